Background: an optimization exercise with open tools, aiming at a short achievable clock period and few clock cycles. Do not read the settings as production practice. RTL that was checked went through simulation tests only; none was proved equivalent to the original. Runs are listed by start time; runs that overlapped did not see each other's results, and the first one shown may already differ from the original design. Some runs may be left out. An edit can pass the tests and still lose a function that they never use. The RTL of runs 4 to 9, 14, 22 and 25 to 27 was laid out without a check of its function. No driver is modelled on the clock port, so clocking that relies on it looks cheaper here than on a real chip. Power figures rest on the tool's default switching activity, not on a simulated workload.

==> flow/design.v <==
`timescale 1ns / 1ps
module CacheController(
    rst,
    clk,
    wr,
    rd,
    data_rd,
    data_wr,
    addr_req,
    addr_resp,
    rdy,
    busy,
    wr_mem,
    rd_mem,
    busy_mem,
    data_rd_mem,
    data_wr_mem,
    addr_mem,
    cache_miss_count,
    cache_hit_count
    );
    input  rst;
    input  clk;
    input  wr;
    input  rd;
    output [31:0] data_rd;
    reg    [31:0] data_rd;
    input  [31:0] data_wr;
    input  [31:0] addr_req;
    output [31:0] addr_resp;
    reg    [31:0] addr_resp;
    output rdy;
    reg    rdy;
    output busy;
    reg    busy;
    output  wr_mem;
    output  rd_mem;
    input   busy_mem;
    input  [31:0] data_rd_mem;
    output [31:0] data_wr_mem;
    output [31:0] addr_mem;
    output [31:0] cache_miss_count;
    output [31:0] cache_hit_count;
    reg [15:0]  cache_valid;
    reg [23:0]  cache_tag [15:0];
    wire [23:0] addr_tag   = addr_req[31:8];
    wire [3:0]  addr_index = addr_req[7:4];
    wire req = wr | rd;
    assign rd_mem      = rd;
    assign wr_mem      = wr;
    assign addr_mem    = addr_req;
    assign data_wr_mem = data_wr;
    wire hit = cache_valid[addr_index] && (cache_tag[addr_index] == addr_tag);
    reg [31:0] hit_base, hit_base1, miss_base, miss_base1;
    reg        last_hit, last_miss;
    assign cache_hit_count  = last_hit  ? hit_base1  : hit_base;
    assign cache_miss_count = last_miss ? miss_base1 : miss_base;
    integer i;
    always @(posedge clk or posedge rst) begin
        if (rst) begin
            cache_valid <= 16'h0000;
            rdy         <= 1'b0;
            busy        <= 1'b1;
            last_hit    <= 1'b0;
            last_miss   <= 1'b0;
            hit_base    <= 32'd0;
            hit_base1   <= 32'd1;
            miss_base   <= 32'd0;
            miss_base1  <= 32'd1;
        end else begin
            rdy  <= req;
            busy <= busy_mem;
            if (req) begin
                cache_valid[addr_index] <= 1'b1;
                last_hit  <= hit;
                last_miss <= !hit;
                if (last_hit) begin
                    hit_base  <= hit_base1;
                    hit_base1 <= hit_base1 + 32'd1;
                end
                if (last_miss) begin
                    miss_base  <= miss_base1;
                    miss_base1 <= miss_base1 + 32'd1;
                end
            end
        end
    end
    always @(posedge clk) begin
        if (req)
            cache_tag[addr_index] <= addr_tag;
    end
    always @(posedge clk or posedge rst) begin
        if (rst) begin
            addr_resp <= 32'h00000000;
            data_rd   <= 32'h00000000;
        end else begin
            addr_resp <= addr_req;
            data_rd   <= data_rd_mem;
        end
    end
endmodule
==> flow/run.sh <==
#!/bin/bash
# synth_recipe.tcl (not shown) runs the flow's synth.tcl, then flattens the netlist and writes it again
# the make line also repeats each setting of config.mk as NAME=value (left out here)
make -C /OpenROAD-flow-scripts/flow DESIGN_CONFIG=/design/flow/config.mk WORK_HOME=/design/flow/orfs CLKGATE_MAP_FILE= SYNTH_SCRIPT=/design/flow/synth_recipe.tcl finish
==> flow/config.mk <==
export PLATFORM = sky130hd
export DESIGN_NAME = CacheController
export DESIGN_NICKNAME = CacheController
export VERILOG_FILES = /design/flow/design.v
export SDC_FILE = /design/flow/constraint.sdc
export NUM_CORES = 4
export LEC_CHECK = 0
export CAP_MARGIN = 20
export CORE_MARGIN = 2
export CORE_UTILIZATION = 45
export PLACE_DENSITY = 0.6
export SLEW_MARGIN = 20
==> flow/constraint.sdc <==
create_clock -name core_clock -period 5.5 [get_ports {clk}]
set_input_delay 1.1000 -clock core_clock [delete_from_list [all_inputs] [get_ports {clk}]]
set_output_delay 1.1000 -clock core_clock [all_outputs]
set_load 0.01 [all_outputs]
==> results of run 1 <==
[stage by stage]
stage          total power (W)  worst slack [ps]  hold slack, ps  instances  util, %
2_1_floorplan          0.00560              1230             423       1513        -
3_3_place_gp           0.00595              1330             440       2377     50.8
3_5_place_dp           0.00597              1230             445       2377     50.8
4_1_cts                 0.0104              1370             462       2501     54.9
5_1_grt                 0.0106              1260             478       2502     54.9
6_report                0.0103              1370             461       2502     54.9
[kinds of logic after synthesis]
group / count (synthesis) / synth area share (%)
fa+ha+maj: 7 / 0.358
flops: 596 / 68.8
buf+inv: 151 / 4.24
mux: 240 / 14.3
compound gates: 109 / 3.48
simple gates: 324 / 5.82
xor+xnor: 86 / 3.08
[routing by layer]
layer	vias to the layer above	track usage, %	part of all wire (%)
met5	-	0	0
met4	0	6.12	2.2
met3	104	4.30	6.5
met2	445	31.9	47
met1	7055	28.9	44
li1	6093	-	-
[final cells by class]
type | count | area, um^2
timing repair buffer | 296 | 2880
clock inverter | 31 | 309
tap | 696 | 871
inverter | 24 | 93.8
clock buffer | 93 | 1880
multi-input combinational | 766 | 6670
sequential | 596 | 16800
fill | 4301 | 24300
[registers in the layout (all words and copies together) (netlist names)]
signal       cells
miss_base       32
addr_resp       32
cache_valid     16
hit_base        32
cache_tag      384
miss_base1      32
data_rd         32
last_miss        1
busy             1
hit_base1       32
last_hit         1
rdy              1
[power by group through the flow]
stage / combinational, W / sequential, W / clock [W]
6_report: 0.000831 / 0.00504 / 0.00440
5_1_grt: 0.000899 / 0.00506 / 0.00468
4_1_cts: 0.000840 / 0.00504 / 0.00451
3_5_place_dp: 0.000836 / 0.00513 / 0
3_3_place_gp: 0.000831 / 0.00512 / 0
2_1_floorplan: 0.000477 / 0.00512 / 0
[placed cells by master (no fill, tap or decap), drive strengths merged, types with 7 or more instances in the layout]
cell and n:
a31oi 8, clkbuf 93, edfxtp 384, dfrtp 209, mux2 105, clkdlybuf4s50 229
o22ai 12, nand4 17, nand2 180, o21ai 13, nor2 48, inv 29
nor3 12, mux2i 64, mux4 71, a22oi 15, xor2 25, a31o 11
nand3 25, xnor2 61, and3 15, and2 8, a221oi 8, ha 7
clkinv 19, buf 67
[worst paths after layout]
check / endpoint / depth (start not counted)
min in group asynchronous: miss_base[5] / 2
worst max register to register: miss_base1[31] / 10
max in group asynchronous: busy / 4
worst min-delay path: cache_valid[14] / 1
worst max-delay path: addr_mem[17] / 2
worst min register to register: cache_valid[14] / 1
==> reports/qor.yml, run 1 <==
yosysTopAreaCell: "edfxtp_1"
power.share.clock_pct: 42.8
period_share_pct: 75.0
switching_power_w: 0.00229
path_common_cell: "clkdlybuf4s50_1"
cts_root_buf: "clkbuf_16"
finalSetupTns_ps: 0
nets: 1859
fin_skew_ps: 23.0
maxCapViolations: 0
synthCells: 1513
layout_min_cycle_time_ps: 4130
cp-end-kind: "output pin"
async_reset_ff_share_pct: 35.6
clk_latency_ps: 610
grt_max_degree: 92
cts.reportedPaths.clkPinSlew_ps: 60
ant_nets: 0
p_int_w: 0.00798
synth-edff-count: 384
ys_ff_latch: 596
clock.fmax_mhz: 242
die_y_um: 237
diodes: 0
r2r-start: "last_miss"
critPathTopFamily: "buffers and inverters"
arrival_ps: 3030
path_max_fanout: 23
gp_congestion: 0.832
crit_start: "addr_req[17]"
synth_ff_type: "edfxtp_1"
slew_headroom_pct: 31.8
slew_violations: 0
synth_top_area_share_pct: 47.1
crit_path_top_delay_cell: "clkdlybuf4s50_1"
grt_pass1_wl_um: 86300
cp-start-kind: "primary input"
pwr-share-comb_pct: 8.1
seq_area_frac_synth_pct: 68.8
start_util_pct: 45.5
grt.total_usage_pct: 20.4
drc_errors: 0
final_cell_area_um2: 29500
port_buffers: 232
tritoncts: "done"
area_growth_pct: 20.6
num_rows: 85
path_cells: "clkdlybuf4s50_1 -> clkdlybuf4s50_1"
power_density_nw_per_um2: 348
synthTopCellsByArea: "edfxtp_1 47%, dfrtp_1 21%, mux2_2 4.8%"
hold_class: "reg -> reg"
drt-pass1-iter-count: 5
core_region_area_um2: 53800
cts_max_level: 3
status: "timing/DRC/antenna clean"
die_x_um: 237
clock_sinks: 596
ys_top_cells_by_count: "384 x edfxtp_1, 209 x dfrtp_1, 180 x nand2_1"
yosys_warnings: 1
ys_types: 69
required_ps: 4400
post_dp_cell_area_um2: 27300
post_cts_buffers: 0
grt_pass1_vias: 13700
io_pins: 297
viasPerCell: 5.47
cts_buffers: 67
synth_area_um2: 24500
pwr-share-seq_pct: 49.1
min_from: "cache_valid[14]"
reg2reg_slack_ps: 2530
drt_iter0_drc: 1077
timing.critical_path.buf_inv: 2
cts_hold_buffers: 0
vias: 13700
drive_gt1_share_pct: 20.2
synthesis.nets: 1621
antenna_found_initial: 1
criticalPathCategory: "in -> out"
p_leak_nw: 11.3
rsz0062_at_grt: "false"
yosysMostFrequentCell: "edfxtp_1"
cts_resized: 0
wl_per_cell_um: 22.7
clockBufferDepth: 3
setup_viol: 0
dp_hpwl_um: 35000
hold_viol: 0
vdd_drop_max_mv: 0.220
crit_path_max_incr_delay_ps: 1140
tightestPinTransition_ps: 1020
dieArea_um2: 56300
avgSynthCellArea_um2: 16.2
grt_overflow: 0
switching_share_pct: 22.3
drt_wl_total_um: 56900
Testbench counts, summed over its fixed seeds: cycles 16,008.
==> run 2: changes to the inputs <==
--- a/flow/config.mk
+++ b/flow/config.mk
@@ -5,8 +5,10 @@
 export SDC_FILE = /design/flow/constraint.sdc
 export NUM_CORES = 4
 export LEC_CHECK = 0
+export ABC_CLOCK_PERIOD_IN_PS = 2000
 export CAP_MARGIN = 20
 export CORE_MARGIN = 2
 export CORE_UTILIZATION = 45
 export PLACE_DENSITY = 0.6
+export SETUP_SLACK_MARGIN = 3.4
 export SLEW_MARGIN = 20
==> reports/qor.yml, run 2 <==
hold_class: "reg -> reg"
die_x_um: 237  # unchanged
hold_viol: 0  # unchanged
synth_top_area_share_pct: 47.1  # unchanged
clockBufferDepth: 3  # unchanged
wl_per_cell_um: 25.9  # +14%
ant_nets: 0  # unchanged
clk_latency_ps: 630  # +20 ps
cts_max_level: 2  # -1
yosysTopAreaCell: "edfxtp_1"
post_dp_cell_area_um2: 27700  # +1.2%
finalSetupTns_ps: 0  # unchanged
yosysMostFrequentCell: "edfxtp_1"
grt.total_usage_pct: 24.0  # +3.6 points
dieArea_um2: 56300  # unchanged
synth_ff_type: "edfxtp_1"
drc_errors: 0  # unchanged
drt_iter0_drc: 1260  # +17%
avgSynthCellArea_um2: 16.2  # unchanged
drt_wl_total_um: 69000  # +21%
status: "timing/DRC/antenna clean"
ys_top_cells_by_count: "384 x edfxtp_1, 209 x dfrtp_1, 180 x nand2_1"
cp-start-kind: "flip-flop"
gp_congestion: 0.789  # -5.2%
num_rows: 85  # unchanged
tightestPinTransition_ps: 948  # -71.8 ps
layout_common_cells: "384 x edfxtp_1, 207 x dfrtp_1, 159 x nand2_1"
p_leak_nw: 13.2  # +16%
r2r_end: "last_miss"
setup_viol: 0  # unchanged
min_path_cells: 1  # unchanged
layout_min_cycle_time_ps: 3010  # -1110 ps
criticalPathCategory: "reg -> out"
cts.reportedPaths.clkPinSlew_ps: 60  # about the same
min_from: "cache_valid[10]"
async_reset_ff_share_pct: 35.6  # unchanged
period_share_pct: 54.8  # -20 points
final_cell_area_um2: 32900  # +11%
diodes: 0  # unchanged
regMostFlops: "cache_tag"
synthCells: 1513  # unchanged
required_ps: 4400  # about the same
synth-edff-count: 384  # unchanged
fin_skew_ps: 29.7  # +6.68 ps
cts_root_buf: "clkbuf_16"
synthTopCellsByArea: "edfxtp_1 47%, dfrtp_1 21%, mux2_2 4.8%"
arrival_ps: 1910  # -1120 ps
grt_max_degree: 116  # +26%
reg2reg_slack_ps: 3140  # +610 ps
vdd_drop_max_mv: 0.244  # +11%
tritoncts: "done"
grt_pass1_wl_um: 99100  # +15%
cp-end-kind: "output pin"
largest_reg_flops: 384  # unchanged
drive_gt1_share_pct: 41.1  # +21 points
yosys_warnings: 1  # unchanged
port_buffers: 232  # unchanged
clock_sinks: 596  # unchanged
dp_hpwl_um: 35000  # about the same
worstHoldEndpoint: "cache_valid[10]"
grt_overflow: 0  # unchanged
ys_types: 69  # unchanged
synthesis.nets: 1621  # unchanged
drt-pass1-iter-count: 5  # unchanged
maxCapViolations: 0  # unchanged
path_max_fanout: 8  # -65%
nets: 2023  # +8.8%
antenna_found_initial: 0  # -1
viasPerCell: 5.58  # +2.0%
seq_area_frac_synth_pct: 68.8  # unchanged
vias: 14900  # +8.6%
start_util_pct: 45.5  # unchanged
die_y_um: 237  # unchanged
clock.fmax_mhz: 332  # +37%
io_pins: 297  # unchanged
area_growth_pct: 34.2
slew_headroom_pct: 36.8  # +5.0 points
grt_pass1_vias: 15000  # +9.0%
rr_worst_depth: 6  # -4
power_density_nw_per_um2: 309  # -11%
rsz0062_at_grt: "true"
synth_area_um2: 24500  # unchanged
ys_ff_latch: 596  # unchanged
r2r-start: "cache_tag[7][8]"
slew_violations: 0  # unchanged
core_region_area_um2: 53800  # unchanged
cts_buffers: 61  # -9.0%
mostFrequentLayoutCell: "edfxtp_1"
run 2: cell counts after synthesis:
Identical to the previous run, type by type.
run 2: worst max path at each step:
stage | from | endpoint | slack, ps
floorplan | rst | addr_resp[0] | 1650
global placement | addr_req[4] | last_miss | 1410
detailed placement | addr_req[4] | last_miss | 1300
CTS | last_hit | cache_hit_count[9] | 2470
global route | last_hit | cache_hit_count[8] | 2450
finish | last_hit | cache_hit_count[9] | 2490
run 2: cells by family (layout without fill, tap and decap cells):
| logic type | count (synthesis) | after routing | synth area share [%] |
|---|---|---|---|
| AND/OR/NAND/NOR | 324 | 330 | 5.82 |
| buffers and inverters | 151 | 598 | 4.24 |
| flip-flops | 596 | 596 | 68.8 |
| multiplexers | 240 | 240 | 14.3 |
| AO/OA/AOI/OAI | 109 | 110 | 3.48 |
| XOR/XNOR | 86 | 86 | 3.08 |
| adder cells (fa/ha/maj) | 7 | 7 | 0.358 |
run 2: what timing repair did:
action / CTS / global route
setup buffers: 102 / 40
resized for setup: 1119 / 109
pin swaps: 41 / 34
cloned: 35 / 10
hold buffers: 0 / 0
setup endpoints to repair: 751 / 417
run 2: layout make-up:
type	instances	area [um^2]
fillers	4012	20900
flip-flops and latches	596	16800
multi-input cells	773	7610
repair buffers	458	5460
clock buffers	77	1620
well taps	696	871
clock inverters	38	333
inverters	24	128
repair inverters	1	5.00
run 2: power breakdown:
part           internal, W  switching, W
Clock              0.00231       0.00175
Sequential         0.00496     0.0000853
Combinational     0.000533      0.000540
run 2: through the flow:
stage	instances	setup WS, ps	hold WS, ps	total power, W	utilization (%)
3_3_place_gp	2361	1410	437	0.00597	51.4
5_1_grt	2663	2450	486	0.0105	61.1
4_1_cts	2613	2470	463	0.0102	59.3
6_report	2663	2490	469	0.0102	61.1
3_5_place_dp	2361	1300	446	0.00599	51.4
2_1_floorplan	1513	1650	423	0.00566	-
run 2: layer usage:
layer	up-vias	global-route usage, %	routed length, um
li1	6466	-	-
met1	7617	32.8	28400
met2	644	38.8	33000
met3	142	5.04	5540
met4	0	7.43	2080
met5	-	0	0
run 2: worst max-delay path, stage by stage (launching register included):
cell     delay, ps
dfrtp_2        440
buf_6          130
buf_12         140
buf_6          120
mux2_4         310
buf_6          130
==> run 3: changes to the inputs <==
--- a/flow/config.mk
+++ b/flow/config.mk
@@ -5,10 +5,10 @@
 export SDC_FILE = /design/flow/constraint.sdc
 export NUM_CORES = 4
 export LEC_CHECK = 0
-export ABC_CLOCK_PERIOD_IN_PS = 2000
+export ABC_CLOCK_PERIOD_IN_PS = 2500
 export CAP_MARGIN = 20
 export CORE_MARGIN = 2
 export CORE_UTILIZATION = 45
 export PLACE_DENSITY = 0.6
-export SETUP_SLACK_MARGIN = 3.4
+export SETUP_SLACK_MARGIN = 3.0
 export SLEW_MARGIN = 20
==> reports/qor.yml, run 3 <==
layout_common_cells: "384 x edfxtp_1, 207 x dfrtp_1, 170 x nand2_1"
min_path_cells: 1  # unchanged
gp_congestion: 0.818  # +3.7%
nets: 1967  # -2.8%
vias: 14500  # -2.6%
yosys_warnings: 1  # unchanged
drt-pass1-iter-count: 7  # +2
cts.reportedPaths.clkPinSlew_ps: 60  # about the same
dieArea_um2: 56300  # unchanged
drt_iter0_drc: 1296  # +2.9%
ys_types: 69  # unchanged
setup_viol: 0  # unchanged
grt_overflow: 0  # unchanged
grt_use_met3_pct: 5.38  # +0.34 points
tritoncts: "done"
period_share_pct: 55.4  # +0.60 points
slew_violations: 0  # unchanged
synth-edff-count: 384  # unchanged
dp_hpwl_um: 34800  # -0.64%
seq_area_frac_synth_pct: 68.8  # unchanged
yosysMostFrequentCell: "edfxtp_1"
hold_class: "reg -> reg"
path_max_fanout: 8  # unchanged
finalSetupTns_ps: 0  # unchanged
viasPerCell: 5.55  # -0.54%
ys_top_cells_by_count: "384 x edfxtp_1, 209 x dfrtp_1, 180 x nand2_1"
place_ws_ps: 1150  # -153 ps
clk_latency_ps: 630  # about the same
port_buffers: 232  # unchanged
required_ps: 4400  # about the same
synth_ff_type: "edfxtp_1"
synthTopCellsByArea: "edfxtp_1 47%, dfrtp_1 21%, mux2_2 4.8%"
grt_pass1_wl_um: 97400  # -1.8%
drt_wl_total_um: 66000  # -4.4%
cts_max_level: 2  # unchanged
reg2reg_slack_ps: 3000  # -140 ps
drive_gt1_share_pct: 35.1  # -6.0 points
met2_usage_pct: 38.1  # -0.68 points
cp-end-kind: "output pin"
ant_nets: 0  # unchanged
cp-start-kind: "flip-flop"
maxCapViolations: 0  # unchanged
arrival_ps: 1940  # +30 ps
io_pins: 297  # unchanged
grt.total_usage_pct: 23.5  # -0.46 points
avgSynthCellArea_um2: 16.2  # unchanged
num_rows: 85  # unchanged
num-fill-cells: 4124  # +2.8%
clock_sinks: 596  # unchanged
layout_min_cycle_time_ps: 3040  # +33.0 ps
core_region_area_um2: 53800  # unchanged
slew_headroom_pct: 39.5  # +2.7 points
clock.fmax_mhz: 328  # -1.1%
largest_reg_flops: 384  # unchanged
rsz0062_at_grt: "true"
mostFrequentLayoutCell: "edfxtp_1"
synthesis.nets: 1621  # unchanged
area_growth_pct: 30.0
hold_viol: 0  # unchanged
clockBufferDepth: 3  # unchanged
power_density_nw_per_um2: 323  # +4.3%
start_util_pct: 45.5  # unchanged
yosysTopAreaCell: "edfxtp_1"
r2r-start: "last_miss"
post_dp_cell_area_um2: 27500  # -0.70%
setup_ws_ps: 2460  # -33.0 ps
cts_buffers: 61  # unchanged
synth_area_um2: 24500  # unchanged
cts_root_buf: "clkbuf_16"
final_cell_area_um2: 31800  # -3.2%
worstHoldEndpoint: "cache_valid[6]"
synth_top_area_share_pct: 47.1  # unchanged
p_leak_nw: 12.7  # -3.4%
synthCells: 1513  # unchanged
status: "timing/DRC/antenna clean"
min_from: "cache_valid[6]"
grt_util_met1_pct: 32.2  # -0.68 points
wl_per_cell_um: 25.3  # -2.4%
fin_util_pct: 59.2  # -1.9 points
die_x_um: 237  # unchanged
die_y_um: 237  # unchanged
cts_hold_buffers: 0  # unchanged
drc_errors: 0  # unchanged
criticalPathCategory: "reg -> out"
r2r_end: "miss_base1[28]"
busiest_layer: "met2"
tightestPinTransition_ps: 908  # -40.0 ps
antenna_found_initial: 0  # unchanged
fin_skew_ps: 16.6  # -13.1 ps
rr_worst_depth: 11  # +5
grt_max_degree: 68  # -41%
ys_ff_latch: 596  # unchanged
async_reset_ff_share_pct: 35.6  # unchanged
grt_pass1_vias: 14600  # -2.4%
vdd_drop_max_mv: 0.232  # -4.9%
regMostFlops: "cache_tag"
[run 3: cell counts after synthesis]
Identical to the previous run, type by type.
[run 3: area by class of cell]
cell class | count | area, um^2 | area share (%)
Multi-Input combinational cell | 775 | 7400 | 23.2
Antenna cell | 1 | 2.50 | 0.00786
Timing Repair Buffer | 401 | 4540 | 14.2
Tap cell | 696 | 871 | 2.74
Clock inverter | 33 | 385 | 1.21
Inverter | 24 | 120 | 0.377
Clock buffer | 82 | 1680 | 5.26
Sequential cell | 596 | 16800 | 52.9
[run 3: power breakdown]
group | internal [W] | switching, W | leakage [nW]
Sequential | 0.00496 | 0.0000838 | 6.15
Clock | 0.00251 | 0.00173 | 1.01
Combinational | 0.000469 | 0.000520 | 5.58
[run 3: repair_timing]
action,in CTS,in global routing
cloned,34,2
resized for setup,833,92
setup endpoints to repair,634,151
pin swaps,29,15
buffers inserted,76,14
endpoints found under the hold margin,0,0
[run 3: through the flow]
step,cells,total power [W],hold slack [ps]
final,2608,0.0103,466
after global routing,2607,0.0106,478
after CTS,2591,0.0104,469
after detailed placement,2366,0.00598,454
after global placement,2366,0.00596,444
after floorplan,1513,0.00563,423
[run 3: how the worst max path moves through the flow]
stage / endpoint / slack [ps] / start
detailed placement: last_miss / 1150 / addr_req[4]
finish: cache_miss_count[6] / 2460 / last_miss
global route: cache_miss_count[6] / 2410 / last_miss
floorplan: addr_resp[0] / 1650 / rst
global placement: last_miss / 1050 / addr_req[5]
CTS: cache_miss_count[0] / 2440 / last_miss
[run 3: layer usage]
metal	wire [um]	up-vias
met5	0	-
met4	1890	0
met3	4760	122
li1	-	6350
met1	27800	7419
met2	31500	592
[run 3: critical path, cell delays in order (launching register included)]
cell     delay (ps)
dfrtp_2         470
buf_6           160
buf_12          120
buf_16          140
mux2_4          300
buf_6           120
[run 3: cell families after synthesis]
group           count (synthesis)  synth area share [%]
flops                         596                  68.8
simple gates                  324                  5.82
mux                           240                  14.3
buf+inv                       151                  4.24
compound gates                109                  3.48
xor+xnor                       86                  3.08
fa+ha+maj                       7                 0.358
==> run 4: changes to the inputs <==
--- a/flow/design.v
+++ b/flow/design.v
@@ -50,37 +50,35 @@
     assign wr_mem      = wr;
     assign addr_mem    = addr_req;
     assign data_wr_mem = data_wr;
-    wire hit = cache_valid[addr_index] && (cache_tag[addr_index] == addr_tag);
-    reg [31:0] hit_base, hit_base1, miss_base, miss_base1;
-    reg        last_hit, last_miss;
-    assign cache_hit_count  = last_hit  ? hit_base1  : hit_base;
-    assign cache_miss_count = last_miss ? miss_base1 : miss_base;
+    reg [15:0] line_hit;
     integer i;
+    always @(*) begin
+        for (i = 0; i < 16; i = i + 1)
+            line_hit[i] = cache_valid[i] && (cache_tag[i] == addr_tag);
+    end
+    wire hit = line_hit[addr_index];
+    reg [31:0] cache_hit_count, cache_miss_count;
+    reg [31:0] hit_count1, miss_count1;
     always @(posedge clk or posedge rst) begin
         if (rst) begin
-            cache_valid <= 16'h0000;
-            rdy         <= 1'b0;
-            busy        <= 1'b1;
-            last_hit    <= 1'b0;
-            last_miss   <= 1'b0;
-            hit_base    <= 32'd0;
-            hit_base1   <= 32'd1;
-            miss_base   <= 32'd0;
-            miss_base1  <= 32'd1;
+            cache_valid      <= 16'h0000;
+            rdy              <= 1'b0;
+            busy             <= 1'b1;
+            cache_hit_count  <= 32'd0;
+            hit_count1       <= 32'd1;
+            cache_miss_count <= 32'd0;
+            miss_count1      <= 32'd1;
         end else begin
             rdy  <= req;
             busy <= busy_mem;
             if (req) begin
                 cache_valid[addr_index] <= 1'b1;
-                last_hit  <= hit;
-                last_miss <= !hit;
-                if (last_hit) begin
-                    hit_base  <= hit_base1;
-                    hit_base1 <= hit_base1 + 32'd1;
-                end
-                if (last_miss) begin
-                    miss_base  <= miss_base1;
-                    miss_base1 <= miss_base1 + 32'd1;
+                if (hit) begin
+                    cache_hit_count <= hit_count1;
+                    hit_count1      <= hit_count1 + 32'd1;
+                end else begin
+                    cache_miss_count <= miss_count1;
+                    miss_count1      <= miss_count1 + 32'd1;
                 end
             end
         end
--- a/flow/config.mk
+++ b/flow/config.mk
@@ -5,10 +5,10 @@
 export SDC_FILE = /design/flow/constraint.sdc
 export NUM_CORES = 4
 export LEC_CHECK = 0
-export ABC_CLOCK_PERIOD_IN_PS = 2500
+export ABC_CLOCK_PERIOD_IN_PS = 2000
 export CAP_MARGIN = 20
 export CORE_MARGIN = 2
 export CORE_UTILIZATION = 45
 export PLACE_DENSITY = 0.6
-export SETUP_SLACK_MARGIN = 3.0
+export SETUP_SLACK_MARGIN = 3.1
 export SLEW_MARGIN = 20
==> reports/qor.yml, run 4 <==
status: "timing/DRC/antenna clean"
gp_congestion: 0.817  # about the same
cp-end-kind: "flip-flop"
grt_pass1_wl_um: 98800  # +1.4%
diodes: 0  # -1
num_rows: 85  # unchanged
num-fill-cells: 4092  # -0.78%
setup_viol: 0  # unchanged
drt_wl_total_um: 67800  # +2.6%
seq_area_frac_synth_pct: 67.9  # -0.87 points
cts.reportedPaths.clkPinSlew_ps: 60  # about the same
hold_class: "reg -> reg"
power_density_nw_per_um2: 333  # +3.0%
grt_pass1_vias: 14500  # -0.68%
tightestPinTransition_ps: 899  # -8.12 ps
ys_top_cells_by_count: "384 x edfxtp_1, 321 x xnor2_1, 207 x dfrtp_1"
synth-edff-count: 384  # unchanged
drc_errors: 0  # unchanged
synth.mux.area_fraction_pct: 3.38  # -11 points
r2r_end: "cache_hit_count[19]"
yosys_warnings: 1  # unchanged
mostFrequentLayoutCell: "edfxtp_1"
cts_hold_buffers: 0  # unchanged
slew_violations: 0  # unchanged
r2r-start: "cache_tag[2][22]"
synth_top_area_share_pct: 46.6  # -0.45 points
power_w: 0.0109  # +6.3%
antenna_found_initial: 2  # +2
synth_top_family_by_area: "XOR/XNOR gates"
vdd_drop_max_mv: 0.221  # -4.6%
area_growth_pct: 32.9
crit_start: "addr_req[30]"
die_x_um: 238  # +0.48%
ys_ff_latch: 594  # -0.34%
async_reset_ff_share_pct: 35.4  # -0.22 points
synthesis.nets: 1715  # +5.8%
synth_area_um2: 24700  # +0.98%
grt.total_usage_pct: 24.1  # +0.56 points
clock_sinks: 594  # -0.34%
port_buffers: 232  # unchanged
layout_min_cycle_time_ps: 3130  # +82.0 ps
drt_iter0_drc: 1244  # -4.0%
period_share_pct: 56.8  # +1.5 points
ys_types: 47  # -32%
dieArea_um2: 56800  # +0.96%
viasPerCell: 5.37  # -3.3%
critPathCapture: "cache_hit_count[19]"
synthCells: 1607  # +6.2%
holdWs_ps: 452  # -14.2 ps
ant_nets: 0  # unchanged
synthXorXnorAreaFrac_pct: 15.9  # +13 points
io_pins: 297  # unchanged
synthAdderAreaFrac_pct: 0.354  # -0.0035 points
synthTopCellsByArea: "edfxtp_1 47%, dfrtp_1 21%, xnor2_1 11%"
dp_hpwl_um: 36900  # +6.2%
regMostFlops: "cache_tag"
core_region_area_um2: 54000  # +0.40%
p_leak_nw: 12.6  # -1.2%
path_max_fanout: 8  # unchanged
fin_skew_ps: 16.0  # -0.520 ps
yosysTopAreaCell: "edfxtp_1"
slew_headroom_pct: 39.7  # +0.21 points
multi_input_comb_area_um2: 8040  # +8.7%
clock.fmax_mhz: 320  # -2.6%
hold_viol: 0  # unchanged
grt_max_degree: 123  # +81%
reg2reg_slack_ps: 2690  # -310 ps
finalSetupTns_ps: 0  # unchanged
maxCapViolations: 0  # unchanged
cts_buffers: 67  # +9.8%
setup_ws_ps: 2370  # -82.0 ps
avgSynthCellArea_um2: 15.4  # -4.9%
vias: 14500  # +0.021%
arrival_ps: 3610  # +1670 ps
criticalPathCategory: "in -> reg"
cts_max_level: 3  # +1
seqCellArea_um2: 16800  # -0.31%
place_ws_ps: 735  # -412 ps
clk_latency_ps: 600  # -30 ps
synth_compound_area_share_pct: 0.966  # -2.5 points
yosys.area_share.simple_pct: 7.46  # +1.6 points
drive_gt1_share_pct: 27.8  # -7.3 points
rsz0062_at_grt: "true"
tritoncts: "done"
drt-pass1-iter-count: 5  # -2
cts_root_buf: "clkbuf_16"
synth_ff_type: "edfxtp_1"
rr_worst_depth: 10  # -1
wl_per_cell_um: 25.1  # -0.76%
cp-start-kind: "primary input"
layout_common_cells: "384 x edfxtp_1, 297 x xnor2_1, 207 x dfrtp_1"
die_y_um: 238  # +0.48%
largest_reg_flops: 384  # unchanged
start_util_pct: 45.8  # +0.26 points
grt_overflow: 0  # unchanged
required_ps: 5980  # +1580 ps
nets: 2056  # +4.5%
yosysMostFrequentCell: "edfxtp_1"
clockBufferDepth: 3  # unchanged
==> run 4: cells by family (layout without fill, tap and decap cells) <==
logic type,after synthesis,count (layout)
DFF,594,594
xor gates and xnor gates,448,448
and+or+nand+nor,316,321
buffers and inverters,147,536
muxes,65,65
AOI/OAI and AO/OA,30,30
adders and majority gates,7,7
==> run 4: area by class of cell <==
cell class | count | area share, %
clock buffer | 98 | 6.00
clock inverter | 24 | 0.423
inverter | 8 | 0.129
multi-input combinational | 871 | 24.5
sequential | 594 | 51.1
tap | 696 | 2.65
timing repair buffer | 405 | 15.2
timing repair inverter | 1 | 0.0152
==> run 4: worst min path at each step <==
stage                          startpoint               to  slack, ps  cells after the start
after floorplan           cache_valid[14]  cache_valid[14]        420                      1
after global placement    cache_valid[14]  cache_valid[14]        430                      1
after detailed placement  cache_valid[14]  cache_valid[14]        440                      1
after CTS                 cache_valid[14]  cache_valid[14]        450                      1
after global routing       cache_valid[7]   cache_valid[7]        480                      1
final                     cache_valid[14]  cache_valid[14]        450                      1
==> run 4: metrics by stage <==
| step | instance area [um^2] | instances | utilization (%) |
|---|---|---|---|
| 2_1_floorplan | 25800 | 1607 | - |
| 3_3_place_gp | 28000 | 2457 | 51.9 |
| 3_5_place_dp | 28000 | 2457 | 51.9 |
| 4_1_cts | 32400 | 2679 | 60.0 |
| 5_1_grt | 32900 | 2697 | 60.8 |
| 6_report | 32900 | 2697 | 60.8 |
==> run 4: worst max-delay path: stages <==
cell	delay, ps
buf_16	120
buf_12	130
xor2_2	140
nor4_2	340
and4_1	260
nand4_1	200
a41oi_2	260
nand4_4	230
buf_6	190
nand2b_4	160
buf_12	160
mux2_4	290
==> run 4: power breakdown <==
part	leakage (nW)	internal, W	switching, W
sequential	6.11	0.00502	0.000169
combinational	5.45	0.000741	0.000697
clock	1.03	0.00253	0.00177
total	12.6	0.00829	0.00264
==> run 4: layer usage <==
layer | track usage (%) | vias up | wire length, um
li1 | - | 6391 | -
met1 | 32.7 | 7474 | 28500
met2 | 39.5 | 499 | 33200
met3 | 4.50 | 122 | 4130
met4 | 7.41 | 0 | 1900
met5 | 0 | - | 0
==> run 4: repair_timing <==
item                                    CTS  global route
cloned                                   24             5
pin swaps                                22            29
gates resized for setup                 622            68
endpoints found under the setup margin  692           231
buffers inserted                         76            13
==> run 5: changes to the inputs <==
--- a/flow/config.mk
+++ b/flow/config.mk
@@ -5,10 +5,10 @@
 export SDC_FILE = /design/flow/constraint.sdc
 export NUM_CORES = 4
 export LEC_CHECK = 0
-export ABC_CLOCK_PERIOD_IN_PS = 2000
+export ABC_CLOCK_PERIOD_IN_PS = 1500
 export CAP_MARGIN = 20
 export CORE_MARGIN = 2
 export CORE_UTILIZATION = 45
 export PLACE_DENSITY = 0.6
-export SETUP_SLACK_MARGIN = 3.1
+export SETUP_SLACK_MARGIN = 3.4
 export SLEW_MARGIN = 20
==> reports/qor.yml, run 5 <==
layout_min_cycle_time_ps: 3070  # -58.7 ps
setup_viol: 0  # unchanged
ys_ff_latch: 594  # unchanged
dp_hpwl_um: 36700  # -0.73%
cts.reportedPaths.clkPinSlew_ps: 60  # about the same
grt_max_degree: 68  # -45%
multi_input_comb_area_um2: 8560  # +6.4%
hold_class: "reg -> reg"
nets: 2219  # +7.9%
vdd_drop_max_mv: 0.284  # +28%
drive_gt1_share_pct: 42.3  # +15 points
port_buffers: 232  # unchanged
setup_ws_ps: 2430  # +58.7 ps
antenna_found_initial: 1  # -1
ys_top_cells_by_count: "384 x edfxtp_1, 321 x xnor2_1, 207 x dfrtp_1"
drt_iter0_drc: 1309  # +5.2%
drt-pass1-iter-count: 5  # unchanged
clock_sinks: 594  # unchanged
maxCapViolations: 0  # unchanged
ys_types: 47  # unchanged
grt_pass1_vias: 15400  # +6.0%
status: "timing/DRC/antenna clean"
yosysTopAreaCell: "edfxtp_1"
arrival_ps: 3570  # -40 ps
area_growth_pct: 41.5
drc_errors: 0  # unchanged
die_y_um: 238  # unchanged
num_rows: 85  # unchanged
avgSynthCellArea_um2: 15.4  # unchanged
largest_reg_flops: 384  # unchanged
slew_headroom_pct: 34.7  # -5.1 points
cts_root_buf: "clkbuf_16"
clk_latency_ps: 620  # +20 ps
period_share_pct: 55.8  # -1.1 points
yosys_warnings: 1  # unchanged
criticalPathCategory: "in -> reg"
path_max_fanout: 8  # unchanged
grt_pass1_wl_um: 105000  # +6.6%
finalSetupTns_ps: 0  # unchanged
ant_nets: 0  # unchanged
gp_congestion: 0.784  # -4.0%
drt_wl_total_um: 73300  # +8.2%
place_ws_ps: 737  # +1.48 ps
tightestPinTransition_ps: 975  # +75.4 ps
mostFrequentLayoutCell: "edfxtp_1"
p_leak_nw: 13.9  # +11%
hold_viol: 0  # unchanged
async_reset_ff_share_pct: 35.4  # unchanged
yosysMostFrequentCell: "edfxtp_1"
wl_per_cell_um: 25.6  # +2.1%
power_density_nw_per_um2: 320  # -3.9%
grt.total_usage_pct: 25.4  # +1.3 points
clockBufferDepth: 3  # unchanged
io_pins: 297  # unchanged
required_ps: 6000  # +20 ps
cts_hold_buffers: 0  # unchanged
synthTopCellsByArea: "edfxtp_1 47%, dfrtp_1 21%, xnor2_1 11%"
cp-start-kind: "primary input"
cts_buffers: 61  # -9.0%
regMostFlops: "cache_tag"
synth_ff_type: "edfxtp_1"
seqCellArea_um2: 16800  # unchanged
cts_max_level: 2  # -1
vias: 15400  # +6.5%
seq_area_frac_synth_pct: 67.9  # unchanged
viasPerCell: 5.40  # +0.49%
synthCells: 1607  # unchanged
cp-end-kind: "flip-flop"
synth-edff-count: 384  # unchanged
synth_top_area_share_pct: 46.6  # unchanged
clock.fmax_mhz: 326  # +1.9%
num-fill-cells: 3927  # -4.0%
die_x_um: 238  # unchanged
grt_overflow: 0  # unchanged
synthesis.nets: 1715  # unchanged
dieArea_um2: 56800  # unchanged
layout_common_cells: "384 x edfxtp_1, 270 x xnor2_1, 210 x buf_4"
fin_skew_ps: 13.8  # -2.23 ps
tritoncts: "done"
core_region_area_um2: 54000  # unchanged
synth_area_um2: 24700  # unchanged
slew_violations: 0  # unchanged
rsz0062_at_grt: "true"
start_util_pct: 45.8  # unchanged
==> run 5: cell counts after synthesis <==
No cell type changed its count.
==> run 5: path summary, 6_finish.rpt <==
path	startpoint	endpoint	slack (ps)	cells after the start
worst max-delay path	addr_req[19]	cache_hit_count[14]	2430	12
worst min-delay path	cache_valid[14]	cache_valid[14]	470	1
worst max register to register	cache_tag[13][19]	cache_hit_count[14]	2740	10
worst min register to register	cache_valid[14]	cache_valid[14]	470	1
max in group asynchronous	rst	addr_resp[5]	3710	4
min in group asynchronous	rst	addr_resp[19]	1230	2
==> run 5: per-layer routing <==
layer	global-route usage, %	share of wire [%]
met5	0	0
met4	7.01	2.4
met2	42.7	50
met3	3.61	5.5
met1	34.7	42
==> run 5: what timing repair did <==
item	4_1_cts	5_1_grt
endpoints found under the hold margin	0	0
endpoints found under the setup margin	858	490
buffers inserted	183	54
gates resized for setup	1057	99
gates cloned	44	5
pin swaps	79	35
==> run 5: kinds of logic after synthesis <==
group / count (synthesis) / synth area share, %
DFF: 594 / 67.9
xor gates and xnor gates: 448 / 15.9
muxes: 65 / 3.38
buffers and inverters: 147 / 4.08
and+or+nand+nor: 316 / 7.46
adders and majority gates: 7 / 0.354
AOI/OAI and AO/OA: 30 / 0.966
==> run 5: power by group <==
group          total [W]  leakage, nW  switching, W  internal, W
logic            0.00175         6.81      0.000797     0.000954
registers        0.00519         6.11      0.000175      0.00502
clock network    0.00425         1.03       0.00175      0.00250
==> run 5: metrics by stage <==
step | cell area [um^2] | utilization, % | hold slack (ps) | instances | power (W)
2_1_floorplan | 26000 | - | 420 | 1607 | 0.00602
3_5_place_dp | 28200 | 52.2 | 448 | 2458 | 0.00645
3_3_place_gp | 28200 | 52.2 | 446 | 2458 | 0.00643
5_1_grt | 35000 | 64.8 | 476 | 2858 | 0.0115
6_report | 35000 | 64.8 | 468 | 2859 | 0.0112
4_1_cts | 34000 | 62.8 | 463 | 2799 | 0.0111
==> run 5: layout make-up <==
cell class / count / area share (%)
clock inverter: 26 / 0.747
antenna: 1 / 0.00715
tap: 696 / 2.49
timing repair buffer: 571 / 19.0
clock buffer: 88 / 5.15
timing repair inverter: 1 / 0.0143
sequential: 594 / 48.0
inverter: 8 / 0.136
multi-input combinational: 874 / 24.5
==> run 5: worst max-delay path: stages <==
cell	delay, ps
buf_16	130
bufbuf_16	280
xnor2_1	160
nand4_1	210
nor4_2	310
a221oi_2	140
o21ai_2	220
nand4_4	150
buf_12	180
buf_12	120
nand2b_4	220
mux2_4	330
==> run 6: changes to the inputs <==
--- a/flow/design.v
+++ b/flow/design.v
@@ -57,30 +57,32 @@
             line_hit[i] = cache_valid[i] && (cache_tag[i] == addr_tag);
     end
     wire hit = line_hit[addr_index];
-    reg [31:0] cache_hit_count, cache_miss_count;
-    reg [31:0] hit_count1, miss_count1;
+    reg [31:0] hit_base, hit_base1, miss_base, miss_base1;
+    reg        last_hit, last_miss;
+    assign cache_hit_count  = last_hit  ? hit_base1  : hit_base;
+    assign cache_miss_count = last_miss ? miss_base1 : miss_base;
     always @(posedge clk or posedge rst) begin
         if (rst) begin
-            cache_valid      <= 16'h0000;
-            rdy              <= 1'b0;
-            busy             <= 1'b1;
-            cache_hit_count  <= 32'd0;
-            hit_count1       <= 32'd1;
-            cache_miss_count <= 32'd0;
-            miss_count1      <= 32'd1;
+            cache_valid <= 16'h0000;
+            rdy         <= 1'b0;
+            busy        <= 1'b1;
+            last_hit    <= 1'b0;
+            last_miss   <= 1'b0;
+            hit_base    <= 32'd0;
+            hit_base1   <= 32'd1;
+            miss_base   <= 32'd0;
+            miss_base1  <= 32'd1;
         end else begin
-            rdy  <= req;
-            busy <= busy_mem;
-            if (req) begin
+            rdy        <= req;
+            busy       <= busy_mem;
+            last_hit   <= req && hit;
+            last_miss  <= req && !hit;
+            hit_base   <= cache_hit_count;
+            hit_base1  <= cache_hit_count + 32'd1;
+            miss_base  <= cache_miss_count;
+            miss_base1 <= cache_miss_count + 32'd1;
+            if (req)
                 cache_valid[addr_index] <= 1'b1;
-                if (hit) begin
-                    cache_hit_count <= hit_count1;
-                    hit_count1      <= hit_count1 + 32'd1;
-                end else begin
-                    cache_miss_count <= miss_count1;
-                    miss_count1      <= miss_count1 + 32'd1;
-                end
-            end
         end
     end
     always @(posedge clk) begin
--- a/flow/config.mk
+++ b/flow/config.mk
@@ -8,7 +8,7 @@
 export ABC_CLOCK_PERIOD_IN_PS = 1500
 export CAP_MARGIN = 20
 export CORE_MARGIN = 2
-export CORE_UTILIZATION = 45
-export PLACE_DENSITY = 0.6
-export SETUP_SLACK_MARGIN = 3.4
+export CORE_UTILIZATION = 55
+export PLACE_DENSITY = 0.7
+export SETUP_SLACK_MARGIN = 3.3
 export SLEW_MARGIN = 20
==> reports/qor.yml, run 6 <==
die_y_um: 215  # -10%
hold_viol: 0  # unchanged
path_max_fanout: 6  # -2
ant_nets: 0  # unchanged
fin_skew_ps: 16.6  # +2.84 ps
dieArea_um2: 46000  # -19%
area_growth_pct: 43.4
critPathTopFamily: "flip-flops"
yosysTopAreaCell: "edfxtp_1"
setup_viol: 0  # unchanged
grt_pass1_wl_um: 102000  # -2.8%
synth_top_area_share_pct: 47.3  # +0.67 points
core_region_area_um2: 44000  # -19%
cp-start-kind: "flip-flop"
drt_wl_total_um: 79100  # +7.8%
ys_ff_latch: 596  # +0.34%
nets: 2294  # +3.4%
grt_pass1_vias: 15900  # +3.1%
largest_reg_flops: 384  # unchanged
timing.critical_path.buf_inv: 3  # -1
crit_path_max_incr_delay_ps: 560  # +230 ps
grt.total_usage_pct: 30.3  # +4.9 points
crit_path_top_delay_cell: "dfrtp_4"
port_buffers: 232  # unchanged
grt_max_degree: 113  # +66%
num-fill-cells: 2250  # -43%
layout_common_cells: "384 x edfxtp_1, 271 x xor2_1, 264 x buf_4"
mostFrequentLayoutCell: "edfxtp_1"
start_util_pct: 55.4  # +9.6 points
clockBufferDepth: 3  # unchanged
synthTopCellsByArea: "edfxtp_1 47%, dfrtp_1 21%, xor2_1 10%"
finalSetupTns_ps: 0  # unchanged
dp_hpwl_um: 34600  # -5.6%
cts_max_level: 2  # unchanged
maxCapViolations: 0  # unchanged
status: "timing/DRC/antenna clean"
period_share_pct: 56.3  # +0.54 points
yosysMostFrequentCell: "edfxtp_1"
wl_per_cell_um: 28.0  # +9.0%
p_leak_nw: 14.3  # +2.3%
reg2reg_slack_ps: 2500  # -240 ps
path_cells: "buf_8 -> buf_12 -> nor2b_2 -> a21o_1 -> buf_6"
clock_sinks: 596  # +0.34%
synth_ff_type: "edfxtp_1"
ys_top_cells_by_count: "384 x edfxtp_1, 279 x xor2_1, 209 x dfrtp_1"
die_x_um: 215  # -10%
cts_root_buf: "clkbuf_16"
slew_violations: 0  # unchanged
gp_congestion: 0.849  # +8.3%
cts_buffers: 60  # -1.6%
regMostFlops: "cache_tag"
drt-pass1-iter-count: 5  # unchanged
grt_overflow: 0  # unchanged
vdd_drop_max_mv: 0.304  # +7.2%
num_rows: 77  # -9.4%
seq_area_frac_synth_pct: 69.1  # +1.2 points
tritoncts: "done"
tightestPinTransition_ps: 855  # -120 ps
drt_iter0_drc: 1553  # +19%
cp-end-kind: "output pin"
clock.fmax_mhz: 323  # -0.96%
clk_latency_ps: 620  # about the same
cts.reportedPaths.clkPinSlew_ps: 60  # about the same
synthesis.nets: 1710  # -0.29%
drc_errors: 0  # unchanged
io_pins: 297  # unchanged
hold_class: "reg -> reg"
synthCells: 1602  # -0.31%
vias: 16300  # +5.6%
criticalPathCategory: "reg -> out"
yosys_warnings: 1  # unchanged
synth_area_um2: 24400  # -1.4%
avgSynthCellArea_um2: 15.2  # -1.1%
async_reset_ff_share_pct: 35.6  # +0.22 points
viasPerCell: 5.76  # +6.7%
rsz0062_at_grt: "true"
slew_headroom_pct: 42.7  # +8.0 points
ys_types: 59  # +26%
drive_gt1_share_pct: 43.4  # +1.1 points
layout_min_cycle_time_ps: 3100  # +29.7 ps
arrival_ps: 2000  # -1570 ps
required_ps: 4400  # -1600 ps
synth-edff-count: 384  # unchanged
antenna_found_initial: 1  # unchanged
power_w: 0.0109  # -2.9%
power_density_nw_per_um2: 311  # -2.8%
==> run 6: cell type report <==
class                   instances  area [um^2]  area share, %
flip-flops and latches        596        16800           48.2
well taps                     592          741           2.12
multi-input cells             854         8400           24.0
diodes                          1         2.50        0.00716
repair inverters                1         5.00         0.0143
repair buffers                639         6950           19.9
inverters                      34          154          0.440
clock buffers                  93         1740           4.97
clock inverters                18          116          0.333
==> run 6: report_power, final <==
part	internal, W	leakage, nW	switching [W]
clock network	0.00221	0.911	0.00173
registers	0.00501	6.16	0.000147
logic	0.000922	7.18	0.000855
total	0.00814	14.3	0.00273
==> run 6: metrics by stage <==
stage          instances  util [%]  hold WS, ps  setup WS [ps]  instance area (um^2)
2_1_floorplan       1602         -          407           1650                 25600
3_3_place_gp        2343      62.3          421           1570                 27400
3_5_place_dp        2343      62.3          434           1530                 27400
4_1_cts             2707      74.9          467           2460                 33000
5_1_grt             2827      79.4          489           2390                 34900
6_report            2828      79.4          474           2400                 35000
==> run 6: worst reg2reg max path, cell delays in order, from the launching register on <==
cell,delay (ps)
dfrtp_4,550
buf_8,170
buf_8,140
mux2i_4,190
buf_6,120
buf_6,110
a2111oi_4,390
nand2_1,190
or3_4,450
nor2_4,260
nand3_2,160
xnor2_2,160
==> run 6: per-layer routing <==
metal / vias up / track usage, % / share of wire, % / wire length, um
li1: 6832 / - / - / -
met5: - / 0 / 0 / 0
met1: 8443 / 39.6 / 39 / 30500
met4: 0 / 11.7 / 4.9 / 3870
met2: 796 / 51.0 / 50 / 39400
met3: 218 / 5.35 / 6.7 / 5280
==> run 6: cell families (layout without fill, tap and decap cells) <==
family                     Yosys count  after routing  synth area share, %
AOI/OAI and AO/OA                   53             53                 1.79
buffers and inverters              162            785                 3.75
adders and majority gates            7              7                0.359
xor gates and xnor gates           443            443                 15.9
DFF                                596            596                 69.1
muxes                               60             60                 2.65
other                                0              1                    0
and+or+nand+nor                    281            291                 6.46
==> run 6: timing repair <==
action / 4_1_cts / 5_1_grt
buffers inserted: 228 / 111
cloned: 25 / 9
gates resized for setup: 1132 / 207
hold buffers: 0 / 0
hold endpoints to repair: 0 / 0
pin swaps: 72 / 88
endpoints found under the setup margin: 657 / 565
==> run 6: final timing paths <==
path,start,end,depth (start not counted)
setup / recovery,last_hit,cache_hit_count[15],5
hold / removal,cache_valid[6],cache_valid[6],1
setup reg to reg,last_miss,miss_base1[29],11
hold reg to reg,cache_valid[6],cache_valid[6],1
max in group asynchronous,rst,data_rd[9],3
min in group asynchronous,rst,cache_valid[6],2
==> run 7: changes to the inputs <==
==> flow/config.mk (replaced) <==
export PLATFORM = sky130hd
export DESIGN_NAME = CacheController
export DESIGN_NICKNAME = CacheController
export VERILOG_FILES = /design/flow/design.v
export SDC_FILE = /design/flow/constraint.sdc
export NUM_CORES = 4
export LEC_CHECK = 0
export ABC_CLOCK_PERIOD_IN_PS = 2000
export CAP_MARGIN = 20
export CORE_MARGIN = 2
export CORE_UTILIZATION = 45
export PLACE_DENSITY = 0.6
export SETUP_SLACK_MARGIN = 3.1
export SLEW_MARGIN = 20
==> reports/qor.yml, run 7 <==
status: "timing/DRC/antenna clean"
die_y_um: 237  # +10%
mostFrequentLayoutCell: "edfxtp_1"
grt_max_degree: 132  # +17%
async_reset_ff_share_pct: 35.6  # unchanged
cts_hold_buffers: 0  # unchanged
ys_top_cells_by_count: "384 x edfxtp_1, 279 x xor2_1, 209 x dfrtp_1"
ys_ff_latch: 596  # unchanged
port_buffers: 232  # unchanged
grt.total_usage_pct: 25.2  # -5.1 points
fin_skew_ps: 17.1  # +0.467 ps
antenna_found_initial: 0  # -1
finalSetupTns_ps: 0  # unchanged
crit_path_top_delay_cell: "dfrtp_4"
cts_max_level: 3  # +1
clock_sinks: 596  # unchanged
nets: 2235  # -2.6%
seqCellArea_um2: 16800  # about the same
criticalPathCategory: "reg -> out"
drt-pass1-iter-count: 5  # unchanged
num_rows: 85  # +10%
yosysTopAreaCell: "edfxtp_1"
required_ps: 4400  # about the same
area_growth_pct: 42.4
clockBufferDepth: 3  # unchanged
cts_buffers: 67  # +12%
drc_errors: 0  # unchanged
synthTopCellsByArea: "edfxtp_1 47%, dfrtp_1 21%, xor2_1 10%"
grt_overflow: 0  # unchanged
period_share_pct: 55.2  # -1.1 points
grt_pass1_vias: 14900  # -6.3%
io_pins: 297  # unchanged
fin_util_pct: 64.6  # -15 points
cts.reportedPaths.clkPinSlew_ps: 60  # about the same
grt_pass1_wl_um: 102000  # -0.51%
finalNonFillerCells: 2875  # +1.7%
vias: 14900  # -8.3%
dp_hpwl_um: 35800  # +3.5%
gp_congestion: 0.817  # -3.8%
hold_viol: 0  # unchanged
slew_violations: 0  # unchanged
min_path_cells: 1  # unchanged
crit_path_max_incr_delay_ps: 560  # about the same
num-fill-cells: 3746  # +66%
drive_gt1_share_pct: 37.5  # -6.0 points
tightestPinTransition_ps: 851  # -4.32 ps
diodes: 0  # -1
regMostFlops: "cache_tag"
setup_viol: 0  # unchanged
yosys_warnings: 1  # unchanged
die_x_um: 237  # +10%
tritoncts: "done"
layout_common_cells: "384 x edfxtp_1, 276 x xor2_1, 229 x buf_4"
synthCells: 1602  # unchanged
path_cells: "buf_12 -> buf_4 -> mux2i_4 -> inv_2 -> buf_2"
rsz0062_at_grt: "true"
largest_reg_flops: 384  # unchanged
wl_per_cell_um: 24.9  # -11%
synth_area_um2: 24400  # unchanged
ant_nets: 0  # unchanged
avgSynthCellArea_um2: 15.2  # unchanged
arrival_ps: 1940  # -60 ps
multi_input_comb_area_um2: 8130  # -3.2%
synth_ff_type: "edfxtp_1"
start_util_pct: 45.4  # -10 points
slew_headroom_pct: 43.3  # +0.60 points
p_leak_nw: 14.0  # -2.2%
ys_types: 59  # unchanged
layout_min_cycle_time_ps: 3040  # -60.2 ps
synth-edff-count: 384  # unchanged
maxCapViolations: 0  # unchanged
cp-start-kind: "flip-flop"
vdd_drop_max_mv: 0.215  # -29%
synth_top_area_share_pct: 47.3  # unchanged
hold_class: "reg -> reg"
post_dp_cell_area_um2: 27500  # +0.22%
drt_iter0_drc: 1266  # -18%
drt_wl_total_um: 71600  # -9.4%
cts_root_buf: "clkbuf_16"
holdWs_ps: 461  # -12.7 ps
seq_area_frac_synth_pct: 69.1  # unchanged
clk_latency_ps: 590  # -30 ps
dieArea_um2: 56100  # +22%
core_region_area_um2: 53700  # +22%
clock.fmax_mhz: 329  # +2.0%
power_density_nw_per_um2: 320  # +3.0%
synthesis.nets: 1710  # unchanged
final_cell_area_um2: 34700  # -0.67%
yosysMostFrequentCell: "edfxtp_1"
path_max_fanout: 8  # +2
dpl.cell_count: 2451  # +4.6%
rr_worst_depth: 20  # +9
cp-end-kind: "output pin"
viasPerCell: 5.20  # -9.8%
-- run 7: cell types whose count changed in the layout (fill, tap and decap cells not counted), moves of 13 or more --
cell and change:
dlygate4sd2_1 +60, buf_2 -54, clkinv_1 +13, buf_4 -35, buf_6 -34
-- run 7: per-stage QoR --
stage	power (W)	setup WS [ps]
after floorplan	0.00583	1650
after CTS	0.0110	2420
after detailed placement	0.00623	1380
after global placement	0.00621	1410
final	0.0111	2460
after global routing	0.0115	2410
-- run 7: cell type report --
class / instances / share of cell area, %
clock inverters: 30 / 0.595
well taps: 696 / 2.51
inverters: 34 / 0.443
flip-flops and latches: 596 / 48.5
repair buffers: 580 / 19.0
multi-input cells: 848 / 23.4
clock buffers: 91 / 5.51
-- run 7: report_power, final --
| part | switching, W | total (W) | leakage, nW | internal, W |
|---|---|---|---|---|
| registers | 0.000125 | 0.00513 | 6.16 | 0.00501 |
| clock network | 0.00177 | 0.00434 | 1.04 | 0.00257 |
| logic | 0.000784 | 0.00164 | 6.75 | 0.000855 |
| total | 0.00268 | 0.0111 | 14.0 | 0.00843 |
-- run 7: repair_timing --
item	4_1_cts	5_1_grt
endpoints found under the hold margin	0	0
setup buffers	211	69
pin swaps	43	60
gates cloned	22	1
setup endpoints to repair	610	160
gates resized for setup	939	149
-- run 7: path summary, 6_finish.rpt --
kind / from / to / slack (ps)
setup / recovery: last_hit / cache_hit_count[14] / 2460
hold reg to reg: cache_valid[6] / cache_valid[6] / 460
setup reg to reg: last_miss / miss_base1[14] / 2550
min in group asynchronous: rst / data_rd[17] / 930
max in group asynchronous: rst / addr_resp[27] / 3380
hold / removal: cache_valid[6] / cache_valid[6] / 460
-- run 7: logic make-up (layout without fill, tap and decap cells) --
| kind of cell | count (synthesis) | in the layout | share of synthesized area [%] |
|---|---|---|---|
| AND/OR/NAND/NOR | 281 | 285 | 6.46 |
| multiplexers | 60 | 60 | 2.65 |
| adder cells (fa/ha/maj) | 7 | 7 | 0.359 |
| XOR/XNOR | 443 | 443 | 15.9 |
| buffers and inverters | 162 | 735 | 3.75 |
| AO/OA/AOI/OAI | 53 | 53 | 1.79 |
| flip-flops | 596 | 596 | 69.1 |
-- run 7: routing by layer --
| layer | GRT usage, % | routed length, um | vias to the layer above |
|---|---|---|---|
| li1 | - | - | 6702 |
| met1 | 33.7 | 30400 | 7648 |
| met2 | 40.8 | 34700 | 461 |
| met3 | 4.85 | 3900 | 127 |
| met4 | 10.0 | 2640 | 0 |
| met5 | 0 | 0 | - |
-- run 7: critical path: cells and delay by family, from the launching register on --
family	cells	cell delay, ps
multiplexers	1	240
flip-flops	1	560
buffers and inverters	4	530
==> run 8: changes to the inputs <==
--- a/flow/design.v
+++ b/flow/design.v
@@ -54,35 +54,27 @@
     integer i;
     always @(*) begin
         for (i = 0; i < 16; i = i + 1)
-            line_hit[i] = cache_valid[i] && (cache_tag[i] == addr_tag);
+            line_hit[i] = (addr_index == i) && cache_valid[i] && (cache_tag[i] == addr_tag);
     end
-    wire hit = line_hit[addr_index];
-    reg [31:0] hit_base, hit_base1, miss_base, miss_base1;
-    reg        last_hit, last_miss;
-    assign cache_hit_count  = last_hit  ? hit_base1  : hit_base;
-    assign cache_miss_count = last_miss ? miss_base1 : miss_base;
+    wire hit = |line_hit;
+    reg [31:0] cache_hit_count, cache_miss_count;
     always @(posedge clk or posedge rst) begin
         if (rst) begin
-            cache_valid <= 16'h0000;
-            rdy         <= 1'b0;
-            busy        <= 1'b1;
-            last_hit    <= 1'b0;
-            last_miss   <= 1'b0;
-            hit_base    <= 32'd0;
-            hit_base1   <= 32'd1;
-            miss_base   <= 32'd0;
-            miss_base1  <= 32'd1;
+            cache_valid      <= 16'h0000;
+            rdy              <= 1'b0;
+            busy             <= 1'b1;
+            cache_hit_count  <= 32'd0;
+            cache_miss_count <= 32'd0;
         end else begin
-            rdy        <= req;
-            busy       <= busy_mem;
-            last_hit   <= req && hit;
-            last_miss  <= req && !hit;
-            hit_base   <= cache_hit_count;
-            hit_base1  <= cache_hit_count + 32'd1;
-            miss_base  <= cache_miss_count;
-            miss_base1 <= cache_miss_count + 32'd1;
-            if (req)
+            rdy  <= req;
+            busy <= busy_mem;
+            if (req) begin
                 cache_valid[addr_index] <= 1'b1;
+                if (hit)
+                    cache_hit_count <= cache_hit_count + 32'd1;
+                else
+                    cache_miss_count <= cache_miss_count + 32'd1;
+            end
         end
     end
     always @(posedge clk) begin
==> reports/qor.yml, run 8 <==
status: "timing/DRC/antenna clean"
p_leak_nw: 12.0  # -14%
dieArea_um2: 51700  # -7.8%
power.share.clock_pct: 39.9  # +0.8 points
ant_nets: 0  # unchanged
die_x_um: 227  # -4.0%
drt_iter0_drc: 1265  # -0.079%
grt_pass1_vias: 13900  # -6.2%
p_int_w: 0.00720  # -15%
avgSynthCellArea_um2: 15.0  # -1.5%
area_growth_pct: 39.8
crit_start: "addr_req[5]"
io_pins: 297  # unchanged
vias: 14100  # -5.5%
tritoncts: "done"
drive_gt1_share_pct: 32.5  # -5.0 points
synth_compound_area_share_pct: 0.814  # -0.97 points
required_ps: 6010  # +1610 ps
cts_max_level: 2  # -1
cts_buffers: 56  # -16%
slew_headroom_pct: 26.8  # -17 points
rsz0062_at_grt: "true"
synth.mux.area_fraction_pct: 0.100  # -2.6 points
synth_top_area_share_pct: 51.4  # +4.1 points
fin_skew_ps: 24.4  # +7.33 ps
setup_viol: 0  # unchanged
hold_class: "reg -> reg"
pwr-share-comb_pct: 12.4  # -2.4 points
criticalPathCategory: "in -> reg"
grt_pass1_wl_um: 97500  # -4.2%
largest_reg_flops: 384  # unchanged
arrival_ps: 3450  # +1510 ps
cts_hold_buffers: 0  # unchanged
grt.total_usage_pct: 26.7  # +1.5 points
hold_viol: 0  # unchanged
clock.fmax_mhz: 341  # +3.4%
grt_overflow: 0  # unchanged
r2r_end: "cache_miss_count[28]"
gp_congestion: 0.794  # -2.8%
layout_min_cycle_time_ps: 2940  # -101 ps
core_region_area_um2: 49100  # -8.7%
clock_sinks: 530  # -11%
switching_power_w: 0.00230  # -14%
ys_types: 40  # -32%
maxCapViolations: 0  # unchanged
layout_common_cells: "405 x xor2_1, 384 x edfxtp_1, 157 x buf_4"
cp-start-kind: "primary input"
antenna_found_initial: 4  # +4
reg2reg_slack_ps: 2840  # +290 ps
yosys.area_share.simple_pct: 8.69  # +2.2 points
synth-edff-count: 384  # unchanged
dp_hpwl_um: 33500  # -6.3%
vdd_drop_max_mv: 0.249  # +16%
critPathCapture: "cache_hit_count[6]"
synthTopCellsByArea: "edfxtp_1 51%, dfrtp_1 16%, xor2_1 16%"
die_y_um: 227  # -4.0%
drt_wl_total_um: 68700  # -4.1%
wl_per_cell_um: 26.1  # +4.8%
path_max_fanout: 7  # -1
yosysMostFrequentCell: "xor2_1"
cts_root_buf: "clkbuf_16"
start_util_pct: 45.8  # +0.36 points
pwr-share-seq_pct: 47.7  # +1.5 points
mostFrequentLayoutCell: "xor2_1"
cp-end-kind: "flip-flop"
seq_area_frac_synth_pct: 67.7  # -1.4 points
clk_latency_ps: 640  # +50 ps
holdWs_ps: 456  # -5.03 ps
period_share_pct: 53.4  # -1.8 points
grt_max_degree: 147  # +11%
viasPerCell: 5.36  # +3.2%
yosysTopAreaCell: "edfxtp_1"
switching_share_pct: 24.2  # +0.095 points
regMostFlops: "cache_tag"
ys_top_cells_by_count: "409 x xor2_1, 384 x edfxtp_1, 145 x dfrtp_1"
r2r-start: "cache_miss_count[6]"
power_w: 0.00950  # -14%
drc_errors: 0  # unchanged
synthCells: 1497  # -6.6%
tightestPinTransition_ps: 1100  # +245 ps
cts.reportedPaths.clkPinSlew_ps: 60  # about the same
async_reset_ff_share_pct: 27.5  # -8.0 points
finalSetupTns_ps: 0  # unchanged
drt-pass1-iter-count: 5  # unchanged
synth_top_family_by_area: "XOR/XNOR gates"
port_buffers: 232  # unchanged
nets: 2024  # -9.4%
slew_violations: 0  # unchanged
clockBufferDepth: 3  # unchanged
num_rows: 81  # -4.7%
synth_area_um2: 22400  # -7.9%
yosys_warnings: 1  # unchanged
synth_ff_type: "edfxtp_1"
rr_worst_depth: 8  # -60%
synthXorXnorAreaFrac_pct: 17.6  # +1.7 points
synthAdderAreaFrac_pct: 0.390  # +0.031 points
power_density_nw_per_um2: 303  # -5.4%
synthesis.nets: 1605  # -6.1%
ys_ff_latch: 530  # -11%
-- run 8: changes by cell type in the layout (fill, tap and decap cells not counted), sizes merged, moves of 36 or more --
cell | before | now
xnor2 | 164 | 40
nor4 | 63 | 99
buf | 467 | 329
clkdlybuf4s15 | 5 | 60
xor2 | 279 | 409
dfrtp | 209 | 145
-- run 8: how the worst min path moves through the flow --
stage                          startpoint              end  slack (ps)  cells after the start
after global placement     cache_valid[5]   cache_valid[5]         440                      1
after CTS                 cache_valid[13]  cache_valid[13]         460                      1
after detailed placement   cache_valid[7]   cache_valid[7]         450                      1
after global routing      cache_valid[13]  cache_valid[13]         470                      1
after floorplan           cache_valid[13]  cache_valid[13]         430                      1
final                      cache_valid[7]   cache_valid[7]         460                      1
-- run 8: area by class of cell --
class                      count  area, um^2
clock buffer                  81        1610
multi-input combinational    824        7330
clock inverter                25         230
tap                          664         831
fill                        3583       17700
inverter                       9        58.8
sequential                   530       15200
timing repair buffer         495        6110
antenna                        2        5.00
-- run 8: cell families (layout without fill, tap and decap cells) --
kind of cell    after synthesis  in the layout
compound gates               24             24
fa+ha+maj                     7              7
simple gates                342            342
buf+inv                     143            610
other cells                   0              2
mux                           2              2
flops                       530            530
xor+xnor                    449            449
-- run 8: what timing repair did --
item,CTS,global route
setup buffers,156,22
endpoints found under the setup margin,628,149
gates cloned,36,1
pin swaps,64,32
resized for setup,790,72
-- run 8: metrics by stage --
stage	util (%)	setup slack [ps]	std cells	instance area, um^2
after global routing	64.0	2520	2629	31400
after global placement	51.7	463	2307	25400
after detailed placement	51.7	445	2307	25400
after floorplan	-	2270	1497	23200
after CTS	63.0	2620	2605	30900
final	64.0	2560	2630	31400
-- run 8: routing by layer --
layer,vias to the layer above,part of all wire (%),global-route usage [%]
met5,-,0,0
met4,0,2.6,8.43
met3,106,7.3,5.03
met2,509,48,42.5
met1,7324,42,37.3
li1,6170,-,-
-- run 8: worst max-delay path, stage by stage --
cell and delay (ps):
buf_12 130, inv_12 50, ha_4 160, nand4b_1 160
nor4_2 350, nand4_1 210, o22ai_4 230, nor4_4 50
buf_4 160, and2_4 190, or4b_4 500, xnor2_2 140
-- run 8: power by group through the flow --
stage          logic (W)  registers (W)  clock network, W
2_1_floorplan   0.000459        0.00464                 0
5_1_grt          0.00124        0.00454           0.00401
3_5_place_dp    0.000795        0.00463                 0
6_report         0.00118        0.00453           0.00380
3_3_place_gp    0.000787        0.00463                 0
4_1_cts          0.00114        0.00453           0.00384
==> run 9: changes to the inputs <==
--- a/flow/config.mk
+++ b/flow/config.mk
@@ -5,10 +5,10 @@
 export SDC_FILE = /design/flow/constraint.sdc
 export NUM_CORES = 4
 export LEC_CHECK = 0
-export ABC_CLOCK_PERIOD_IN_PS = 2000
+export ABC_CLOCK_PERIOD_IN_PS = 1000
 export CAP_MARGIN = 20
 export CORE_MARGIN = 2
 export CORE_UTILIZATION = 45
 export PLACE_DENSITY = 0.6
-export SETUP_SLACK_MARGIN = 3.1
+export SETUP_SLACK_MARGIN = 3.3
 export SLEW_MARGIN = 20
==> reports/qor.yml, run 9 <==
status: "timing/DRC/antenna clean"
antenna_found_initial: 0  # -4
ant_nets: 0  # unchanged
r2r-start: "cache_hit_count[4]"
power_density_nw_per_um2: 305  # +0.71%
num_rows: 81  # unchanged
finalSetupTns_ps: 0  # unchanged
hold_viol: 0  # unchanged
die_y_um: 227  # unchanged
layout_common_cells: "405 x xor2_1, 384 x edfxtp_1, 160 x buf_4"
cp-end-kind: "flip-flop"
clk_latency_ps: 640  # about the same
crit_path_max_incr_delay_ps: 510  # about the same
cts_root_buf: "clkbuf_16"
vias: 14100  # +0.12%
seq_area_frac_synth_pct: 67.7  # unchanged
critPathTopFamily: "simple AND/OR/NAND/NOR gates"
dieArea_um2: 51700  # unchanged
avgSynthCellArea_um2: 15.0  # unchanged
worstHoldEndpoint: "cache_valid[5]"
synth_top_area_share_pct: 51.4  # unchanged
timing.critical_path.buf_inv: 4  # +1
ys_ff_latch: 530  # unchanged
hold_class: "reg -> reg"
num-fill-cells: 3638  # +1.5%
criticalPathCategory: "in -> reg"
gp_congestion: 0.770  # -3.1%
setup_viol: 0  # unchanged
grt_overflow: 0  # unchanged
wl_per_cell_um: 25.3  # -3.1%
drt_iter0_drc: 1005  # -21%
synthesis.nets: 1605  # unchanged
maxCapViolations: 0  # unchanged
core_region_area_um2: 49100  # unchanged
drt_wl_total_um: 66800  # -2.7%
yosysTopAreaCell: "edfxtp_1"
clock.fmax_mhz: 334  # -1.9%
cts.reportedPaths.clkPinSlew_ps: 60  # about the same
yosysMostFrequentCell: "xor2_1"
tritoncts: "done"
clock_sinks: 530  # unchanged
slew_violations: 0  # unchanged
layout_min_cycle_time_ps: 2990  # +58.3 ps
cp-start-kind: "primary input"
viasPerCell: 5.35  # -0.30%
fin_util_pct: 63.8  # -0.15 points
drc_errors: 0  # unchanged
tightestPinTransition_ps: 1200  # +101 ps
reg2reg_slack_ps: 2750  # -90 ps
ys_top_cells_by_count: "409 x xor2_1, 384 x edfxtp_1, 145 x dfrtp_1"
path_common_cell: "buf_16"
grt.total_usage_pct: 26.0  # -0.68 points
rr_worst_depth: 7  # -1
slew_headroom_pct: 19.9  # -6.9 points
nets: 2036  # +0.59%
diodes: 0  # -2
largest_reg_flops: 384  # unchanged
drt-pass1-iter-count: 5  # unchanged
fin_skew_ps: 28.1  # +3.69 ps
synth-edff-count: 384  # unchanged
period_share_pct: 54.4  # +1.1 points
synthTopCellsByArea: "edfxtp_1 51%, dfrtp_1 16%, xor2_1 16%"
regMostFlops: "cache_tag"
io_pins: 297  # unchanged
drive_gt1_share_pct: 37.2  # +4.6 points
p_leak_nw: 12.0  # +0.37%
grt_max_degree: 130  # -12%
grt_pass1_wl_um: 95800  # -1.7%
start_util_pct: 45.8  # unchanged
ys_types: 40  # unchanged
cts_buffers: 57  # +1.8%
path_max_fanout: 11  # +4
arrival_ps: 3500  # +50 ps
path_cells: "buf_16 -> xor2_1 -> nor4_1 -> nand4_1 -> o22ai_4 -> nor4_4 -> buf_4 -> nand2_8 -> buf_6 -> buf_16 -> nand2_4 -> mux2_4"
min_from: "cache_valid[5]"
area_growth_pct: 39.5
die_x_um: 227  # unchanged
cts_max_level: 2  # unchanged
synth_area_um2: 22400  # unchanged
grt_pass1_vias: 13900  # -0.22%
async_reset_ff_share_pct: 27.5  # unchanged
crit_path_top_delay_cell: "nor4_1"
dp_hpwl_um: 33900  # +1.0%
required_ps: 6010  # about the same
rsz0062_at_grt: "true"
port_buffers: 232  # unchanged
min_path_cells: 1  # unchanged
clockBufferDepth: 3  # unchanged
mostFrequentLayoutCell: "xor2_1"
synthCells: 1497  # unchanged
cts_hold_buffers: 0  # unchanged
yosys_warnings: 1  # unchanged
r2r_end: "cache_hit_count[27]"
vdd_drop_max_mv: 0.258  # +3.8%
synth_ff_type: "edfxtp_1"
## run 9: timing repair
| action | CTS | global route |
|---|---|---|
| cloned | 29 | 2 |
| setup buffers | 154 | 34 |
| pin swaps | 52 | 80 |
| gates resized for setup | 1090 | 95 |
| setup endpoints to repair | 660 | 331 |
## run 9: cells by family after synthesis
family | share of synthesized area, %
AOI/OAI and AO/OA | 0.814
xor gates and xnor gates | 17.6
adders and majority gates | 0.390
buffers and inverters | 4.76
DFF | 67.7
muxes | 0.100
and+or+nand+nor | 8.69
## run 9: worst max-delay path by stage
stage | startpoint | to | slack (ps) | cells after the start
finish | addr_req[17] | cache_hit_count[1] | 2510 | 12
global route | addr_req[17] | cache_hit_count[1] | 2470 | 12
CTS | addr_req[24] | cache_hit_count[20] | 2500 | 12
detailed placement | addr_req[5] | cache_hit_count[6] | 510 | 10
global placement | addr_req[5] | cache_miss_count[28] | 590 | 11
floorplan | addr_req[5] | cache_hit_count[6] | 2270 | 12
## run 9: report_power, final
part / internal, W / total (W) / switching, W
Clock: 0.00222 / 0.00381 / 0.00160
Sequential: 0.00446 / 0.00454 / 0.0000797
Combinational: 0.000582 / 0.00119 / 0.000611
## run 9: cell type report
cell class,instances,area [um^2],area share [%]
clock inverters,30,290,0.927
inverters,9,58.8,0.188
repair buffers,506,5940,19.0
well taps,664,831,2.65
flip-flops and latches,530,15200,48.6
multi-input cells,824,7420,23.7
clock buffers,78,1560,4.97
## run 9: through the flow
step | worst slack [ps] | hold slack (ps) | instance area [um^2] | power (W) | instances
6_report | 2510 | 457 | 31300 | 0.00955 | 2641
5_1_grt | 2470 | 482 | 31300 | 0.00985 | 2641
4_1_cts | 2500 | 457 | 30400 | 0.00954 | 2605
3_5_place_dp | 508 | 444 | 25500 | 0.00544 | 2314
3_3_place_gp | 595 | 440 | 25500 | 0.00542 | 2314
2_1_floorplan | 2270 | 427 | 23500 | 0.00512 | 1497
## run 9: layer usage
metal | wire, um | global-route usage, %
met3 | 4020 | 4.63
met1 | 28100 | 36.2
met4 | 1720 | 7.59
met5 | 0 | 0
met2 | 33000 | 42.2
==> run 10: changes to the inputs <==
--- a/flow/design.v
+++ b/flow/design.v
@@ -57,24 +57,52 @@
             line_hit[i] = (addr_index == i) && cache_valid[i] && (cache_tag[i] == addr_tag);
     end
     wire hit = |line_hit;
-    reg [31:0] cache_hit_count, cache_miss_count;
+    reg [31:0] hit_base, hit_base1, miss_base, miss_base1;
+    reg [7:0]  hit_sel, miss_sel;
+    wire [31:0] hit_now, miss_now;    
+    genvar g;
+    generate
+        for (g = 0; g < 8; g = g + 1) begin : grp
+            assign hit_now[4*g+3:4*g]  = hit_sel[g]  ? hit_base1[4*g+3:4*g]  : hit_base[4*g+3:4*g];
+            assign miss_now[4*g+3:4*g] = miss_sel[g] ? miss_base1[4*g+3:4*g] : miss_base[4*g+3:4*g];
+        end
+    endgenerate
+    assign cache_hit_count  = hit_now;
+    assign cache_miss_count = miss_now;
+    wire [7:0] hit_carry, miss_carry;
+    generate
+        for (g = 0; g < 8; g = g + 1) begin : cry
+            if (g == 0) begin : c0
+                assign hit_carry[g]  = 1'b1;
+                assign miss_carry[g] = 1'b1;
+            end else begin : cn
+                assign hit_carry[g]  = &hit_now[4*g-1:0];
+                assign miss_carry[g] = &miss_now[4*g-1:0];
+            end
+        end
+    endgenerate
     always @(posedge clk or posedge rst) begin
         if (rst) begin
-            cache_valid      <= 16'h0000;
-            rdy              <= 1'b0;
-            busy             <= 1'b1;
-            cache_hit_count  <= 32'd0;
-            cache_miss_count <= 32'd0;
+            cache_valid <= 16'h0000;
+            rdy         <= 1'b0;
+            busy        <= 1'b1;
+            hit_sel     <= 8'h00;
+            miss_sel    <= 8'h00;
+            hit_base    <= 32'd0;
+            hit_base1   <= 32'd1;
+            miss_base   <= 32'd0;
+            miss_base1  <= 32'd1;
         end else begin
-            rdy  <= req;
-            busy <= busy_mem;
-            if (req) begin
+            rdy        <= req;
+            busy       <= busy_mem;
+            hit_sel    <= (req &&  hit) ? hit_carry  : 8'h00;
+            miss_sel   <= (req && !hit) ? miss_carry : 8'h00;
+            hit_base   <= hit_now;
+            hit_base1  <= hit_now + 32'd1;
+            miss_base  <= miss_now;
+            miss_base1 <= miss_now + 32'd1;
+            if (req)
                 cache_valid[addr_index] <= 1'b1;
-                if (hit)
-                    cache_hit_count <= cache_hit_count + 32'd1;
-                else
-                    cache_miss_count <= cache_miss_count + 32'd1;
-            end
         end
     end
     always @(posedge clk) begin
--- a/flow/config.mk
+++ b/flow/config.mk
@@ -5,10 +5,10 @@
 export SDC_FILE = /design/flow/constraint.sdc
 export NUM_CORES = 4
 export LEC_CHECK = 0
-export ABC_CLOCK_PERIOD_IN_PS = 1000
+export ABC_CLOCK_PERIOD_IN_PS = 2000
 export CAP_MARGIN = 20
 export CORE_MARGIN = 2
 export CORE_UTILIZATION = 45
 export PLACE_DENSITY = 0.6
-export SETUP_SLACK_MARGIN = 3.3
+export SETUP_SLACK_MARGIN = 3.1
 export SLEW_MARGIN = 20
==> reports/qor.yml, run 10 <==
start_util_pct: 45.6  # -0.14 points
synth-edff-count: 384  # unchanged
yosysTopAreaCell: "edfxtp_1"
area_growth_pct: 40.6
grt_pass1_vias: 15600  # +12%
finalNonFillerCells: 2997  # +13%
path_max_fanout: 3  # -8
clock.fmax_mhz: 363  # +8.6%
seq_area_frac_synth_pct: 68.3  # +0.61 points
dpl.cell_count: 2547  # +10%
dp_hpwl_um: 37100  # +9.6%
ant_nets: 0  # unchanged
yosys_warnings: 1  # unchanged
drt_wl_total_um: 72300  # +8.2%
drc_errors: 0  # unchanged
die_y_um: 241  # +5.8%
core_region_area_um2: 55200  # +13%
ys_ff_latch: 610  # +15%
vdd_drop_max_mv: 0.231  # -10%
synth_top_area_share_pct: 45.8  # -5.6 points
worstHoldEndpoint: "cache_valid[11]"
grt_pass1_wl_um: 103000  # +7.9%
reg2reg_slack_ps: 2780  # +30 ps
drive_gt1_share_pct: 37.6  # +0.41 points
slew_headroom_pct: 27.1  # +7.2 points
post_dp_cell_area_um2: 28000  # +10%
status: "timing/DRC/antenna clean"
synthesis.nets: 1748  # +8.9%
cp-start-kind: "flip-flop"
cts_hold_buffers: 0  # unchanged
criticalPathCategory: "reg -> out"
async_reset_ff_share_pct: 37.0  # +9.5 points
clockBufferDepth: 3  # unchanged
holdWs_ps: 465  # +7.38 ps
fin_skew_ps: 22.3  # -5.81 ps
gp_congestion: 0.814  # +5.7%
layout_common_cells: "384 x edfxtp_1, 339 x xnor2_1, 247 x buf_4"
port_buffers: 232  # unchanged
p_leak_nw: 13.8  # +15%
slew_violations: 0  # unchanged
synth_ff_type: "edfxtp_1"
grt.total_usage_pct: 24.8  # -1.2 points
cts.reportedPaths.clkPinSlew_ps: 60  # about the same
cts_max_level: 3  # +1
required_ps: 4400  # -1610 ps
synthTopCellsByArea: "edfxtp_1 46%, dfrtp_1 22%, xnor2_1 12%"
die_x_um: 241  # +5.8%
maxCapViolations: 0  # unchanged
cts_buffers: 67  # +18%
io_pins: 297  # unchanged
ys_types: 56  # +40%
num_rows: 86  # +6.2%
setup_ws_ps: 2740  # +238 ps
rsz0062_at_grt: "true"
mostFrequentLayoutCell: "edfxtp_1"
tightestPinTransition_ps: 1090  # -103 ps
place_ws_ps: 1240  # +728 ps
clock_sinks: 610  # +15%
synth_area_um2: 25200  # +12%
finalSetupTns_ps: 0  # unchanged
drt_iter0_drc: 1112  # +11%
ys_top_cells_by_count: "384 x edfxtp_1, 342 x xnor2_1, 223 x dfrtp_1"
cp-end-kind: "output pin"
yosysMostFrequentCell: "edfxtp_1"
vias: 15400  # +9.4%
nets: 2306  # +13%
setup_viol: 0  # unchanged
viasPerCell: 5.15  # -3.6%
rr_worst_depth: 19  # +12
antenna_found_initial: 3  # +3
min_path_cells: 1  # unchanged
dieArea_um2: 57900  # +12%
r2r_end: "miss_base1[17]"
hold_class: "reg -> reg"
drt-pass1-iter-count: 7  # +2
grt_max_degree: 170  # +31%
power_density_nw_per_um2: 307  # +0.81%
period_share_pct: 50.1  # -4.3 points
tritoncts: "done"
cts_root_buf: "clkbuf_16"
final_cell_area_um2: 35400  # +13%
hold_viol: 0  # unchanged
layout_min_cycle_time_ps: 2760  # -238 ps
largest_reg_flops: 384  # unchanged
regMostFlops: "cache_tag"
wl_per_cell_um: 24.1  # -4.6%
avgSynthCellArea_um2: 15.4  # +2.4%
grt_overflow: 0  # unchanged
clk_latency_ps: 610  # -30 ps
r2r-start: "miss_sel[4]"
arrival_ps: 1660  # -1840 ps
min_from: "cache_valid[11]"
synthCells: 1640  # +9.6%
-- run 10: cell types whose count changed in the layout (fill, tap and decap cells not counted), sizes merged, moves of 12 or more --
cell / previous run / this run
mux2: 2 / 33
dlygate4sd2: 1 / 64
nand3: 49 / 32
xnor2: 40 / 342
inv: 9 / 35
mux2i: 0 / 29
dfrtp: 145 / 223
nand2: 34 / 48
clkbuf: 80 / 92
nor4: 99 / 42
buf: 453 / 505
xor2: 409 / 99
nand4: 37 / 83
-- run 10: cells by family (layout without fill, tap and decap cells) --
logic type | Yosys count | count (layout) | share of synthesized area (%)
DFF | 610 | 610 | 68.3
xor gates and xnor gates | 441 | 441 | 15.3
and+or+nand+nor | 314 | 315 | 7.06
buffers and inverters | 163 | 770 | 4.94
muxes | 62 | 62 | 2.63
AOI/OAI and AO/OA | 43 | 43 | 1.42
adders and majority gates | 7 | 7 | 0.348
other | 0 | 1 | 0
-- run 10: per-stage QoR --
| stage | total power, W | util (%) |
|---|---|---|
| final | 0.0109 | 64.1 |
| after detailed placement | 0.00604 | 50.8 |
| after floorplan | 0.00573 | - |
| after global placement | 0.00602 | 50.7 |
| after global routing | 0.0112 | 64.1 |
| after CTS | 0.0109 | 62.2 |
-- run 10: routing by layer --
| layer | wire length [um] | track usage, % | part of all wire [%] | up-vias |
|---|---|---|---|---|
| li1 | - | - | - | 6883 |
| met1 | 30500 | 33.1 | 42 | 7979 |
| met2 | 35300 | 40.3 | 49 | 457 |
| met3 | 4240 | 4.83 | 5.9 | 124 |
| met4 | 2290 | 9.82 | 3.2 | 4 |
| met5 | 28 | 0 | 0.039 | - |
-- run 10: worst max path at each step --
stage | startpoint | to | depth (start not counted)
5_1_grt | miss_sel[4] | cache_miss_count[16] | 5
6_report | miss_sel[4] | cache_miss_count[16] | 5
2_1_floorplan | rst | addr_resp[0] | 1
4_1_cts | miss_sel[1] | cache_miss_count[5] | 3
3_5_place_dp | addr_req[7] | hit_sel[6] | 8
3_3_place_gp | addr_req[7] | hit_sel[2] | 8
-- run 10: layout make-up --
cell class	count	area, um^2
timing repair buffer	618	6860
clock inverter	27	357
tap	748	936
antenna	1	2.50
sequential	610	17200
clock buffer	92	1870
inverter	33	150
fill	3971	19800
multi-input combinational	868	8000
-- run 10: critical path, stage by stage (launching register included) --
cell	delay (ps)
dfrtp_2	440
buf_6	130
buf_6	110
mux2i_4	180
inv_2	80
buf_6	130
-- run 10: report_power, final --
part           leakage, nW  switching, W  internal [W]  total [W]
registers             6.36     0.0000850       0.00506    0.00514
logic                 6.35      0.000564      0.000592    0.00116
clock network         1.09       0.00185       0.00273    0.00458
total                 13.8       0.00250       0.00838     0.0109
-- run 10: repair_timing --
action / in CTS / in global routing
setup buffers: 260 / 55
pin swaps: 17 / 40
gates cloned: 15 / 0
setup endpoints to repair: 588 / 200
resized for setup: 991 / 133
Testbench counts for the RTL of run 10, summed over its fixed seeds: cycles 16,008.
==> run 11: changes to the inputs <==
--- a/flow/config.mk
+++ b/flow/config.mk
@@ -9,6 +9,8 @@
 export CAP_MARGIN = 20
 export CORE_MARGIN = 2
 export CORE_UTILIZATION = 45
+export CTS_CLUSTER_DIAMETER = 80
+export CTS_CLUSTER_SIZE = 40
 export PLACE_DENSITY = 0.6
-export SETUP_SLACK_MARGIN = 3.1
+export SETUP_SLACK_MARGIN = 3.2
 export SLEW_MARGIN = 20
==> reports/qor.yml, run 11 <==
synth_ff_type: "edfxtp_1"
hold_class: "reg -> reg"
synthXorXnorAreaFrac_pct: 15.3  # unchanged
arrival_ps: 1610  # -50 ps
seq_area_frac_synth_pct: 68.3  # unchanged
drt_wl_total_um: 71400  # -1.3%
num_rows: 86  # unchanged
synth_compound_area_share_pct: 1.42  # unchanged
fin_skew_ps: 29.3  # +7.02 ps
vias: 15300  # -0.83%
status: "timing/DRC/antenna clean"
drc_errors: 0  # unchanged
synth-edff-count: 384  # unchanged
synthAdderAreaFrac_pct: 0.348  # unchanged
clock_sinks: 610  # unchanged
regMostFlops: "cache_tag"
grt_max_degree: 86  # -49%
dieArea_um2: 57900  # unchanged
cts_max_level: 2  # -1
ys_types: 56  # unchanged
path_cells: "buf_6 -> mux2_4 -> buf_6"
synth_area_um2: 25200  # unchanged
p_leak_nw: 13.5  # -1.8%
finalSetupTns_ps: 0  # unchanged
tightestPinTransition_ps: 973  # -120 ps
synthTopCellsByArea: "edfxtp_1 46%, dfrtp_1 22%, xnor2_1 12%"
yosysMostFrequentCell: "edfxtp_1"
drt_iter0_drc: 1135  # +2.1%
setup_viol: 0  # unchanged
diodes: 0  # -1
clk_latency_ps: 590  # -20 ps
core_region_area_um2: 55200  # unchanged
ant_nets: 0  # unchanged
slew_violations: 0  # unchanged
yosysTopAreaCell: "edfxtp_1"
clockBufferDepth: 3  # unchanged
required_ps: 4400  # about the same
port_buffers: 232  # unchanged
die_y_um: 241  # unchanged
drt-pass1-iter-count: 5  # -2
path_max_fanout: 4  # +1
synth_top_area_share_pct: 45.8  # unchanged
post_dp_cell_area_um2: 28100  # +0.15%
layout_min_cycle_time_ps: 2710  # -45.6 ps
crit_path_max_incr_delay_ps: 470  # +30 ps
cp-end-kind: "output pin"
seqCellArea_um2: 17200  # unchanged
maxCapViolations: 0  # unchanged
grt.total_usage_pct: 24.5  # -0.33 points
multi_input_comb_area_um2: 8130  # +1.6%
grt_pass1_vias: 15400  # -1.6%
dp_hpwl_um: 37300  # +0.41%
grt_overflow: 0  # unchanged
io_pins: 297  # unchanged
cts_buffers: 37  # -45%
criticalPathCategory: "reg -> out"
synth.mux.area_fraction_pct: 2.63  # unchanged
wl_per_cell_um: 24.0  # -0.61%
ys_ff_latch: 610  # unchanged
ys_top_cells_by_count: "384 x edfxtp_1, 342 x xnor2_1, 223 x dfrtp_1"
antenna_found_initial: 0  # -3
mostFrequentLayoutCell: "edfxtp_1"
synth_top_family_by_area: "XOR/XNOR gates"
area_growth_pct: 37.8
crit_path_top_delay_cell: "dfrtp_2"
timing.critical_path.buf_inv: 2  # -2
path_common_cell: "buf_6"
num-fill-cells: 4056  # +2.1%
slew_headroom_pct: 35.0  # +7.9 points
layout_common_cells: "384 x edfxtp_1, 340 x xnor2_1, 281 x buf_4"
avgSynthCellArea_um2: 15.4  # unchanged
largest_reg_flops: 384  # unchanged
critPathTopFamily: "flip-flops"
yosys_warnings: 1  # unchanged
yosys.area_share.simple_pct: 7.06  # unchanged
cts_root_buf: "clkbuf_16"
grt_pass1_wl_um: 103000  # -0.67%
final_cell_area_um2: 34700  # -2.0%
cp-start-kind: "flip-flop"
cts.reportedPaths.clkPinSlew_ps: 100  # +40 ps
period_share_pct: 49.3  # -0.83 points
clock.fmax_mhz: 369  # +1.7%
vdd_drop_max_mv: 0.186  # -20%
start_util_pct: 45.6  # unchanged
viasPerCell: 5.15  # -0.16%
gp_congestion: 0.832  # +2.3%
nets: 2311  # +0.22%
power_density_nw_per_um2: 272  # -12%
async_reset_ff_share_pct: 37.0  # unchanged
drive_gt1_share_pct: 41.0  # +3.4 points
tritoncts: "done"
rsz0062_at_grt: "true"
die_x_um: 241  # unchanged
synthCells: 1640  # unchanged
hold_viol: 0  # unchanged
synthesis.nets: 1748  # unchanged
run 11: cell types whose count changed in the layout (fill, tap and decap cells not counted), moves of 4 or more:
cell           delta
nor4_1            -5
buf_12           -10
buf_2            +46
buf_4            +34
buf_16            +4
dlygate4sd2_1    -64
clkbuf_1         -15
bufinv_16         -5
clkbuf_16        -31
clkbuf_8          -5
clkbuf_2         +11
clkinv_2          -9
run 11: per-stage QoR:
step	total power [W]	worst slack, ps	hold WS [ps]	util, %	std cells
2_1_floorplan	0.00575	1450	407	-	1640
3_3_place_gp	0.00603	1310	422	50.8	2549
3_5_place_dp	0.00605	1240	432	50.8	2551
4_1_cts	0.00945	2760	466	61.3	2915
5_1_grt	0.00974	2750	491	62.8	2977
6_report	0.00942	2790	473	62.8	2977
run 11: worst reg2reg max path, cell delays in order (launching register included):
cell and delay, ps:
dfrtp_2 430, buf_6 140, mux2i_4 180, inv_2 80, buf_6 90, buf_6 80
buf_6 80, buf_6 80, buf_6 80, buf_6 90, buf_6 80, buf_6 80
buf_6 80, buf_6 80, buf_6 90, nand3_4 110, nor3_4 290, nand2_1 100
xnor2_1 130
run 11: repair_timing:
action | 4_1_cts | 5_1_grt
gates resized for setup | 1156 | 155
setup buffers | 281 | 60
hold buffers | 0 | 0
pin swaps | 37 | 39
endpoints found under the setup margin | 591 | 198
gates cloned | 18 | 2
endpoints found under the hold margin | 0 | 0
run 11: final cells by class:
| cell class | count | area share [%] |
|---|---|---|
| clock buffer | 40 | 2.73 |
| timing repair buffer | 652 | 20.1 |
| tap | 748 | 2.70 |
| inverter | 33 | 0.433 |
| clock inverter | 25 | 0.949 |
| multi-input combinational | 869 | 23.4 |
| sequential | 610 | 49.6 |
run 11: logic make-up after synthesis:
group,after synthesis
AO/OA/AOI/OAI,43
XOR/XNOR,441
adder cells (fa/ha/maj),7
buffers and inverters,163
flip-flops,610
multiplexers,62
AND/OR/NAND/NOR,314
run 11: path summary, 6_finish.rpt:
check	slack, ps	from	end	cells after the start
min reg2reg	470	cache_valid[3]	cache_valid[3]	1
max	2790	miss_sel[6]	cache_miss_count[26]	3
max in group asynchronous	3410	rst	miss_sel[0]	3
min	470	cache_valid[3]	cache_valid[3]	1
min in group asynchronous	1090	rst	hit_base1[14]	2
max reg2reg	3030	hit_sel[6]	hit_base1[30]	18
run 11: power by group:
part           switching (W)  total [W]  internal [W]
combinational       0.000565    0.00117      0.000604
clock                0.00168    0.00311       0.00143
sequential         0.0000881    0.00514       0.00505
total                0.00233    0.00942       0.00709
run 11: layer usage:
metal,vias up,part of all wire (%),global-route usage (%)
li1,6865,-,-
met3,92,4.3,2.80
met1,7992,42,33.5
met2,370,51,42.1
met4,0,2.3,5.87
met5,-,0,0
==> run 12: changes to the inputs <==
==> flow/flow/run.sh (new file) <==
#!/bin/bash
# Standard layout with an extra timing-repair pass after clock tree synthesis
# (flow/post_cts.tcl). Each tool's full output stays in orfs/logs/; the make
# output is also kept in standard.log.
set -euo pipefail
here=$(pwd)
export POST_CTS_TCL="$here/flow/post_cts.tcl"
bash standard.sh > "$here/standard.log" 2>&1
==> flow/flow/post_cts.tcl (new file) <==
# Extra setup repair after CTS: more passes and all move types, then legalise.
estimate_parasitics -placement
report_worst_slack -max
log_cmd repair_timing -setup -setup_margin 3.4 -repair_tns 100 -max_passes 400 -verbose
detailed_placement
check_placement -verbose
estimate_parasitics -placement
report_worst_slack -max
==> flow/standard.sh (new file) <==
#!/bin/bash
# synth_recipe.tcl (not shown) runs the flow's synth.tcl, then flattens the netlist and writes it again
# the make line also repeats each setting of config.mk as NAME=value (left out here)
make -C /OpenROAD-flow-scripts/flow DESIGN_CONFIG=/design/flow/config.mk WORK_HOME=/design/flow/orfs CLKGATE_MAP_FILE= SYNTH_SCRIPT=/design/flow/synth_recipe.tcl "${@:-finish}"
removed: flow/run.sh
==> reports/qor.yml, run 12 <==
status: "timing/DRC/antenna clean"
num_rows: 86  # unchanged
nets: 2372  # +2.6%
ys_types: 56  # unchanged
io_pins: 297  # unchanged
grt_pass1_wl_um: 108000  # +5.4%
clock.fmax_mhz: 369  # about the same
criticalPathCategory: "reg -> out"
antenna_found_initial: 0  # unchanged
post_dp_cell_area_um2: 28100  # unchanged
core_region_area_um2: 55200  # unchanged
grt.total_usage_pct: 26.0  # +1.5 points
die_x_um: 241  # unchanged
diodes: 0  # unchanged
wl_per_cell_um: 24.5  # +2.2%
slew_violations: 0  # unchanged
rsz0062_at_grt: "true"
grt_pass1_vias: 15900  # +3.3%
p_leak_nw: 14.0  # +3.5%
num-fill-cells: 3912  # -3.6%
synthesis.nets: 1748  # unchanged
tightestPinTransition_ps: 760  # -214 ps
gp_congestion: 0.832  # unchanged
period_share_pct: 49.3  # about the same
grt_max_degree: 86  # unchanged
grt_overflow: 0  # unchanged
maxCapViolations: 0  # unchanged
crit_path_max_incr_delay_ps: 450  # -20 ps
final_cell_area_um2: 35500  # +2.5%
pwr-share-comb_pct: 12.8  # +0.4 points
p_int_w: 0.00711  # +0.33%
synth_ff_type: "edfxtp_1"
clock_sinks: 610  # unchanged
drc_errors: 0  # unchanged
path_cells: "buf_6 -> mux2_4 -> buf_6"
cp-start-kind: "flip-flop"
synth_top_area_share_pct: 45.8  # unchanged
critPathTopFamily: "flip-flops"
clk_latency_ps: 600  # about the same
r2r_end: "hit_base1[13]"
yosysMostFrequentCell: "edfxtp_1"
layout_min_cycle_time_ps: 2710  # +1.97 ps
power_density_nw_per_um2: 267  # -1.8%
largest_reg_flops: 384  # unchanged
drt-pass1-iter-count: 5  # unchanged
switching_power_w: 0.00236  # +1.3%
rr_worst_depth: 17  # -1
viasPerCell: 5.15  # +0.17%
ys_top_cells_by_count: "384 x edfxtp_1, 342 x xnor2_1, 223 x dfrtp_1"
dp_hpwl_um: 37300  # unchanged
pwr-share-seq_pct: 54.2  # -0.3 points
switching_share_pct: 25.0  # +0.18 points
synth_area_um2: 25200  # unchanged
reg2reg_slack_ps: 2890  # -140 ps
synthCells: 1640  # unchanged
power_w: 0.00947  # +0.57%
crit_path_top_delay_cell: "dfrtp_2"
yosysTopAreaCell: "edfxtp_1"
area_growth_pct: 41.1
setup_viol: 0  # unchanged
holdWs_ps: 469  # -3.95 ps
arrival_ps: 1610  # about the same
fin_skew_ps: 30.9  # +1.55 ps
tritoncts: "done"
min_from: "cache_valid[3]"
ant_nets: 0  # unchanged
slew_headroom_pct: 48.9  # +14 points
dieArea_um2: 57900  # unchanged
avgSynthCellArea_um2: 15.4  # unchanged
port_buffers: 232  # unchanged
finalSetupTns_ps: 0  # unchanged
place_ws_ps: 1240  # unchanged
seq_area_frac_synth_pct: 68.3  # unchanged
required_ps: 4400  # about the same
drive_gt1_share_pct: 44.1  # +3.1 points
cp-end-kind: "output pin"
vias: 15700  # +2.2%
min_path_cells: 1  # unchanged
regMostFlops: "cache_tag"
worstHoldEndpoint: "cache_valid[3]"
drt_wl_total_um: 74500  # +4.3%
setup_ws_ps: 2790  # -1.97 ps
synth-edff-count: 384  # unchanged
vdd_drop_max_mv: 0.190  # +2.1%
power.share.clock_pct: 33.0  # about the same
die_y_um: 241  # unchanged
r2r-start: "hit_sel[3]"
yosys_warnings: 1  # unchanged
ys_ff_latch: 610  # unchanged
cts.reportedPaths.clkPinSlew_ps: 90  # about the same
drt_iter0_drc: 1221  # +7.6%
path_common_cell: "buf_6"
synthTopCellsByArea: "edfxtp_1 46%, dfrtp_1 22%, xnor2_1 12%"
async_reset_ff_share_pct: 37.0  # unchanged
start_util_pct: 45.6  # unchanged
hold_class: "reg -> reg"
layout_common_cells: "384 x edfxtp_1, 330 x xnor2_1, 315 x buf_4"
hold_viol: 0  # unchanged
path_max_fanout: 4  # unchanged
mostFrequentLayoutCell: "edfxtp_1"
timing.critical_path.buf_inv: 2  # unchanged
## run 12: worst max path at each step
stage / start / endpoint / slack, ps / cells past startpoint
detailed placement: addr_req[4] / hit_sel[5] / 1240 / 9
finish: hit_sel[3] / cache_hit_count[15] / 2790 / 3
floorplan: rst / addr_resp[0] / 1450 / 1
global placement: addr_req[4] / hit_sel[2] / 1310 / 9
global route: hit_sel[3] / cache_hit_count[15] / 2740 / 3
## run 12: logic make-up (layout without fill, tap and decap cells)
logic type	count (synthesis)	after routing	share of synthesized area (%)
flops	610	610	68.3
simple gates	314	323	7.06
compound gates	43	43	1.42
xor+xnor	441	441	15.3
mux	62	62	2.63
buf+inv	163	804	4.94
fa+ha+maj	7	7	0.348
## run 12: layout make-up
cell class	instances	area, um^2	share of cell area (%)
clock inverter	25	329	0.926
tap	748	936	2.63
timing repair inverter	1	7.51	0.0211
clock buffer	40	947	2.67
sequential	610	17200	48.4
multi-input combinational	876	8430	23.7
timing repair buffer	705	7530	21.2
inverter	33	150	0.422
## run 12: routing by layer
metal / up-vias / GRT usage (%) / routed length (um)
met2: 419 / 44.9 / 37800
met1: 8149 / 35.3 / 31500
met3: 96 / 2.95 / 3450
li1: 6995 / - / -
met4: 0 / 6.04 / 1820
met5: - / 0 / 0
## run 12: through the flow
stage,util [%],instances
final,64.4,3038
after global routing,64.4,3038
after detailed placement,50.8,2551
after global placement,50.8,2549
after floorplan,-,1640
## run 12: power groups by stage
stage	Sequential [W]	Clock [W]	Combinational, W
floorplan	0.00522	0	0.000533
global placement	0.00522	0	0.000810
detailed placement	0.00522	0	0.000822
global route	0.00516	0.00335	0.00128
finish	0.00514	0.00313	0.00121
==> run 13: changes to the inputs <==
==> flow/run.sh (new file) <==
#!/bin/bash
# synth_recipe.tcl (not shown) runs the flow's synth.tcl, then flattens the netlist and writes it again
# the make line also repeats each setting of config.mk as NAME=value (left out here)
make -C /OpenROAD-flow-scripts/flow DESIGN_CONFIG=/design/flow/config.mk WORK_HOME=/design/flow/orfs CLKGATE_MAP_FILE= SYNTH_SCRIPT=/design/flow/synth_recipe.tcl finish
--- a/flow/config.mk
+++ b/flow/config.mk
@@ -5,7 +5,7 @@
 export SDC_FILE = /design/flow/constraint.sdc
 export NUM_CORES = 4
 export LEC_CHECK = 0
-export ABC_CLOCK_PERIOD_IN_PS = 2000
+export ABC_CLOCK_PERIOD_IN_PS = 400
 export CAP_MARGIN = 20
 export CORE_MARGIN = 2
 export CORE_UTILIZATION = 45
removed: flow/flow/run.sh
removed: flow/flow/post_cts.tcl
removed: flow/standard.sh
==> reports/qor.yml, run 13 <==
drt_wl_total_um: 71400  # -4.1%
layout_common_cells: "384 x edfxtp_1, 340 x xnor2_1, 281 x buf_4"
drive_gt1_share_pct: 41.0  # -3.1 points
worstHoldEndpoint: "cache_valid[3]"
ys_ff_latch: 610  # unchanged
pwr-share-seq_pct: 54.5  # +0.3 points
gp_congestion: 0.832  # unchanged
cp-start-kind: "flip-flop"
cts_buffers: 37
vdd_drop_max_mv: 0.186  # -2.0%
seq_area_frac_synth_pct: 68.3  # unchanged
die_y_um: 241  # unchanged
arrival_ps: 1610  # about the same
switching_power_w: 0.00233  # -1.3%
cts.reportedPaths.clkPinSlew_ps: 100  # about the same
io_pins: 297  # unchanged
switching_share_pct: 24.8  # -0.18 points
num_rows: 86  # unchanged
hold_viol: 0  # unchanged
yosysMostFrequentCell: "edfxtp_1"
status: "timing/DRC/antenna clean"
ys_types: 56  # unchanged
core_region_area_um2: 55200  # unchanged
grt_overflow: 0  # unchanged
grt.total_usage_pct: 24.5  # -1.5 points
drt-pass1-iter-count: 5  # unchanged
synthesis.nets: 1748  # unchanged
drt_iter0_drc: 1135  # -7.0%
mostFrequentLayoutCell: "edfxtp_1"
viasPerCell: 5.15  # -0.17%
cts_hold_buffers: 0
yosys_warnings: 1  # unchanged
start_util_pct: 45.6  # unchanged
diodes: 0  # unchanged
clk_latency_ps: 590  # about the same
p_leak_nw: 13.5  # -3.4%
r2r-start: "hit_sel[6]"
synthCells: 1640  # unchanged
setup_viol: 0  # unchanged
tritoncts: "done"
reg2reg_slack_ps: 3030  # +140 ps
power_density_nw_per_um2: 272  # +1.9%
drc_errors: 0  # unchanged
slew_violations: 0  # unchanged
post_dp_cell_area_um2: 28100  # unchanged
grt_max_degree: 86  # unchanged
port_buffers: 232  # unchanged
clockBufferDepth: 3
finalNonFillerCells: 2977  # -2.0%
criticalPathCategory: "reg -> out"
async_reset_ff_share_pct: 37.0  # unchanged
dieArea_um2: 57900  # unchanged
clock.fmax_mhz: 369  # about the same
r2r_end: "hit_base1[30]"
dp_hpwl_um: 37300  # unchanged
ant_nets: 0  # unchanged
num-fill-cells: 4056  # +3.7%
synth-edff-count: 384  # unchanged
finalSetupTns_ps: 0  # unchanged
grt_pass1_wl_um: 103000  # -5.1%
largest_reg_flops: 384  # unchanged
hold_class: "reg -> reg"
area_growth_pct: 37.8
cp-end-kind: "output pin"
antenna_found_initial: 0  # unchanged
ys_top_cells_by_count: "384 x edfxtp_1, 342 x xnor2_1, 223 x dfrtp_1"
layout_min_cycle_time_ps: 2710  # -1.97 ps
final_cell_area_um2: 34700  # -2.4%
grt_pass1_vias: 15400  # -3.1%
nets: 2311  # -2.6%
power.share.clock_pct: 33.1  # about the same
vias: 15300  # -2.2%
multi_input_comb_area_um2: 8130  # -3.5%
regMostFlops: "cache_tag"
p_int_w: 0.00709  # -0.33%
tightestPinTransition_ps: 973  # +214 ps
required_ps: 4400  # about the same
clock_sinks: 610  # unchanged
slew_headroom_pct: 35.0  # -14 points
maxCapViolations: 0  # unchanged
dpl.cell_count: 2551  # unchanged
yosysTopAreaCell: "edfxtp_1"
pwr-share-comb_pct: 12.4  # -0.4 points
synthTopCellsByArea: "edfxtp_1 46%, dfrtp_1 22%, xnor2_1 12%"
min_from: "cache_valid[3]"
cts_max_level: 2
die_x_um: 241  # unchanged
rr_worst_depth: 18  # +1
synth_top_area_share_pct: 45.8  # unchanged
wl_per_cell_um: 24.0  # -2.2%
seqCellArea_um2: 17200  # unchanged
period_share_pct: 49.3  # about the same
rsz0062_at_grt: "true"
avgSynthCellArea_um2: 15.4  # unchanged
cts_root_buf: "clkbuf_16"
path_max_fanout: 4  # unchanged
synth_area_um2: 25200  # unchanged
fin_skew_ps: 29.3  # -1.55 ps
min_path_cells: 1  # unchanged
synth_ff_type: "edfxtp_1"
run 13: cell types whose count changed in the layout (fill, tap and decap cells not counted), moves of 6 or more:
cell,delta
buf_6,-25
xnor2_2,-10
buf_2,+9
buf_4,-34
xnor2_1,+10
nor2_1,+6
nand2_1,+6
nor2_4,-11
buf_12,-6
run 13: stage by stage:
stage | hold slack, ps | total power [W] | worst slack [ps] | util (%)
floorplan | 407 | 0.00575 | 1450 | -
global placement | 422 | 0.00603 | 1310 | 50.8
detailed placement | 432 | 0.00605 | 1240 | 50.8
CTS | 466 | 0.00945 | 2760 | 61.3
global route | 491 | 0.00974 | 2750 | 62.8
finish | 473 | 0.00942 | 2790 | 62.8
run 13: layout make-up:
cell class | instances | share of cell area (%)
multi-input cells | 869 | 23.4
clock buffers | 40 | 2.73
flip-flops and latches | 610 | 49.6
clock inverters | 25 | 0.949
inverters | 33 | 0.433
well taps | 748 | 2.70
repair buffers | 652 | 20.1
run 13: worst max-delay path by stage:
stage	startpoint	end	slack [ps]	cells past startpoint
after floorplan	rst	addr_resp[0]	1450	1
after global routing	hit_sel[3]	cache_hit_count[15]	2750	3
after detailed placement	addr_req[4]	hit_sel[5]	1240	9
after global placement	addr_req[4]	hit_sel[2]	1310	9
final	miss_sel[6]	cache_miss_count[26]	2790	3
after CTS	miss_sel[6]	cache_miss_count[26]	2760	3
run 13: metal layers:
metal  global-route usage [%]  vias up  part of all wire [%]  routed length, um
li1                         -     6865                     -                  -
met1                     33.5     7992                    42              30200
met2                     42.1      370                    51              36600
met3                     2.80       92                   4.3               3070
met4                     5.87        0                   2.3               1610
met5                        0        -                     0                  0
run 13: logic make-up after synthesis:
| logic type | Yosys count | synth area share (%) |
|---|---|---|
| AOI/OAI and AO/OA | 43 | 1.42 |
| xor gates and xnor gates | 441 | 15.3 |
| adders and majority gates | 7 | 0.348 |
| buffers and inverters | 163 | 4.94 |
| DFF | 610 | 68.3 |
| muxes | 62 | 2.63 |
| and+or+nand+nor | 314 | 7.06 |
run 13: worst max-delay path, cell delays in order (launching register included):
cell     delay [ps]
dfrtp_2         470
buf_6           130
mux2_4          300
buf_6           130
run 13: power groups by stage:
stage | sequential [W] | combinational [W] | clock (W)
3_5_place_dp | 0.00522 | 0.000822 | 0
2_1_floorplan | 0.00522 | 0.000533 | 0
5_1_grt | 0.00515 | 0.00124 | 0.00335
3_3_place_gp | 0.00522 | 0.000810 | 0
6_report | 0.00514 | 0.00117 | 0.00311
4_1_cts | 0.00513 | 0.00113 | 0.00318
run 13: timing repair:
item                                     CTS  global route
pin swaps                                 37            39
setup buffers                            281            60
gates cloned                              18             2
gates resized for setup                 1156           155
endpoints found under the setup margin   591           198
==> run 14: changes to the inputs <==
--- a/flow/design.v
+++ b/flow/design.v
@@ -60,6 +60,8 @@
     reg [31:0] hit_base, hit_base1, miss_base, miss_base1;
     reg [7:0]  hit_sel, miss_sel;
     wire [31:0] hit_now, miss_now;    
+    wire [31:0] hit_next  = hit_sel[0]  ? hit_base1  : hit_base;
+    wire [31:0] miss_next = miss_sel[0] ? miss_base1 : miss_base;
     genvar g;
     generate
         for (g = 0; g < 8; g = g + 1) begin : grp
@@ -76,8 +78,8 @@
                 assign hit_carry[g]  = 1'b1;
                 assign miss_carry[g] = 1'b1;
             end else begin : cn
-                assign hit_carry[g]  = &hit_now[4*g-1:0];
-                assign miss_carry[g] = &miss_now[4*g-1:0];
+                assign hit_carry[g]  = &hit_next[4*g-1:0];
+                assign miss_carry[g] = &miss_next[4*g-1:0];
             end
         end
     endgenerate
@@ -97,10 +99,10 @@
             busy       <= busy_mem;
             hit_sel    <= (req &&  hit) ? hit_carry  : 8'h00;
             miss_sel   <= (req && !hit) ? miss_carry : 8'h00;
-            hit_base   <= hit_now;
-            hit_base1  <= hit_now + 32'd1;
-            miss_base  <= miss_now;
-            miss_base1 <= miss_now + 32'd1;
+            hit_base   <= hit_next;
+            hit_base1  <= hit_next + 32'd1;
+            miss_base  <= miss_next;
+            miss_base1 <= miss_next + 32'd1;
             if (req)
                 cache_valid[addr_index] <= 1'b1;
         end
--- a/flow/config.mk
+++ b/flow/config.mk
@@ -5,7 +5,7 @@
 export SDC_FILE = /design/flow/constraint.sdc
 export NUM_CORES = 4
 export LEC_CHECK = 0
-export ABC_CLOCK_PERIOD_IN_PS = 400
+export ABC_CLOCK_PERIOD_IN_PS = 2000
 export CAP_MARGIN = 20
 export CORE_MARGIN = 2
 export CORE_UTILIZATION = 45
==> reports/qor.yml, run 14 <==
status: "timing/DRC/antenna clean"
core_region_area_um2: 56600  # +2.5%
setup_ws_ps: 2730  # -56.4 ps
die_x_um: 244  # +1.2%
clockBufferDepth: 3  # unchanged
p_leak_nw: 13.5  # -0.16%
power_density_nw_per_um2: 275  # +1.1%
wl_per_cell_um: 23.6  # -1.4%
ys_top_cells_by_count: "384 x edfxtp_1, 229 x xor2_1, 223 x dfrtp_1"
arrival_ps: 1670  # +60 ps
rsz0062_at_grt: "true"
crit_path_max_incr_delay_ps: 520  # +50 ps
synthCells: 1719  # +4.8%
path_max_fanout: 5  # +1
slew_violations: 0  # unchanged
criticalPathCategory: "reg -> out"
cts.reportedPaths.clkPinSlew_ps: 100  # about the same
drc_errors: 0  # unchanged
drt-pass1-iter-count: 5  # unchanged
grt_max_degree: 127  # +48%
finalSetupTns_ps: 0  # unchanged
io_pins: 297  # unchanged
cp-end-kind: "output pin"
viasPerCell: 5.22  # +1.5%
vias: 15300  # -0.45%
synth_ff_type: "edfxtp_1"
place_ws_ps: 699  # -544 ps
yosysMostFrequentCell: "edfxtp_1"
mostFrequentLayoutCell: "edfxtp_1"
tritoncts: "done"
grt_pass1_wl_um: 101000  # -1.4%
area_growth_pct: 32.4
fin_skew_ps: 23.1  # -6.26 ps
layout_min_cycle_time_ps: 2770  # +56.4 ps
clock_sinks: 610  # unchanged
critPathTopFamily: "flip-flops"
timing.critical_path.buf_inv: 2  # unchanged
synth-edff-count: 384  # unchanged
ys_ff_latch: 610  # unchanged
synth_top_area_share_pct: 44.7  # -1.1 points
avgSynthCellArea_um2: 15.0  # -2.2%
synthesis.nets: 1827  # +4.5%
maxCapViolations: 0  # unchanged
power_w: 0.00939  # -0.34%
ys_types: 57  # +1.8%
ant_nets: 0  # unchanged
synth_area_um2: 25800  # +2.5%
vdd_drop_max_mv: 0.209  # +12%
required_ps: 4400  # about the same
grt_overflow: 0  # unchanged
dieArea_um2: 59300  # +2.5%
hold_class: "reg -> reg"
die_y_um: 244  # +1.2%
yosys_warnings: 1  # unchanged
setup_viol: 0  # unchanged
port_buffers: 232  # unchanged
drt_wl_total_um: 69100  # -3.3%
synthTopCellsByArea: "edfxtp_1 45%, dfrtp_1 22%, xor2_1 7.8%"
drt_iter0_drc: 1217  # +7.2%
tightestPinTransition_ps: 919  # -54.3 ps
cp-start-kind: "flip-flop"
num-fill-cells: 4372  # +7.8%
regMostFlops: "cache_tag"
antenna_found_initial: 1  # +1
grt_pass1_vias: 15400  # +0.14%
dp_hpwl_um: 38100  # +2.1%
num_rows: 87  # +1.2%
layout_common_cells: "384 x edfxtp_1, 228 x xor2_1, 210 x dfrtp_1"
slew_headroom_pct: 38.4  # +3.4 points
path_common_cell: "buf_6"
yosysTopAreaCell: "edfxtp_1"
crit_path_top_delay_cell: "dfrtp_4"
start_util_pct: 45.6  # about the same
clock.fmax_mhz: 361  # -2.0%
grt.total_usage_pct: 23.0  # -1.5 points
async_reset_ff_share_pct: 37.0  # unchanged
period_share_pct: 50.3  # +1.0 points
gp_congestion: 0.789  # -5.2%
cts_max_level: 2  # unchanged
hold_viol: 0  # unchanged
cts_root_buf: "clkbuf_16"
largest_reg_flops: 384  # unchanged
drive_gt1_share_pct: 37.3  # -3.7 points
clk_latency_ps: 590  # about the same
nets: 2246  # -2.8%
cts_buffers: 35  # -5.4%
seq_area_frac_synth_pct: 66.6  # -1.7 points
path_cells: "buf_6 -> mux2_4 -> buf_6"
==> run 14: changes by cell type in the layout (fill, tap and decap cells not counted), moves of 24 or more <==
cell and delta:
inv_1 +25, buf_4 -114, nor4_1 +25, nand4_1 -25, mux2_2 +38, xnor2_1 -136
mux2i_1 +24, xor2_1 +132
==> run 14: what timing repair did <==
| action | 4_1_cts | 5_1_grt |
|---|---|---|
| setup buffers | 168 | 32 |
| cloned | 22 | 4 |
| hold buffers | 0 | 0 |
| gates resized for setup | 1071 | 147 |
| endpoints found under the setup margin | 619 | 297 |
| pin swaps | 24 | 38 |
==> run 14: path summary, 6_finish.rpt <==
path / start / endpoint / slack, ps / cells past startpoint
hold reg to reg: cache_valid[13] / cache_valid[13] / 470 / 1
setup / recovery: hit_sel[0] / cache_hit_count[1] / 2730 / 3
max in group asynchronous: rst / addr_resp[21] / 3420 / 3
hold / removal: cache_valid[13] / cache_valid[13] / 470 / 1
setup reg to reg: hit_sel[0] / hit_sel[1] / 2750 / 17
min in group asynchronous: rst / miss_base1[1] / 1040 / 2
==> run 14: cell families (layout without fill, tap and decap cells) <==
logic type,after synthesis,count (layout),synth area share (%)
adder cells (fa/ha/maj),7,7,0.339
AND/OR/NAND/NOR,321,323,7.04
buffers and inverters,173,615,4.46
AO/OA/AOI/OAI,49,49,1.61
other,0,1,0
XOR/XNOR,443,443,15.0
flip-flops,610,610,66.6
multiplexers,116,116,4.91
==> run 14: metrics by stage <==
stage | hold WS (ps) | instances | utilization [%] | instance area [um^2]
after global routing | 504 | 2920 | 60.4 | 34200
after detailed placement | 430 | 2631 | 51.2 | 29000
after CTS | 473 | 2883 | 59.0 | 33400
final | 468 | 2920 | 60.4 | 34200
after global placement | 415 | 2626 | 51.1 | 28900
after floorplan | 407 | 1719 | - | 26900
==> run 14: worst register-to-register path: cells and delay by family (launching register included) <==
kind / cells / cell delay (ps)
mux: 1 / 170
simple gates: 2 / 290
buf+inv: 14 / 1670
flops: 1 / 520
==> run 14: final cells by class <==
class / instances / area (um^2) / area share (%)
Timing Repair Buffer: 517 / 5920 / 17.3
Tap cell: 756 / 946 / 2.77
Sequential cell: 610 / 17200 / 50.3
Multi-Input combinational cell: 938 / 8730 / 25.5
Inverter: 35 / 164 / 0.479
Timing Repair inverter: 1 / 5.00 / 0.0146
Clock inverter: 27 / 334 / 0.977
Antenna cell: 1 / 2.50 / 0.00732
Clock buffer: 35 / 876 / 2.56
==> run 14: power by group <==
part / switching [W] / internal (W)
clock: 0.00173 / 0.00130
combinational: 0.000597 / 0.000609
sequential: 0.0000887 / 0.00506
total: 0.00242 / 0.00697
==> run 14: layer usage <==
layer | track usage (%) | vias to the layer above | share of wire, % | wire (um)
li1 | - | 6882 | - | -
met1 | 32.5 | 7887 | 43 | 29900
met2 | 38.9 | 409 | 50 | 34800
met3 | 2.83 | 72 | 4.8 | 3320
met4 | 3.98 | 0 | 1.5 | 1050
met5 | 0 | - | 0 | 0
==> run 15: changes to the inputs <==
--- a/flow/design.v
+++ b/flow/design.v
@@ -60,8 +60,6 @@
     reg [31:0] hit_base, hit_base1, miss_base, miss_base1;
     reg [7:0]  hit_sel, miss_sel;
     wire [31:0] hit_now, miss_now;    
-    wire [31:0] hit_next  = hit_sel[0]  ? hit_base1  : hit_base;
-    wire [31:0] miss_next = miss_sel[0] ? miss_base1 : miss_base;
     genvar g;
     generate
         for (g = 0; g < 8; g = g + 1) begin : grp
@@ -78,8 +76,8 @@
                 assign hit_carry[g]  = 1'b1;
                 assign miss_carry[g] = 1'b1;
             end else begin : cn
-                assign hit_carry[g]  = &hit_next[4*g-1:0];
-                assign miss_carry[g] = &miss_next[4*g-1:0];
+                assign hit_carry[g]  = &hit_now[4*g-1:0];
+                assign miss_carry[g] = &miss_now[4*g-1:0];
             end
         end
     endgenerate
@@ -99,10 +97,10 @@
             busy       <= busy_mem;
             hit_sel    <= (req &&  hit) ? hit_carry  : 8'h00;
             miss_sel   <= (req && !hit) ? miss_carry : 8'h00;
-            hit_base   <= hit_next;
-            hit_base1  <= hit_next + 32'd1;
-            miss_base  <= miss_next;
-            miss_base1 <= miss_next + 32'd1;
+            hit_base   <= hit_now;
+            hit_base1  <= hit_now + 32'd1;
+            miss_base  <= miss_now;
+            miss_base1 <= miss_now + 32'd1;
             if (req)
                 cache_valid[addr_index] <= 1'b1;
         end
==> flow/config.mk (replaced) <==
export PLATFORM = sky130hd
export DESIGN_NAME = CacheController
export DESIGN_NICKNAME = CacheController
export VERILOG_FILES = /design/flow/design.v
export SDC_FILE = /design/flow/constraint.sdc
export NUM_CORES = 4
export LEC_CHECK = 0
export CAP_MARGIN = 20
export CORE_MARGIN = 2
export CORE_UTILIZATION = 30
export CTS_CLUSTER_DIAMETER = 80
export CTS_CLUSTER_SIZE = 40
export PLACE_DENSITY = 0.45
export SETUP_SLACK_MARGIN = 3.2
export SLEW_MARGIN = 20
==> reports/qor.yml, run 15 <==
status: "timing/DRC/antenna clean"
rsz0062_at_grt: "true"
wl_per_cell_um: 24.0  # +1.3%
slew_headroom_pct: 42.0  # +3.6 points
period_share_pct: 50.4  # +0.067 points
criticalPathCategory: "reg -> out"
fin_skew_ps: 21.9  # -1.13 ps
synth_area_um2: 25200  # -2.5%
seq_area_frac_synth_pct: 68.3  # +1.7 points
crit_start: "miss_sel[5]"
cp-start-kind: "flip-flop"
dieArea_um2: 86300  # +45%
area_growth_pct: 38.8
drt_iter0_drc: 743  # -39%
dp_hpwl_um: 43900  # +15%
rr_worst_depth: 20  # +3
yosys_warnings: 1  # unchanged
finalSetupTns_ps: 0  # unchanged
synth_top_area_share_pct: 45.8  # +1.1 points
start_util_pct: 30.2  # -15 points
arrival_ps: 1670  # about the same
io_pins: 297  # unchanged
p_leak_nw: 13.4  # -0.55%
tritoncts: "done"
clock.fmax_mhz: 361  # -0.13%
viasPerCell: 4.55  # -13%
slew_violations: 0  # unchanged
synthCells: 1640  # -4.6%
grt_max_degree: 99  # -22%
tightestPinTransition_ps: 869  # -50.5 ps
grt_pass1_vias: 15300  # -0.40%
avgSynthCellArea_um2: 15.4  # +2.2%
synthesis.nets: 1748  # -4.3%
critPathCapture: "cache_miss_count[23]"
cts_buffers: 38  # +8.6%
yosysMostFrequentCell: "edfxtp_1"
diodes: 0  # -1
drt-pass1-iter-count: 5  # unchanged
layout_common_cells: "384 x edfxtp_1, 328 x xnor2_1, 270 x buf_4"
cts.reportedPaths.clkPinSlew_ps: 90  # about the same
antenna_found_initial: 0  # -1
min_from: "cache_valid[9]"
ys_top_cells_by_count: "384 x edfxtp_1, 342 x xnor2_1, 223 x dfrtp_1"
r2r_end: "miss_base1[22]"
die_x_um: 294  # +21%
nets: 2296  # +2.2%
drt_wl_total_um: 79000  # +14%
layout_min_cycle_time_ps: 2770  # +3.66 ps
ys_ff_latch: 610  # unchanged
cp-end-kind: "output pin"
port_buffers: 232  # unchanged
synth_ff_type: "edfxtp_1"
ys_types: 56  # -1.8%
r2r-start: "miss_sel[5]"
grt_pass1_wl_um: 112000  # +10%
yosysTopAreaCell: "edfxtp_1"
reg2reg_slack_ps: 2730  # -20 ps
core_region_area_um2: 83400  # +47%
grt_overflow: 0  # unchanged
clock_sinks: 610  # unchanged
ant_nets: 0  # unchanged
clockBufferDepth: 3  # unchanged
cts_hold_buffers: 0  # unchanged
required_ps: 4400  # about the same
vias: 15000  # -1.7%
drc_errors: 0  # unchanged
num_rows: 106  # +22%
hold_viol: 0  # unchanged
dpl.cell_count: 2900  # +10%
power_density_nw_per_um2: 277  # +0.91%
synth-edff-count: 384  # unchanged
async_reset_ff_share_pct: 37.0  # unchanged
regMostFlops: "cache_tag"
hold_class: "reg -> reg"
cts_max_level: 2  # unchanged
finalNonFillerCells: 3297  # +13%
path_max_fanout: 2  # -3
die_y_um: 294  # +21%
setup_viol: 0  # unchanged
vdd_drop_max_mv: 0.182  # -13%
gp_congestion: 0.758  # -3.8%
grt.total_usage_pct: 18.0  # -5.0 points
largest_reg_flops: 384  # unchanged
drive_gt1_share_pct: 41.3  # +4.1 points
cts_root_buf: "clkbuf_16"
clk_latency_ps: 590  # about the same
maxCapViolations: 0  # unchanged
synthTopCellsByArea: "edfxtp_1 46%, dfrtp_1 22%, xnor2_1 12%"
mostFrequentLayoutCell: "edfxtp_1"
## run 15: changes by cell type after synthesis, sizes merged, moves of 6 or more
| cell | before | now |
|---|---|---|
| a31o | 8 | 0 |
| buf | 134 | 123 |
| mux2 | 86 | 33 |
| nand2 | 41 | 48 |
| nand3 | 38 | 32 |
| nand4 | 56 | 82 |
| nor2 | 41 | 35 |
| nor4 | 65 | 42 |
| xnor2 | 214 | 342 |
| xor2 | 229 | 99 |
## run 15: per-stage QoR
step / setup slack, ps / area [um^2] / power, W / hold slack [ps] / utilization, %
2_1_floorplan: 1450 / 25900 / 0.00575 / 407 / -
3_3_place_gp: 944 / 28500 / 0.00608 / 425 / 34.2
3_5_place_dp: 1020 / 28600 / 0.00609 / 438 / 34.2
4_1_cts: 2730 / 33800 / 0.00978 / 469 / 40.5
5_1_grt: 2660 / 35000 / 0.0101 / 488 / 41.9
6_report: 2730 / 35000 / 0.00969 / 469 / 41.9
## run 15: where the power goes
| part | switching [W] | total (W) | leakage (nW) | internal, W |
|---|---|---|---|---|
| sequential | 0.0000847 | 0.00513 | 6.36 | 0.00505 |
| clock | 0.00176 | 0.00340 | 0.681 | 0.00164 |
| combinational | 0.000582 | 0.00115 | 6.41 | 0.000572 |
| total | 0.00242 | 0.00969 | 13.4 | 0.00726 |
## run 15: cell families after synthesis
| group | share of synthesized area (%) |
|---|---|
| xor+xnor | 15.3 |
| simple gates | 7.06 |
| flops | 68.3 |
| mux | 2.63 |
| fa+ha+maj | 0.348 |
| buf+inv | 4.94 |
| compound gates | 1.42 |
## run 15: per-layer routing
metal	global-route usage [%]	routed length, um	vias to the layer above
li1	-	-	6833
met1	24.6	36000	7839
met2	30.9	39500	248
met3	2.33	2290	70
met4	3.11	1220	0
met5	0	0	-
## run 15: critical path, stage by stage, from the launching register on
cell and delay (ps):
dfrtp_2 420, buf_6 120, buf_6 120, mux2_4 300
buf_6 120
## run 15: area by class of cell
class | count | area, um^2
timing repair buffer | 636 | 6690
tap | 1080 | 1350
clock buffer | 45 | 1040
clock inverter | 24 | 365
multi-input combinational | 869 | 8150
inverter | 33 | 150
fill | 7552 | 48500
sequential | 610 | 17200
## run 15: what timing repair did
item,in CTS,in global routing
endpoints found under the setup margin,649,185
pin swaps,21,34
resized for setup,1190,155
setup buffers,254,56
cloned,15,2
## run 15: worst min path at each step
stage                     end  slack (ps)  cells past startpoint
6_report       cache_valid[9]         470                      1
4_1_cts        cache_valid[2]         470                      1
3_3_place_gp    miss_base1[0]         430                      1
3_5_place_dp    miss_base1[0]         440                      1
2_1_floorplan   miss_base1[0]         410                      1
5_1_grt        cache_valid[9]         490                      1
Testbench counts for the RTL of run 15, summed over its fixed seeds: cycles 16,008.
==> run 16: changes to the inputs <==
==> flow/flow/run.sh (new file) <==
#!/bin/bash
# The standard layout, with each feed-through input placed next to the output
# it drives (addr_req[i]/addr_mem[i], data_wr[i]/data_wr_mem[i], rd/rd_mem,
# wr/wr_mem). Each tool's full output stays in orfs/logs/; the make output is
# also kept in standard.log.
set -euo pipefail
here=$(pwd)
args=""
for i in $(seq 0 31); do
  args+=" -group_pins {addr_req[$i] addr_mem[$i]}"
  args+=" -group_pins {data_wr[$i] data_wr_mem[$i]}"
done
args+=" -group_pins {rd rd_mem} -group_pins {wr wr_mem}"
export PLACE_PINS_ARGS="$args"
bash standard.sh > "$here/standard.log" 2>&1
==> flow/standard.sh (new file) <==
#!/bin/bash
# synth_recipe.tcl (not shown) runs the flow's synth.tcl, then flattens the netlist and writes it again
# the make line also repeats each setting of config.mk as NAME=value (left out here)
make -C /OpenROAD-flow-scripts/flow DESIGN_CONFIG=/design/flow/config.mk WORK_HOME=/design/flow/orfs CLKGATE_MAP_FILE= SYNTH_SCRIPT=/design/flow/synth_recipe.tcl "${@:-finish}"
--- a/flow/config.mk
+++ b/flow/config.mk
@@ -5,11 +5,12 @@
 export SDC_FILE = /design/flow/constraint.sdc
 export NUM_CORES = 4
 export LEC_CHECK = 0
+export ABC_CLOCK_PERIOD_IN_PS = 2000
 export CAP_MARGIN = 20
 export CORE_MARGIN = 2
-export CORE_UTILIZATION = 30
+export CORE_UTILIZATION = 45
 export CTS_CLUSTER_DIAMETER = 80
 export CTS_CLUSTER_SIZE = 40
-export PLACE_DENSITY = 0.45
+export PLACE_DENSITY = 0.6
 export SETUP_SLACK_MARGIN = 3.2
 export SLEW_MARGIN = 20
removed: flow/run.sh
==> reports/qor.yml, run 16 <==
cts_root_buf: "clkbuf_16"
hold_class: "reg -> reg"
largest_reg_flops: 384  # unchanged
seq_area_frac_synth_pct: 68.3  # unchanged
vias: 15000  # +0.35%
seqCellArea_um2: 17200  # about the same
slew_violations: 0  # unchanged
ant_nets: 0  # unchanged
setup_viol: 0  # unchanged
dr_wl_met3_um: 3320  # +45%
drt_iter0_drc: 1253  # +69%
grt_pass1_vias: 15200  # -1.0%
yosysMostFrequentCell: "edfxtp_1"
slew_headroom_pct: 31.9  # -10 points
required_ps: 4400  # about the same
synthesis.nets: 1748  # unchanged
cts.reportedPaths.clkPinSlew_ps: 90  # about the same
hold_viol: 0  # unchanged
die_y_um: 241  # -18%
regMostFlops: "cache_tag"
path_max_fanout: 4  # +2
period_share_pct: 50.8  # +0.39 points
post_dp_cell_area_um2: 28100  # -1.6%
ys_types: 56  # unchanged
drt_wl_total_um: 68700  # -13%
wl_met2_um: 34800  # -12%
cts_buffers: 36  # -5.3%
yosysTopAreaCell: "edfxtp_1"
synth_top_area_share_pct: 45.8  # unchanged
min_from: "cache_valid[1]"
drc_errors: 0  # unchanged
ys_ff_latch: 610  # unchanged
io_pins: 297  # unchanged
synth_area_um2: 25200  # unchanged
multi_input_comb_area_um2: 8020  # -1.6%
cp-start-kind: "flip-flop"
num-fill-cells: 4039  # -47%
synthTopCellsByArea: "edfxtp_1 46%, dfrtp_1 22%, xnor2_1 12%"
r2r-start: "hit_sel[3]"
wl_per_cell_um: 23.3  # -2.8%
tightestPinTransition_ps: 1020  # +153 ps
crit_path_top_delay_cell: "dfrtp_2"
layout_min_cycle_time_ps: 2790  # +21.6 ps
die_x_um: 241  # -18%
gp_congestion: 0.851  # +12%
antenna_found_initial: 0  # unchanged
path_cells: "mux2i_1 -> inv_1 -> buf_6"
async_reset_ff_share_pct: 37.0  # unchanged
grt_pass1_wl_um: 97500  # -13%
power_density_nw_per_um2: 275  # -0.67%
min_path_cells: 1  # unchanged
maxCapViolations: 0  # unchanged
final_cell_area_um2: 34100  # -2.5%
grt_overflow: 0  # unchanged
synthCells: 1640  # unchanged
cp-end-kind: "output pin"
yosys_warnings: 1  # unchanged
clock.fmax_mhz: 358  # -0.77%
rr_worst_depth: 18  # -10%
viasPerCell: 5.10  # +12%
crit_path_max_incr_delay_ps: 440  # +20 ps
wl_met1_um: 28800  # -20%
drive_gt1_share_pct: 40.4  # -0.93 points
status: "timing/DRC/antenna clean"
drt-pass1-iter-count: 5  # unchanged
highest_layer: "met4"
worstHoldEndpoint: "cache_valid[1]"
start_util_pct: 45.6  # +15 points
grt.total_usage_pct: 23.0  # +5.0 points
avgSynthCellArea_um2: 15.4  # unchanged
cts_max_level: 2  # unchanged
reg2reg_slack_ps: 2900  # +170 ps
clockBufferDepth: 3  # unchanged
finalSetupTns_ps: 0  # unchanged
rsz0062_at_grt: "true"
area_growth_pct: 35.3
synth_ff_type: "edfxtp_1"
synth-edff-count: 384  # unchanged
layout_common_cells: "384 x edfxtp_1, 337 x xnor2_1, 250 x buf_4"
core_region_area_um2: 55200  # -34%
nets: 2283  # -0.57%
cts_hold_buffers: 0  # unchanged
clock_sinks: 610  # unchanged
clk_latency_ps: 600  # about the same
criticalPathCategory: "reg -> out"
tritoncts: "done"
arrival_ps: 1690  # +20 ps
r2r_end: "hit_base1[13]"
ys_top_cells_by_count: "384 x edfxtp_1, 342 x xnor2_1, 223 x dfrtp_1"
dp_hpwl_um: 37500  # -14%
grt_max_degree: 175  # +77%
diodes: 0  # unchanged
mostFrequentLayoutCell: "edfxtp_1"
vdd_drop_max_mv: 0.181  # -0.18%
num_rows: 86  # -19%
p_leak_nw: 13.1  # -2.5%
fin_skew_ps: 31.0  # +9.04 ps
port_buffers: 232  # unchanged
dieArea_um2: 57900  # -33%
-- run 16: cell counts after synthesis --
Identical to the previous run, type by type.
-- run 16: repair_timing --
item,in CTS,in global routing
pin swaps,22,45
cloned,11,2
setup endpoints to repair,590,217
gates resized for setup,1091,196
setup buffers,239,76
-- run 16: worst max path at each step --
| stage | startpoint | endpoint | slack (ps) |
|---|---|---|---|
| final | miss_sel[5] | cache_miss_count[22] | 2710 |
| after global routing | miss_sel[5] | cache_miss_count[22] | 2630 |
| after global placement | addr_req[7] | hit_sel[2] | 1200 |
| after CTS | miss_sel[6] | cache_miss_count[26] | 2740 |
| after floorplan | rst | addr_resp[0] | 1450 |
| after detailed placement | addr_req[7] | hit_sel[2] | 1170 |
-- run 16: per-layer routing --
| metal | up-vias | GRT usage, % |
|---|---|---|
| li1 | 6792 | - |
| met1 | 7775 | 31.0 |
| met2 | 375 | 39.0 |
| met3 | 101 | 3.05 |
| met4 | 0 | 6.51 |
| met5 | - | 0 |
-- run 16: stage by stage --
step                instances  setup slack [ps]  utilization, %  total power, W  hold slack (ps)
floorplan                1640              1450               -         0.00575              407
global placement         2554              1200            50.8         0.00603              424
detailed placement       2557              1170            50.9         0.00604              436
CTS                      2871              2740            59.2         0.00940              476
global route             2949              2630            61.7         0.00970              487
finish                   2949              2710            61.7         0.00938              470
-- run 16: worst max-delay path, delay by kind of cell (launching register included) --
family                 cells  cell delay (ps)
multiplexers               1              370
buffers and inverters      2              310
flip-flops                 1              440
-- run 16: report_power, final --
group	total (W)	internal, W	switching, W
clock network	0.00317	0.00144	0.00173
logic	0.00108	0.000536	0.000539
registers	0.00513	0.00505	0.0000798
total	0.00938	0.00703	0.00235
-- run 16: logic make-up after synthesis --
| logic type | Yosys count | synth area share, % |
|---|---|---|
| flops | 610 | 68.3 |
| xor+xnor | 441 | 15.3 |
| simple gates | 314 | 7.06 |
| buf+inv | 163 | 4.94 |
| mux | 62 | 2.63 |
| compound gates | 43 | 1.42 |
| fa+ha+maj | 7 | 0.348 |
-- run 16: layout make-up --
class	count	area share, %
multi-input combinational	871	23.6
inverter	33	0.441
tap	748	2.75
sequential	610	50.5
timing repair buffer	623	19.0
clock inverter	27	1.08
clock buffer	37	2.72
==> run 17: changes to the inputs <==
--- a/flow/flow/run.sh
+++ b/flow/flow/run.sh
@@ -12,4 +12,5 @@
 done
 args+=" -group_pins {rd rd_mem} -group_pins {wr wr_mem}"
 export PLACE_PINS_ARGS="$args"
+export POST_CTS_TCL="$here/flow/post_cts.tcl"
 bash standard.sh > "$here/standard.log" 2>&1
==> flow/flow/post_cts.tcl (new file) <==
# Extra setup repair after CTS, raising the target in small steps, then
# legalise the placement again.
estimate_parasitics -placement
report_worst_slack -max
foreach m {2.80 2.85 2.90 2.95 3.00 3.05 3.10 3.15 3.20 3.30} {
  log_cmd repair_timing -setup -setup_margin $m -repair_tns 100 -verbose
  report_worst_slack -max
}
detailed_placement
check_placement -verbose
estimate_parasitics -placement
report_worst_slack -max
==> reports/qor.yml, run 17 <==
vdd_drop_max_mv: 0.182  # +0.24%
layout_min_cycle_time_ps: 2750  # -46.5 ps
p_int_w: 0.00706  # +0.43%
regMostFlops: "cache_tag"
fin_skew_ps: 23.9  # -7.12 ps
hold_viol: 0  # unchanged
layout_common_cells: "384 x edfxtp_1, 332 x xnor2_1, 295 x buf_4"
core_region_area_um2: 55200  # unchanged
fin_util_pct: 63.4  # +1.6 points
diodes: 0  # unchanged
wl_per_cell_um: 24.1  # +3.7%
switching_share_pct: 25.3  # +0.20 points
pwr-share-comb_pct: 11.9  # +0.4 points
ys_types: 56  # unchanged
synth-edff-count: 384  # unchanged
async_reset_ff_share_pct: 37.0  # unchanged
p_leak_nw: 13.7  # +4.4%
switching_power_w: 0.00239  # +1.5%
ant_nets: 0  # unchanged
ys_top_cells_by_count: "384 x edfxtp_1, 342 x xnor2_1, 223 x dfrtp_1"
ys_ff_latch: 610  # unchanged
slew_headroom_pct: 29.6  # -2.3 points
die_y_um: 241  # unchanged
synth_ff_type: "edfxtp_1"
drt_iter0_drc: 1309  # +4.5%
num_rows: 86  # unchanged
finalSetupTns_ps: 0  # unchanged
vias: 15600  # +3.5%
mostFrequentLayoutCell: "edfxtp_1"
synthesis.nets: 1748  # unchanged
yosysMostFrequentCell: "edfxtp_1"
avgSynthCellArea_um2: 15.4  # unchanged
io_pins: 297  # unchanged
clock.fmax_mhz: 364  # +1.7%
pwr-share-seq_pct: 54.3  # -0.4 points
drc_errors: 0  # unchanged
start_util_pct: 45.6  # unchanged
clk_latency_ps: 600  # about the same
tritoncts: "done"
synth_top_area_share_pct: 45.8  # unchanged
synthTopCellsByArea: "edfxtp_1 46%, dfrtp_1 22%, xnor2_1 12%"
status: "timing/DRC/antenna clean"
post_dp_cell_area_um2: 28100  # unchanged
synth_area_um2: 25200  # unchanged
power.share.clock_pct: 33.8  # about the same
dieArea_um2: 57900  # unchanged
setup_viol: 0  # unchanged
viasPerCell: 5.15  # +0.89%
dp_hpwl_um: 37500  # unchanged
maxCapViolations: 0  # unchanged
grt_overflow: 0  # unchanged
grt.total_usage_pct: 24.8  # +1.8 points
antenna_found_initial: 1  # +1
drt-pass1-iter-count: 5  # unchanged
cp-start-kind: "flip-flop"
path_max_fanout: 4  # unchanged
synthCells: 1640  # unchanged
largest_reg_flops: 384  # unchanged
criticalPathCategory: "reg -> out"
seq_area_frac_synth_pct: 68.3  # unchanged
required_ps: 4400  # about the same
die_x_um: 241  # unchanged
grt_pass1_vias: 16200  # +6.5%
tightestPinTransition_ps: 1060  # +34.7 ps
num-fill-cells: 3938  # -2.5%
area_growth_pct: 38.9
rsz0062_at_grt: "true"
yosys_warnings: 1  # unchanged
final_cell_area_um2: 35000  # +2.6%
hold_class: "reg -> reg"
nets: 2358  # +3.3%
power_w: 0.00944  # +0.70%
cp-end-kind: "output pin"
yosysTopAreaCell: "edfxtp_1"
cts.reportedPaths.clkPinSlew_ps: 100  # about the same
multi_input_comb_area_um2: 8220  # +2.4%
grt_pass1_wl_um: 105000  # +7.3%
arrival_ps: 1650  # -40 ps
holdWs_ps: 469  # -1.04 ps
clock_sinks: 610  # unchanged
port_buffers: 232  # unchanged
drive_gt1_share_pct: 43.0  # +2.6 points
period_share_pct: 49.9  # -0.85 points
power_density_nw_per_um2: 270  # -1.9%
drt_wl_total_um: 73000  # +6.3%
seqCellArea_um2: 17200  # unchanged
slew_violations: 0  # unchanged
grt_max_degree: 175  # unchanged
gp_congestion: 0.851  # unchanged
run 17: cell counts after synthesis:
Identical to the previous run, type by type.
run 17: stage by stage:
stage	setup WS (ps)	cells
2_1_floorplan	1450	1640
5_1_grt	2700	3024
6_report	2750	3024
3_3_place_gp	1200	2554
3_5_place_dp	1170	2557
run 17: logic make-up after synthesis:
group / count (synthesis) / synth area share [%]
XOR/XNOR: 441 / 15.3
AND/OR/NAND/NOR: 314 / 7.06
multiplexers: 62 / 2.63
AO/OA/AOI/OAI: 43 / 1.42
flip-flops: 610 / 68.3
adder cells (fa/ha/maj): 7 / 0.348
buffers and inverters: 163 / 4.94
run 17: routing by layer:
layer	vias to the layer above	wire length [um]	global-route usage [%]	share of wire [%]
li1	6955	-	-	-
met1	8008	29700	32.4	41
met2	468	37000	42.7	51
met3	130	4180	3.76	5.7
met4	2	2110	7.60	2.9
met5	-	13	0	0.018
run 17: path summary, 6_finish.rpt:
kind	slack [ps]	depth (start not counted)	from	endpoint
worst min-delay path	470	1	cache_valid[1]	cache_valid[1]
worst max register to register	2810	19	hit_sel[3]	hit_base1[13]
worst max-delay path	2750	5	hit_sel[5]	cache_hit_count[20]
min in group asynchronous	1060	3	rst	hit_base1[13]
worst min register to register	470	1	cache_valid[1]	cache_valid[1]
max in group asynchronous	3510	3	rst	miss_sel[0]
run 17: power by group through the flow:
stage,registers [W],clock network (W),logic [W]
floorplan,0.00522,0,0.000533
global placement,0.00522,0,0.000813
detailed placement,0.00522,0,0.000823
global route,0.00515,0.00341,0.00120
finish,0.00513,0.00319,0.00113
run 17: area by class of cell:
cell class	instances	area share [%]
timing repair buffer	695	20.5
clock inverter	27	1.05
tap	748	2.68
clock buffer	37	2.65
inverter	33	0.429
sequential	610	49.2
multi-input combinational	874	23.5
run 17: critical path, stage by stage (launching register included):
cell,delay (ps)
dfrtp_2,460
buf_6,130
buf_6,110
mux2i_4,180
inv_2,70
buf_6,120
==> run 18: changes to the inputs <==
--- a/flow/flow/run.sh
+++ b/flow/flow/run.sh
@@ -12,5 +12,4 @@
 done
 args+=" -group_pins {rd rd_mem} -group_pins {wr wr_mem}"
 export PLACE_PINS_ARGS="$args"
-export POST_CTS_TCL="$here/flow/post_cts.tcl"
 bash standard.sh > "$here/standard.log" 2>&1
==> flow/config.mk (replaced) <==
export PLATFORM = sky130hd
export DESIGN_NAME = CacheController
export DESIGN_NICKNAME = CacheController
export VERILOG_FILES = /design/flow/design.v
export SDC_FILE = /design/flow/constraint.sdc
export NUM_CORES = 4
export LEC_CHECK = 0
export CAP_MARGIN = 20
export CORE_MARGIN = 2
export CORE_UTILIZATION = 55
export PLACE_DENSITY = 0.7
export SETUP_SLACK_MARGIN = 3.2
export SLEW_MARGIN = 20
removed: flow/flow/post_cts.tcl
==> reports/qor.yml, run 18 <==
viasPerCell: 5.59  # +8.7%
drt_iter0_drc: 1397  # +6.7%
dieArea_um2: 47500  # -18%
finalNonFillerCells: 2874  # -5.0%
synthesis.nets: 1748  # unchanged
p_int_w: 0.00806  # +14%
clock_sinks: 610  # unchanged
grt_max_degree: 148  # -15%
power_density_nw_per_um2: 300  # +11%
path_cells: "buf_6 -> mux2i_4 -> inv_2 -> buf_6 -> buf_6 -> buf_6 -> buf_6 -> buf_6 -> buf_6 -> buf_6 -> nand4_1 -> or3_4 -> buf_12 -> nor3_4 -> nand2_1 -> xnor2_1"
setup_ws_ps: 2650  # -106 ps
crit_path_max_incr_delay_ps: 450  # about the same
antenna_found_initial: 1  # unchanged
criticalPathCategory: "reg -> reg"
fin_util_pct: 77.5  # +14 points
layout_min_cycle_time_ps: 2850  # +106 ps
clockBufferDepth: 3
crit_path_top_delay_cell: "dfrtp_2"
synth_top_area_share_pct: 45.8  # unchanged
cts.reportedPaths.clkPinSlew_ps: 60  # -40 ps
grt_overflow: 0  # unchanged
tightestPinTransition_ps: 776  # -281 ps
power.share.clock_pct: 39.3  # +5.5 points
clock.fmax_mhz: 351  # -3.7%
num_rows: 78  # -9.3%
synth_area_um2: 25200  # unchanged
fin_skew_ps: 17.7  # -6.13 ps
wl_per_cell_um: 25.5  # +5.6%
cts_buffers: 61
cts_root_buf: "clkbuf_16"
switching_power_w: 0.00246  # +3.2%
ys_types: 56  # unchanged
slew_violations: 0  # unchanged
vdd_drop_max_mv: 0.315  # +73%
largest_reg_flops: 384  # unchanged
cts_hold_buffers: 0
grt_pass1_wl_um: 102000  # -2.9%
port_buffers: 232  # unchanged
die_y_um: 218  # -9.4%
diodes: 0  # unchanged
yosysMostFrequentCell: "edfxtp_1"
arrival_ps: 3370  # +1720 ps
finalSetupTns_ps: 0  # unchanged
period_share_pct: 51.9  # +1.9 points
drive_gt1_share_pct: 41.7  # -1.3 points
tritoncts: "done"
p_leak_nw: 13.9  # +1.3%
seq_area_frac_synth_pct: 68.3  # unchanged
avgSynthCellArea_um2: 15.4  # unchanged
switching_share_pct: 23.4  # -1.9 points
cp-end-kind: "flip-flop"
mostFrequentLayoutCell: "edfxtp_1"
power_w: 0.0105  # +11%
rsz0062_at_grt: "true"
regMostFlops: "cache_tag"
slew_headroom_pct: 48.1  # +19 points
pwr-share-seq_pct: 48.9  # -5.4 points
dpl.cell_count: 2391  # -6.5%
drt-pass1-iter-count: 5  # unchanged
critPathTopFamily: "buffers and inverters"
nets: 2331  # -1.1%
pwr-share-comb_pct: 11.8  # about the same
area_growth_pct: 39.5
cp-start-kind: "flip-flop"
maxCapViolations: 0  # unchanged
timing.critical_path.buf_inv: 10  # +6
synthTopCellsByArea: "edfxtp_1 46%, dfrtp_1 22%, xnor2_1 12%"
grt.total_usage_pct: 29.1  # +4.3 points
required_ps: 6020  # +1620 ps
drt_wl_total_um: 73300  # +0.40%
place_ws_ps: 1270  # +102 ps
synth_ff_type: "edfxtp_1"
vias: 16100  # +3.3%
yosysTopAreaCell: "edfxtp_1"
grt_pass1_vias: 16300  # +0.67%
ant_nets: 0  # unchanged
setup_viol: 0  # unchanged
dp_hpwl_um: 36000  # -4.1%
core_region_area_um2: 45300  # -18%
synthCells: 1640  # unchanged
clk_latency_ps: 640  # +40 ps
die_x_um: 218  # -9.4%
status: "timing/DRC/antenna clean"
cts_max_level: 2
path_common_cell: "buf_6"
layout_common_cells: "384 x edfxtp_1, 337 x xnor2_1, 276 x buf_4"
hold_viol: 0  # unchanged
reg2reg_slack_ps: 2650  # -160 ps
hold_class: "reg -> reg"
start_util_pct: 55.6  # +10 points
gp_congestion: 0.856  # +0.61%
yosys_warnings: 1  # unchanged
path_max_fanout: 3  # -1
drc_errors: 0  # unchanged
io_pins: 297  # unchanged
synth-edff-count: 384  # unchanged
ys_ff_latch: 610  # unchanged
ys_top_cells_by_count: "384 x edfxtp_1, 342 x xnor2_1, 223 x dfrtp_1"
async_reset_ff_share_pct: 37.0  # unchanged
[run 18: cell count changes in the layout (fill, tap and decap cells not counted), moves of 7 or more]
| cell | change |
|---|---|
| clkbuf_8 | +7 |
| nor2_4 | -7 |
| buf_4 | -19 |
| clkinv_2 | +10 |
| buf_6 | -62 |
| buf_2 | +12 |
| clkbuf_1 | +7 |
| clkinv_1 | +19 |
| buf_12 | +16 |
| clkbuf_16 | +27 |
| inv_8 | -9 |
[run 18: per-layer routing]
metal  GRT usage (%)  routed length, um
met1            38.8              28700
met2            48.3              37000
met3            4.52               4680
met5               0                 13
met4            11.6               2850
[run 18: path summary, 6_finish.rpt]
kind | startpoint | end | cells past startpoint
max in group asynchronous | rst | miss_base1[0] | 3
min in group asynchronous | rst | data_rd[1] | 2
worst max-delay path | hit_sel[4] | hit_base1[30] | 16
worst min-delay path | cache_valid[10] | cache_valid[10] | 1
worst max register to register | hit_sel[4] | hit_base1[30] | 16
worst min register to register | cache_valid[10] | cache_valid[10] | 1
[run 18: timing repair]
action / 4_1_cts / 5_1_grt
setup endpoints to repair: 592 / 253
pin swaps: 43 / 49
gates cloned: 11 / 1
buffers inserted: 287 / 69
resized for setup: 1202 / 130
[run 18: power by group through the flow]
stage,clock (W),combinational (W),sequential (W)
5_1_grt,0.00435,0.00131,0.00516
2_1_floorplan,0,0.000533,0.00522
3_3_place_gp,0,0.000791,0.00522
3_5_place_dp,0,0.000812,0.00522
6_report,0.00414,0.00124,0.00515
4_1_cts,0.00414,0.00112,0.00514
[run 18: kinds of logic after synthesis]
kind of cell	after synthesis	share of synthesized area, %
buffers and inverters	163	4.94
flip-flops	610	68.3
AND/OR/NAND/NOR	314	7.06
XOR/XNOR	441	15.3
adder cells (fa/ha/maj)	7	0.348
AO/OA/AOI/OAI	43	1.42
multiplexers	62	2.63
[run 18: final cells by class]
| class | instances | area [um^2] |
|---|---|---|
| repair buffers | 648 | 6870 |
| multi-input cells | 869 | 8150 |
| clock buffers | 79 | 1750 |
| clock inverters | 35 | 235 |
| flip-flops and latches | 610 | 17200 |
| inverters | 33 | 150 |
| fillers | 2503 | 10200 |
| well taps | 600 | 751 |
[run 18: metrics by stage]
stage / hold slack, ps / cell area (um^2)
final: 459 / 35100
after global routing: 483 / 35100
after CTS: 462 / 33900
after detailed placement: 440 / 27800
after global placement: 417 / 27800
after floorplan: 407 / 25900
==> run 19: changes to the inputs <==
--- a/flow/config.mk
+++ b/flow/config.mk
@@ -7,7 +7,7 @@
 export LEC_CHECK = 0
 export CAP_MARGIN = 20
 export CORE_MARGIN = 2
-export CORE_UTILIZATION = 55
-export PLACE_DENSITY = 0.7
+export CORE_UTILIZATION = 45
+export PLACE_DENSITY = 0.6
 export SETUP_SLACK_MARGIN = 3.2
 export SLEW_MARGIN = 20
==> reports/qor.yml, run 19 <==
status: "timing/DRC/antenna clean"
vias: 15300  # -5.1%
clock_sinks: 610  # unchanged
grt_pass1_wl_um: 97700  # -3.8%
setup_viol: 0  # unchanged
post_dp_cell_area_um2: 28100  # +1.1%
dieArea_um2: 57900  # +22%
wl_per_cell_um: 22.9  # -10%
async_reset_ff_share_pct: 37.0  # unchanged
drt_wl_total_um: 68700  # -6.3%
hold_class: "reg -> reg"
ys_ff_latch: 610  # unchanged
ys_types: 56  # unchanged
criticalPathCategory: "reg -> out"
grt_max_degree: 175  # +18%
clk_latency_ps: 610  # -30 ps
seq_area_frac_synth_pct: 68.3  # unchanged
drt_iter0_drc: 1257  # -10%
grt.total_usage_pct: 23.0  # -6.1 points
dp_hpwl_um: 37500  # +4.3%
mostFrequentLayoutCell: "edfxtp_1"
required_ps: 4400  # -1620 ps
cp-end-kind: "output pin"
synthCells: 1640  # unchanged
antenna_found_initial: 0  # -1
cts_root_buf: "clkbuf_16"
core_region_area_um2: 55200  # +22%
start_util_pct: 45.6  # -10 points
period_share_pct: 50.0  # -1.8 points
area_growth_pct: 38.1
vdd_drop_max_mv: 0.194  # -38%
reg2reg_slack_ps: 2880  # +230 ps
die_x_um: 241  # +10%
path_max_fanout: 4  # +1
drc_errors: 0  # unchanged
drive_gt1_share_pct: 40.0  # -1.7 points
num_rows: 86  # +10%
p_leak_nw: 13.5  # -2.5%
synth_ff_type: "edfxtp_1"
slew_headroom_pct: 28.4  # -20 points
diodes: 0  # unchanged
nets: 2307  # -1.0%
arrival_ps: 1650  # -1720 ps
viasPerCell: 5.08  # -9.2%
largest_reg_flops: 384  # unchanged
fin_skew_ps: 28.1  # +10.3 ps
cts_max_level: 3  # +1
grt_pass1_vias: 15500  # -4.9%
fin_util_pct: 63.0  # -15 points
synth_area_um2: 25200  # unchanged
cp-start-kind: "flip-flop"
maxCapViolations: 0  # unchanged
clockBufferDepth: 3  # unchanged
drt-pass1-iter-count: 7  # +2
synth_top_area_share_pct: 45.8  # unchanged
yosysTopAreaCell: "edfxtp_1"
ys_top_cells_by_count: "384 x edfxtp_1, 342 x xnor2_1, 223 x dfrtp_1"
die_y_um: 241  # +10%
cts.reportedPaths.clkPinSlew_ps: 60  # about the same
layout_min_cycle_time_ps: 2750  # -101 ps
dpl.cell_count: 2557  # +6.9%
tightestPinTransition_ps: 1070  # +297 ps
tritoncts: "done"
min_path_cells: 1  # unchanged
clock.fmax_mhz: 363  # +3.7%
io_pins: 297  # unchanged
rr_worst_depth: 18  # +2
port_buffers: 232  # unchanged
hold_viol: 0  # unchanged
cts_buffers: 68  # +11%
power_w: 0.0106  # +0.67%
avgSynthCellArea_um2: 15.4  # unchanged
rsz0062_at_grt: "true"
grt_overflow: 0  # unchanged
layout_common_cells: "384 x edfxtp_1, 337 x xnor2_1, 265 x buf_4"
synthTopCellsByArea: "edfxtp_1 46%, dfrtp_1 22%, xnor2_1 12%"
num-fill-cells: 4022  # +61%
finalSetupTns_ps: 0  # unchanged
synthesis.nets: 1748  # unchanged
gp_congestion: 0.851  # -0.61%
regMostFlops: "cache_tag"
power_density_nw_per_um2: 305  # +1.6%
slew_violations: 0  # unchanged
yosysMostFrequentCell: "edfxtp_1"
finalNonFillerCells: 3002  # +4.5%
yosys_warnings: 1  # unchanged
ant_nets: 0  # unchanged
final_cell_area_um2: 34800  # -0.94%
synth-edff-count: 384  # unchanged
[run 19: area by class of cell]
cell class / count / area, um^2 / share of cell area (%)
Multi-Input combinational cell: 871 / 7960 / 22.9
Timing Repair Buffer: 615 / 6410 / 18.4
Clock inverter: 23 / 181 / 0.522
Clock buffer: 102 / 1940 / 5.59
Inverter: 33 / 150 / 0.432
Tap cell: 748 / 936 / 2.69
Sequential cell: 610 / 17200 / 49.5
[run 19: path summary, 6_finish.rpt]
check,from,end
max,hit_sel[3],cache_hit_count[13]
min,cache_valid[1],cache_valid[1]
max reg2reg,hit_sel[3],hit_base1[13]
min reg2reg,cache_valid[1],cache_valid[1]
max in group asynchronous,rst,miss_sel[3]
min in group asynchronous,rst,hit_base1[13]
[run 19: repair_timing]
action	4_1_cts	5_1_grt
cloned	11	8
buffers inserted	205	96
endpoints found under the hold margin	0	0
resized for setup	1110	134
pin swaps	22	48
setup endpoints to repair	590	239
hold buffers	0	0
[run 19: power breakdown]
group	total (W)	leakage [nW]	switching (W)	internal, W
clock network	0.00436	1.03	0.00181	0.00255
logic	0.00110	6.12	0.000548	0.000555
registers	0.00514	6.36	0.0000801	0.00506
total	0.0106	13.5	0.00244	0.00816
[run 19: critical path, stage by stage, from the launching register on]
cell and delay, ps:
dfrtp_2 460, buf_6 140, mux2i_4 230, inv_2 90, buf_6 130
[run 19: metal layers]
layer | up-vias | part of all wire (%) | GRT usage [%] | wire, um
met5 | - | 0 | 0 | 0
met3 | 109 | 5.1 | 3.50 | 3530
met1 | 7869 | 42 | 30.9 | 28900
met4 | 0 | 2.2 | 6.57 | 1520
met2 | 381 | 51 | 38.9 | 34800
li1 | 6897 | - | - | -
[run 19: cell families after synthesis]
family,synth area share [%]
xor gates and xnor gates,15.3
buffers and inverters,4.94
adders and majority gates,0.348
DFF,68.3
and+or+nand+nor,7.06
muxes,2.63
AOI/OAI and AO/OA,1.42
[run 19: per-stage QoR]
step	hold WS, ps	setup WS (ps)
global placement	424	1200
floorplan	407	1450
finish	464	2750
detailed placement	436	1170
global route	480	2700
CTS	468	2720
==> run 20: changes to the inputs <==
--- a/flow/flow/run.sh
+++ b/flow/flow/run.sh
@@ -11,5 +11,6 @@
   args+=" -group_pins {data_wr[$i] data_wr_mem[$i]}"
 done
 args+=" -group_pins {rd rd_mem} -group_pins {wr wr_mem}"
+args+=" -exclude top:* -exclude right:*"
 export PLACE_PINS_ARGS="$args"
 bash standard.sh > "$here/standard.log" 2>&1
--- a/flow/config.mk
+++ b/flow/config.mk
@@ -5,9 +5,12 @@
 export SDC_FILE = /design/flow/constraint.sdc
 export NUM_CORES = 4
 export LEC_CHECK = 0
+export ABC_CLOCK_PERIOD_IN_PS = 2000
 export CAP_MARGIN = 20
 export CORE_MARGIN = 2
 export CORE_UTILIZATION = 45
+export CTS_CLUSTER_DIAMETER = 80
+export CTS_CLUSTER_SIZE = 40
 export PLACE_DENSITY = 0.6
 export SETUP_SLACK_MARGIN = 3.2
 export SLEW_MARGIN = 20
==> reports/qor.yml, run 20 <==
final_cell_area_um2: 34800  # about the same
status: "timing/DRC/antenna clean"
rsz0062_at_grt: "true"
grt_pass1_wl_um: 112000  # +15%
min_from: "cache_valid[9]"
clockBufferDepth: 3  # unchanged
core_region_area_um2: 55200  # unchanged
slew_headroom_pct: 43.2  # +15 points
synth_top_area_share_pct: 45.8  # unchanged
viasPerCell: 5.29  # +4.1%
drt_iter0_drc: 1287  # +2.4%
worstHoldEndpoint: "cache_valid[9]"
synth-edff-count: 384  # unchanged
grt.total_usage_pct: 27.1  # +4.1 points
path_max_fanout: 4  # unchanged
drt_wl_total_um: 78900  # +15%
io_pins: 297  # unchanged
dp_hpwl_um: 42500  # +13%
antenna_found_initial: 5  # +5
drt-pass1-iter-count: 5  # -2
cp-end-kind: "output pin"
p_leak_nw: 13.6  # +0.38%
hold_viol: 0  # unchanged
synthesis.nets: 1748  # unchanged
mostFrequentLayoutCell: "edfxtp_1"
critPathTopFamily: "flip-flops"
cts.reportedPaths.clkPinSlew_ps: 110  # +50 ps
synthTopCellsByArea: "edfxtp_1 46%, dfrtp_1 22%, xnor2_1 12%"
yosys_warnings: 1  # unchanged
power_density_nw_per_um2: 269  # -12%
arrival_ps: 1710  # +60 ps
crit_path_top_delay_cell: "dfrtp_2"
clock_sinks: 610  # unchanged
vias: 15700  # +3.2%
path_common_cell: "buf_6"
maxCapViolations: 0  # unchanged
synth_ff_type: "edfxtp_1"
regMostFlops: "cache_tag"
cts_max_level: 1  # -2
dpl.cell_count: 2556  # -0.039%
required_ps: 4400  # about the same
ys_top_cells_by_count: "384 x edfxtp_1, 342 x xnor2_1, 223 x dfrtp_1"
largest_reg_flops: 384  # unchanged
r2r_end: "miss_base1[3]"
yosysTopAreaCell: "edfxtp_1"
ant_nets: 0  # unchanged
start_util_pct: 45.6  # unchanged
synth_area_um2: 25200  # unchanged
crit_path_max_incr_delay_ps: 490  # +30 ps
die_y_um: 241  # unchanged
post_dp_cell_area_um2: 28100  # about the same
port_buffers: 232  # unchanged
criticalPathCategory: "reg -> out"
hold_class: "reg -> reg"
rr_worst_depth: 19  # +1
grt_overflow: 0  # unchanged
path_cells: "buf_6 -> mux2_4 -> buf_6"
cts_root_buf: "clkbuf_16"
wl_per_cell_um: 26.5  # +16%
r2r-start: "miss_sel[0]"
finalSetupTns_ps: 0  # unchanged
clock.fmax_mhz: 356  # -2.0%
yosysMostFrequentCell: "edfxtp_1"
dieArea_um2: 57900  # unchanged
ys_ff_latch: 610  # unchanged
avgSynthCellArea_um2: 15.4  # unchanged
seq_area_frac_synth_pct: 68.3  # unchanged
drc_errors: 0  # unchanged
vdd_drop_max_mv: 0.261  # +34%
gp_congestion: 0.863  # +1.5%
cp-start-kind: "flip-flop"
finalNonFillerCells: 2976  # -0.87%
reg2reg_slack_ps: 2730  # -150 ps
cts_buffers: 31  # -54%
slew_violations: 0  # unchanged
clk_latency_ps: 640  # +30 ps
timing.critical_path.buf_inv: 2  # -1
area_growth_pct: 38.1  # about the same
min_path_cells: 1  # unchanged
setup_viol: 0  # unchanged
grt_pass1_vias: 15800  # +1.8%
power_w: 0.00936  # -12%
num_rows: 86  # unchanged
cts_hold_buffers: 0  # unchanged
layout_min_cycle_time_ps: 2810  # +56.0 ps
synthCells: 1640  # unchanged
period_share_pct: 51.0  # +1.0 points
fin_skew_ps: 38.7  # +10.6 ps
layout_common_cells: "384 x edfxtp_1, 337 x xnor2_1, 253 x buf_4"
grt_max_degree: 108  # -38%
async_reset_ff_share_pct: 37.0  # unchanged
ys_types: 56  # unchanged
drive_gt1_share_pct: 41.8  # +1.8 points
nets: 2310  # +0.13%
die_x_um: 241  # unchanged
tritoncts: "done"
tightestPinTransition_ps: 851  # -223 ps
run 20: cell count changes in the layout (fill, tap and decap cells not counted), moves of 6 or more:
cell	before	now
bufbuf_16	10	18
dfrtp_2	16	26
dfrtp_1	207	197
buf_4	265	253
buf_8	12	19
clkbuf_16	76	31
clkbuf_1	26	1
clkinv_1	11	2
nor3_4	8	15
buf_6	172	224
nor4_2	20	13
buf_16	23	29
buf_2	64	54
run 20: worst max path at each step:
stage	startpoint	cells past startpoint	end	slack, ps
2_1_floorplan	rst	1	addr_resp[0]	1450
3_3_place_gp	addr_req[6]	7	hit_sel[6]	1220
3_5_place_dp	addr_req[6]	7	hit_sel[1]	1070
4_1_cts	miss_sel[1]	3	cache_miss_count[5]	2680
5_1_grt	miss_sel[1]	3	cache_miss_count[6]	2670
6_report	miss_sel[1]	3	cache_miss_count[6]	2690
run 20: repair_timing:
| item | 4_1_cts | 5_1_grt |
|---|---|---|
| setup endpoints to repair | 596 | 224 |
| resized for setup | 1264 | 170 |
| buffers inserted | 277 | 62 |
| pin swaps | 39 | 44 |
| gates cloned | 22 | 0 |
run 20: per-stage QoR:
step	hold WS, ps	setup slack, ps	util [%]
2_1_floorplan	407	1450	-
3_3_place_gp	426	1220	50.8
3_5_place_dp	429	1070	50.9
4_1_cts	468	2680	60.8
5_1_grt	482	2670	63.0
6_report	470	2690	63.0
run 20: kinds of logic after synthesis:
logic type,after synthesis,share of synthesized area (%)
xor gates and xnor gates,441,15.3
adders and majority gates,7,0.348
AOI/OAI and AO/OA,43,1.42
DFF,610,68.3
buffers and inverters,163,4.94
and+or+nand+nor,314,7.06
muxes,62,2.63
run 20: where the power goes:
part	switching (W)	internal [W]	total, W
sequential	0.0000995	0.00505	0.00515
combinational	0.000630	0.000690	0.00132
clock	0.00172	0.00117	0.00289
run 20: cell type report:
type,instances,area (um^2)
inverter,33,153
tap,748,936
sequential,610,17200
clock buffer,32,779
clock inverter,25,350
multi-input combinational,870,8140
timing repair buffer,656,7200
antenna,2,5.00
fill,4001,20400
run 20: metal layers:
metal  vias to the layer above  share of wire (%)  track usage, %
met2                       491                 50            46.0
met4                         0                2.0            5.46
li1                       6874                  -               -
met5                         -                  0               0
met1                      8281                 42            37.6
met3                        94                5.7            3.72
==> run 21: changes to the inputs <==
==> flow/run.sh (new file) <==
#!/bin/bash
# synth_recipe.tcl (not shown) runs the flow's synth.tcl, then flattens the netlist and writes it again
# the make line also repeats each setting of config.mk as NAME=value (left out here)
make -C /OpenROAD-flow-scripts/flow DESIGN_CONFIG=/design/flow/config.mk WORK_HOME=/design/flow/orfs CLKGATE_MAP_FILE= SYNTH_SCRIPT=/design/flow/synth_recipe.tcl finish
--- a/flow/config.mk
+++ b/flow/config.mk
@@ -5,7 +5,7 @@
 export SDC_FILE = /design/flow/constraint.sdc
 export NUM_CORES = 4
 export LEC_CHECK = 0
-export ABC_CLOCK_PERIOD_IN_PS = 2000
+export ABC_AREA = 1
 export CAP_MARGIN = 20
 export CORE_MARGIN = 2
 export CORE_UTILIZATION = 45
removed: flow/flow/run.sh
removed: flow/standard.sh
==> reports/qor.yml, run 21 <==
place_ws_ps: 1490  # +424 ps
slew_violations: 0  # unchanged
drt_wl_total_um: 87800  # +11%
mostFrequentLayoutCell: "nand2_1"
required_ps: 4400  # about the same
period_share_pct: 49.7  # -1.3 points
synth-edff-count: 384  # unchanged
criticalPathCategory: "reg -> out"
r2r-start: "hit_sel[3]"
crit_path_max_incr_delay_ps: 430  # -60 ps
layout_common_cells: "664 x nand2_1, 384 x edfxtp_1, 245 x inv_1"
antenna_found_initial: 1  # -4
ant_nets: 0  # unchanged
cts_max_level: 2  # +1
regMostFlops: "cache_tag"
io_pins: 297  # unchanged
clk_latency_ps: 610  # -30 ps
grt.total_usage_pct: 27.5  # +0.35 points
die_x_um: 248  # +3.0%
rsz0062_at_grt: "true"
setup_viol: 0  # unchanged
avgSynthCellArea_um2: 10.3  # -33%
tightestPinTransition_ps: 960  # +109 ps
synthTopCellsByArea: "edfxtp_1 43%, dfrtp_1 21%, nand2_1 10%"
yosysTopAreaCell: "edfxtp_1"
cts_root_buf: "clkbuf_16"
hold_viol: 0  # unchanged
vdd_drop_max_mv: 0.238  # -8.8%
path_max_fanout: 4  # unchanged
nets: 3261  # +41%
clockBufferDepth: 3  # unchanged
gp_congestion: 0.884  # +2.4%
reg2reg_slack_ps: 2800  # +70 ps
hold_class: "reg -> reg"
num_rows: 89  # +3.5%
yosysMostFrequentCell: "nand2_1"
drt_iter0_drc: 1765  # +37%
area_growth_pct: 36.9
grt_pass1_wl_um: 124000  # +11%
crit_path_top_delay_cell: "dfrtp_2"
largest_reg_flops: 384  # unchanged
crit_start: "hit_sel[7]"
num-fill-cells: 4590  # +15%
clock_sinks: 610  # unchanged
viasPerCell: 5.17  # -2.3%
grt_max_degree: 118  # +9.3%
ys_ff_latch: 610  # unchanged
clock.fmax_mhz: 366  # +2.6%
setup_ws_ps: 2760  # +71.6 ps
grt_overflow: 0  # unchanged
vias: 20400  # +30%
port_buffers: 232  # unchanged
cp-start-kind: "flip-flop"
critPathTopFamily: "buffers and inverters"
synthesis.nets: 2711  # +55%
status: "timing/DRC/antenna clean"
min_path_cells: 2  # +1
start_util_pct: 45.4  # -0.21 points
diodes: 0  # -2
die_y_um: 248  # +3.0%
cts.reportedPaths.clkPinSlew_ps: 100  # about the same
ys_top_cells_by_count: "744 x nand2_1, 384 x edfxtp_1, 312 x inv_1"
synth_area_um2: 26700  # +6.2%
wl_per_cell_um: 22.2  # -16%
power_density_nw_per_um2: 262  # -2.5%
core_region_area_um2: 58900  # +6.7%
grt_pass1_vias: 19900  # +27%
ys_types: 36  # -36%
arrival_ps: 1640  # -70 ps
slew_headroom_pct: 35.9  # -7.3 points
worstHoldEndpoint: "cache_valid[1]"
drive_gt1_share_pct: 32.5  # -9.3 points
rr_worst_depth: 18  # -1
finalSetupTns_ps: 0  # unchanged
drc_errors: 0  # unchanged
cts_buffers: 37  # +19%
layout_min_cycle_time_ps: 2740  # -71.6 ps
power_w: 0.00960  # +2.6%
seq_area_frac_synth_pct: 64.3  # -4.0 points
synth_ff_type: "edfxtp_1"
fin_util_pct: 62.1  # -0.87 points
async_reset_ff_share_pct: 37.0  # unchanged
path_cells: "buf_6 -> buf_8 -> o21ai_4 -> inv_2 -> buf_6"
fin_skew_ps: 47.0  # +8.36 ps
r2r_end: "hit_base1[27]"
synth_top_area_share_pct: 43.1  # -2.7 points
cp-end-kind: "output pin"
synthCells: 2603  # +59%
cts_hold_buffers: 0  # unchanged
path_common_cell: "buf_6"
dieArea_um2: 61400  # +6.1%
timing.critical_path.buf_inv: 4  # +2
drt-pass1-iter-count: 7  # +2
tritoncts: "done"
p_leak_nw: 15.9  # +17%
yosys_warnings: 1  # unchanged
dp_hpwl_um: 47200  # +11%
min_from: "cache_valid[1]"
maxCapViolations: 0  # unchanged
==> run 21: cell count changes in the layout (fill, tap and decap cells not counted), moves of 36 or more <==
cell,previous run,this run
nand2_1,37,664
inv_1,1,245
xnor2_1,337,117
nor2_1,12,226
o21ai_0,2,74
nand4_1,81,23
nand2_2,6,58
o21ai_4,0,48
xor2_1,98,61
nor2_2,3,39
==> run 21: metal layers <==
layer	up-vias	routed length (um)	track usage (%)
met1	10100	34500	35.5
met5	-	0	0
met3	206	6010	3.61
met2	811	43500	47.0
li1	9302	-	-
met4	0	3730	10.9
==> run 21: power by group <==
part	internal [W]	switching [W]	leakage, nW
Clock	0.00147	0.00173	0.626
Sequential	0.00505	0.0000716	6.33
Combinational	0.000571	0.000712	8.91
Total	0.00708	0.00252	15.9
==> run 21: cell type report <==
class	instances	area [um^2]	area share, %
flip-flops and latches	610	17200	47.0
clock buffers	42	966	2.64
inverters	318	1320	3.61
clock inverters	23	343	0.937
repair buffers	630	6700	18.3
well taps	773	967	2.64
multi-input cells	1555	9090	24.8
repair inverters	1	8.76	0.0239
==> run 21: logic make-up (layout without fill, tap and decap cells) <==
group | after synthesis | in the layout | synth area share, %
AO/OA/AOI/OAI | 184 | 184 | 3.67
XOR/XNOR | 183 | 183 | 5.99
adder cells (fa/ha/maj) | 7 | 7 | 0.327
buffers and inverters | 438 | 1014 | 7.41
flip-flops | 610 | 610 | 64.3
multiplexers | 12 | 12 | 0.505
AND/OR/NAND/NOR | 1169 | 1169 | 17.8
==> run 21: worst max path at each step <==
stage                                 to  slack (ps)  cells past startpoint
global placement             miss_sel[7]        1540                     13
CTS                 cache_miss_count[30]        2750                      3
floorplan                   addr_resp[0]        1450                      1
detailed placement           miss_sel[2]        1490                     13
finish               cache_hit_count[28]        2760                      5
global route         cache_hit_count[28]        2710                      5
==> run 21: repair_timing <==
item	4_1_cts	5_1_grt
setup buffers	272	72
pin swaps	81	84
resized for setup	1355	255
cloned	12	3
setup endpoints to repair	596	159
==> run 21: metrics by stage <==
| stage | std cells | instance area [um^2] | hold WS (ps) |
|---|---|---|---|
| 2_1_floorplan | 2603 | 27400 | 427 |
| 5_1_grt | 3952 | 36600 | 500 |
| 3_5_place_dp | 3528 | 29800 | 455 |
| 4_1_cts | 3877 | 35200 | 466 |
| 6_report | 3952 | 36600 | 476 |
| 3_3_place_gp | 3526 | 29800 | 446 |
==> run 21: worst register-to-register path: stages, from the launching register on <==
cell and delay [ps]:
dfrtp_2 500, buf_6 170, nand2_4 60, o21ai_4 60
inv_2 70, buf_6 90, buf_6 80, buf_6 80
buf_6 80, buf_6 90, buf_6 80, buf_6 90
buf_6 90, buf_6 110, nand2_8 70, nor3_4 240
nand2_2 90, nor4_4 320, xor2_1 250
==> run 22: changes to the inputs <==
--- a/flow/design.v
+++ b/flow/design.v
@@ -56,9 +56,14 @@
         for (i = 0; i < 16; i = i + 1)
             line_hit[i] = (addr_index == i) && cache_valid[i] && (cache_tag[i] == addr_tag);
     end
-    wire hit = |line_hit;
+    wire hit_lo  = |line_hit[7:0];
+    wire hit_hi  = |line_hit[15:8];
+    wire miss_lo = !addr_index[3] && !hit_lo;
+    wire miss_hi =  addr_index[3] && !hit_hi;
     reg [31:0] hit_base, hit_base1, miss_base, miss_base1;
-    reg [7:0]  hit_sel, miss_sel;
+    reg [7:0]  hit_sel_lo, hit_sel_hi, miss_sel_lo, miss_sel_hi;
+    wire [7:0] hit_sel  = hit_sel_lo  | hit_sel_hi;
+    wire [7:0] miss_sel = miss_sel_lo | miss_sel_hi;
     wire [31:0] hit_now, miss_now;    
     genvar g;
     generate
@@ -86,8 +91,10 @@
             cache_valid <= 16'h0000;
             rdy         <= 1'b0;
             busy        <= 1'b1;
-            hit_sel     <= 8'h00;
-            miss_sel    <= 8'h00;
+            hit_sel_lo  <= 8'h00;
+            hit_sel_hi  <= 8'h00;
+            miss_sel_lo <= 8'h00;
+            miss_sel_hi <= 8'h00;
             hit_base    <= 32'd0;
             hit_base1   <= 32'd1;
             miss_base   <= 32'd0;
@@ -95,8 +102,10 @@
         end else begin
             rdy        <= req;
             busy       <= busy_mem;
-            hit_sel    <= (req &&  hit) ? hit_carry  : 8'h00;
-            miss_sel   <= (req && !hit) ? miss_carry : 8'h00;
+            hit_sel_lo  <= (req && hit_lo)  ? hit_carry  : 8'h00;
+            hit_sel_hi  <= (req && hit_hi)  ? hit_carry  : 8'h00;
+            miss_sel_lo <= (req && miss_lo) ? miss_carry : 8'h00;
+            miss_sel_hi <= (req && miss_hi) ? miss_carry : 8'h00;
             hit_base   <= hit_now;
             hit_base1  <= hit_now + 32'd1;
             miss_base  <= miss_now;
--- a/flow/config.mk
+++ b/flow/config.mk
@@ -5,7 +5,7 @@
 export SDC_FILE = /design/flow/constraint.sdc
 export NUM_CORES = 4
 export LEC_CHECK = 0
-export ABC_AREA = 1
+export ABC_CLOCK_PERIOD_IN_PS = 2000
 export CAP_MARGIN = 20
 export CORE_MARGIN = 2
 export CORE_UTILIZATION = 45
==> reports/qor.yml, run 22 <==
status: "timing/DRC/antenna clean"
cts_buffers: 34  # -8.1%
hold_class: "reg -> reg"
path_cells: "buf_6 -> nor2_4 -> mux2_4 -> buf_6"
async_reset_ff_share_pct: 38.7  # +1.6 points
antenna_found_initial: 0  # -1
mostFrequentLayoutCell: "edfxtp_1"
ys_ff_latch: 626  # +2.6%
wl_per_cell_um: 24.2  # +8.8%
synth_area_um2: 25700  # -3.9%
core_region_area_um2: 56400  # -4.3%
cts.reportedPaths.clkPinSlew_ps: 110  # about the same
grt_max_degree: 110  # -6.8%
layout_min_cycle_time_ps: 2920  # +186 ps
dpl.cell_count: 2630  # -25%
clock_sinks: 626  # +2.6%
critPathCapture: "cache_miss_count[6]"
drt-pass1-iter-count: 6  # -1
hold_viol: 0  # unchanged
cp-start-kind: "flip-flop"
die_x_um: 243  # -2.0%
r2r-start: "miss_sel_lo[0]"
grt_pass1_vias: 16200  # -19%
min_path_cells: 1  # -1
timing.critical_path.buf_inv: 2  # -2
cts_max_level: 2  # unchanged
dieArea_um2: 59000  # -3.9%
arrival_ps: 1820  # +180 ps
vias: 16100  # -21%
r2r_end: "miss_base[3]"
yosysTopAreaCell: "edfxtp_1"
grt_overflow: 0  # unchanged
seqCellArea_um2: 17600  # +2.3%
clock.fmax_mhz: 342  # -6.4%
power_density_nw_per_um2: 267  # +1.9%
path_max_fanout: 6  # +2
synthTopCellsByArea: "edfxtp_1 45%, dfrtp_1 23%, xnor2_1 11%"
avgSynthCellArea_um2: 14.9  # +45%
regMostFlops: "cache_tag"
maxCapViolations: 0  # unchanged
drt_iter0_drc: 1208  # -32%
vdd_drop_max_mv: 0.220  # -7.3%
grt.total_usage_pct: 24.3  # -3.2 points
area_growth_pct: 40.2
reg2reg_slack_ps: 2690  # -110 ps
num_rows: 87  # -2.2%
port_buffers: 232  # unchanged
nets: 2398  # -26%
grt_pass1_wl_um: 106000  # -14%
synthCells: 1719  # -34%
viasPerCell: 5.24  # +1.5%
num-fill-cells: 4097  # -11%
gp_congestion: 0.789  # -11%
seq_area_frac_synth_pct: 68.5  # +4.2 points
slew_headroom_pct: 36.6  # +0.78 points
cts_root_buf: "clkbuf_16"
tightestPinTransition_ps: 949  # -10.4 ps
crit_path_top_delay_cell: "dfrtp_2"
slew_violations: 0  # unchanged
synth_top_area_share_pct: 44.9  # +1.8 points
dp_hpwl_um: 39000  # -18%
die_y_um: 243  # -2.0%
clk_latency_ps: 590  # -20 ps
finalSetupTns_ps: 0  # unchanged
rsz0062_at_grt: "true"
layout_common_cells: "384 x edfxtp_1, 307 x xnor2_1, 267 x buf_4"
path_common_cell: "buf_6"
ant_nets: 0  # unchanged
p_leak_nw: 14.4  # -9.0%
crit_path_max_incr_delay_ps: 470  # +40 ps
rr_worst_depth: 19  # +1
crit_start: "miss_sel_hi[1]"
criticalPathCategory: "reg -> out"
cp-end-kind: "output pin"
tritoncts: "done"
cp.depth: 4  # -1
drt_wl_total_um: 74200  # -15%
drive_gt1_share_pct: 42.5  # +10 points
diodes: 0  # unchanged
yosysMostFrequentCell: "edfxtp_1"
synth_ff_type: "edfxtp_1"
period_share_pct: 53.1  # +3.4 points
required_ps: 4400  # about the same
ys_types: 63  # +75%
setup_viol: 0  # unchanged
multi_input_comb_area_um2: 9110  # +0.17%
clockBufferDepth: 3  # unchanged
largest_reg_flops: 384  # unchanged
io_pins: 297  # unchanged
yosys_warnings: 1  # unchanged
critPathTopFamily: "flip-flops"
drc_errors: 0  # unchanged
start_util_pct: 45.6  # +0.16 points
ys_top_cells_by_count: "384 x edfxtp_1, 326 x xnor2_1, 239 x dfrtp_1"
synth-edff-count: 384  # unchanged
synthesis.nets: 1827  # -33%
holdWs_ps: 486  # +10.0 ps
fin_skew_ps: 19.2  # -27.8 ps
finalNonFillerCells: 3071  # -22%
==> run 22: cell count changes after synthesis, sizes merged, moves of 53 or more <==
| cell | change |
|---|---|
| inv | -284 |
| xor2 | +53 |
| nand4 | +54 |
| xnor2 | +205 |
| o21ai | -157 |
| nor2 | -246 |
| nand2 | -685 |
==> run 22: cell type report <==
cell class,instances,share of cell area (%)
inverter,30,0.424
sequential,626,48.9
timing repair buffer,656,19.5
multi-input combinational,942,25.3
clock buffer,36,2.44
tap,756,2.63
clock inverter,25,0.875
==> run 22: through the flow <==
step	area (um^2)	total power [W]	utilization (%)	worst slack, ps
after floorplan	26600	0.00586	-	1230
after global placement	28900	0.00615	51.2	1370
after detailed placement	28900	0.00617	51.2	1350
after CTS	34600	0.00952	61.3	2600
after global routing	36000	0.00994	63.9	2530
final	36000	0.00963	63.9	2580
==> run 22: what timing repair did <==
item                       in CTS  in global routing
hold buffers                    0                  0
gates resized for setup      1237                199
pin swaps                      64                 72
gates cloned                   16                  3
setup buffers                 275                 86
setup endpoints to repair     630                227
==> run 22: logic make-up after synthesis <==
| family | after synthesis | synth area share [%] |
|---|---|---|
| and+or+nand+nor | 363 | 7.93 |
| DFF | 626 | 68.5 |
| buffers and inverters | 156 | 3.76 |
| AOI/OAI and AO/OA | 61 | 1.75 |
| adders and majority gates | 7 | 0.341 |
| muxes | 65 | 2.71 |
| xor gates and xnor gates | 441 | 15.0 |
==> run 22: worst min path at each step <==
stage,start,end,slack (ps)
global route,cache_valid[8],cache_valid[8],520
CTS,cache_valid[9],cache_valid[9],490
detailed placement,miss_base[0],miss_base1[0],430
finish,cache_valid[9],cache_valid[9],490
floorplan,hit_base[0],hit_base1[0],410
global placement,miss_base[0],miss_base1[0],430
==> run 22: worst register-to-register path: stages (launching register included) <==
cell	delay [ps]
dfrtp_2	460
nor2_4	180
mux2i_2	240
inv_1	90
buf_4	150
buf_6	110
buf_6	100
buf_6	100
buf_6	110
buf_6	110
buf_6	100
buf_6	100
buf_6	100
buf_6	100
buf_6	100
buf_6	100
buf_6	100
buf_4	120
buf_4	120
buf_4	120
==> run 22: metal layers <==
metal / wire length [um] / track usage [%]
met4: 2260 / 8.12
met1: 31700 / 33.0
met5: 0 / 0
met2: 37100 / 40.7
met3: 3100 / 3.13
==> run 22: where the power goes <==
group          total (W)  leakage [nW]  internal (W)  switching [W]
registers        0.00524          6.59       0.00516      0.0000738
logic            0.00137          7.27      0.000723       0.000646
clock network    0.00303         0.579       0.00132        0.00171
==> run 23: changes to the inputs <==
--- a/flow/design.v
+++ b/flow/design.v
@@ -56,14 +56,9 @@
         for (i = 0; i < 16; i = i + 1)
             line_hit[i] = (addr_index == i) && cache_valid[i] && (cache_tag[i] == addr_tag);
     end
-    wire hit_lo  = |line_hit[7:0];
-    wire hit_hi  = |line_hit[15:8];
-    wire miss_lo = !addr_index[3] && !hit_lo;
-    wire miss_hi =  addr_index[3] && !hit_hi;
+    wire hit = |line_hit;
     reg [31:0] hit_base, hit_base1, miss_base, miss_base1;
-    reg [7:0]  hit_sel_lo, hit_sel_hi, miss_sel_lo, miss_sel_hi;
-    wire [7:0] hit_sel  = hit_sel_lo  | hit_sel_hi;
-    wire [7:0] miss_sel = miss_sel_lo | miss_sel_hi;
+    reg [7:0]  hit_sel, miss_sel;
     wire [31:0] hit_now, miss_now;    
     genvar g;
     generate
@@ -91,10 +86,8 @@
             cache_valid <= 16'h0000;
             rdy         <= 1'b0;
             busy        <= 1'b1;
-            hit_sel_lo  <= 8'h00;
-            hit_sel_hi  <= 8'h00;
-            miss_sel_lo <= 8'h00;
-            miss_sel_hi <= 8'h00;
+            hit_sel     <= 8'h00;
+            miss_sel    <= 8'h00;
             hit_base    <= 32'd0;
             hit_base1   <= 32'd1;
             miss_base   <= 32'd0;
@@ -102,10 +95,8 @@
         end else begin
             rdy        <= req;
             busy       <= busy_mem;
-            hit_sel_lo  <= (req && hit_lo)  ? hit_carry  : 8'h00;
-            hit_sel_hi  <= (req && hit_hi)  ? hit_carry  : 8'h00;
-            miss_sel_lo <= (req && miss_lo) ? miss_carry : 8'h00;
-            miss_sel_hi <= (req && miss_hi) ? miss_carry : 8'h00;
+            hit_sel    <= (req &&  hit) ? hit_carry  : 8'h00;
+            miss_sel   <= (req && !hit) ? miss_carry : 8'h00;
             hit_base   <= hit_now;
             hit_base1  <= hit_now + 32'd1;
             miss_base  <= miss_now;
--- a/flow/config.mk
+++ b/flow/config.mk
@@ -5,12 +5,11 @@
 export SDC_FILE = /design/flow/constraint.sdc
 export NUM_CORES = 4
 export LEC_CHECK = 0
-export ABC_CLOCK_PERIOD_IN_PS = 2000
 export CAP_MARGIN = 20
 export CORE_MARGIN = 2
 export CORE_UTILIZATION = 45
 export CTS_CLUSTER_DIAMETER = 80
 export CTS_CLUSTER_SIZE = 40
 export PLACE_DENSITY = 0.6
-export SETUP_SLACK_MARGIN = 3.2
+export SETUP_SLACK_MARGIN = 3.6
 export SLEW_MARGIN = 20
==> reports/qor.yml, run 23 <==
status: "timing/DRC/antenna clean"
dieArea_um2: 57900  # -2.0%
yosysMostFrequentCell: "edfxtp_1"
seq_area_frac_synth_pct: 68.3  # -0.20 points
hold_class: "reg -> reg"
hold_viol: 0  # unchanged
path_cells: "buf_6 -> mux2_4 -> buf_6"
drt-pass1-iter-count: 5  # -1
power_density_nw_per_um2: 268  # +0.30%
synth_ff_type: "edfxtp_1"
io_pins: 297  # unchanged
dp_hpwl_um: 37900  # -2.7%
setup_ws_ps: 2740  # +162 ps
grt_util_met1_pct: 33.9  # +0.89 points
clk_latency_ps: 610  # +20 ps
synth_area_um2: 25200  # -2.0%
vdd_drop_max_mv: 0.279  # +26%
tritoncts: "done"
grt.total_usage_pct: 25.9  # +1.6 points
required_ps: 4400  # about the same
yosysTopAreaCell: "edfxtp_1"
synthTopCellsByArea: "edfxtp_1 46%, dfrtp_1 22%, xnor2_1 12%"
cts.reportedPaths.clkPinSlew_ps: 110  # about the same
finalSetupTns_ps: 0  # unchanged
ys_types: 56  # -11%
drt_wl_total_um: 76200  # +2.7%
num_rows: 86  # -1.1%
drt_iter0_drc: 1275  # +5.5%
ant_nets: 0  # unchanged
mostFrequentLayoutCell: "edfxtp_1"
setup_viol: 0  # unchanged
avgSynthCellArea_um2: 15.4  # +2.7%
arrival_ps: 1660  # -160 ps
slew_headroom_pct: 52.1  # +15 points
layout_common_cells: "384 x edfxtp_1, 324 x xnor2_1, 277 x buf_4"
path_common_cell: "buf_6"
async_reset_ff_share_pct: 37.0  # -1.6 points
layout_min_cycle_time_ps: 2760  # -162 ps
nets: 2371  # -1.1%
viasPerCell: 5.23  # -0.26%
vias: 15900  # -1.4%
synth-edff-count: 384  # unchanged
cp-start-kind: "flip-flop"
drc_errors: 0  # unchanged
holdWs_ps: 472  # -15.0 ps
ys_top_cells_by_count: "384 x edfxtp_1, 342 x xnor2_1, 223 x dfrtp_1"
clock.fmax_mhz: 362  # +5.9%
slew_violations: 0  # unchanged
grt_overflow: 0  # unchanged
timing.critical_path.buf_inv: 2  # unchanged
p_leak_nw: 14.2  # -1.6%
synthesis.nets: 1748  # -4.3%
crit_path_max_incr_delay_ps: 490  # +20 ps
met2_usage_pct: 43.1  # +2.3 points
diodes: 0  # unchanged
grt_use_met3_pct: 4.95  # +1.8 points
die_y_um: 241  # -0.99%
grt_pass1_vias: 15800  # -2.8%
grt_pass1_wl_um: 107000  # +0.25%
largest_reg_flops: 384  # unchanged
clock_sinks: 610  # -2.6%
ys_ff_latch: 610  # -2.6%
core_region_area_um2: 55200  # -2.1%
busiest_layer: "met2"
grt_max_degree: 123  # +12%
critPathTopFamily: "flip-flops"
maxCapViolations: 0  # unchanged
synth_top_area_share_pct: 45.8  # +0.91 points
crit_path_top_delay_cell: "dfrtp_2"
fin_util_pct: 65.2  # +1.4 points
place_ws_ps: 1210  # -134 ps
wl_per_cell_um: 25.1  # +3.8%
antenna_found_initial: 0  # unchanged
die_x_um: 241  # -0.99%
cp-end-kind: "output pin"
regMostFlops: "cache_tag"
start_util_pct: 45.6  # +0.050 points
area_growth_pct: 43.0
synthCells: 1640  # -4.6%
port_buffers: 232  # unchanged
fin_skew_ps: 37.1  # +17.8 ps
tightestPinTransition_ps: 712  # -238 ps
drive_gt1_share_pct: 44.6  # +2.2 points
cts_root_buf: "clkbuf_16"
criticalPathCategory: "reg -> out"
clockBufferDepth: 3  # unchanged
path_max_fanout: 4  # -2
rsz0062_at_grt: "true"
yosys_warnings: 1  # unchanged
cts_max_level: 2  # unchanged
cts_buffers: 36  # +5.9%
gp_congestion: 0.815  # +3.3%
period_share_pct: 50.2  # -2.9 points
==> run 23: power breakdown <==
part           switching [W]  total [W]  internal (W)
registers          0.0000866    0.00513       0.00505
logic               0.000629    0.00129      0.000659
clock network        0.00178    0.00323       0.00146
total                0.00249    0.00966       0.00717
==> run 23: cell type report <==
| class | instances | area, um^2 |
|---|---|---|
| clock inverter | 24 | 380 |
| timing repair buffer | 700 | 7730 |
| sequential | 610 | 17200 |
| fill | 3955 | 19200 |
| clock buffer | 40 | 968 |
| inverter | 33 | 153 |
| multi-input combinational | 882 | 8630 |
| tap | 748 | 936 |
==> run 23: worst paths after layout <==
path / from / endpoint / slack [ps] / depth (start not counted)
worst max-delay path: hit_sel[0] / cache_hit_count[1] / 2740 / 3
worst min-delay path: cache_valid[3] / cache_valid[3] / 470 / 1
worst max register to register: hit_sel[0] / hit_base1[3] / 2840 / 17
worst min register to register: cache_valid[3] / cache_valid[3] / 470 / 1
max in group asynchronous: rst / miss_sel[6] / 3770 / 3
min in group asynchronous: rst / hit_base[8] / 800 / 2
==> run 23: logic make-up after synthesis <==
logic type / count (synthesis) / synth area share (%)
AOI/OAI and AO/OA: 43 / 1.42
xor gates and xnor gates: 441 / 15.3
adders and majority gates: 7 / 0.348
buffers and inverters: 163 / 4.94
DFF: 610 / 68.3
muxes: 62 / 2.63
and+or+nand+nor: 314 / 7.06
==> run 23: metrics by stage <==
step                      power, W  std cells  instance area (um^2)
final                      0.00966       3037                 36000
after global routing       0.00999       3037                 36000
after CTS                  0.00961       2945                 34400
after detailed placement   0.00609       2542                 28300
after global placement     0.00607       2540                 28300
after floorplan            0.00578       1640                 26300
==> run 23: routing by layer <==
metal | part of all wire [%] | vias to the layer above
li1 | - | 6998
met1 | 40 | 8245
met2 | 50 | 526
met3 | 6.6 | 117
met4 | 3.9 | 0
met5 | 0 | -
==> run 23: what timing repair did <==
item                                     CTS  global route
cloned                                    29             2
hold buffers                               0             0
pin swaps                                 73            78
buffers inserted                         310            90
endpoints found under the setup margin   655           603
gates resized for setup                 1244           169
hold endpoints to repair                   0             0
Testbench counts for the RTL of run 23, summed over its fixed seeds: cycles 16,008.
==> run 24: changes to the inputs <==
--- a/flow/config.mk
+++ b/flow/config.mk
@@ -11,5 +11,5 @@
 export CTS_CLUSTER_DIAMETER = 80
 export CTS_CLUSTER_SIZE = 40
 export PLACE_DENSITY = 0.6
-export SETUP_SLACK_MARGIN = 3.6
+export SETUP_SLACK_MARGIN = 2.95
 export SLEW_MARGIN = 20
==> reports/qor.yml, run 24 <==
status: "timing/DRC/antenna clean"
tightestPinTransition_ps: 887  # +175 ps
num-fill-cells: 4176  # +5.6%
r2r_end: "miss_base1[21]"
clockBufferDepth: 3  # unchanged
mostFrequentLayoutCell: "edfxtp_1"
setup_viol: 0  # unchanged
synth_top_area_share_pct: 45.8  # unchanged
fin_skew_ps: 28.0  # -9.05 ps
drt_wl_total_um: 68800  # -9.8%
synth_compound_area_share_pct: 1.42  # unchanged
cts.reportedPaths.clkPinSlew_ps: 100  # about the same
required_ps: 4400  # about the same
dieArea_um2: 57900  # unchanged
clk_latency_ps: 580  # -30 ps
num_rows: 86  # unchanged
ant_nets: 0  # unchanged
synth.mux.area_fraction_pct: 2.63  # unchanged
period_share_pct: 49.8  # -0.34 points
setup_ws_ps: 2760  # +18.7 ps
layout_min_cycle_time_ps: 2740  # -18.7 ps
slew_violations: 0  # unchanged
cts_root_buf: "clkbuf_16"
drc_errors: 0  # unchanged
synthTopCellsByArea: "edfxtp_1 46%, dfrtp_1 22%, xnor2_1 12%"
seq_area_frac_synth_pct: 68.3  # unchanged
dp_hpwl_um: 37200  # -1.9%
diodes: 0  # unchanged
synth_area_um2: 25200  # unchanged
regMostFlops: "cache_tag"
criticalPathCategory: "reg -> out"
yosysMostFrequentCell: "edfxtp_1"
min_path_cells: 1  # unchanged
grt_overflow: 0  # unchanged
gp_congestion: 0.846  # +3.7%
switching_share_pct: 25.6  # -0.23 points
async_reset_ff_share_pct: 37.0  # unchanged
reg2reg_slack_ps: 2880  # +40 ps
avgSynthCellArea_um2: 15.4  # unchanged
rr_worst_depth: 19  # +2
port_buffers: 232  # unchanged
power_w: 0.00937  # -3.0%
clock_sinks: 610  # unchanged
multi_input_comb_area_um2: 7980  # -7.6%
worstHoldEndpoint: "cache_valid[2]"
grt_pass1_vias: 14900  # -5.6%
vdd_drop_max_mv: 0.203  # -27%
yosys.area_share.simple_pct: 7.06  # unchanged
synth_ff_type: "edfxtp_1"
cts_max_level: 2  # unchanged
die_y_um: 241  # unchanged
hold_class: "reg -> reg"
cts_buffers: 37  # +2.8%
synth_top_family_by_area: "XOR/XNOR gates"
wl_per_cell_um: 23.9  # -4.6%
min_from: "cache_valid[2]"
ys_types: 56  # unchanged
grt.total_usage_pct: 23.7  # -2.2 points
nets: 2206  # -7.0%
r2r-start: "miss_sel[5]"
synthXorXnorAreaFrac_pct: 15.3  # unchanged
start_util_pct: 45.6  # unchanged
viasPerCell: 5.23  # about the same
drive_gt1_share_pct: 33.7  # -11 points
io_pins: 297  # unchanged
slew_headroom_pct: 40.9  # -11 points
arrival_ps: 1640  # -20 ps
power.share.clock_pct: 34.0  # +0.5 points
rsz0062_at_grt: "true"
yosys_warnings: 1  # unchanged
grt_pass1_wl_um: 99300  # -7.0%
synthCells: 1640  # unchanged
cts_hold_buffers: 0  # unchanged
hold_viol: 0  # unchanged
power_density_nw_per_um2: 281  # +4.8%
place_ws_ps: 1350  # +138 ps
largest_reg_flops: 384  # unchanged
cp-start-kind: "flip-flop"
antenna_found_initial: 1  # +1
path_max_fanout: 4  # unchanged
finalSetupTns_ps: 0  # unchanged
yosysTopAreaCell: "edfxtp_1"
drt-pass1-iter-count: 7  # +2
synth-edff-count: 384  # unchanged
seqCellArea_um2: 17200  # unchanged
pwr-share-comb_pct: 11.3  # -2.0 points
ys_top_cells_by_count: "384 x edfxtp_1, 342 x xnor2_1, 223 x dfrtp_1"
p_leak_nw: 12.7  # -11%
switching_power_w: 0.00240  # -3.8%
clock.fmax_mhz: 365  # +0.68%
synthesis.nets: 1748  # unchanged
grt_max_degree: 93  # -24%
holdWs_ps: 469  # -2.34 ps
area_growth_pct: 32.4
vias: 15000  # -5.5%
tritoncts: "done"
die_x_um: 241  # unchanged
core_region_area_um2: 55200  # unchanged
layout_common_cells: "384 x edfxtp_1, 339 x xnor2_1, 207 x dfrtp_1"
drt_iter0_drc: 1197  # -6.1%
cp-end-kind: "output pin"
pwr-share-seq_pct: 54.8  # +1.6 points
ys_ff_latch: 610  # unchanged
p_int_w: 0.00697  # -2.7%
maxCapViolations: 0  # unchanged
synthAdderAreaFrac_pct: 0.348  # unchanged
==> run 24: layout make-up <==
cell class	count	share of cell area (%)
clock buffers	40	2.81
clock inverters	25	1.10
inverters	33	0.405
multi-input cells	878	23.9
flip-flops and latches	610	51.6
well taps	748	2.81
repair buffers	538	17.3
==> run 24: worst max-delay path by stage <==
stage,from,end,slack (ps),cells past startpoint
after floorplan,rst,addr_resp[0],1450,1
after global placement,addr_req[7],hit_sel[2],1400,7
after detailed placement,addr_req[7],hit_sel[7],1350,7
after CTS,hit_sel[6],cache_hit_count[27],2730,4
after global routing,hit_sel[2],cache_hit_count[9],2720,3
final,hit_sel[6],cache_hit_count[26],2760,3
==> run 24: power groups by stage <==
stage	clock [W]	combinational [W]	sequential [W]
floorplan	0	0.000509	0.00522
CTS	0.00325	0.00101	0.00513
global route	0.00341	0.00112	0.00515
detailed placement	0	0.000815	0.00522
finish	0.00318	0.00105	0.00513
global placement	0	0.000804	0.00522
==> run 24: layer usage <==
metal	vias to the layer above	GRT usage [%]	wire length (um)
li1	6666	-	-
met1	7820	32.5	29000
met2	446	39.9	34500
met3	84	3.75	3870
met4	0	5.80	1380
met5	-	0	0
==> run 24: timing repair <==
item                       in CTS  in global routing
setup endpoints to repair     577                183
buffers inserted              201                 38
gates cloned                   22                  0
resized for setup             909                120
pin swaps                      30                 28
==> run 24: worst max-delay path, cell delays in order, from the launching register on <==
cell and delay, ps:
dfrtp_2 480, buf_6 140, mux2_4 310, buf_6 120
==> run 24: stage by stage <==
step / utilization [%] / std cells / instance area (um^2)
3_5_place_dp: 50.5 / 2545 / 27900
5_1_grt: 60.4 / 2872 / 33300
6_report: 60.4 / 2872 / 33300
4_1_cts: 58.8 / 2833 / 32500
3_3_place_gp: 50.4 / 2543 / 27800
2_1_floorplan: - / 1640 / 25500
==> run 24: cell families (layout without fill, tap and decap cells) <==
family	count (synthesis)	in the layout
XOR/XNOR	441	441
multiplexers	62	62
buffers and inverters	163	636
AO/OA/AOI/OAI	43	43
flip-flops	610	610
AND/OR/NAND/NOR	314	325
adder cells (fa/ha/maj)	7	7
==> run 25: changes to the inputs <==
--- a/flow/design.v
+++ b/flow/design.v
@@ -60,6 +60,9 @@
     reg [31:0] hit_base, hit_base1, miss_base, miss_base1;
     reg [7:0]  hit_sel, miss_sel;
     wire [31:0] hit_now, miss_now;    
+    reg         last_hit;
+    wire [31:0] hit_next  = (rdy &&  last_hit) ? hit_base1  : hit_base;
+    wire [31:0] miss_next = (rdy && !last_hit) ? miss_base1 : miss_base;
     genvar g;
     generate
         for (g = 0; g < 8; g = g + 1) begin : grp
@@ -76,8 +79,8 @@
                 assign hit_carry[g]  = 1'b1;
                 assign miss_carry[g] = 1'b1;
             end else begin : cn
-                assign hit_carry[g]  = &hit_now[4*g-1:0];
-                assign miss_carry[g] = &miss_now[4*g-1:0];
+                assign hit_carry[g]  = &hit_next[4*g-1:0];
+                assign miss_carry[g] = &miss_next[4*g-1:0];
             end
         end
     endgenerate
@@ -86,6 +89,7 @@
             cache_valid <= 16'h0000;
             rdy         <= 1'b0;
             busy        <= 1'b1;
+            last_hit    <= 1'b0;
             hit_sel     <= 8'h00;
             miss_sel    <= 8'h00;
             hit_base    <= 32'd0;
@@ -95,12 +99,13 @@
         end else begin
             rdy        <= req;
             busy       <= busy_mem;
+            last_hit   <= hit;
             hit_sel    <= (req &&  hit) ? hit_carry  : 8'h00;
             miss_sel   <= (req && !hit) ? miss_carry : 8'h00;
-            hit_base   <= hit_now;
-            hit_base1  <= hit_now + 32'd1;
-            miss_base  <= miss_now;
-            miss_base1 <= miss_now + 32'd1;
+            hit_base   <= hit_next;
+            hit_base1  <= hit_next + 32'd1;
+            miss_base  <= miss_next;
+            miss_base1 <= miss_next + 32'd1;
             if (req)
                 cache_valid[addr_index] <= 1'b1;
         end
--- a/flow/config.mk
+++ b/flow/config.mk
@@ -5,11 +5,12 @@
 export SDC_FILE = /design/flow/constraint.sdc
 export NUM_CORES = 4
 export LEC_CHECK = 0
+export ABC_CLOCK_PERIOD_IN_PS = 2000
 export CAP_MARGIN = 20
 export CORE_MARGIN = 2
 export CORE_UTILIZATION = 45
 export CTS_CLUSTER_DIAMETER = 80
 export CTS_CLUSTER_SIZE = 40
 export PLACE_DENSITY = 0.6
-export SETUP_SLACK_MARGIN = 2.95
+export SETUP_SLACK_MARGIN = 3.2
 export SLEW_MARGIN = 20
==> reports/qor.yml, run 25 <==
cp-end-kind: "flip-flop"
layout_common_cells: "384 x edfxtp_1, 344 x xnor2_1, 210 x dfrtp_1"
slew_violations: 0  # unchanged
post_dp_cell_area_um2: 28900  # +3.9%
cts_root_buf: "clkbuf_16"
p_leak_nw: 13.8  # +8.7%
grt_pass1_wl_um: 106000  # +7.1%
drt-pass1-iter-count: 5  # -2
grt_overflow: 0  # unchanged
mostFrequentLayoutCell: "edfxtp_1"
antenna_found_initial: 0  # -1
cts.reportedPaths.clkPinSlew_ps: 100  # about the same
drc_errors: 0  # unchanged
synthCells: 1764  # +7.6%
synth_area_um2: 25800  # +2.5%
io_pins: 297  # unchanged
seq_area_frac_synth_pct: 66.7  # -1.6 points
cts_max_level: 2  # unchanged
ys_top_cells_by_count: "384 x edfxtp_1, 362 x xnor2_1, 224 x dfrtp_1"
arrival_ps: 3250  # +1610 ps
ys_types: 59  # +5.4%
grt_max_degree: 138  # +48%
hold_viol: 0  # unchanged
clockBufferDepth: 3  # unchanged
layout_min_cycle_time_ps: 2740  # +1.15 ps
synth_ff_type: "edfxtp_1"
hold_class: "reg -> reg"
synth_top_area_share_pct: 44.7  # -1.1 points
largest_reg_flops: 384  # unchanged
area_growth_pct: 35.7
setup_viol: 0  # unchanged
yosysTopAreaCell: "edfxtp_1"
die_x_um: 243  # +1.2%
drt_wl_total_um: 72400  # +5.3%
fin_skew_ps: 31.4  # +3.33 ps
drt_iter0_drc: 1357  # +13%
avgSynthCellArea_um2: 14.6  # -4.7%
diodes: 0  # unchanged
gp_congestion: 0.786  # -7.0%
regMostFlops: "cache_tag"
critPathCapture: "hit_sel[1]"
grt_pass1_vias: 15800  # +5.8%
vias: 15800  # +5.3%
num-fill-cells: 4143  # -0.79%
wl_per_cell_um: 24.2  # +1.1%
cts_buffers: 34  # -8.1%
criticalPathCategory: "in -> reg"
reg2reg_slack_ps: 2810  # -70 ps
power_density_nw_per_um2: 271  # -3.6%
final_cell_area_um2: 35000  # +5.1%
tightestPinTransition_ps: 875  # -12.1 ps
status: "timing/DRC/antenna clean"
nets: 2317  # +5.0%
start_util_pct: 45.7  # +0.071 points
r2r-start: "rdy"
drive_gt1_share_pct: 38.1  # +4.5 points
dp_hpwl_um: 37500  # +0.95%
cts_hold_buffers: 0  # unchanged
rr_worst_depth: 12  # -7
num_rows: 87  # +1.2%
path_max_fanout: 4  # unchanged
ys_ff_latch: 611  # +0.16%
ant_nets: 0  # unchanged
synthesis.nets: 1872  # +7.1%
tritoncts: "done"
synth-edff-count: 384  # unchanged
rsz0062_at_grt: "true"
viasPerCell: 5.29  # +1.1%
async_reset_ff_share_pct: 37.2  # +0.10 points
synthTopCellsByArea: "edfxtp_1 45%, dfrtp_1 22%, xnor2_1 12%"
clock.fmax_mhz: 365  # about the same
maxCapViolations: 0  # unchanged
clock_sinks: 611  # +0.16%
yosysMostFrequentCell: "edfxtp_1"
vdd_drop_max_mv: 0.261  # +28%
port_buffers: 232  # unchanged
required_ps: 6010  # +1610 ps
finalSetupTns_ps: 0  # unchanged
grt.total_usage_pct: 24.2  # +0.52 points
crit_start: "addr_req[27]"
r2r_end: "hit_base1[30]"
clk_latency_ps: 610  # +30 ps
die_y_um: 243  # +1.2%
dieArea_um2: 59300  # +2.5%
period_share_pct: 49.9  # about the same
yosys_warnings: 1  # unchanged
slew_headroom_pct: 41.6  # +0.67 points
cp-start-kind: "primary input"
core_region_area_um2: 56500  # +2.3%
==> run 25: cell count changes in the layout (fill, tap and decap cells not counted), sizes merged, moves of 7 or more <==
cell | before | now
dlygate4sd2 | 64 | 0
buf | 421 | 481
nand3 | 32 | 39
clkinv | 7 | 17
nand3b | 10 | 1
mux2 | 33 | 85
bufbuf | 11 | 20
xor2 | 99 | 83
a31o | 0 | 8
xnor2 | 342 | 362
nand2 | 48 | 84
nand2b | 3 | 12
==> run 25: worst max-delay path: stages <==
cell	delay [ps]
buf_16	120
buf_4	170
xnor2_1	160
nand4_1	210
nor4_4	450
a32oi_1	180
and3_1	220
nand4_1	110
buf_6	140
buf_12	110
buf_16	100
nor3b_4	160
==> run 25: layout make-up <==
| class | instances | area (um^2) | share of cell area [%] |
|---|---|---|---|
| clock inverter | 25 | 327 | 0.932 |
| timing repair buffer | 538 | 6230 | 17.8 |
| multi-input combinational | 986 | 9190 | 26.2 |
| tap | 756 | 946 | 2.70 |
| inverter | 37 | 176 | 0.504 |
| timing repair inverter | 1 | 5.00 | 0.0143 |
| clock buffer | 37 | 926 | 2.64 |
| sequential | 611 | 17200 | 49.2 |
==> run 25: cell families after synthesis <==
group | synth area share [%]
flip-flops | 66.7
XOR/XNOR | 15.1
AND/OR/NAND/NOR | 7.72
buffers and inverters | 3.82
multiplexers | 5.07
AO/OA/AOI/OAI | 1.26
adder cells (fa/ha/maj) | 0.339
==> run 25: how the worst min path moves through the flow <==
stage                          startpoint              end  slack [ps]  depth (start not counted)
after detailed placement   cache_valid[1]   cache_valid[1]         460                          1
after CTS                    miss_base[0]    miss_base1[0]         480                          1
after global placement    cache_valid[15]  cache_valid[15]         440                          1
after global routing         miss_base[0]    miss_base1[0]         500                          1
final                        miss_base[0]    miss_base1[0]         490                          1
after floorplan           cache_valid[15]  cache_valid[15]         430                          1
==> run 25: per-layer routing <==
metal	GRT usage, %	routed length, um
met1	33.9	31300
met3	3.64	3930
met5	0	0
met2	40.7	36000
met4	4.45	1260
==> run 25: what timing repair did <==
item | CTS | global route
resized for setup | 1191 | 126
hold endpoints to repair | 0 | 0
buffers inserted | 188 | 42
pin swaps | 47 | 39
setup endpoints to repair | 807 | 172
gates cloned | 28 | 1
==> run 25: stage by stage <==
step | hold WS, ps | util (%) | power [W] | std cells | worst slack, ps
final | 486 | 62.0 | 0.00950 | 2991 | 2760
after global routing | 498 | 62.0 | 0.00981 | 2991 | 2730
after CTS | 481 | 60.3 | 0.00954 | 2944 | 2760
after detailed placement | 456 | 51.2 | 0.00619 | 2666 | 1240
after global placement | 443 | 51.2 | 0.00617 | 2665 | 1270
after floorplan | 428 | - | 0.00585 | 1764 | 1440
==> run 25: power by group <==
group	internal (W)	switching (W)	leakage (nW)
sequential	0.00507	0.000101	6.37
clock	0.00134	0.00173	0.603
combinational	0.000645	0.000607	6.82
total	0.00705	0.00244	13.8
==> run 26: changes to the inputs <==
--- a/flow/design.v
+++ b/flow/design.v
@@ -90,8 +90,6 @@
             rdy         <= 1'b0;
             busy        <= 1'b1;
             last_hit    <= 1'b0;
-            hit_sel     <= 8'h00;
-            miss_sel    <= 8'h00;
             hit_base    <= 32'd0;
             hit_base1   <= 32'd1;
             miss_base   <= 32'd0;
@@ -100,8 +98,6 @@
             rdy        <= req;
             busy       <= busy_mem;
             last_hit   <= hit;
-            hit_sel    <= (req &&  hit) ? hit_carry  : 8'h00;
-            miss_sel   <= (req && !hit) ? miss_carry : 8'h00;
             hit_base   <= hit_next;
             hit_base1  <= hit_next + 32'd1;
             miss_base  <= miss_next;
@@ -109,6 +105,10 @@
             if (req)
                 cache_valid[addr_index] <= 1'b1;
         end
+    end
+    always @(posedge clk) begin
+        hit_sel  <= (req &&  hit) ? hit_carry  : 8'h00;
+        miss_sel <= (req && !hit) ? miss_carry : 8'h00;
     end
     always @(posedge clk) begin
         if (req)
==> reports/qor.yml, run 26 <==
path_cells: "buf_16 -> buf_12 -> bufbuf_16 -> xor2_2 -> nor4_2 -> nand4_1 -> nor4_4 -> nor4_4 -> nand3_4 -> buf_12 -> buf_16 -> and3_4"
io_pins: 297  # unchanged
start_util_pct: 45.5  # -0.14 points
synthCells: 1785  # +1.2%
dpl.cell_count: 2688  # +0.83%
synth_ff_type: "edfxtp_1"
cts_buffers: 37  # +8.8%
vdd_drop_max_mv: 0.266  # +1.9%
cts_max_level: 2  # unchanged
clockBufferDepth: 3  # unchanged
path_max_fanout: 6  # +2
seqCellArea_um2: 17200  # -0.24%
required_ps: 6020  # about the same
num-fill-cells: 4147  # +0.097%
grt_pass1_wl_um: 103000  # -2.9%
ys_top_cells_by_count: "384 x edfxtp_1, 298 x xnor2_1, 208 x dfrtp_1"
nets: 2334  # +0.73%
synth-edff-count: 384  # unchanged
drt-pass1-iter-count: 5  # unchanged
tightestPinTransition_ps: 922  # +47.2 ps
arrival_ps: 3320  # +70 ps
area_growth_pct: 35.8  # about the same
cts.reportedPaths.clkPinSlew_ps: 90  # about the same
drt_iter0_drc: 1309  # -3.5%
hold_viol: 0  # unchanged
synthTopCellsByArea: "edfxtp_1 45%, dfrtp_1 20%, xnor2_1 10%"
layout_min_cycle_time_ps: 2800  # +60.4 ps
synth_area_um2: 25700  # -0.30%
fin_skew_ps: 35.5  # +4.10 ps
regMostFlops: "cache_tag"
dp_hpwl_um: 38400  # +2.4%
min_path_cells: 1  # unchanged
ys_ff_latch: 611  # unchanged
slew_headroom_pct: 38.5  # -3.1 points
clock_sinks: 611  # unchanged
num_rows: 87  # unchanged
wl_per_cell_um: 23.6  # -2.4%
rsz0062_at_grt: "true"
grt_pass1_vias: 16000  # +1.6%
viasPerCell: 5.26  # -0.52%
antenna_found_initial: 0  # unchanged
grt.total_usage_pct: 23.3  # -0.91 points
rr_worst_depth: 10  # -2
setup_viol: 0  # unchanged
cp-start-kind: "primary input"
finalSetupTns_ps: 0  # unchanged
yosysMostFrequentCell: "edfxtp_1"
maxCapViolations: 0  # unchanged
grt_max_degree: 175  # +27%
port_buffers: 232  # unchanged
clk_latency_ps: 600  # about the same
synth_top_area_share_pct: 44.8  # +0.13 points
clock.fmax_mhz: 357  # -2.2%
die_y_um: 243  # -0.15%
p_leak_nw: 13.8  # about the same
criticalPathCategory: "in -> reg"
crit_path_max_incr_delay_ps: 410  # -40 ps
cts_hold_buffers: 0  # unchanged
layout_common_cells: "384 x edfxtp_1, 279 x xnor2_1, 207 x dfrtp_1"
vias: 15800  # +0.044%
post_dp_cell_area_um2: 28900  # -0.13%
cp-end-kind: "flip-flop"
die_x_um: 243  # -0.15%
status: "timing/DRC/antenna clean"
drc_errors: 0  # unchanged
grt_overflow: 0  # unchanged
ant_nets: 0  # unchanged
final_cell_area_um2: 34900  # -0.26%
power_density_nw_per_um2: 273  # +0.55%
avgSynthCellArea_um2: 14.4  # -1.5%
multi_input_comb_area_um2: 9140  # -0.54%
yosysTopAreaCell: "edfxtp_1"
tritoncts: "done"
finalNonFillerCells: 3008  # +0.57%
async_reset_ff_share_pct: 34.5  # -2.6 points
slew_violations: 0  # unchanged
cts_root_buf: "clkbuf_16"
synthesis.nets: 1893  # +1.1%
crit_path_top_delay_cell: "nor4_4"
seq_area_frac_synth_pct: 66.6  # -0.11 points
dieArea_um2: 59100  # -0.30%
yosys_warnings: 1  # unchanged
drive_gt1_share_pct: 36.9  # -1.3 points
hold_class: "reg -> reg"
mostFrequentLayoutCell: "edfxtp_1"
ys_types: 54  # -8.5%
core_region_area_um2: 56500  # unchanged
largest_reg_flops: 384  # unchanged
gp_congestion: 0.848  # +7.9%
period_share_pct: 51.0  # +1.1 points
drt_wl_total_um: 71100  # -1.9%
diodes: 0  # unchanged
[run 26: final cells by class]
| type | instances | share of cell area (%) |
|---|---|---|
| clock buffer | 40 | 2.74 |
| clock inverter | 25 | 0.949 |
| inverter | 37 | 0.483 |
| multi-input combinational | 1004 | 26.2 |
| sequential | 611 | 49.2 |
| tap | 756 | 2.71 |
| timing repair buffer | 535 | 17.7 |
[run 26: power by group]
| part | internal, W | switching, W | total, W |
|---|---|---|---|
| sequential | 0.00506 | 0.0000915 | 0.00515 |
| combinational | 0.000620 | 0.000586 | 0.00121 |
| clock | 0.00147 | 0.00170 | 0.00317 |
| total | 0.00715 | 0.00237 | 0.00952 |
[run 26: metrics by stage]
step | hold slack, ps | setup WS, ps | util, % | power [W]
after global placement | 450 | 1230 | 51.1 | 0.00614
after detailed placement | 462 | 1220 | 51.2 | 0.00616
after floorplan | 429 | 1660 | - | 0.00585
final | 472 | 2700 | 61.8 | 0.00952
after global routing | 515 | 2640 | 61.8 | 0.00984
after CTS | 478 | 2810 | 59.4 | 0.00953
[run 26: logic make-up (layout without fill, tap and decap cells)]
family / Yosys count / in the layout / share of synthesized area, %
simple gates: 398 / 403 / 8.29
fa+ha+maj: 7 / 7 / 0.340
buf+inv: 175 / 637 / 3.86
flops: 611 / 611 / 66.6
xor+xnor: 448 / 448 / 15.2
mux: 110 / 110 / 4.67
compound gates: 36 / 36 / 1.00
[run 26: final timing paths]
kind	to	slack, ps	from
worst max-delay path	hit_sel[4]	2700	addr_req[8]
worst min-delay path	miss_base1[0]	470	miss_base[0]
worst max register to register	miss_base1[30]	2910	rdy
worst min register to register	miss_base1[0]	470	miss_base[0]
max in group asynchronous	hit_base1[7]	3490	rst
min in group asynchronous	addr_resp[22]	720	rst
[run 26: repair_timing]
action,4_1_cts,5_1_grt
gates cloned,22,5
endpoints found under the setup margin,642,246
resized for setup,1105,202
setup buffers,164,62
pin swaps,46,64
[run 26: worst max-delay path, delay by kind of cell]
family	cells	cell delay, ps
buffers and inverters	5	730
AND/OR/NAND/NOR	6	1300
XOR/XNOR	1	170
[run 26: per-layer routing]
metal / up-vias / share of wire, % / routed length [um] / global-route usage (%)
met5: - / 0 / 0 / 0
met4: 0 / 1.7 / 1180 / 5.12
met3: 69 / 4.7 / 3350 / 3.06
met2: 449 / 50 / 35600 / 39.8
met1: 8184 / 44 / 31000 / 32.0
li1: 7116 / - / - / -
==> run 27: changes to the inputs <==
--- a/flow/design.v
+++ b/flow/design.v
@@ -50,19 +50,19 @@
     assign wr_mem      = wr;
     assign addr_mem    = addr_req;
     assign data_wr_mem = data_wr;
-    reg [15:0] line_hit;
-    integer i;
-    always @(*) begin
-        for (i = 0; i < 16; i = i + 1)
-            line_hit[i] = (addr_index == i) && cache_valid[i] && (cache_tag[i] == addr_tag);
-    end
+    wire [15:0] line_hit;
+    genvar l;
+    generate
+        for (l = 0; l < 16; l = l + 1) begin : line
+            LineMatch #(.INDEX(l)) match(
+                .addr_tag(addr_tag), .addr_index(addr_index),
+                .tag(cache_tag[l]), .valid(cache_valid[l]), .hit(line_hit[l]));
+        end
+    endgenerate
     wire hit = |line_hit;
     reg [31:0] hit_base, hit_base1, miss_base, miss_base1;
     reg [7:0]  hit_sel, miss_sel;
     wire [31:0] hit_now, miss_now;    
-    reg         last_hit;
-    wire [31:0] hit_next  = (rdy &&  last_hit) ? hit_base1  : hit_base;
-    wire [31:0] miss_next = (rdy && !last_hit) ? miss_base1 : miss_base;
     genvar g;
     generate
         for (g = 0; g < 8; g = g + 1) begin : grp
@@ -79,8 +79,8 @@
                 assign hit_carry[g]  = 1'b1;
                 assign miss_carry[g] = 1'b1;
             end else begin : cn
-                assign hit_carry[g]  = &hit_next[4*g-1:0];
-                assign miss_carry[g] = &miss_next[4*g-1:0];
+                assign hit_carry[g]  = &hit_now[4*g-1:0];
+                assign miss_carry[g] = &miss_now[4*g-1:0];
             end
         end
     endgenerate
@@ -89,7 +89,8 @@
             cache_valid <= 16'h0000;
             rdy         <= 1'b0;
             busy        <= 1'b1;
-            last_hit    <= 1'b0;
+            hit_sel     <= 8'h00;
+            miss_sel    <= 8'h00;
             hit_base    <= 32'd0;
             hit_base1   <= 32'd1;
             miss_base   <= 32'd0;
@@ -97,18 +98,15 @@
         end else begin
             rdy        <= req;
             busy       <= busy_mem;
-            last_hit   <= hit;
-            hit_base   <= hit_next;
-            hit_base1  <= hit_next + 32'd1;
-            miss_base  <= miss_next;
-            miss_base1 <= miss_next + 32'd1;
+            hit_sel    <= (req &&  hit) ? hit_carry  : 8'h00;
+            miss_sel   <= (req && !hit) ? miss_carry : 8'h00;
+            hit_base   <= hit_now;
+            hit_base1  <= hit_now + 32'd1;
+            miss_base  <= miss_now;
+            miss_base1 <= miss_now + 32'd1;
             if (req)
                 cache_valid[addr_index] <= 1'b1;
         end
-    end
-    always @(posedge clk) begin
-        hit_sel  <= (req &&  hit) ? hit_carry  : 8'h00;
-        miss_sel <= (req && !hit) ? miss_carry : 8'h00;
     end
     always @(posedge clk) begin
         if (req)
@@ -124,3 +122,12 @@
         end
     end
 endmodule
+module LineMatch #(parameter INDEX = 0) (
+    input  [23:0] addr_tag,
+    input  [3:0]  addr_index,
+    input  [23:0] tag,
+    input         valid,
+    output        hit
+    );
+    assign hit = (addr_index == INDEX) && valid && (tag == addr_tag);
+endmodule
--- a/flow/config.mk
+++ b/flow/config.mk
@@ -5,7 +5,6 @@
 export SDC_FILE = /design/flow/constraint.sdc
 export NUM_CORES = 4
 export LEC_CHECK = 0
-export ABC_CLOCK_PERIOD_IN_PS = 2000
 export CAP_MARGIN = 20
 export CORE_MARGIN = 2
 export CORE_UTILIZATION = 45
@@ -14,3 +13,5 @@
 export PLACE_DENSITY = 0.6
 export SETUP_SLACK_MARGIN = 3.2
 export SLEW_MARGIN = 20
+export SYNTH_HIERARCHICAL = 1
+export SYNTH_MINIMUM_KEEP_SIZE = 0
==> reports/qor.yml, run 27 <==
status: "timing/DRC/antenna clean"
slew_headroom_pct: 45.5  # +7.0 points
synth_area_um2: 25400  # -1.3%
power_w: 0.00940  # -1.3%
antenna_found_initial: 0  # unchanged
yosys.area_share.simple_pct: 9.39  # +1.1 points
nets: 2398  # +2.7%
io_pins: 297  # unchanged
grt.total_usage_pct: 23.6  # +0.22 points
drt_wl_total_um: 74300  # +4.5%
grt_overflow: 0  # unchanged
yosysTopAreaCell: "edfxtp_1"
synthCells: 1668  # -6.6%
drc_errors: 0  # unchanged
async_reset_ff_share_pct: 37.0  # +2.5 points
synth_ff_type: "edfxtp_1"
viasPerCell: 5.29  # +0.68%
cp-end-kind: "flip-flop"
cts.reportedPaths.clkPinSlew_ps: 90  # about the same
drt_iter0_drc: 1303  # -0.46%
synthTopCellsByArea: "edfxtp_1 45%, dfrtp_1 22%, xnor2_1 8.4%"
arrival_ps: 3490  # +170 ps
num_rows: 87  # unchanged
ant_nets: 0  # unchanged
drt-pass1-iter-count: 5  # unchanged
grt_max_degree: 123  # -30%
cts_buffers: 34  # -8.1%
vias: 16300  # +2.8%
start_util_pct: 45.3  # -0.23 points
core_region_area_um2: 56100  # -0.77%
cts_hold_buffers: 0  # unchanged
layout_common_cells: "384 x edfxtp_1, 254 x buf_6, 234 x xnor2_1"
largest_reg_flops: 384  # unchanged
slew_violations: 0  # unchanged
period_share_pct: 54.6  # +3.6 points
seq_area_frac_synth_pct: 67.7  # +1.1 points
vdd_drop_max_mv: 0.192  # -28%
crit_path_max_incr_delay_ps: 340  # -70 ps
ys_top_cells_by_count: "384 x edfxtp_1, 243 x xnor2_1, 223 x dfrtp_1"
drive_gt1_share_pct: 42.6  # +5.7 points
clock.fmax_mhz: 333  # -6.7%
grt_pass1_vias: 15900  # -0.71%
clockBufferDepth: 3  # unchanged
required_ps: 5990  # -30 ps
rsz0062_at_grt: "true"
avgSynthCellArea_um2: 15.2  # +5.6%
ys_ff_latch: 610  # -0.16%
diodes: 0  # unchanged
criticalPathCategory: "in -> reg"
yosys_warnings: 7  # +6
ys_types: 64  # +19%
port_buffers: 232  # unchanged
critPathTopFamily: "simple AND/OR/NAND/NOR gates"
fin_skew_ps: 18.2  # -17.3 ps
synth_top_area_share_pct: 45.4  # +0.58 points
synth_compound_area_share_pct: 1.78  # +0.78 points
power_density_nw_per_um2: 264  # -3.2%
cts_root_buf: "clkbuf_16"
finalSetupTns_ps: 0  # unchanged
clk_latency_ps: 590  # about the same
gp_congestion: 0.798  # -5.9%
die_y_um: 242  # -0.63%
synth-edff-count: 384  # unchanged
area_growth_pct: 40.3
hold_class: "reg -> reg"
die_x_um: 242  # -0.63%
hold_viol: 0  # unchanged
dp_hpwl_um: 36900  # -4.0%
synthesis.nets: 1775  # -6.2%
tightestPinTransition_ps: 816  # -105 ps
synthAdderAreaFrac_pct: 0.296  # -0.045 points
p_leak_nw: 14.3  # +3.7%
dieArea_um2: 58400  # -1.3%
maxCapViolations: 0  # unchanged
grt_pass1_wl_um: 104000  # +0.31%
cts_max_level: 2  # unchanged
clock_sinks: 610  # -0.16%
regMostFlops: "cache_tag"
synthXorXnorAreaFrac_pct: 15.3  # +0.094 points
setup_viol: 0  # unchanged
synth.mux.area_fraction_pct: 2.37  # -2.3 points
mostFrequentLayoutCell: "edfxtp_1"
path_max_fanout: 6  # unchanged
cp-start-kind: "primary input"
timing.critical_path.buf_inv: 2  # -3
crit_path_top_delay_cell: "nor4_2"
layout_min_cycle_time_ps: 3000  # +200 ps
synth_top_family_by_area: "XOR/XNOR gates"
path_cells: "buf_16 -> buf_8 -> xor2_2 -> nor4_2 -> nand4_1 -> nor4_4 -> nor4_4 -> nand4_1 -> nand2_2 -> or2_4 -> nor4b_2"
yosysMostFrequentCell: "edfxtp_1"
wl_per_cell_um: 24.2  # +2.4%
tritoncts: "done"
[run 27: cell count changes in the layout (fill, tap and decap cells not counted), sizes merged, moves of 16 or more]
| cell | previous run | this run |
|---|---|---|
| dfxtp | 16 | 0 |
| nand2 | 121 | 56 |
| nor2 | 40 | 58 |
| mux2 | 74 | 23 |
| xnor2 | 298 | 243 |
| nor4 | 58 | 79 |
| xor2 | 150 | 202 |
| buf | 461 | 603 |
[run 27: cells by family after synthesis]
family | Yosys count
DFF | 610
xor gates and xnor gates | 445
and+or+nand+nor | 368
buffers and inverters | 129
muxes | 57
AOI/OAI and AO/OA | 53
adders and majority gates | 6
[run 27: power by group]
| group | leakage (nW) | switching, W | internal [W] |
|---|---|---|---|
| clock | 0.573 | 0.00164 | 0.00132 |
| combinational | 7.38 | 0.000613 | 0.000698 |
| sequential | 6.36 | 0.0000910 | 0.00504 |
| total | 14.3 | 0.00234 | 0.00706 |
[run 27: area by class of cell]
class	count	area, um^2
Fill cell	3980	20400
Sequential cell	610	17200
Multi-Input combinational cell	939	8960
Timing Repair Buffer	662	7190
Tap cell	756	946
Clock buffer	36	901
Clock inverter	25	256
Inverter	44	178
[run 27: per-stage QoR]
step           instance area, um^2  hold slack [ps]  cells  worst slack, ps  utilization, %
6_report                     35600              470   3072             2500            63.6
5_1_grt                      35600              489   3072             2460            63.6
4_1_cts                      33800              468   2956             2590            60.2
3_5_place_dp                 28500              437   2610             1040            50.9
3_3_place_gp                 28500              428   2610             1140            50.9
2_1_floorplan                26000              407   1668             1450               -
[run 27: path summary, 6_finish.rpt]
check                                start              to  slack (ps)  cells past startpoint
setup / recovery              addr_req[15]      hit_sel[7]        2500                     11
hold / removal              cache_valid[6]  cache_valid[6]         470                      1
setup reg to reg           cache_tag[9][0]      hit_sel[7]        2760                      9
hold reg to reg             cache_valid[6]  cache_valid[6]         470                      1
max in group asynchronous              rst     miss_sel[6]        3580                      3
min in group asynchronous              rst    addr_resp[4]         860                      2
[run 27: timing repair]
| action | in CTS | in global routing |
|---|---|---|
| buffers inserted | 264 | 105 |
| pin swaps | 32 | 50 |
| cloned | 21 | 11 |
| setup endpoints to repair | 586 | 362 |
| resized for setup | 1149 | 249 |
[run 27: per-layer routing]
layer	wire, um	up-vias	track usage, %
met5	37	-	0.490
met3	3820	111	3.67
met4	2500	2	6.89
li1	-	7189	-
met1	30500	8463	31.2
met2	37500	500	40.1

-- separate check: timing with driven ports --
No port has a modelled driver above. Below, the same layouts with a new extraction and two added sets of constraints. Step 1, drivers: a clkbuf_16 drives clk and a buf_2 each remaining input, both assumed. Step 2 moves the port delays by t, midway between the first and last clock arrival at a register: inputs arrive t later, outputs are due t later. That takes back most of the time a late clock gives input paths. a / b / c = ideal / step 1 / step 2; a / b = the first two.
run | t, ns | setup slack, ns | latest minus earliest clock arrival (ns) | worst register clock-pin slew, ns | pins driven straight from the clock port
run 1 | 0.651 | 1.374 / 1.352 / 1.237 | 0.035 / 0.035 | 0.07 / 0.07 | 1
run 2 | 0.682 | 2.489 / 2.415 / 1.732 | 0.039 / 0.039 | 0.07 / 0.07 | 1
run 3 | 0.691 | 2.456 / 2.390 / 1.699 | 0.027 / 0.026 | 0.07 / 0.07 | 1
run 4 | 0.651 | 2.374 / 2.324 / 1.673 | 0.016 / 0.016 | 0.06 / 0.06 | 1
run 5 | 0.679 | 2.432 / 2.378 / 1.699 | 0.015 / 0.015 | 0.07 / 0.07 | 1
run 6 | 0.675 | 2.403 / 2.342 / 2.307 | 0.023 / 0.023 | 0.07 / 0.07 | 1
run 7 | 0.642 | 2.463 / 2.404 / 2.350 | 0.021 / 0.020 | 0.06 / 0.06 | 1
run 8 | 0.684 | 2.564 / 2.499 / 1.815 | 0.029 / 0.030 | 0.07 / 0.07 | 1
run 9 | 0.681 | 2.506 / 2.441 / 1.760 | 0.030 / 0.030 | 0.06 / 0.06 | 1
run 10 | 0.657 | 2.743 / 2.681 / 2.110 | 0.023 / 0.023 | 0.06 / 0.06 | 1
run 11 | 0.634 | 2.789 / 2.727 / 2.180 | 0.032 / 0.032 | 0.11 / 0.11 | 1
run 12 | 0.641 | 2.787 / 2.725 / 2.162 | 0.032 / 0.032 | 0.11 / 0.11 | 1
run 13 | 0.634 | 2.789 / 2.727 / 2.180 | 0.032 / 0.032 | 0.11 / 0.11 | 1
run 14 | 0.641 | 2.732 / 2.670 / 2.094 | 0.026 / 0.025 | 0.12 / 0.12 | 1
run 15 | 0.649 | 2.729 / 2.661 / 2.068 | 0.031 / 0.031 | 0.11 / 0.11 | 1
run 16 | 0.645 | 2.707 / 2.646 / 2.134 | 0.036 / 0.035 | 0.11 / 0.11 | 1
run 17 | 0.645 | 2.754 / 2.694 / 2.188 | 0.029 / 0.030 | 0.11 / 0.11 | 1
run 18 | 0.685 | 2.648 / 2.648 / 2.067 | 0.023 / 0.023 | 0.07 / 0.07 | 1
run 19 | 0.659 | 2.749 / 2.685 / 2.080 | 0.030 / 0.030 | 0.06 / 0.06 | 1
run 20 | 0.669 | 2.693 / 2.634 / 1.964 | 0.040 / 0.039 | 0.12 / 0.12 | 1
run 21 | 0.647 | 2.764 / 2.700 / 2.346 | 0.047 / 0.047 | 0.12 / 0.12 | 1
run 22 | 0.639 | 2.578 / 2.517 / 2.262 | 0.023 / 0.023 | 0.11 / 0.11 | 1
run 23 | 0.650 | 2.740 / 2.676 / 2.123 | 0.044 / 0.044 | 0.12 / 0.12 | 1
run 24 | 0.630 | 2.759 / 2.702 / 2.253 | 0.036 / 0.036 | 0.11 / 0.11 | 1
run 25 | 0.645 | 2.758 / 2.701 / 2.056 | 0.033 / 0.033 | 0.12 / 0.12 | 1
run 26 | 0.643 | 2.697 / 2.680 / 2.037 | 0.041 / 0.040 | 0.11 / 0.11 | 1
run 27 | 0.644 | 2.497 / 2.395 / 1.751 | 0.026 / 0.026 | 0.11 / 0.11 | 1
After both steps every run listed still meets setup and hold.
